Source: an optimization exercise on an open RTL-to-GDS flow (aim: small area, a short achievable clock period and few clock cycles). Production flows keep margins and buffers that such runs may drop.
Function was checked by simulation only, so behaviour that the tests miss may differ from the original.
Order is by start time. A run may have started before the one above it ended, and the first run may already hold edits.
Some runs may be left out. An edit can pass the tests and still lose a function that they never use.

**run.sh**
```bash
#!/bin/bash
# synth_recipe.tcl (not shown) runs the flow's synth.tcl, then flattens the netlist and writes it again
# the make line also repeats each setting of config.mk as NAME=value (left out here)
make -C /OpenROAD-flow-scripts/flow DESIGN_CONFIG=/design/flow/config.mk WORK_HOME=/design/flow/orfs CLKGATE_MAP_FILE= SYNTH_SCRIPT=/design/flow/synth_recipe.tcl finish
```
**config.mk**
```make
export PLATFORM = sky130hd
export DESIGN_NAME = d_BCH_KES_top
export DESIGN_NICKNAME = d_BCH_KES_top
export VERILOG_FILES = /design/flow/design.v
export SDC_FILE = /design/flow/constraint.sdc
export NUM_CORES = 4
export LEC_CHECK = 0
export CAP_MARGIN = 20
export CORE_MARGIN = 2
export CORE_UTILIZATION = 30
export PLACE_DENSITY = 0.5
export SLEW_MARGIN = 20
```
**constraint.sdc**
```tcl
create_clock -name core_clock -period 8.5 [get_ports {i_clk}]
set_input_delay 1.7000 -clock core_clock [delete_from_list [all_inputs] [get_ports {i_clk}]]
set_output_delay 1.7000 -clock core_clock [all_outputs]
set_load 0.01 [all_outputs]
```
**design.v**
```verilog
`timescale 1ns / 1ps
module d_partial_FFM_gate_6b
(
	input  wire [5:0]  i_a,  
	input  wire [5:0]  i_b,  
	output wire [10:0] o_r   
);
	assign o_r[10] = (i_a[5]&i_b[5]);
	assign o_r[ 9] = (i_a[4]&i_b[5]) ^ (i_a[5]&i_b[4]);
	assign o_r[ 8] = (i_a[3]&i_b[5]) ^ (i_a[4]&i_b[4]) ^ (i_a[5]&i_b[3]);
	assign o_r[ 7] = (i_a[2]&i_b[5]) ^ (i_a[3]&i_b[4]) ^ (i_a[4]&i_b[3]) ^ (i_a[5]&i_b[2]);
	assign o_r[ 6] = (i_a[1]&i_b[5]) ^ (i_a[2]&i_b[4]) ^ (i_a[3]&i_b[3]) ^ (i_a[4]&i_b[2]) ^ (i_a[5]&i_b[1]);
	assign o_r[ 5] = (i_a[0]&i_b[5]) ^ (i_a[1]&i_b[4]) ^ (i_a[2]&i_b[3]) ^ (i_a[3]&i_b[2]) ^ (i_a[4]&i_b[1]) ^ (i_a[5]&i_b[0]);
	assign o_r[ 4] = (i_a[0]&i_b[4]) ^ (i_a[1]&i_b[3]) ^ (i_a[2]&i_b[2]) ^ (i_a[3]&i_b[1]) ^ (i_a[4]&i_b[0]);
	assign o_r[ 3] = (i_a[0]&i_b[3]) ^ (i_a[1]&i_b[2]) ^ (i_a[2]&i_b[1]) ^ (i_a[3]&i_b[0]);
	assign o_r[ 2] = (i_a[0]&i_b[2]) ^ (i_a[1]&i_b[1]) ^ (i_a[2]&i_b[0]);
	assign o_r[ 1] = (i_a[0]&i_b[1]) ^ (i_a[1]&i_b[0]);
	assign o_r[ 0] = (i_a[0]&i_b[0]);
endmodule
`timescale 1ns / 1ps
module d_parallel_FFM_gate_GF12
(
	input  wire [11: 0] i_poly_form_A,      
	input  wire [11: 0] i_poly_form_B,      
	output wire [11: 0] o_poly_form_result  
);
	wire [11: 6] w_p_A1;  
	wire [ 5: 0] w_p_A0;  
	wire [11: 6] w_p_B1;  
	wire [ 5: 0] w_p_B0;  
	wire [16: 6] w_p_r_A1_B0;  
	wire [10: 0] w_p_r_A0_B0;  
	wire [22:12] w_p_r_A1_B1;  
	wire [16: 6] w_p_r_A0_B1;  
	wire [22: 0] w_p_r_sum;  
	assign w_p_A1[11: 6] = i_poly_form_A[11: 6];
	assign w_p_A0[ 5: 0] = i_poly_form_A[ 5: 0];
	assign w_p_B1[11: 6] = i_poly_form_B[11: 6];
	assign w_p_B0[ 5: 0] = i_poly_form_B[ 5: 0];
	d_partial_FFM_gate_6b p_mul_A1_B0 (
    .i_a(w_p_A1[11: 6]), 
    .i_b(w_p_B0[ 5: 0]), 
    .o_r(w_p_r_A1_B0[16: 6]));
	d_partial_FFM_gate_6b p_mul_A0_B0 (
    .i_a(w_p_A0[ 5: 0]), 
    .i_b(w_p_B0[ 5: 0]), 
    .o_r(w_p_r_A0_B0[10: 0]));
	d_partial_FFM_gate_6b p_mul_A1_B1 (
    .i_a(w_p_A1[11: 6]), 
    .i_b(w_p_B1[11: 6]), 
    .o_r(w_p_r_A1_B1[22:12]));
	d_partial_FFM_gate_6b p_mul_A0_B1 (
    .i_a(w_p_A0[ 5: 0]), 
    .i_b(w_p_B1[11: 6]), 
    .o_r(w_p_r_A0_B1[16: 6]));
	assign w_p_r_sum[22:17] = w_p_r_A1_B1[22:17];
	assign w_p_r_sum[16:12] = w_p_r_A1_B1[16:12] ^ w_p_r_A0_B1[16:12] ^ w_p_r_A1_B0[16:12];
	assign w_p_r_sum[11]    = w_p_r_A0_B1[11]    ^ w_p_r_A1_B0[11];
	assign w_p_r_sum[10: 6] = w_p_r_A0_B1[10: 6] ^ w_p_r_A1_B0[10: 6] ^ w_p_r_A0_B0[10: 6];
	assign w_p_r_sum[ 5: 0] = w_p_r_A0_B0[ 5: 0];
	assign o_poly_form_result[11] = w_p_r_sum[11] ^ w_p_r_sum[16] ^ w_p_r_sum[19] ^ w_p_r_sum[20] ^ w_p_r_sum[21];
	assign o_poly_form_result[10] = w_p_r_sum[10] ^ w_p_r_sum[15] ^ w_p_r_sum[18] ^ w_p_r_sum[19] ^ w_p_r_sum[20] ^ w_p_r_sum[22];
	assign o_poly_form_result[ 9] = w_p_r_sum[ 9] ^ w_p_r_sum[14] ^ w_p_r_sum[17] ^ w_p_r_sum[18] ^ w_p_r_sum[19] ^ w_p_r_sum[21];
	assign o_poly_form_result[ 8] = w_p_r_sum[ 8] ^ w_p_r_sum[13] ^ w_p_r_sum[16] ^ w_p_r_sum[17] ^ w_p_r_sum[18] ^ w_p_r_sum[20];
	assign o_poly_form_result[ 7] = w_p_r_sum[ 7] ^ w_p_r_sum[12] ^ w_p_r_sum[15] ^ w_p_r_sum[16] ^ w_p_r_sum[17] ^ w_p_r_sum[19] ^ w_p_r_sum[22];
	assign o_poly_form_result[ 6] = w_p_r_sum[ 6] ^ w_p_r_sum[14] ^ w_p_r_sum[15] ^ w_p_r_sum[18] ^ w_p_r_sum[19] ^ w_p_r_sum[20] ^ w_p_r_sum[22];
	assign o_poly_form_result[ 5] = w_p_r_sum[ 5] ^ w_p_r_sum[13] ^ w_p_r_sum[14] ^ w_p_r_sum[17] ^ w_p_r_sum[18] ^ w_p_r_sum[19] ^ w_p_r_sum[21] ^ w_p_r_sum[22];
	assign o_poly_form_result[ 4] = w_p_r_sum[ 4] ^ w_p_r_sum[12] ^ w_p_r_sum[13] ^ w_p_r_sum[16] ^ w_p_r_sum[17] ^ w_p_r_sum[18] ^ w_p_r_sum[20] ^ w_p_r_sum[21];
	assign o_poly_form_result[ 3] = w_p_r_sum[ 3] ^ w_p_r_sum[12] ^ w_p_r_sum[15] ^ w_p_r_sum[17] ^ w_p_r_sum[21] ^ w_p_r_sum[22];
	assign o_poly_form_result[ 2] = w_p_r_sum[ 2] ^ w_p_r_sum[14] ^ w_p_r_sum[19] ^ w_p_r_sum[22];
	assign o_poly_form_result[ 1] = w_p_r_sum[ 1] ^ w_p_r_sum[13] ^ w_p_r_sum[18] ^ w_p_r_sum[21] ^ w_p_r_sum[22];
	assign o_poly_form_result[ 0] = w_p_r_sum[ 0] ^ w_p_r_sum[12] ^ w_p_r_sum[17] ^ w_p_r_sum[20] ^ w_p_r_sum[21] ^ w_p_r_sum[22];
endmodule
`timescale 1ns / 1ps
module d_KES_PE_DC_2MAXodr  
(
	input  wire                       i_clk,
	input  wire                       i_RESET_KES,
	input  wire						  i_stop_dec,
	input  wire                       i_EXECUTE_PE_DC,
	input  wire [12-1:0] i_S_in,
    input  wire [12-1:0] i_v_2i_X,
    output wire  [12-1:0] o_coef_2ip1
);
	parameter [11:0] D_KES_VALUE_ZERO = 12'b0000_0000_0000;
	parameter [11:0] D_KES_VALUE_ONE = 12'b0000_0000_0001;
	parameter PE_DC_RST = 2'b01;  
	parameter PE_DC_INP = 2'b10;  
	reg [1:0] r_cur_state;
	reg [1:0] r_nxt_state;
	reg  [12-1:0] r_S_in_b;
    reg  [12-1:0] r_v_2i_X_b;
	wire [12-1:0] w_coef_term;
	always @ (posedge i_clk)
	begin
		if ((i_RESET_KES) || (i_stop_dec)) begin
			r_cur_state <= PE_DC_RST;
		end else begin
			r_cur_state <= r_nxt_state;
		end
	end
	always @ ( * )
	begin
		case (r_cur_state)
		PE_DC_RST: begin
			r_nxt_state <= (i_EXECUTE_PE_DC)? (PE_DC_INP):(PE_DC_RST);
		end
		PE_DC_INP: begin
			r_nxt_state <= PE_DC_RST;
		end
		default: begin
			r_nxt_state <= PE_DC_RST;
		end
		endcase
	end
	always @ (posedge i_clk)
	begin
		if ((i_RESET_KES) || (i_stop_dec)) begin  
			r_S_in_b <= 0;
			r_v_2i_X_b <= 0;
		end
		else begin		
			case (r_nxt_state)
			PE_DC_RST: begin  
				r_S_in_b <= r_S_in_b;
				r_v_2i_X_b <= r_v_2i_X_b;
			end
			PE_DC_INP: begin  
				r_S_in_b <= i_S_in;
				r_v_2i_X_b <= i_v_2i_X;
			end
			default: begin
				r_S_in_b <= r_S_in_b;
				r_v_2i_X_b <= r_v_2i_X_b;
			end
			endcase
		end
	end	
	d_parallel_FFM_gate_GF12 d_S_in_FFM_v_2i_X (
    .i_poly_form_A     (r_S_in_b[12-1:0]), 
    .i_poly_form_B     (r_v_2i_X_b[12-1:0]), 
    .o_poly_form_result(w_coef_term[12-1:0]));
	assign o_coef_2ip1 = w_coef_term;
endmodule
`timescale 1ns / 1ps
module d_KES_PE_DC_NMLodr  
(
	input  wire                       i_clk,
	input  wire                       i_RESET_KES,
	input  wire						  i_stop_dec,
	input  wire                       i_EXECUTE_PE_DC,
	input  wire [12-1:0] i_S_in,
    input  wire [12-1:0] i_v_2i_X,
	output wire [12-1:0] o_S_out,
    output wire  [12-1:0] o_coef_2ip1
);
	parameter [11:0] D_KES_VALUE_ZERO = 12'b0000_0000_0000;
	parameter [11:0] D_KES_VALUE_ONE = 12'b0000_0000_0001;
	parameter PE_DC_RST = 2'b01;  
	parameter PE_DC_INP = 2'b10;  
	reg [1:0] r_cur_state;
	reg [1:0] r_nxt_state;
	reg  [12-1:0] r_S_in_b;
    reg  [12-1:0] r_v_2i_X_b;
	wire [12-1:0] w_coef_term;
	always @ (posedge i_clk)
	begin
		if ((i_RESET_KES) || (i_stop_dec)) begin
			r_cur_state <= PE_DC_RST;
		end else begin
			r_cur_state <= r_nxt_state;
		end
	end
	always @ ( * )
	begin
		case (r_cur_state)
		PE_DC_RST: begin
			r_nxt_state <= (i_EXECUTE_PE_DC)? (PE_DC_INP):(PE_DC_RST);
		end
		PE_DC_INP: begin
			r_nxt_state <= PE_DC_RST;
		end
		default: begin
			r_nxt_state <= PE_DC_RST;
		end
		endcase
	end
	always @ (posedge i_clk)
	begin
		if ((i_RESET_KES) || (i_stop_dec)) begin  
			r_S_in_b <= 0;
			r_v_2i_X_b <= 0;
		end
		else begin		
			case (r_nxt_state)
			PE_DC_RST: begin  
				r_S_in_b <= r_S_in_b;
				r_v_2i_X_b <= r_v_2i_X_b;
			end
			PE_DC_INP: begin  
				r_S_in_b <= i_S_in;
				r_v_2i_X_b <= i_v_2i_X;
			end
			default: begin
				r_S_in_b <= r_S_in_b;
				r_v_2i_X_b <= r_v_2i_X_b;
			end
			endcase
		end
	end	
	d_parallel_FFM_gate_GF12 d_S_in_FFM_v_2i_X (
    .i_poly_form_A     (r_S_in_b[12-1:0]), 
    .i_poly_form_B     (r_v_2i_X_b[12-1:0]), 
    .o_poly_form_result(w_coef_term[12-1:0]));
	assign o_S_out[12-1:0] = r_S_in_b[12-1:0];
    assign o_coef_2ip1 = w_coef_term;
endmodule
`timescale 1ns / 1ps
module d_KES_PE_ELU_MINodr  
(
	input  wire                       i_clk,
	input  wire                       i_RESET_KES,
	input  wire						  i_stop_dec,
	input  wire                       i_EXECUTE_PE_ELU,
	input  wire [12-1:0] i_delta_2im2,
	output reg  [12-1:0] o_v_2i_X,
	output reg                        o_v_2i_X_deg_chk_bit,
    output reg  [12-1:0] o_k_2i_X
);
	parameter [11:0] D_KES_VALUE_ZERO = 12'b0000_0000_0000;
	parameter [11:0] D_KES_VALUE_ONE = 12'b0000_0000_0001;
	parameter PE_ELU_RST = 2'b01;  
	parameter PE_ELU_OUT = 2'b10;  
	reg [1:0] r_cur_state;
	reg [1:0] r_nxt_state;
	wire [12-1:0] w_v_2ip2_X_term_A;
	wire [12-1:0] w_v_2ip2_X;
	wire [12-1:0] w_k_2ip2_X;
	always @ (posedge i_clk)
	begin
		if ((i_RESET_KES) || (i_stop_dec)) begin
			r_cur_state <= PE_ELU_RST;
		end else begin
			r_cur_state <= r_nxt_state;
		end
	end
	always @ ( * )
	begin
		case (r_cur_state)
		PE_ELU_RST: begin
			r_nxt_state <= (i_EXECUTE_PE_ELU)? (PE_ELU_OUT):(PE_ELU_RST);
		end
		PE_ELU_OUT: begin
			r_nxt_state <= PE_ELU_RST;
		end
		default: begin
			r_nxt_state <= PE_ELU_RST;
		end
		endcase
	end
	always @ (posedge i_clk)
	begin
		if ((i_RESET_KES) || (i_stop_dec)) begin  
			o_v_2i_X[12-1:0] <= D_KES_VALUE_ONE[12-1:0];
			o_v_2i_X_deg_chk_bit <= 1;
			o_k_2i_X[12-1:0] <= D_KES_VALUE_ONE[12-1:0];
		end
		else begin		
			case (r_nxt_state)
			PE_ELU_RST: begin  
				o_v_2i_X[12-1:0] <= o_v_2i_X[12-1:0];
				o_v_2i_X_deg_chk_bit <= o_v_2i_X_deg_chk_bit;
				o_k_2i_X[12-1:0] <= o_k_2i_X[12-1:0];
			end
			PE_ELU_OUT: begin  
				o_v_2i_X[12-1:0] <= w_v_2ip2_X[12-1:0];
				o_v_2i_X_deg_chk_bit <= |(w_v_2ip2_X[12-1:0]);
				o_k_2i_X[12-1:0] <= w_k_2ip2_X[12-1:0];
			end
			default: begin
				o_v_2i_X[12-1:0] <= o_v_2i_X[12-1:0];
				o_v_2i_X_deg_chk_bit <= o_v_2i_X_deg_chk_bit;
				o_k_2i_X[12-1:0] <= o_k_2i_X[12-1:0];
			end
			endcase
		end
	end
    d_parallel_FFM_gate_GF12 d_delta_2im2_FFM_v_2i_X (
    .i_poly_form_A     (i_delta_2im2[12-1:0]), 
    .i_poly_form_B     (o_v_2i_X[12-1:0]), 
    .o_poly_form_result(w_v_2ip2_X_term_A[12-1:0]));
	assign w_v_2ip2_X[12-1:0] = w_v_2ip2_X_term_A[12-1:0];
	assign w_k_2ip2_X[12-1:0] = D_KES_VALUE_ZERO[12-1:0];
endmodule
`timescale 1ns / 1ps
module d_KES_PE_ELU_sMINodr  
(
	input  wire                       i_clk,
	input  wire                       i_RESET_KES,
	input  wire						  i_stop_dec,
	input  wire                       i_EXECUTE_PE_ELU,
	input  wire [12-1:0] i_v_2i_Xm1,
    input  wire [12-1:0] i_k_2i_Xm1,
    input  wire [12-1:0] i_d_2i,
    input  wire [12-1:0] i_delta_2im2,
    input  wire                       i_condition_2i,
	output reg  [12-1:0] o_v_2i_X,
	output reg                        o_v_2i_X_deg_chk_bit,
    output reg  [12-1:0] o_k_2i_X
);
	parameter [11:0] D_KES_VALUE_ZERO = 12'b0000_0000_0000;
	parameter [11:0] D_KES_VALUE_ONE = 12'b0000_0000_0001;
	parameter PE_ELU_RST = 2'b01;  
	parameter PE_ELU_OUT = 2'b10;  
	reg  [1:0] r_cur_state;
	reg  [1:0] r_nxt_state;
	wire [12-1:0] w_v_2ip2_X_term_A;
	wire [12-1:0] w_v_2ip2_X_term_B;
	wire [12-1:0] w_v_2ip2_X;
	wire [12-1:0] w_k_2ip2_X;
	always @ (posedge i_clk)
	begin
		if ((i_RESET_KES) || (i_stop_dec)) begin
			r_cur_state <= PE_ELU_RST;
		end else begin
			r_cur_state <= r_nxt_state;
		end
	end
	always @ ( * )
	begin
		case (r_cur_state)
		PE_ELU_RST: begin
			r_nxt_state <= (i_EXECUTE_PE_ELU)? (PE_ELU_OUT):(PE_ELU_RST);
		end
		PE_ELU_OUT: begin
			r_nxt_state <= PE_ELU_RST;
		end
		default: begin
			r_nxt_state <= PE_ELU_RST;
		end
		endcase
	end
	always @ (posedge i_clk)
	begin
		if ((i_RESET_KES) || (i_stop_dec)) begin  
			o_v_2i_X[12-1:0] <= D_KES_VALUE_ZERO[12-1:0];
			o_v_2i_X_deg_chk_bit <= 0;
			o_k_2i_X[12-1:0] <= D_KES_VALUE_ZERO[12-1:0];
		end
		else begin		
			case (r_nxt_state)
			PE_ELU_RST: begin  
				o_v_2i_X[12-1:0] <= o_v_2i_X[12-1:0];
				o_v_2i_X_deg_chk_bit <= o_v_2i_X_deg_chk_bit;
				o_k_2i_X[12-1:0] <= o_k_2i_X[12-1:0];
			end
			PE_ELU_OUT: begin  
				o_v_2i_X[12-1:0] <= w_v_2ip2_X[12-1:0];
				o_v_2i_X_deg_chk_bit <= |(w_v_2ip2_X[12-1:0]);
				o_k_2i_X[12-1:0] <= w_k_2ip2_X[12-1:0];
			end
			default: begin
				o_v_2i_X[12-1:0] <= o_v_2i_X[12-1:0];
				o_v_2i_X_deg_chk_bit <= o_v_2i_X_deg_chk_bit;
				o_k_2i_X[12-1:0] <= o_k_2i_X[12-1:0];
			end
			endcase
		end
	end
	d_parallel_FFM_gate_GF12 d_delta_2im2_FFM_v_2i_X (
    .i_poly_form_A     (i_delta_2im2[12-1:0]), 
    .i_poly_form_B     (o_v_2i_X[12-1:0]), 
    .o_poly_form_result(w_v_2ip2_X_term_A[12-1:0]));
	d_parallel_FFM_gate_GF12 d_d_2i_FFM_k_2i_Xm1 (
    .i_poly_form_A     (i_d_2i[12-1:0]), 
    .i_poly_form_B     (i_k_2i_Xm1[12-1:0]), 
    .o_poly_form_result(w_v_2ip2_X_term_B[12-1:0]));
	assign w_v_2ip2_X[12-1:0] = w_v_2ip2_X_term_A[12-1:0] ^ w_v_2ip2_X_term_B[12-1:0];
	assign w_k_2ip2_X[12-1:0] = (i_condition_2i)? (i_v_2i_Xm1[12-1:0]):(D_KES_VALUE_ZERO[12-1:0]);
endmodule
`timescale 1ns / 1ps
module d_KES_PE_ELU_NMLodr  
(
	input  wire                       i_clk,
	input  wire                       i_RESET_KES,
	input  wire						  i_stop_dec,
	input  wire                       i_EXECUTE_PE_ELU,
	input  wire [12-1:0] i_v_2i_Xm1,
    input  wire [12-1:0] i_k_2i_Xm1,
    input  wire [12-1:0] i_k_2i_Xm2,
    input  wire [12-1:0] i_d_2i,
    input  wire [12-1:0] i_delta_2im2,
    input  wire                       i_condition_2i,
	output reg  [12-1:0] o_v_2i_X,
	output reg                        o_v_2i_X_deg_chk_bit,
    output reg  [12-1:0] o_k_2i_X
);
	parameter [11:0] D_KES_VALUE_ZERO = 12'b0000_0000_0000;
	parameter [11:0] D_KES_VALUE_ONE = 12'b0000_0000_0001;
	parameter PE_ELU_RST = 2'b01;  
	parameter PE_ELU_OUT = 2'b10;  
	reg  [1:0] r_cur_state;
	reg  [1:0] r_nxt_state;
	wire [12-1:0] w_v_2ip2_X_term_A;
	wire [12-1:0] w_v_2ip2_X_term_B;
	wire [12-1:0] w_v_2ip2_X;
	wire [12-1:0] w_k_2ip2_X;
	always @ (posedge i_clk)
	begin
		if ((i_RESET_KES) || (i_stop_dec)) begin
			r_cur_state <= PE_ELU_RST;
		end else begin
			r_cur_state <= r_nxt_state;
		end
	end
	always @ ( * )
	begin
		case (r_cur_state)
		PE_ELU_RST: begin
			r_nxt_state <= (i_EXECUTE_PE_ELU)? (PE_ELU_OUT):(PE_ELU_RST);
		end
		PE_ELU_OUT: begin
			r_nxt_state <= PE_ELU_RST;
		end
		default: begin
			r_nxt_state <= PE_ELU_RST;
		end
		endcase
	end
	always @ (posedge i_clk)
	begin
		if ((i_RESET_KES) || (i_stop_dec)) begin  
			o_v_2i_X[12-1:0] <= D_KES_VALUE_ZERO[12-1:0];
			o_v_2i_X_deg_chk_bit <= 0;
			o_k_2i_X[12-1:0] <= D_KES_VALUE_ZERO[12-1:0];
		end
		else begin		
			case (r_nxt_state)
			PE_ELU_RST: begin  
				o_v_2i_X[12-1:0] <= o_v_2i_X[12-1:0];
				o_v_2i_X_deg_chk_bit <= o_v_2i_X_deg_chk_bit;
				o_k_2i_X[12-1:0] <= o_k_2i_X[12-1:0];
			end
			PE_ELU_OUT: begin  
				o_v_2i_X[12-1:0] <= w_v_2ip2_X[12-1:0];
				o_v_2i_X_deg_chk_bit <= |(w_v_2ip2_X[12-1:0]);
				o_k_2i_X[12-1:0] <= w_k_2ip2_X[12-1:0];
			end
			default: begin
				o_v_2i_X[12-1:0] <= o_v_2i_X[12-1:0];
				o_v_2i_X_deg_chk_bit <= o_v_2i_X_deg_chk_bit;
				o_k_2i_X[12-1:0] <= o_k_2i_X[12-1:0];
			end
			endcase
		end
	end	
	d_parallel_FFM_gate_GF12 d_delta_2im2_FFM_v_2i_X (
    .i_poly_form_A     (i_delta_2im2[12-1:0]), 
    .i_poly_form_B     (o_v_2i_X[12-1:0]), 
    .o_poly_form_result(w_v_2ip2_X_term_A[12-1:0]));
	d_parallel_FFM_gate_GF12 d_d_2i_FFM_k_2i_Xm1 (
    .i_poly_form_A     (i_d_2i[12-1:0]), 
    .i_poly_form_B     (i_k_2i_Xm1[12-1:0]), 
    .o_poly_form_result(w_v_2ip2_X_term_B[12-1:0]));
	assign w_v_2ip2_X[12-1:0] = w_v_2ip2_X_term_A[12-1:0] ^ w_v_2ip2_X_term_B[12-1:0];
	assign w_k_2ip2_X[12-1:0] = (i_condition_2i)? (i_v_2i_Xm1[12-1:0]):(i_k_2i_Xm2[12-1:0]);
endmodule
`timescale 1ns / 1ps
module d_KES_PE_ELU_eMAXodr  
(
	input  wire                       i_clk,
	input  wire                       i_RESET_KES,
	input  wire						  i_stop_dec,
	input  wire                       i_EXECUTE_PE_ELU,
    input  wire [12-1:0] i_k_2i_Xm1,
    input  wire [12-1:0] i_d_2i,
    input  wire [12-1:0] i_delta_2im2,
	output reg                        o_v_2i_X_deg_chk_bit
);
	parameter [11:0] D_KES_VALUE_ZERO = 12'b0000_0000_0000;
	parameter [11:0] D_KES_VALUE_ONE = 12'b0000_0000_0001;
	parameter PE_ELU_RST = 2'b01;  
	parameter PE_ELU_OUT = 2'b10;  
	reg  [1:0] r_cur_state;
	reg  [1:0] r_nxt_state;
	wire [12-1:0] w_v_2ip2_X_term_A;
	wire [12-1:0] w_v_2ip2_X_term_B;
	wire [12-1:0] w_v_2ip2_X;
	reg  [12-1:0] r_v_2i_X;
	always @ (posedge i_clk)
	begin
		if ((i_RESET_KES) || (i_stop_dec)) begin
			r_cur_state <= PE_ELU_RST;
		end else begin
			r_cur_state <= r_nxt_state;
		end
	end
	always @ ( * )
	begin
		case (r_cur_state)
		PE_ELU_RST: begin
			r_nxt_state <= (i_EXECUTE_PE_ELU)? (PE_ELU_OUT):(PE_ELU_RST);
		end
		PE_ELU_OUT: begin
			r_nxt_state <= PE_ELU_RST;
		end
		default: begin
			r_nxt_state <= PE_ELU_RST;
		end
		endcase
	end
	always @ (posedge i_clk)
	begin
		if ((i_RESET_KES) || (i_stop_dec)) begin  
			r_v_2i_X[12-1:0] <= D_KES_VALUE_ZERO[12-1:0];
			o_v_2i_X_deg_chk_bit <= 0;
		end
		else begin		
			case (r_nxt_state)
			PE_ELU_RST: begin  
				r_v_2i_X[12-1:0] <= r_v_2i_X[12-1:0];
				o_v_2i_X_deg_chk_bit <= o_v_2i_X_deg_chk_bit;
			end
			PE_ELU_OUT: begin  
				r_v_2i_X[12-1:0] <= w_v_2ip2_X[12-1:0];  
				o_v_2i_X_deg_chk_bit <= |(w_v_2ip2_X[12-1:0]);
			end
			default: begin
				r_v_2i_X[12-1:0] <= D_KES_VALUE_ZERO[12-1:0];
				o_v_2i_X_deg_chk_bit <= 0;
			end
			endcase
		end
	end
	d_parallel_FFM_gate_GF12 d_delta_2im2_FFM_v_2i_X (
    .i_poly_form_A     (i_delta_2im2[12-1:0]), 
    .i_poly_form_B     (r_v_2i_X[12-1:0]), 
    .o_poly_form_result(w_v_2ip2_X_term_A[12-1:0]));
	d_parallel_FFM_gate_GF12 d_d_2i_FFM_k_2i_Xm1 (
    .i_poly_form_A     (i_d_2i[12-1:0]), 
    .i_poly_form_B     (i_k_2i_Xm1[12-1:0]), 
    .o_poly_form_result(w_v_2ip2_X_term_B[12-1:0]));
	assign w_v_2ip2_X[12-1:0] = w_v_2ip2_X_term_A[12-1:0] ^ w_v_2ip2_X_term_B[12-1:0];
endmodule
`timescale 1ns / 1ps
module d_BCH_KES_top
(
	input  wire 						i_clk,
	input  wire 						i_RESET,
	input  wire							i_stop_dec,
    input  wire [3:0]                   i_channel_sel,
	input  wire 						i_execute_kes,
    input  wire                         i_data_fowarding,
	input  wire							i_buf_available,
	input  wire	     					i_chunk_number,
	input  wire							i_buf_sequence_end,
	output reg							o_kes_sequence_end,
	output wire							o_kes_fail,
	output wire							o_kes_available,
	output reg  [3:0]                   o_channel_sel,				
	output reg 	     					o_chunk_number,
	output reg							o_buf_sequence_end,
	output reg	[4-1:0]	o_error_count,
    input wire [12*(14*2-1)-1:0] i_syndromes,
    output wire [12-1:0] 	o_v_2i_000,
    output wire [12-1:0] 	o_v_2i_001,
    output wire [12-1:0] 	o_v_2i_002,
    output wire [12-1:0] 	o_v_2i_003,
    output wire [12-1:0] 	o_v_2i_004,
    output wire [12-1:0] 	o_v_2i_005,
    output wire [12-1:0] 	o_v_2i_006,
    output wire [12-1:0] 	o_v_2i_007,
    output wire [12-1:0] 	o_v_2i_008,
    output wire [12-1:0] 	o_v_2i_009,
    output wire [12-1:0] 	o_v_2i_010,
    output wire [12-1:0] 	o_v_2i_011,
    output wire [12-1:0] 	o_v_2i_012,
    output wire [12-1:0] 	o_v_2i_013,
    output wire [12-1:0] 	o_v_2i_014
);
	parameter [11:0] D_KES_VALUE_ZERO = 12'b0000_0000_0000;
	parameter [11:0] D_KES_VALUE_ONE = 12'b0000_0000_0001;
	parameter KES_FSM_BIT = 7;
	parameter KES_RESET = 7'b0000001;  
	parameter KES_START = 7'b0000010;  
	parameter KES_STEP1 = 7'b0000100; 
	parameter KES_STEP2 = 7'b0001000; 
    parameter KES_FWD   = 7'b0010000;
    parameter KES_PAUSE = 7'b0100000;
	parameter KES_OUT	= 7'b1000000;
	wire [12-1:0] w_coef_2ip1_000;
    wire [12-1:0] w_coef_2ip1_001;
    wire [12-1:0] w_coef_2ip1_002;
    wire [12-1:0] w_coef_2ip1_003;
    wire [12-1:0] w_coef_2ip1_004;
    wire [12-1:0] w_coef_2ip1_005;
    wire [12-1:0] w_coef_2ip1_006;
    wire [12-1:0] w_coef_2ip1_007;
    wire [12-1:0] w_coef_2ip1_008;
    wire [12-1:0] w_coef_2ip1_009;
    wire [12-1:0] w_coef_2ip1_010;
    wire [12-1:0] w_coef_2ip1_011;
    wire [12-1:0] w_coef_2ip1_012;
    wire [12-1:0] w_coef_2ip1_013;
    wire [12-1:0] w_coef_2ip1_014;
    wire w_v_2i_X_deg_chk_bit_000;  
    wire w_v_2i_X_deg_chk_bit_001;  
    wire w_v_2i_X_deg_chk_bit_002;  
    wire w_v_2i_X_deg_chk_bit_003;  
    wire w_v_2i_X_deg_chk_bit_004;  
    wire w_v_2i_X_deg_chk_bit_005;  
    wire w_v_2i_X_deg_chk_bit_006;  
    wire w_v_2i_X_deg_chk_bit_007;  
    wire w_v_2i_X_deg_chk_bit_008;  
    wire w_v_2i_X_deg_chk_bit_009;  
    wire w_v_2i_X_deg_chk_bit_010;  
    wire w_v_2i_X_deg_chk_bit_011;  
    wire w_v_2i_X_deg_chk_bit_012;  
    wire w_v_2i_X_deg_chk_bit_013;  
    wire w_v_2i_X_deg_chk_bit_014;  
    wire w_v_2i_X_deg_chk_bit_015;  
	reg [(14*2*12)-1:0] r_sdr_buffer;
	reg [KES_FSM_BIT-1:0] r_cur_state;
	reg [KES_FSM_BIT-1:0] r_nxt_state;
	reg [4-1:0] r_count_kes;  
	reg  r_RESET_kes_sequence;
	wire w_RESET_KES;
	wire w_last_interation;
	wire [14:0]	w_v_error;
	wire                       w_d_2i_ZERO_chk_bit;
    wire [12-1:0] w_d_2i;
	wire [12-1:0] w_delta_2i;
	reg  [12-1:0] r_delta_2im2;
	reg  [12-1:0] r_delta_2im2_d0;  
	wire w_condition_2i;
	reg r_EXECUTE_PE_DC;
	reg r_EXECUTE_PE_ELU;
	wire [14+1:0] w_v_2ip2_deg_info;
	reg  [14+1:0] r_v_2i_X_deg_chk_bit_b;
	reg r_ELP_degree_condition_violation;
	reg [4-1:0] r_v_2i_maximum_deg;
	reg r_v_2i_deg_condition;
	wire [12-1:0] w_sdr_to_DC_001;
	wire [12-1:0] w_sdr_to_DC_000;
	reg						   r_buf_sequence_end;
    reg                        r_data_fowarding;
	assign w_RESET_KES = (i_RESET) | (r_RESET_kes_sequence);	
	assign w_last_interation = (r_count_kes == 14);
	assign o_kes_fail = (o_error_count == 4'b1110);
	assign o_kes_available = (r_cur_state == KES_RESET);  
	assign w_delta_2i[12-1:0] = (w_condition_2i)? (w_d_2i[12-1:0]):(r_delta_2im2[12-1:0]);
	assign w_v_error[14:0] = { (|o_v_2i_000[12-1:0]) , (|o_v_2i_001[12-1:0]) , (|o_v_2i_002[12-1:0]) , (|o_v_2i_003[12-1:0]) , (|o_v_2i_004[12-1:0]) , (|o_v_2i_005[12-1:0]) , (|o_v_2i_006[12-1:0]) , (|o_v_2i_007[12-1:0]) , (|o_v_2i_008[12-1:0]) , (|o_v_2i_009[12-1:0]) , (|o_v_2i_010[12-1:0]) , (|o_v_2i_011[12-1:0]) , (|o_v_2i_012[12-1:0]) , (|o_v_2i_013[12-1:0]) , (|o_v_2i_014[12-1:0]) };
    assign w_d_2i = w_coef_2ip1_000[12-1:0]^ w_coef_2ip1_001[12-1:0]^ w_coef_2ip1_002[12-1:0]^ w_coef_2ip1_003[12-1:0]^ w_coef_2ip1_004[12-1:0]^ w_coef_2ip1_005[12-1:0]^ w_coef_2ip1_006[12-1:0]^ w_coef_2ip1_007[12-1:0]^ w_coef_2ip1_008[12-1:0]^ w_coef_2ip1_009[12-1:0]^ w_coef_2ip1_010[12-1:0]^ w_coef_2ip1_011[12-1:0]^ w_coef_2ip1_012[12-1:0]^ w_coef_2ip1_013[12-1:0]^ w_coef_2ip1_014[12-1:0] ;
    assign w_v_2ip2_deg_info[14+1:0] = { w_v_2i_X_deg_chk_bit_015, w_v_2i_X_deg_chk_bit_014, w_v_2i_X_deg_chk_bit_013, w_v_2i_X_deg_chk_bit_012, w_v_2i_X_deg_chk_bit_011, w_v_2i_X_deg_chk_bit_010, w_v_2i_X_deg_chk_bit_009, w_v_2i_X_deg_chk_bit_008, w_v_2i_X_deg_chk_bit_007, w_v_2i_X_deg_chk_bit_006, w_v_2i_X_deg_chk_bit_005, w_v_2i_X_deg_chk_bit_004, w_v_2i_X_deg_chk_bit_003, w_v_2i_X_deg_chk_bit_002, w_v_2i_X_deg_chk_bit_001, w_v_2i_X_deg_chk_bit_000};
	assign w_d_2i_ZERO_chk_bit = |(w_d_2i[12-1:0]);
	always @ ( r_v_2i_maximum_deg, r_count_kes )
	begin	
		if ( r_v_2i_maximum_deg > r_count_kes )	begin
			r_v_2i_deg_condition <= 1'b0;
		end	else begin
			r_v_2i_deg_condition <= 1'b1;
		end
	end
	assign w_condition_2i = (w_d_2i_ZERO_chk_bit) & (r_v_2i_deg_condition);
	assign w_sdr_to_DC_001[12-1:0] = r_sdr_buffer[(14*2  )*12-1:(14*2-1)*12];
	assign w_sdr_to_DC_000[12-1:0] = r_sdr_buffer[(14*2-1)*12-1:(14*2-2)*12];
	always @ (posedge i_clk)
	begin
		if ((i_RESET) || (i_stop_dec)) begin
			r_cur_state <= KES_RESET;
		end else begin
			r_cur_state <= r_nxt_state;
		end
	end
	always @ ( * )
	begin
		if (o_kes_fail) begin
			r_nxt_state <= KES_RESET;
		end	else begin
			case (r_cur_state)
			KES_RESET: begin
				r_nxt_state <= (i_execute_kes)? KES_START:KES_RESET;
			end
			KES_START: begin
				r_nxt_state <= (r_data_fowarding)? KES_FWD:KES_STEP1;
			end
			KES_STEP1: begin
				r_nxt_state <= KES_STEP2;
			end
			KES_STEP2: begin
				r_nxt_state <= (w_last_interation)? ((i_buf_available)? (KES_OUT): (KES_PAUSE)):(KES_STEP1);
			end
            KES_FWD: begin
                r_nxt_state <= (i_buf_available)? (KES_OUT): (KES_FWD);
            end
            KES_PAUSE: begin
                r_nxt_state <= (i_buf_available)? (KES_OUT): (KES_PAUSE);
            end
			KES_OUT: begin
				r_nxt_state <= KES_RESET;
			end
			default: begin
				r_nxt_state <= KES_RESET;
			end
			endcase
		end
	end
	always @ (posedge i_clk)
	begin
		if ((i_RESET) || (i_stop_dec)) 
			o_kes_sequence_end <= 0;
		else begin
			case (r_nxt_state)
			KES_OUT: 
				o_kes_sequence_end <= 1'b1;
			default: 
				o_kes_sequence_end <= 0;
			endcase
			end
	end
	always @ (posedge i_clk)
	begin
		if ((i_RESET) || (i_stop_dec)) begin
			r_count_kes <= 0;
			r_sdr_buffer[(14*2*12)-1:0] <= 0;
			r_RESET_kes_sequence <= 1;
			r_v_2i_X_deg_chk_bit_b <= 0;
			r_EXECUTE_PE_DC <= 0;
			r_EXECUTE_PE_ELU <= 0;
			r_delta_2im2[12-1:0] <= D_KES_VALUE_ONE[12-1:0];
			r_delta_2im2_d0[12-1:0] <= 0;
		end
		else begin		
			case (r_nxt_state)
			KES_RESET: begin
				r_count_kes <= 0;
				r_sdr_buffer[(14*2*12)-1:0] <= 0;
				r_RESET_kes_sequence <= 1;
				r_v_2i_X_deg_chk_bit_b <= 0;
				r_EXECUTE_PE_DC <= 0;
				r_EXECUTE_PE_ELU <= 0;
				r_delta_2im2[12-1:0] <= D_KES_VALUE_ONE[12-1:0];
				r_delta_2im2_d0[12-1:0] <= 0;
			end
			KES_START: begin
				r_count_kes <= 0;
				r_sdr_buffer[(14*2*12)-1:0] <= { D_KES_VALUE_ONE[12-1:0], i_syndromes[12*(14*2-1)-1:0] };
				r_RESET_kes_sequence <= 0;
				r_v_2i_X_deg_chk_bit_b[14+1:0] <= w_v_2ip2_deg_info[14+1:0];
				r_EXECUTE_PE_DC <= 1;
				r_EXECUTE_PE_ELU <= 0;
				r_delta_2im2[12-1:0] <= w_delta_2i[12-1:0];
                r_delta_2im2_d0[12-1:0] <= 0;
			end
			KES_STEP1: begin
				r_count_kes <= r_count_kes + 1;
				r_sdr_buffer[(14*2*12)-1:0] <= r_sdr_buffer[(14*2*12)-1:0];
				r_RESET_kes_sequence <= 0;
				r_v_2i_X_deg_chk_bit_b[14+1:0] <= w_v_2ip2_deg_info[14+1:0];
				r_EXECUTE_PE_DC <= 0;
				r_EXECUTE_PE_ELU <= 1;
				r_delta_2im2[12-1:0] <= w_delta_2i[12-1:0];
				r_delta_2im2_d0[12-1:0] <= r_delta_2im2[12-1:0];
			end
			KES_STEP2: begin
				r_count_kes <= r_count_kes;
				r_sdr_buffer[(14*2*12)-1:0] <= (r_sdr_buffer[(14*2*12)-1:0]) << (12*2);
				r_RESET_kes_sequence <= 0;
				r_v_2i_X_deg_chk_bit_b[14+1:0] <= w_v_2ip2_deg_info[14+1:0];
				r_EXECUTE_PE_DC <= 1;
				r_EXECUTE_PE_ELU <= 0;
				r_delta_2im2[12-1:0] <= w_delta_2i[12-1:0];
				r_delta_2im2_d0 <= 0;
			end
            KES_FWD: begin
                r_count_kes <= 0;
				r_sdr_buffer[(14*2*12)-1:0] <= 0;
				r_RESET_kes_sequence <= 1;
				r_v_2i_X_deg_chk_bit_b <= 0;
				r_EXECUTE_PE_DC <= 0;
				r_EXECUTE_PE_ELU <= 0;
				r_delta_2im2[12-1:0] <= D_KES_VALUE_ONE[12-1:0];
				r_delta_2im2_d0[12-1:0] <= 0;
            end
            KES_PAUSE: begin
                r_count_kes <= r_count_kes;
				r_sdr_buffer[(14*2*12)-1:0] <= r_sdr_buffer[(14*2*12)-1:0];
				r_RESET_kes_sequence <= 0;
				r_v_2i_X_deg_chk_bit_b[14+1:0] <= r_v_2i_X_deg_chk_bit_b[14+1:0];
				r_EXECUTE_PE_DC <= 0;
				r_EXECUTE_PE_ELU <= 0;
				r_delta_2im2[12-1:0] <= r_delta_2im2[12-1:0];
				r_delta_2im2_d0 <= 0;
            end
			KES_OUT: begin
				r_count_kes <= r_count_kes;
				r_sdr_buffer[(14*2*12)-1:0] <= r_sdr_buffer[(14*2*12)-1:0];
				r_RESET_kes_sequence <= 1;  
				r_v_2i_X_deg_chk_bit_b[14+1:0] <= r_v_2i_X_deg_chk_bit_b[14+1:0];
				r_EXECUTE_PE_DC <= 0;
				r_EXECUTE_PE_ELU <= 0;
				r_delta_2im2[12-1:0] <= r_delta_2im2[12-1:0];
				r_delta_2im2_d0 <= 0;
			end
			default: begin
			end
			endcase
		end
	end
	always @ (posedge i_clk)
	begin
		if ((i_RESET) || (i_stop_dec)) begin
            r_data_fowarding <= 0;
			o_chunk_number <= 0;
            o_channel_sel <= 0;
			o_buf_sequence_end <= 0;
			r_buf_sequence_end <= 0;
			end
		else begin
			case (r_nxt_state)
				KES_RESET: begin
                    r_data_fowarding <= 0;
					o_chunk_number <= 0;
                    o_channel_sel <= o_channel_sel;
					o_buf_sequence_end <= 0;
					r_buf_sequence_end <= 0;
					end
				KES_START: begin
                    r_data_fowarding <= i_data_fowarding;
					o_chunk_number <= i_chunk_number;
                    o_channel_sel <= i_channel_sel;
					o_buf_sequence_end <= 0;
					r_buf_sequence_end <= i_buf_sequence_end;
					end
				KES_OUT: begin
                    r_data_fowarding <= r_data_fowarding;
					o_chunk_number <= o_chunk_number;
                    o_channel_sel <= o_channel_sel;
					o_buf_sequence_end <= r_buf_sequence_end;
					r_buf_sequence_end <= r_buf_sequence_end;
					end
				default: begin
                    r_data_fowarding <= r_data_fowarding;
					o_chunk_number <= o_chunk_number;
                    o_channel_sel <= o_channel_sel;
					o_buf_sequence_end <= 0;
					r_buf_sequence_end <= r_buf_sequence_end;
					end
			endcase
			end
	end
	always @ (posedge i_clk)
	begin
		if ((i_RESET) || (i_stop_dec)) begin
			o_error_count <= 0;
			end
		else
			case (r_nxt_state)
				KES_OUT: begin
					casez (w_v_error[14:0])
						15'b1?????????????1: begin
							o_error_count <= 4'b1110;
						end
						15'b1????????????10: begin
							o_error_count <= 4'b1101;
						end
						15'b1???????????100: begin
							o_error_count <= 4'b1100;
						end
						15'b1??????????1000: begin
							o_error_count <= 4'b1011;
						end
						15'b1?????????10000: begin
							o_error_count <= 4'b1010;
						end
						15'b1????????100000: begin
							o_error_count <= 4'b1001;
						end
						15'b1???????1000000: begin
							o_error_count <= 4'b1000;
						end
						15'b1??????10000000: begin
							o_error_count <= 4'b0111;
						end
						15'b1?????100000000: begin
							o_error_count <= 4'b0110;
						end
						15'b1????1000000000: begin
							o_error_count <= 4'b0101;
						end
						15'b1???10000000000: begin
							o_error_count <= 4'b0100;
						end
						15'b1??100000000000: begin
							o_error_count <= 4'b0011;
						end
						15'b1?1000000000000: begin
							o_error_count <= 4'b0010;
						end
						15'b110000000000000: begin
							o_error_count <= 4'b0001;
						end
						default: begin
							o_error_count <= 4'b0000;
						end
						endcase
					end
			default:
				o_error_count <= 0;
			endcase
	end
	always @ (posedge i_clk)
	begin
		if ((w_RESET_KES) || (i_stop_dec)) begin
			r_ELP_degree_condition_violation <= 0;
			r_v_2i_maximum_deg[4-1:0] <= 0;
		end	else begin			
			r_ELP_degree_condition_violation <= (w_last_interation)? r_v_2i_X_deg_chk_bit_b[14+1]:1'b0;
            casez (r_v_2i_X_deg_chk_bit_b[14+1:0])
            16'b000000000000000?: begin
                r_v_2i_maximum_deg[4 - 1:0] <= 4'b0000;
            end
            16'b000000000000001?: begin
                r_v_2i_maximum_deg[4 - 1:0] <= 4'b0001;
            end
            16'b00000000000001??: begin
                r_v_2i_maximum_deg[4 - 1:0] <= 4'b0010;
            end
            16'b0000000000001???: begin
                r_v_2i_maximum_deg[4 - 1:0] <= 4'b0011;
            end
            16'b000000000001????: begin
                r_v_2i_maximum_deg[4 - 1:0] <= 4'b0100;
            end
            16'b00000000001?????: begin
                r_v_2i_maximum_deg[4 - 1:0] <= 4'b0101;
            end
            16'b0000000001??????: begin
                r_v_2i_maximum_deg[4 - 1:0] <= 4'b0110;
            end
            16'b000000001???????: begin
                r_v_2i_maximum_deg[4 - 1:0] <= 4'b0111;
            end
            16'b00000001????????: begin
                r_v_2i_maximum_deg[4 - 1:0] <= 4'b1000;
            end
            16'b0000001?????????: begin
                r_v_2i_maximum_deg[4 - 1:0] <= 4'b1001;
            end
            16'b000001??????????: begin
                r_v_2i_maximum_deg[4 - 1:0] <= 4'b1010;
            end
            16'b00001???????????: begin
                r_v_2i_maximum_deg[4 - 1:0] <= 4'b1011;
            end
            16'b0001????????????: begin
                r_v_2i_maximum_deg[4 - 1:0] <= 4'b1100;
            end
            16'b001?????????????: begin
                r_v_2i_maximum_deg[4 - 1:0] <= 4'b1101;
            end
            16'b01??????????????: begin
                r_v_2i_maximum_deg[4 - 1:0] <= 4'b1110;
            end
            16'b1???????????????: begin
                r_v_2i_maximum_deg[4 - 1:0] <= 4'b1111;
            end
            default: begin
                r_v_2i_maximum_deg[4 - 1:0] <= 4'b0000;
            end
            endcase
		end
	end
    wire [12-1:0] w_sdr_from_DC_012_to_DC_014;
    wire [12-1:0] w_sdr_from_DC_011_to_DC_013;
    wire [12-1:0] w_sdr_from_DC_010_to_DC_012;
    wire [12-1:0] w_sdr_from_DC_009_to_DC_011;
    wire [12-1:0] w_sdr_from_DC_008_to_DC_010;
    wire [12-1:0] w_sdr_from_DC_007_to_DC_009;
    wire [12-1:0] w_sdr_from_DC_006_to_DC_008;
    wire [12-1:0] w_sdr_from_DC_005_to_DC_007;
    wire [12-1:0] w_sdr_from_DC_004_to_DC_006;
    wire [12-1:0] w_sdr_from_DC_003_to_DC_005;
    wire [12-1:0] w_sdr_from_DC_002_to_DC_004;
    wire [12-1:0] w_sdr_from_DC_001_to_DC_003;
    wire [12-1:0] w_sdr_from_DC_000_to_DC_002;
    d_KES_PE_DC_2MAXodr DC_014 (
    .i_clk(i_clk),
    .i_RESET_KES(w_RESET_KES),
	.i_stop_dec(i_stop_dec),
    .i_EXECUTE_PE_DC(r_EXECUTE_PE_DC),
    .i_S_in(w_sdr_from_DC_012_to_DC_014[12 - 1:0]),
    .i_v_2i_X(o_v_2i_014[12-1:0]),
    .o_coef_2ip1(w_coef_2ip1_014[12 - 1:0]));
    d_KES_PE_DC_2MAXodr DC_013 (
    .i_clk(i_clk),
    .i_RESET_KES(w_RESET_KES),
	.i_stop_dec(i_stop_dec),
    .i_EXECUTE_PE_DC(r_EXECUTE_PE_DC),
    .i_S_in(w_sdr_from_DC_011_to_DC_013[12 - 1:0]),
    .i_v_2i_X(o_v_2i_013[12-1:0]),
    .o_coef_2ip1(w_coef_2ip1_013[12 - 1:0]));
    d_KES_PE_DC_NMLodr DC_012 (
    .i_clk(i_clk),
    .i_RESET_KES(w_RESET_KES),
	.i_stop_dec(i_stop_dec),
    .i_EXECUTE_PE_DC(r_EXECUTE_PE_DC),
    .i_S_in(w_sdr_from_DC_010_to_DC_012[12 - 1:0]),
    .i_v_2i_X(o_v_2i_012[12-1:0]),
    .o_S_out(w_sdr_from_DC_012_to_DC_014[12 - 1:0]),
    .o_coef_2ip1(w_coef_2ip1_012[12 - 1:0]));
    d_KES_PE_DC_NMLodr DC_011 (
    .i_clk(i_clk),
    .i_RESET_KES(w_RESET_KES),
	.i_stop_dec(i_stop_dec),
    .i_EXECUTE_PE_DC(r_EXECUTE_PE_DC),
    .i_S_in(w_sdr_from_DC_009_to_DC_011[12 - 1:0]),
    .i_v_2i_X(o_v_2i_011[12-1:0]),
    .o_S_out(w_sdr_from_DC_011_to_DC_013[12 - 1:0]),
    .o_coef_2ip1(w_coef_2ip1_011[12 - 1:0]));
    d_KES_PE_DC_NMLodr DC_010 (
    .i_clk(i_clk),
    .i_RESET_KES(w_RESET_KES),
	.i_stop_dec(i_stop_dec),
    .i_EXECUTE_PE_DC(r_EXECUTE_PE_DC),
    .i_S_in(w_sdr_from_DC_008_to_DC_010[12 - 1:0]),
    .i_v_2i_X(o_v_2i_010[12-1:0]),
    .o_S_out(w_sdr_from_DC_010_to_DC_012[12 - 1:0]),
    .o_coef_2ip1(w_coef_2ip1_010[12 - 1:0]));
    d_KES_PE_DC_NMLodr DC_009 (
    .i_clk(i_clk),
    .i_RESET_KES(w_RESET_KES),
	.i_stop_dec(i_stop_dec),
    .i_EXECUTE_PE_DC(r_EXECUTE_PE_DC),
    .i_S_in(w_sdr_from_DC_007_to_DC_009[12 - 1:0]),
    .i_v_2i_X(o_v_2i_009[12-1:0]),
    .o_S_out(w_sdr_from_DC_009_to_DC_011[12 - 1:0]),
    .o_coef_2ip1(w_coef_2ip1_009[12 - 1:0]));
    d_KES_PE_DC_NMLodr DC_008 (
    .i_clk(i_clk),
    .i_RESET_KES(w_RESET_KES),
	.i_stop_dec(i_stop_dec),
    .i_EXECUTE_PE_DC(r_EXECUTE_PE_DC),
    .i_S_in(w_sdr_from_DC_006_to_DC_008[12 - 1:0]),
    .i_v_2i_X(o_v_2i_008[12-1:0]),
    .o_S_out(w_sdr_from_DC_008_to_DC_010[12 - 1:0]),
    .o_coef_2ip1(w_coef_2ip1_008[12 - 1:0]));
    d_KES_PE_DC_NMLodr DC_007 (
    .i_clk(i_clk),
    .i_RESET_KES(w_RESET_KES),
	.i_stop_dec(i_stop_dec),
    .i_EXECUTE_PE_DC(r_EXECUTE_PE_DC),
    .i_S_in(w_sdr_from_DC_005_to_DC_007[12 - 1:0]),
    .i_v_2i_X(o_v_2i_007[12-1:0]),
    .o_S_out(w_sdr_from_DC_007_to_DC_009[12 - 1:0]),
    .o_coef_2ip1(w_coef_2ip1_007[12 - 1:0]));
    d_KES_PE_DC_NMLodr DC_006 (
    .i_clk(i_clk),
    .i_RESET_KES(w_RESET_KES),
	.i_stop_dec(i_stop_dec),
    .i_EXECUTE_PE_DC(r_EXECUTE_PE_DC),
    .i_S_in(w_sdr_from_DC_004_to_DC_006[12 - 1:0]),
    .i_v_2i_X(o_v_2i_006[12-1:0]),
    .o_S_out(w_sdr_from_DC_006_to_DC_008[12 - 1:0]),
    .o_coef_2ip1(w_coef_2ip1_006[12 - 1:0]));
    d_KES_PE_DC_NMLodr DC_005 (
    .i_clk(i_clk),
    .i_RESET_KES(w_RESET_KES),
	.i_stop_dec(i_stop_dec),
    .i_EXECUTE_PE_DC(r_EXECUTE_PE_DC),
    .i_S_in(w_sdr_from_DC_003_to_DC_005[12 - 1:0]),
    .i_v_2i_X(o_v_2i_005[12-1:0]),
    .o_S_out(w_sdr_from_DC_005_to_DC_007[12 - 1:0]),
    .o_coef_2ip1(w_coef_2ip1_005[12 - 1:0]));
    d_KES_PE_DC_NMLodr DC_004 (
    .i_clk(i_clk),
    .i_RESET_KES(w_RESET_KES),
	.i_stop_dec(i_stop_dec),
    .i_EXECUTE_PE_DC(r_EXECUTE_PE_DC),
    .i_S_in(w_sdr_from_DC_002_to_DC_004[12 - 1:0]),
    .i_v_2i_X(o_v_2i_004[12-1:0]),
    .o_S_out(w_sdr_from_DC_004_to_DC_006[12 - 1:0]),
    .o_coef_2ip1(w_coef_2ip1_004[12 - 1:0]));
    d_KES_PE_DC_NMLodr DC_003 (
    .i_clk(i_clk),
    .i_RESET_KES(w_RESET_KES),
	.i_stop_dec(i_stop_dec),
    .i_EXECUTE_PE_DC(r_EXECUTE_PE_DC),
    .i_S_in(w_sdr_from_DC_001_to_DC_003[12 - 1:0]),
    .i_v_2i_X(o_v_2i_003[12-1:0]),
    .o_S_out(w_sdr_from_DC_003_to_DC_005[12 - 1:0]),
    .o_coef_2ip1(w_coef_2ip1_003[12 - 1:0]));
    d_KES_PE_DC_NMLodr DC_002 (
    .i_clk(i_clk),
    .i_RESET_KES(w_RESET_KES),
	.i_stop_dec(i_stop_dec),
    .i_EXECUTE_PE_DC(r_EXECUTE_PE_DC),
    .i_S_in(w_sdr_from_DC_000_to_DC_002[12 - 1:0]),
    .i_v_2i_X(o_v_2i_002[12-1:0]),
    .o_S_out(w_sdr_from_DC_002_to_DC_004[12 - 1:0]),
    .o_coef_2ip1(w_coef_2ip1_002[12 - 1:0]));
    d_KES_PE_DC_NMLodr DC_001 (
    .i_clk(i_clk),
    .i_RESET_KES(w_RESET_KES),
	.i_stop_dec(i_stop_dec),
    .i_EXECUTE_PE_DC(r_EXECUTE_PE_DC),
    .i_S_in(w_sdr_to_DC_001[12 - 1:0]),
    .i_v_2i_X(o_v_2i_001[12-1:0]),
    .o_S_out(w_sdr_from_DC_001_to_DC_003[12 - 1:0]),
    .o_coef_2ip1(w_coef_2ip1_001[12 - 1:0]));
    d_KES_PE_DC_NMLodr DC_000 (
    .i_clk(i_clk),
    .i_RESET_KES(w_RESET_KES),
	.i_stop_dec(i_stop_dec),
    .i_EXECUTE_PE_DC(r_EXECUTE_PE_DC),
    .i_S_in(w_sdr_to_DC_000[12 - 1:0]),
    .i_v_2i_X(o_v_2i_000[12-1:0]),
    .o_S_out(w_sdr_from_DC_000_to_DC_002[12 - 1:0]),
    .o_coef_2ip1(w_coef_2ip1_000[12 - 1:0]));
    wire [12-1:0] w_k_014;
    wire [12-1:0] w_k_013;
    wire [12-1:0] w_k_012;
    wire [12-1:0] w_k_011;
    wire [12-1:0] w_k_010;
    wire [12-1:0] w_k_009;
    wire [12-1:0] w_k_008;
    wire [12-1:0] w_k_007;
    wire [12-1:0] w_k_006;
    wire [12-1:0] w_k_005;
    wire [12-1:0] w_k_004;
    wire [12-1:0] w_k_003;
    wire [12-1:0] w_k_002;
    wire [12-1:0] w_k_001;
    wire [12-1:0] w_k_000;
    d_KES_PE_ELU_eMAXodr ELU_015 (
    .i_clk(i_clk),
    .i_RESET_KES(w_RESET_KES),
    .i_stop_dec(i_stop_dec),
    .i_EXECUTE_PE_ELU(r_EXECUTE_PE_ELU),
    .i_k_2i_Xm1(w_k_014[12-1:0]),
    .i_d_2i(w_d_2i[12-1:0]),
    .i_delta_2im2(r_delta_2im2_d0[12-1:0]),
    .o_v_2i_X_deg_chk_bit(w_v_2i_X_deg_chk_bit_015));
    d_KES_PE_ELU_NMLodr ELU_014 (
    .i_clk(i_clk),
    .i_RESET_KES(w_RESET_KES),
    .i_stop_dec(i_stop_dec),
    .i_EXECUTE_PE_ELU(r_EXECUTE_PE_ELU),
    .i_v_2i_Xm1(o_v_2i_013[12-1:0]),
    .i_k_2i_Xm1(w_k_013[12-1:0]),
    .i_k_2i_Xm2(w_k_012[12-1:0]),
    .i_d_2i(w_d_2i[12-1:0]),
    .i_delta_2im2(r_delta_2im2_d0[12-1:0]),
    .i_condition_2i(w_condition_2i),
    .o_v_2i_X(o_v_2i_014[12-1:0]),
    .o_v_2i_X_deg_chk_bit(w_v_2i_X_deg_chk_bit_014),
    .o_k_2i_X(w_k_014[12-1:0]));
    d_KES_PE_ELU_NMLodr ELU_013 (
    .i_clk(i_clk),
    .i_RESET_KES(w_RESET_KES),
    .i_stop_dec(i_stop_dec),
    .i_EXECUTE_PE_ELU(r_EXECUTE_PE_ELU),
    .i_v_2i_Xm1(o_v_2i_012[12-1:0]),
    .i_k_2i_Xm1(w_k_012[12-1:0]),
    .i_k_2i_Xm2(w_k_011[12-1:0]),
    .i_d_2i(w_d_2i[12-1:0]),
    .i_delta_2im2(r_delta_2im2_d0[12-1:0]),
    .i_condition_2i(w_condition_2i),
    .o_v_2i_X(o_v_2i_013[12-1:0]),
    .o_v_2i_X_deg_chk_bit(w_v_2i_X_deg_chk_bit_013),
    .o_k_2i_X(w_k_013[12-1:0]));
    d_KES_PE_ELU_NMLodr ELU_012 (
    .i_clk(i_clk),
    .i_RESET_KES(w_RESET_KES),
    .i_stop_dec(i_stop_dec),
    .i_EXECUTE_PE_ELU(r_EXECUTE_PE_ELU),
    .i_v_2i_Xm1(o_v_2i_011[12-1:0]),
    .i_k_2i_Xm1(w_k_011[12-1:0]),
    .i_k_2i_Xm2(w_k_010[12-1:0]),
    .i_d_2i(w_d_2i[12-1:0]),
    .i_delta_2im2(r_delta_2im2_d0[12-1:0]),
    .i_condition_2i(w_condition_2i),
    .o_v_2i_X(o_v_2i_012[12-1:0]),
    .o_v_2i_X_deg_chk_bit(w_v_2i_X_deg_chk_bit_012),
    .o_k_2i_X(w_k_012[12-1:0]));
    d_KES_PE_ELU_NMLodr ELU_011 (
    .i_clk(i_clk),
    .i_RESET_KES(w_RESET_KES),
    .i_stop_dec(i_stop_dec),
    .i_EXECUTE_PE_ELU(r_EXECUTE_PE_ELU),
    .i_v_2i_Xm1(o_v_2i_010[12-1:0]),
    .i_k_2i_Xm1(w_k_010[12-1:0]),
    .i_k_2i_Xm2(w_k_009[12-1:0]),
    .i_d_2i(w_d_2i[12-1:0]),
    .i_delta_2im2(r_delta_2im2_d0[12-1:0]),
    .i_condition_2i(w_condition_2i),
    .o_v_2i_X(o_v_2i_011[12-1:0]),
    .o_v_2i_X_deg_chk_bit(w_v_2i_X_deg_chk_bit_011),
    .o_k_2i_X(w_k_011[12-1:0]));
    d_KES_PE_ELU_NMLodr ELU_010 (
    .i_clk(i_clk),
    .i_RESET_KES(w_RESET_KES),
    .i_stop_dec(i_stop_dec),
    .i_EXECUTE_PE_ELU(r_EXECUTE_PE_ELU),
    .i_v_2i_Xm1(o_v_2i_009[12-1:0]),
    .i_k_2i_Xm1(w_k_009[12-1:0]),
    .i_k_2i_Xm2(w_k_008[12-1:0]),
    .i_d_2i(w_d_2i[12-1:0]),
    .i_delta_2im2(r_delta_2im2_d0[12-1:0]),
    .i_condition_2i(w_condition_2i),
    .o_v_2i_X(o_v_2i_010[12-1:0]),
    .o_v_2i_X_deg_chk_bit(w_v_2i_X_deg_chk_bit_010),
    .o_k_2i_X(w_k_010[12-1:0]));
    d_KES_PE_ELU_NMLodr ELU_009 (
    .i_clk(i_clk),
    .i_RESET_KES(w_RESET_KES),
    .i_stop_dec(i_stop_dec),
    .i_EXECUTE_PE_ELU(r_EXECUTE_PE_ELU),
    .i_v_2i_Xm1(o_v_2i_008[12-1:0]),
    .i_k_2i_Xm1(w_k_008[12-1:0]),
    .i_k_2i_Xm2(w_k_007[12-1:0]),
    .i_d_2i(w_d_2i[12-1:0]),
    .i_delta_2im2(r_delta_2im2_d0[12-1:0]),
    .i_condition_2i(w_condition_2i),
    .o_v_2i_X(o_v_2i_009[12-1:0]),
    .o_v_2i_X_deg_chk_bit(w_v_2i_X_deg_chk_bit_009),
    .o_k_2i_X(w_k_009[12-1:0]));
    d_KES_PE_ELU_NMLodr ELU_008 (
    .i_clk(i_clk),
    .i_RESET_KES(w_RESET_KES),
    .i_stop_dec(i_stop_dec),
    .i_EXECUTE_PE_ELU(r_EXECUTE_PE_ELU),
    .i_v_2i_Xm1(o_v_2i_007[12-1:0]),
    .i_k_2i_Xm1(w_k_007[12-1:0]),
    .i_k_2i_Xm2(w_k_006[12-1:0]),
    .i_d_2i(w_d_2i[12-1:0]),
    .i_delta_2im2(r_delta_2im2_d0[12-1:0]),
    .i_condition_2i(w_condition_2i),
    .o_v_2i_X(o_v_2i_008[12-1:0]),
    .o_v_2i_X_deg_chk_bit(w_v_2i_X_deg_chk_bit_008),
    .o_k_2i_X(w_k_008[12-1:0]));
    d_KES_PE_ELU_NMLodr ELU_007 (
    .i_clk(i_clk),
    .i_RESET_KES(w_RESET_KES),
    .i_stop_dec(i_stop_dec),
    .i_EXECUTE_PE_ELU(r_EXECUTE_PE_ELU),
    .i_v_2i_Xm1(o_v_2i_006[12-1:0]),
    .i_k_2i_Xm1(w_k_006[12-1:0]),
    .i_k_2i_Xm2(w_k_005[12-1:0]),
    .i_d_2i(w_d_2i[12-1:0]),
    .i_delta_2im2(r_delta_2im2_d0[12-1:0]),
    .i_condition_2i(w_condition_2i),
    .o_v_2i_X(o_v_2i_007[12-1:0]),
    .o_v_2i_X_deg_chk_bit(w_v_2i_X_deg_chk_bit_007),
    .o_k_2i_X(w_k_007[12-1:0]));
    d_KES_PE_ELU_NMLodr ELU_006 (
    .i_clk(i_clk),
    .i_RESET_KES(w_RESET_KES),
    .i_stop_dec(i_stop_dec),
    .i_EXECUTE_PE_ELU(r_EXECUTE_PE_ELU),
    .i_v_2i_Xm1(o_v_2i_005[12-1:0]),
    .i_k_2i_Xm1(w_k_005[12-1:0]),
    .i_k_2i_Xm2(w_k_004[12-1:0]),
    .i_d_2i(w_d_2i[12-1:0]),
    .i_delta_2im2(r_delta_2im2_d0[12-1:0]),
    .i_condition_2i(w_condition_2i),
    .o_v_2i_X(o_v_2i_006[12-1:0]),
    .o_v_2i_X_deg_chk_bit(w_v_2i_X_deg_chk_bit_006),
    .o_k_2i_X(w_k_006[12-1:0]));
    d_KES_PE_ELU_NMLodr ELU_005 (
    .i_clk(i_clk),
    .i_RESET_KES(w_RESET_KES),
    .i_stop_dec(i_stop_dec),
    .i_EXECUTE_PE_ELU(r_EXECUTE_PE_ELU),
    .i_v_2i_Xm1(o_v_2i_004[12-1:0]),
    .i_k_2i_Xm1(w_k_004[12-1:0]),
    .i_k_2i_Xm2(w_k_003[12-1:0]),
    .i_d_2i(w_d_2i[12-1:0]),
    .i_delta_2im2(r_delta_2im2_d0[12-1:0]),
    .i_condition_2i(w_condition_2i),
    .o_v_2i_X(o_v_2i_005[12-1:0]),
    .o_v_2i_X_deg_chk_bit(w_v_2i_X_deg_chk_bit_005),
    .o_k_2i_X(w_k_005[12-1:0]));
    d_KES_PE_ELU_NMLodr ELU_004 (
    .i_clk(i_clk),
    .i_RESET_KES(w_RESET_KES),
    .i_stop_dec(i_stop_dec),
    .i_EXECUTE_PE_ELU(r_EXECUTE_PE_ELU),
    .i_v_2i_Xm1(o_v_2i_003[12-1:0]),
    .i_k_2i_Xm1(w_k_003[12-1:0]),
    .i_k_2i_Xm2(w_k_002[12-1:0]),
    .i_d_2i(w_d_2i[12-1:0]),
    .i_delta_2im2(r_delta_2im2_d0[12-1:0]),
    .i_condition_2i(w_condition_2i),
    .o_v_2i_X(o_v_2i_004[12-1:0]),
    .o_v_2i_X_deg_chk_bit(w_v_2i_X_deg_chk_bit_004),
    .o_k_2i_X(w_k_004[12-1:0]));
    d_KES_PE_ELU_NMLodr ELU_003 (
    .i_clk(i_clk),
    .i_RESET_KES(w_RESET_KES),
    .i_stop_dec(i_stop_dec),
    .i_EXECUTE_PE_ELU(r_EXECUTE_PE_ELU),
    .i_v_2i_Xm1(o_v_2i_002[12-1:0]),
    .i_k_2i_Xm1(w_k_002[12-1:0]),
    .i_k_2i_Xm2(w_k_001[12-1:0]),
    .i_d_2i(w_d_2i[12-1:0]),
    .i_delta_2im2(r_delta_2im2_d0[12-1:0]),
    .i_condition_2i(w_condition_2i),
    .o_v_2i_X(o_v_2i_003[12-1:0]),
    .o_v_2i_X_deg_chk_bit(w_v_2i_X_deg_chk_bit_003),
    .o_k_2i_X(w_k_003[12-1:0]));
    d_KES_PE_ELU_NMLodr ELU_002 (
    .i_clk(i_clk),
    .i_RESET_KES(w_RESET_KES),
    .i_stop_dec(i_stop_dec),
    .i_EXECUTE_PE_ELU(r_EXECUTE_PE_ELU),
    .i_v_2i_Xm1(o_v_2i_001[12-1:0]),
    .i_k_2i_Xm1(w_k_001[12-1:0]),
    .i_k_2i_Xm2(w_k_000[12-1:0]),
    .i_d_2i(w_d_2i[12-1:0]),
    .i_delta_2im2(r_delta_2im2_d0[12-1:0]),
    .i_condition_2i(w_condition_2i),
    .o_v_2i_X(o_v_2i_002[12-1:0]),
    .o_v_2i_X_deg_chk_bit(w_v_2i_X_deg_chk_bit_002),
    .o_k_2i_X(w_k_002[12-1:0]));
    d_KES_PE_ELU_sMINodr ELU_001 (
    .i_clk(i_clk),
    .i_RESET_KES(w_RESET_KES),
    .i_stop_dec(i_stop_dec),
    .i_EXECUTE_PE_ELU(r_EXECUTE_PE_ELU),
    .i_v_2i_Xm1(o_v_2i_000[12-1:0]),
    .i_k_2i_Xm1(w_k_000[12-1:0]),
    .i_d_2i(w_d_2i[12-1:0]),
    .i_delta_2im2(r_delta_2im2_d0[12-1:0]),
    .i_condition_2i(w_condition_2i),
    .o_v_2i_X(o_v_2i_001[12-1:0]),
    .o_v_2i_X_deg_chk_bit(w_v_2i_X_deg_chk_bit_001),
    .o_k_2i_X(w_k_001[12-1:0]));
    d_KES_PE_ELU_MINodr ELU_000 (
    .i_clk(i_clk),
    .i_RESET_KES(w_RESET_KES),
    .i_stop_dec(i_stop_dec),
    .i_EXECUTE_PE_ELU(r_EXECUTE_PE_ELU),
    .i_delta_2im2(r_delta_2im2_d0[12-1:0]),
    .o_v_2i_X(o_v_2i_000[12-1:0]),
    .o_v_2i_X_deg_chk_bit(w_v_2i_X_deg_chk_bit_000),
    .o_k_2i_X(w_k_000[12-1:0]));
endmodule
```
==> impl_summary.log, run 1 <==
INFO  metric met3_length = 87500 um
INFO  metric worst-path-buf-inv = 2
INFO  metric globalRouteOverflowTotal = 0
INFO  metric critical_path.max_fanout = 18
INFO  metric setup.worst_path.class = flip-flop to flip-flop
INFO  metric netlist.area_leader.share = 0.294
INFO  metric kind_of_start_point_of_the_critical_path = flip-flop
INFO  metric number_of_antenna_violations_at_the_first_check_in_global_routing = 94
INFO  metric slew_violations = 0
INFO  metric post-synth-top-area-cell = sky130_fd_sc_hd__xnor2_1
INFO  metric filler_cell_count = 50331
INFO  metric postSynthRegisterBits = 1204
INFO  metric utilization = 0.347
INFO  metric syn-mean-instance-area = 6.89 um^2
INFO  metric reg_with_most_ffs = r_sdr_buffer
INFO  metric actual_transition_at_the_worst_max_transition_pin = 1.37 ns
INFO  metric worst_hold_path_type = flip-flop to flip-flop
INFO  metric synth_compound_area_frac = 0.0659
INFO  metric clk-insertion-delay-late = 0.99 ns
INFO  metric netlist_instances = 20622
INFO  metric period_minus_slack = 8.11 ns
INFO  metric yosys-top-cells-count = sky130_fd_sc_hd__nand2_1, sky130_fd_sc_hd__xnor2_1, sky130_fd_sc_hd__clkbuf_1, sky130_fd_sc_hd__xor2_1, sky130_fd_sc_hd__dfxtp_1
INFO  metric cp_slowest_stage_delay = 0.80 ns
INFO  metric synth_nets = 20964
INFO  metric max_cap_violations = 0
INFO  metric timing.fmax = 0.123 GHz
INFO  metric die_x = 692 um
INFO  metric detail_route.wirelength = 809000 um
INFO  metric routed-wl-met2 = 339000 um
INFO  metric post-route-period-util = 0.954
INFO  metric place_congestion = 1.11
INFO  metric vias = 142766
INFO  metric drt_drc_violations_left = 0
INFO  metric worst_setup_hold_path_clk_slew = 0.06 ns
INFO  metric clock_tree.root_cell = sky130_fd_sc_hd__clkbuf_16
INFO  metric first_pass_iters = 6
INFO  metric main_combinational_cell_family_by_area_after_synthesis = XOR/XNOR gates
INFO  metric cts_buffers = 168
INFO  metric setup_repair_bufs_after_cts = 0
INFO  metric post_synth_xor_area_fraction = 0.453
INFO  metric final_net_count = 20915
INFO  metric post_synth_mux_area_share = 0.00279
INFO  metric layout-drive-gt1-share = 0.0750
INFO  metric dpl.hpwl = 589000 um
INFO  metric route.detailed.vias_per_inst = 5.29
INFO  metric ys.warnings.count = 7
INFO  metric cpMostUsedCell = sky130_fd_sc_hd__xnor3_1
INFO  metric cts_max_level = 4
INFO  metric floorplan.initialDensity = 0.301
INFO  metric pin_count_of_the_biggest_net_entering_global_routing = 206
INFO  metric cts_resized = 0
INFO  metric report.final.hold_viol_count = 0
INFO  metric ctsHoldBuffers = 0
INFO  metric area_growth = 15.3%
INFO  metric count_of_different_cell_masters_after_synthesis = 70
INFO  metric detail_route.wirelength.met1 = 327000 um
INFO  metric cts.sinks = 1204
INFO  metric detail_route.iter0.violations = 18878
INFO  metric worst_path_dominant_cell_family = XOR/XNOR gates
INFO  metric timing.final.setup_violations = 0
INFO  metric worstPathCellList = buf_4 > nand2_1 > xor2_1 > xnor3_1 > xnor2_1 > xnor3_1 > xnor2_1 > xnor3_1 > xnor3_1 > xor3_4 > buf_4 > nand2_1 > xnor3_1 > xnor2_1 > xor2_1 > xnor2_1 > or3_1 > a211oi_1 > a31oi_1
INFO  metric yosys_most_used_dff = sky130_fd_sc_hd__dfxtp_1
INFO  metric placement.cell_area = 158000 um^2
INFO  metric rel_slew_slack = 0.0845
INFO  metric critical_path.endpoint_type = flip-flop
INFO  metric critical_path_cell_with_the_highest_stage_delay = sky130_fd_sc_hd__xnor3_1
INFO  metric grt_setup_unrepaired = false
INFO  metric final_area = 164000 um^2
INFO  metric timing.critical_path.arrival = 8.90 ns
INFO  metric floorplan.core_area = 471000 um^2
INFO  metric io_pins = 529
INFO  metric largest_register_ff_count = 336
INFO  metric final.setup.tns = 0 ns
INFO  metric number_of_enable_flip_flop_cells_after_synthesis = 0
INFO  metric synth_async_sr_flop_share = 0
INFO  metric cp_data_required_time = 9.29 ns
INFO  metric topRoutingLayerUsed = met5
INFO  metric port_buffers = 528
INFO  metric syn-cell-area = 142000 um^2
INFO  metric die_h = 692 um
INFO  metric yosys.area_share.simple = 0.254
INFO  metric first_pass_grt_wire_length = 1100000 um
INFO  metric synth.top_cells.by_area = sky130_fd_sc_hd__xnor2_1, sky130_fd_sc_hd__nand2_1, sky130_fd_sc_hd__dfxtp_1
INFO  metric synth_fa_ha_area_frac = 0.000528
INFO  metric largestRegisters = r_sdr_buffer: 336 flops, r_v_2i_X_deg_chk_bit_b: 15 flops
INFO  metric die_area = 479000 um^2
INFO  metric yosys.cell_count.top_type = sky130_fd_sc_hd__nand2_1
INFO  metric fin_skew = 0.120 ns
INFO  metric synth_sequential_area_ratio = 0.170
INFO  metric outcome = complete, no violations
INFO  metric rows = 252
INFO  metric first_global_vias = 131206
INFO  metric wl_per_cell = 30.0 um
INFO  metric final-seq-area = 24200 um^2
INFO  metric ant_nets = 0
INFO  metric tritoncts_clock_tree = built
INFO  metric multi_input_logic_area = 110000 um^2
INFO  metric global_route.usage.total = 0.323
INFO  metric number_of_buffers_between_clock_root_and_the_deepest_sink = 4
## final cells by class
class,count,share of cell area
well taps,6223,0.0475
inverters,57,0.00134
clock buffers,221,0.0291
diodes,42,0.000642
flip-flops and latches,1204,0.148
repair buffers,1687,0.0922
multi-input cells,17455,0.675
clock inverters,81,0.00710
## path summary, 6_finish.rpt
| path | start | endpoint | slack, ns | cells after the start |
|---|---|---|---|---|
| worst max-delay path | DC_013.r_v_2i_X_b[8] | ELU_014.o_v_2i_X_deg_chk_bit | 0.39 | 19 |
| worst min-delay path | r_delta_2im2[8] | r_delta_2im2[8] | 0.45 | 2 |
| worst max register to register | DC_013.r_v_2i_X_b[8] | ELU_014.o_v_2i_X_deg_chk_bit | 0.39 | 19 |
| worst min register to register | r_delta_2im2[8] | r_delta_2im2[8] | 0.45 | 2 |
## cell usage in the layout, fill, tap and decap left out, types with 145 or more instances in the layout
| master | n |
|---|---|
| sky130_fd_sc_hd__dfxtp_1 | 1171 |
| sky130_fd_sc_hd__xnor2_1 | 4771 |
| sky130_fd_sc_hd__xnor3_1 | 463 |
| sky130_fd_sc_hd__nand2_1 | 8255 |
| sky130_fd_sc_hd__a311oi_1 | 145 |
| sky130_fd_sc_hd__xor2_1 | 1267 |
| sky130_fd_sc_hd__a21oi_1 | 747 |
| sky130_fd_sc_hd__clkbuf_16 | 170 |
| sky130_fd_sc_hd__buf_4 | 1065 |
| sky130_fd_sc_hd__nor2_1 | 757 |
| sky130_fd_sc_hd__clkdlybuf4s50_1 | 528 |
| sky130_fd_sc_hd__a22oi_1 | 369 |
## stage by stage
stage	hold WS [ns]	setup WS (ns)	std cells
finish	0.448	0.389	26970
global route	0.460	0.368	26935
CTS	0.449	0.647	26923
detailed placement	0.441	0.725	26621
global placement	0.434	0.599	26617
floorplan	0.427	2.71	20622
## cells by family (layout without fill, tap and decap cells)
| family | count (synthesis) | in the layout |
|---|---|---|
| compound gates | 1493 | 1493 |
| xor+xnor | 6556 | 6556 |
| fa+ha+maj | 6 | 6 |
| buf+inv | 1963 | 2046 |
| flops | 1204 | 1204 |
| mux | 38 | 38 |
| other cells | 0 | 42 |
| simple gates | 9362 | 9362 |
## worst min-delay path, cell delays in order, from the launching register on
cell and delay [ns]:
sky130_fd_sc_hd__dfxtp_1 0.30, sky130_fd_sc_hd__nand2_1 0.05, sky130_fd_sc_hd__a21oi_1 0.05
## routing by layer
metal	vias up	global-route usage
met4	66	0.175
met2	8243	0.484
met5	-	0
met3	1942	0.0850
li1	63537	-
met1	68978	0.420
Power of run 1 is not shown: the default activity estimate is doubtful for this run.
==> run 2: too many edits to list; what changed since run 1 <==
design.v: 1348 -> 824 lines; modules unchanged: 0
  d_BCH_KES_top: edited, 803 -> 823 lines, shown in part
  removed: d_partial_FFM_gate_6b, d_parallel_FFM_gate_GF12, d_KES_PE_DC_2MAXodr, d_KES_PE_DC_NMLodr, d_KES_PE_ELU_MINodr, d_KES_PE_ELU_sMINodr, d_KES_PE_ELU_NMLodr, d_KES_PE_ELU_eMAXodr
  code outside the modules changed too, not shown
==> module d_BCH_KES_top, changes in run 2, first 47 of 1623 lines <==
@@ -1,803 +1,823 @@
 module d_BCH_KES_top
 (
-	input  wire 						i_clk,
-	input  wire 						i_RESET,
-	input  wire							i_stop_dec,
-    input  wire [3:0]                   i_channel_sel,
-	input  wire 						i_execute_kes,
-    input  wire                         i_data_fowarding,
-	input  wire							i_buf_available,
-	input  wire	     					i_chunk_number,
-	input  wire							i_buf_sequence_end,
-	output reg							o_kes_sequence_end,
-	output wire							o_kes_fail,
-	output wire							o_kes_available,
-	output reg  [3:0]                   o_channel_sel,				
-	output reg 	     					o_chunk_number,
-	output reg							o_buf_sequence_end,
-	output reg	[4-1:0]	o_error_count,
-    input wire [12*(14*2-1)-1:0] i_syndromes,
-    output wire [12-1:0] 	o_v_2i_000,
-    output wire [12-1:0] 	o_v_2i_001,
-    output wire [12-1:0] 	o_v_2i_002,
-    output wire [12-1:0] 	o_v_2i_003,
-    output wire [12-1:0] 	o_v_2i_004,
-    output wire [12-1:0] 	o_v_2i_005,
-    output wire [12-1:0] 	o_v_2i_006,
-    output wire [12-1:0] 	o_v_2i_007,
-    output wire [12-1:0] 	o_v_2i_008,
-    output wire [12-1:0] 	o_v_2i_009,
-    output wire [12-1:0] 	o_v_2i_010,
-    output wire [12-1:0] 	o_v_2i_011,
-    output wire [12-1:0] 	o_v_2i_012,
-    output wire [12-1:0] 	o_v_2i_013,
-    output wire [12-1:0] 	o_v_2i_014
+    input  wire         i_clk,
+    input  wire         i_RESET,
+    input  wire         i_stop_dec,
+    input  wire [3:0]   i_channel_sel,
+    input  wire         i_execute_kes,
+    input  wire         i_data_fowarding,
+    input  wire         i_buf_available,
+    input  wire         i_chunk_number,
+    input  wire         i_buf_sequence_end,
+    output reg          o_kes_sequence_end,
+    output wire         o_kes_fail,
+    output wire         o_kes_available,
--- a/config.mk
+++ b/config.mk
@@ -6,7 +6,9 @@
 export NUM_CORES = 4
 export LEC_CHECK = 0
+export ABC_CLOCK_PERIOD_IN_PS = 3000
 export CAP_MARGIN = 20
 export CORE_MARGIN = 2
-export CORE_UTILIZATION = 30
-export PLACE_DENSITY = 0.5
+export CORE_UTILIZATION = 40
+export PLACE_DENSITY = 0.6
+export SETUP_SLACK_MARGIN = 5
 export SLEW_MARGIN = 20
==> run 2 against run 1 <==
- setup slack better by 4.2 ns
- worst hold slack got worse by 0.14 ns
- synthesized area decreased by 6.0%
- cell count is 18% lower
- utilization grew 12 points
- first-iteration DRC count rose by 8.8%
- critical path depth shrank 6
- sequential share of layout area is 8.0 points higher
- cell area is 4.8% lower
- sequential cell count is 454 higher
- largest cell class unchanged
==> impl_summary.log, run 2 <==
INFO  metric outcome = complete, no violations
INFO  metric timing.hold.worst.start = b_t[20][5]
INFO  metric first_global_vias = 112442 (-14%)
INFO  metric actual_transition_at_the_worst_max_transition_pin = 1.20 ns (-0.168 ns)
INFO  metric cts.sinks = 1658 (+38%)
INFO  metric slew_violations = 0 (unchanged)
INFO  metric cp_data_required_time = 9.36 ns (+0.07 ns)
INFO  metric largestRegisters = a_t: 324 flops, b_t: 324 flops
INFO  metric yosys-top-cells-count = sky130_fd_sc_hd__nand2_1, sky130_fd_sc_hd__xnor2_1, sky130_fd_sc_hd__xor2_1, sky130_fd_sc_hd__dfxtp_1, sky130_fd_sc_hd__clkbuf_1
INFO  metric ys.warnings.count = 8 (+1)
INFO  metric final.setup.tns = 0 ns (unchanged)
INFO  metric worst_hold_path_type = flip-flop to flip-flop
INFO  metric wl_per_cell = 34.2 um (+14%)
INFO  metric fin_skew = 0.100 ns (-0.0198 ns)
INFO  metric rows = 212 (-16%)
INFO  metric multi_input_logic_area = 94800 um^2 (-14%)
INFO  metric setup.worst_path.class = flip-flop to flip-flop
INFO  metric ctsHoldBuffers = 0 (unchanged)
INFO  metric dpl.hpwl = 461000 um (-22%)
INFO  metric yosys_most_used_dff = sky130_fd_sc_hd__dfxtp_1
INFO  metric cp_slowest_stage_delay = 0.46 ns (-0.34 ns)
INFO  metric worstHoldEndpoint = a_t[18][5]
INFO  metric port_buffers = 528 (unchanged)
INFO  metric hold_path_depth = 0 (-2)
INFO  metric rr_startpoint = a_t[24][4]
INFO  metric report.final.hold_viol_count = 0 (unchanged)
INFO  metric io_pins = 529 (unchanged)
INFO  metric netlist_instances = 17319 (-16%)
INFO  metric critical_path_cell_with_the_highest_stage_delay = sky130_fd_sc_hd__dfxtp_1
INFO  metric final-seq-area = 35500 um^2 (+47%)
INFO  metric final.setup.worst_slack = 4.64 ns (+4.25 ns)
INFO  metric synth_async_sr_flop_share = 0 (unchanged)
INFO  metric placement.cell_area = 143000 um^2 (-9.1%)
INFO  metric worstPathCellList = buf_6 > nand2_1 > xnor2_1 > xnor2_1 > xnor2_1 > xnor2_2 > xnor2_2 > xnor2_2 > xnor2_4 > buf_6 > xor2_2 > xnor3_1 > a22o_1
INFO  metric critical_path.max_fanout = 12 (-6)
INFO  metric global_route.usage.total = 0.427 (+0.104)
INFO  metric first_pass_iters = 9 (+3)
INFO  metric worst_r2r_path_depth = 13 (-6)
INFO  metric grt_setup_unrepaired = true
INFO  metric ant_nets = 0 (unchanged)
INFO  metric worst_r2r_endpoint = b_d[4]
INFO  metric cts_buffers = 192 (+14%)
INFO  metric post-route-period-util = 0.455 (-0.500)
INFO  metric rel_slew_slack = 0.198 (+0.113)
INFO  metric die_area = 339000 um^2 (-29%)
INFO  metric worst_setup_hold_path_clk_slew = 0.07 ns (about the same)
INFO  metric timing.fmax = 0.259 GHz (+110%)
INFO  metric kind_of_start_point_of_the_critical_path = flip-flop
INFO  metric post-synth-top-area-cell = sky130_fd_sc_hd__xnor2_1
INFO  metric worst-path-buf-inv = 2 (unchanged)
INFO  metric synth_nets = 17669 (-16%)
INFO  metric clk-insertion-delay-late = 0.97 ns (-0.02 ns)
INFO  metric number_of_buffers_between_clock_root_and_the_deepest_sink = 4 (unchanged)
INFO  metric tritoncts_clock_tree = built
INFO  metric syn-cell-area = 134000 um^2 (-6.0%)
INFO  metric place_congestion = 1.07 (-3.7%)
INFO  metric floorplan.core_area = 333000 um^2 (-29%)
INFO  metric max_cap_violations = 0 (unchanged)
INFO  metric worst_slack_after_detailed_placement = 3.98 ns (+3.25 ns)
INFO  metric fin_hold_ws = 0.307 ns (-0.141 ns)
INFO  metric globalRouteOverflowTotal = 0 (unchanged)
INFO  metric die_h = 582 um (-16%)
INFO  metric drt_drc_violations_left = 0 (unchanged)
INFO  metric area_growth = 16.7%
INFO  metric route.detailed.vias_per_inst = 5.70 (+7.7%)
INFO  metric final_net_count = 17759 (-15%)
INFO  metric netlist.area_leader.share = 0.344 (+0.0497)
INFO  metric layout.cells.most_common = sky130_fd_sc_hd__nand2_1
INFO  metric floorplan.initialDensity = 0.401 (+0.0998)
INFO  metric synth.top_cells.by_area = sky130_fd_sc_hd__xnor2_1, sky130_fd_sc_hd__dfxtp_1, sky130_fd_sc_hd__nand2_1
INFO  metric timing.final.setup_violations = 0 (unchanged)
INFO  metric syn-mean-instance-area = 7.71 um^2 (+12%)
INFO  metric number_of_enable_flip_flop_cells_after_synthesis = 191 (+191)
INFO  metric regToRegSetupSlack = 4.64 ns (+4.25 ns)
INFO  metric die_x = 582 um (-16%)
INFO  metric worst_path_dominant_cell_family = XOR/XNOR gates
INFO  metric number_of_antenna_violations_at_the_first_check_in_global_routing = 129 (+37%)
INFO  metric postSynthRegisterBits = 1658 (+38%)
INFO  metric pin_count_of_the_biggest_net_entering_global_routing = 161 (-22%)
INFO  metric timing.critical_path.arrival = 4.72 ns (-4.18 ns)
INFO  metric filler_cell_count = 32349 (-36%)
INFO  metric detail_route.wirelength = 754000 um (-6.7%)
INFO  metric detail_route.iter0.violations = 20530 (+8.8%)
INFO  metric clock_tree.root_cell = sky130_fd_sc_hd__clkbuf_16
INFO  metric period_minus_slack = 3.86 ns (-4.25 ns)
INFO  metric layout.cells.most_common_list = sky130_fd_sc_hd__nand2_1, sky130_fd_sc_hd__xnor2_1, sky130_fd_sc_hd__xor2_1
INFO  metric synth_sequential_area_ratio = 0.263 (+0.0932)
INFO  metric critical_path.endpoint_type = flip-flop
INFO  metric final_area = 156000 um^2 (-4.8%)
INFO  metric yosys.cell_count.top_type = sky130_fd_sc_hd__nand2_1
INFO  metric vias = 125653 (-12%)
INFO  metric count_of_different_cell_masters_after_synthesis = 45 (-36%)
INFO  metric layout-drive-gt1-share = 0.106 (+0.0312)
INFO  metric first_pass_grt_wire_length = 1000000 um (-9.2%)
INFO  metric cts_max_level = 4 (unchanged)
-- run 2: changes by cell type after synthesis, sizes merged, moves of 191 or more --
cell	change
xnor2	+465
nor2	-743
edfxtp	+191
xor2	+216
nand2	-1757
a22oi	-369
a21oi	-744
nor2b	+372
dfxtp	+263
clkbuf	-724
xnor3	-452
mux2	+485
-- run 2: repair_timing --
item / in CTS / in global routing
endpoints found under the setup margin: 379 / 153
buffers inserted: 98 / 90
gates resized for setup: 673 / 323
cloned: 8 / 4
pin swaps: 20 / 38
-- run 2: final cells by class --
| class | instances | area share |
|---|---|---|
| tap | 4387 | 0.0352 |
| antenna | 92 | 0.00148 |
| clock buffer | 244 | 0.0339 |
| clock inverter | 112 | 0.00970 |
| sequential | 1658 | 0.228 |
| multi-input combinational | 14341 | 0.608 |
| timing repair buffer | 1204 | 0.0836 |
| inverter | 12 | 0.000313 |
-- run 2: cells by family (layout without fill, tap and decap cells) --
| kind of cell | after synthesis | after routing | synth area share |
|---|---|---|---|
| mux | 500 | 500 | 0.0421 |
| compound gates | 46 | 46 | 0.00257 |
| simple gates | 7017 | 7019 | 0.206 |
| flops | 1658 | 1658 | 0.263 |
| fa+ha+maj | 14 | 14 | 0.00131 |
| xor+xnor | 6762 | 6762 | 0.446 |
| other cells | 0 | 92 | 0 |
| buf+inv | 1322 | 1572 | 0.0387 |
-- run 2: worst max path at each step --
| stage | start | endpoint | slack [ns] | cells after the start |
|---|---|---|---|---|
| floorplan | r_pend | r_avail | 4.81 | 4 |
| global placement | a_t[13][7] | b_d[4] | 3.54 | 11 |
| detailed placement | b_dlt[11] | a_v[11][9] | 3.98 | 10 |
| CTS | a_t[26][11] | b_d[4] | 4.68 | 14 |
| global route | a_t[26][11] | b_d[4] | 4.69 | 14 |
| finish | a_t[24][4] | b_d[4] | 4.64 | 13 |
-- run 2: through the flow --
stage	cells	utilization
2_1_floorplan	17319	-
3_3_place_gp	21401	0.430
3_5_place_dp	21402	0.431
4_1_cts	21864	0.460
5_1_grt	21966	0.467
6_report	22050	0.468
-- run 2: routing by layer --
layer / wire length [um] / vias to the layer above / GRT usage
met3: 104000 / 2902 / 0.149
li1: - / 52257 / -
met2: 299000 / 10638 / 0.599
met1: 290000 / 59812 / 0.550
met4: 60800 / 44 / 0.277
met5: 405 / - / 0
Testbench counts for the RTL of run 2, summed over its fixed seeds: cycles 17,936.
Power of run 2 is not shown: the default activity estimate is doubtful for this run.
==> run 3: too many edits to list; what changed since run 2 <==
design.v: 824 -> 1090 lines; modules unchanged: 0
  d_BCH_KES_top: edited, 823 -> 1089 lines, shown in part
==> module d_BCH_KES_top as of run 3, first 54 of 1089 lines <==
module d_BCH_KES_top
(
    input  wire         i_clk,
    input  wire         i_RESET,
    input  wire         i_stop_dec,
    input  wire [3:0]   i_channel_sel,
    input  wire         i_execute_kes,
    input  wire         i_data_fowarding,
    input  wire         i_buf_available,
    input  wire         i_chunk_number,
    input  wire         i_buf_sequence_end,
    output reg          o_kes_sequence_end,
    output wire         o_kes_fail,
    output wire         o_kes_available,
    output wire [3:0]   o_channel_sel,
    output wire         o_chunk_number,
    output wire         o_buf_sequence_end,
    output wire [3:0]   o_error_count,
    input  wire [323:0] i_syndromes,
    output wire [11:0]  o_v_2i_000,
    output wire [11:0]  o_v_2i_001,
    output wire [11:0]  o_v_2i_002,
    output wire [11:0]  o_v_2i_003,
    output wire [11:0]  o_v_2i_004,
    output wire [11:0]  o_v_2i_005,
    output wire [11:0]  o_v_2i_006,
    output wire [11:0]  o_v_2i_007,
    output wire [11:0]  o_v_2i_008,
    output wire [11:0]  o_v_2i_009,
    output wire [11:0]  o_v_2i_010,
    output wire [11:0]  o_v_2i_011,
    output wire [11:0]  o_v_2i_012,
    output wire [11:0]  o_v_2i_013,
    output wire [11:0]  o_v_2i_014
);
    wire w_rst = i_RESET | i_stop_dec;
    reg         a_val, a_fwd, a_yng;
    reg  [3:0]  a_cnt, a_dp;
    reg  [5:0]  a_tag;
    reg  [11:0] a_dlt, a_rp;
    reg  [11:0] a_v [0:15];
    reg  [11:0] a_k [1:14];
    reg  [11:0] a_t [0:26];
    reg         b_val, b_fwd, b_yng, b_cd, b_cbd;
    reg  [3:0]  b_cnt, b_deg;
    reg  [5:0]  b_tag;
    reg  [11:0] b_dlt, b_rp, b_d;
    reg  [11:0] b_v [0:15];
    reg  [11:0] b_k [1:14];
    reg  [11:0] b_t [0:26];
    reg         r_pend, r_fail;
    reg  [3:0]  r_ec;
    reg  [5:0]  r_tag;
    reg  [11:0] r_v [0:14];
--- a/config.mk
+++ b/config.mk
@@ -9,6 +9,6 @@
 export CAP_MARGIN = 20
 export CORE_MARGIN = 2
-export CORE_UTILIZATION = 40
-export PLACE_DENSITY = 0.6
+export CORE_UTILIZATION = 30
+export PLACE_DENSITY = 0.5
 export SETUP_SLACK_MARGIN = 5
 export SLEW_MARGIN = 20
==> run 3 against run 2 <==
- synthesized area shrank 11%
- via count shrank 18%
- still clean
- synthesized cell count shrank 15%
==> impl_summary.log, run 3 <==
INFO  metric max_cap_violations = 0 (unchanged)
INFO  metric critical_path_cell_with_the_highest_stage_delay = sky130_fd_sc_hd__xnor3_2
INFO  metric ant_nets = 0 (unchanged)
INFO  metric route.detailed.vias_per_inst = 5.04 (-12%)
INFO  metric netlist.area_leader.share = 0.336 (-0.00821)
INFO  metric worst_setup_hold_path_clk_slew = 0.07 ns (about the same)
INFO  metric worst_hold_path_type = flip-flop to flip-flop
INFO  metric post-synth-top-area-cell = sky130_fd_sc_hd__xnor2_1
INFO  metric yosys-top-cells-count = sky130_fd_sc_hd__xnor2_1, sky130_fd_sc_hd__nand2_1, sky130_fd_sc_hd__nor2_1, sky130_fd_sc_hd__dfxtp_1, sky130_fd_sc_hd__xor2_1
INFO  metric clock_tree.root_cell = sky130_fd_sc_hd__clkbuf_16
INFO  metric floorplan.core_area = 396000 um^2 (+19%)
INFO  metric first_pass_grt_wire_length = 854000 um (-15%)
INFO  metric critical_path.endpoint_type = flip-flop
INFO  metric grt_setup_unrepaired = true
INFO  metric worst_path_dominant_cell_family = XOR/XNOR gates
INFO  metric number_of_buffers_between_clock_root_and_the_deepest_sink = 4 (unchanged)
INFO  metric worstPathCellList = buf_4 > nand2_1 > xor2_1 > xnor2_1 > xnor2_1 > xnor2_2 > xnor3_2 > xnor3_1 > xnor2_2 > xnor3_1 > xor2_1 > a22o_1
INFO  metric count_of_different_cell_masters_after_synthesis = 48 (+6.7%)
INFO  metric die_area = 403000 um^2 (+19%)
INFO  metric globalRouteOverflowTotal = 0 (unchanged)
INFO  metric topRoutingLayerUsed = met5
INFO  metric synth.top_cells.by_area = sky130_fd_sc_hd__xnor2_1, sky130_fd_sc_hd__dfxtp_1, sky130_fd_sc_hd__nand2_1
INFO  metric number_of_enable_flip_flop_cells_after_synthesis = 191 (unchanged)
INFO  metric critical_path.max_fanout = 6 (-6)
INFO  metric filler_cell_count = 40563 (+25%)
INFO  metric final.setup.tns = 0 ns (unchanged)
INFO  metric layout.cells.most_common = sky130_fd_sc_hd__xnor2_1
INFO  metric syn-mean-instance-area = 8.14 um^2 (+5.6%)
INFO  metric rel_slew_slack = 0.292 (+0.0946)
INFO  metric tritoncts_clock_tree = built
INFO  metric synth_nets = 14993 (-15%)
INFO  metric port_buffers = 528 (unchanged)
INFO  metric syn-cell-area = 119000 um^2 (-11%)
INFO  metric detail_route.wirelength.met1 = 255000 um (-12%)
INFO  metric cts.sinks = 1658 (unchanged)
INFO  metric synth_sequential_area_ratio = 0.294 (+0.0315)
INFO  metric actual_transition_at_the_worst_max_transition_pin = 1.06 ns (-0.142 ns)
INFO  metric met3_length = 64200 um (-38%)
INFO  metric global_route.usage.total = 0.307 (-0.120)
INFO  metric final_net_count = 15305 (-14%)
INFO  metric report.final.hold_viol_count = 0 (unchanged)
INFO  metric first_pass_iters = 7 (-2)
INFO  metric rows = 231 (+9.0%)
INFO  metric netlist_instances = 14643 (-15%)
INFO  metric placement.cell_area = 131000 um^2 (-8.9%)
INFO  metric period_minus_slack = 3.75 ns (-0.113 ns)
INFO  metric cp_data_required_time = 9.31 ns (-0.05 ns)
INFO  metric fin_skew = 0.117 ns (+0.0170 ns)
INFO  metric number_of_antenna_violations_at_the_first_check_in_global_routing = 66 (-49%)
INFO  metric dpl.hpwl = 444000 um (-3.6%)
INFO  metric layout-drive-gt1-share = 0.147 (+0.0410)
INFO  metric detail_route.iter0.violations = 13310 (-35%)
INFO  metric cts_max_level = 4 (unchanged)
INFO  metric drt_drc_violations_left = 0 (unchanged)
INFO  metric timing.critical_path.arrival = 4.56 ns (-0.16 ns)
INFO  metric floorplan.initialDensity = 0.301 (-0.0998)
INFO  metric synth_async_sr_flop_share = 0 (unchanged)
INFO  metric vias = 102760 (-18%)
INFO  metric worst_slack_after_detailed_placement = 3.88 ns (-0.0929 ns)
INFO  metric ys.warnings.count = 8 (unchanged)
INFO  metric kind_of_start_point_of_the_critical_path = flip-flop
INFO  metric cts_buffers = 195 (+1.6%)
INFO  metric die_h = 634 um (+9.0%)
INFO  metric timing.fmax = 0.267 GHz (+3.0%)
INFO  metric final_area = 146000 um^2 (-6.5%)
INFO  metric place.detailed.instances = 19682 (-8.0%)
INFO  metric detail_route.wirelength = 644000 um (-15%)
INFO  metric setup.worst_path.class = flip-flop to flip-flop
INFO  metric layout.cells.most_common_list = sky130_fd_sc_hd__xnor2_1, sky130_fd_sc_hd__nand2_1, sky130_fd_sc_hd__nor2_1
INFO  metric pin_count_of_the_biggest_net_entering_global_routing = 151 (-6.2%)
INFO  metric yosys_most_used_dff = sky130_fd_sc_hd__dfxtp_1
INFO  metric worst-path-buf-inv = 1 (-1)
INFO  metric first_global_vias = 96049 (-15%)
INFO  metric clk-insertion-delay-late = 1.01 ns (+0.04 ns)
INFO  metric routed-wl-met2 = 273000 um (-8.7%)
INFO  metric largestRegisters = a_t: 324 flops, b_t: 324 flops
INFO  metric wl_per_cell = 31.6 um (-7.7%)
INFO  metric postSynthRegisterBits = 1658 (unchanged)
INFO  metric cp_slowest_stage_delay = 0.50 ns (+0.04 ns)
INFO  metric area_growth = 22.2%
INFO  metric slew_violations = 0 (unchanged)
INFO  metric final.setup.worst_slack = 4.75 ns (+0.113 ns)
INFO  metric layout.cells.non_filler = 20406 (-7.5%)
INFO  metric die_x = 634 um (+9.0%)
INFO  metric io_pins = 529 (unchanged)
INFO  metric place_congestion = 1.04 (-2.6%)
INFO  metric outcome = complete, no violations
INFO  metric post-route-period-util = 0.441 (-0.0133)
INFO  metric timing.final.setup_violations = 0 (unchanged)
INFO  metric yosys.cell_count.top_type = sky130_fd_sc_hd__xnor2_1
==> run 3: changes by cell type in the layout (fill, tap and decap cells not counted), sizes merged, moves of 8 or more <==
cell	before	now
a22oi	0	8
buf	673	784
clkbuf	256	282
clkinv	51	41
diode	92	45
mux2	498	510
nand2	6500	3292
nor2	15	1601
xnor2	5255	4576
xnor3	20	46
xor2	1487	1173
==> run 3: cell families after synthesis <==
logic type	Yosys count	share of synthesized area
compound gates	59	0.00357
xor+xnor	5795	0.431
fa+ha+maj	14	0.00147
buf+inv	1202	0.0404
flops	1658	0.294
mux	511	0.0482
simple gates	5404	0.181
==> run 3: cell type report <==
class,instances,area [um^2],area share
Antenna cell,45,113,0.000773
Clock buffer,273,5590,0.0384
Clock inverter,88,1130,0.00777
Inverter,13,56.3,0.000386
Multi-Input combinational cell,11784,82800,0.569
Sequential cell,1658,35700,0.245
Tap cell,5242,6560,0.0450
Timing Repair Buffer,1303,13700,0.0940
==> run 3: metal layers <==
metal / vias to the layer above / global-route usage
li1: 44803 / -
met1: 49941 / 0.392
met2: 6259 / 0.465
met4: 24 / 0.201
met5: - / 0
met3: 1733 / 0.0680
==> run 3: path summary, 6_finish.rpt <==
path              startpoint   endpoint  slack, ns  cells past startpoint
setup / recovery  a_v[12][1]     b_d[7]       4.75                     12
hold / removal    b_t[10][5]  a_t[8][5]       0.26                      0
setup reg to reg  a_v[12][1]     b_d[7]       4.75                     12
hold reg to reg   b_t[10][5]  a_t[8][5]       0.26                      0
==> run 3: repair_timing <==
item,CTS,global route
cloned,3,5
buffers inserted,187,123
hold buffers,0,0
setup endpoints to repair,524,83
gates resized for setup,1096,326
pin swaps,89,92
==> run 3: per-stage QoR <==
stage                util  hold WS (ns)
global route        0.368         0.266
finish              0.368         0.257
detailed placement  0.330         0.312
floorplan               -         0.310
CTS                 0.361         0.255
global placement    0.330         0.310
Testbench counts for the RTL of run 3, summed over its fixed seeds: cycles 17,936.
Power of run 3 is not shown: the default activity estimate is doubtful for this run.
--- run 4: outline of the changes from run 3 ---
design.v: 1090 -> 1119 lines; modules unchanged: 0
  d_BCH_KES_top: edited, 1089 -> 1118 lines, shown in part
==> module d_BCH_KES_top, changes in run 4, first 39 of 196 lines <==
@@ -46,4 +46,6 @@
     reg  [5:0]  b_tag;
     reg  [11:0] b_dlt, b_rp, b_d;
+    reg  [5:0]  b_dlts, b_ds;
+    reg         r_g;
     reg  [11:0] b_v [0:15];
     reg  [11:0] b_k [1:14];
@@ -54,45 +56,60 @@
     reg  [11:0] r_v [0:14];
     wire [5:0] w_avs0 = a_v[0][5:0] ^ a_v[0][11:6];
-    wire [5:0] w_ats0 = a_t[0][5:0] ^ a_t[0][11:6];
+    wire [11:0] w_w0 = a_t[0] & {12{r_g}};
+    wire [5:0] w_ats0 = w_w0[5:0] ^ w_w0[11:6];
     wire [5:0] w_avs1 = a_v[1][5:0] ^ a_v[1][11:6];
-    wire [5:0] w_ats1 = a_t[26][5:0] ^ a_t[26][11:6];
+    wire [11:0] w_w1 = a_t[26] & {12{r_g}};
+    wire [5:0] w_ats1 = w_w1[5:0] ^ w_w1[11:6];
     wire [5:0] w_avs2 = a_v[2][5:0] ^ a_v[2][11:6];
-    wire [5:0] w_ats2 = a_t[25][5:0] ^ a_t[25][11:6];
+    wire [11:0] w_w2 = a_t[25] & {12{r_g}};
+    wire [5:0] w_ats2 = w_w2[5:0] ^ w_w2[11:6];
     wire [5:0] w_avs3 = a_v[3][5:0] ^ a_v[3][11:6];
-    wire [5:0] w_ats3 = a_t[24][5:0] ^ a_t[24][11:6];
+    wire [11:0] w_w3 = a_t[24] & {12{r_g}};
+    wire [5:0] w_ats3 = w_w3[5:0] ^ w_w3[11:6];
     wire [5:0] w_avs4 = a_v[4][5:0] ^ a_v[4][11:6];
-    wire [5:0] w_ats4 = a_t[23][5:0] ^ a_t[23][11:6];
+    wire [11:0] w_w4 = a_t[23] & {12{r_g}};
+    wire [5:0] w_ats4 = w_w4[5:0] ^ w_w4[11:6];
     wire [5:0] w_avs5 = a_v[5][5:0] ^ a_v[5][11:6];
-    wire [5:0] w_ats5 = a_t[22][5:0] ^ a_t[22][11:6];
+    wire [11:0] w_w5 = a_t[22] & {12{r_g}};
+    wire [5:0] w_ats5 = w_w5[5:0] ^ w_w5[11:6];
     wire [5:0] w_avs6 = a_v[6][5:0] ^ a_v[6][11:6];
-    wire [5:0] w_ats6 = a_t[21][5:0] ^ a_t[21][11:6];
+    wire [11:0] w_w6 = a_t[21] & {12{r_g}};
+    wire [5:0] w_ats6 = w_w6[5:0] ^ w_w6[11:6];
     wire [5:0] w_avs7 = a_v[7][5:0] ^ a_v[7][11:6];
-    wire [5:0] w_ats7 = a_t[20][5:0] ^ a_t[20][11:6];
removed: run.sh
==> flow/run.sh (new file) <==
#!/bin/bash
# Layout flow: the standard ORFS flow (standard.sh, unchanged synthesis), with plain
# buf_2 cells as the port buffers instead of the default delay buffers.
set -euo pipefail
cd "$(dirname "$0")/.."
bash standard.sh "BUFFER_PORTS_ARGS=-buffer_cell sky130_fd_sc_hd__buf_2" finish > run_standard.log 2>&1
==> standard.sh (new file) <==
#!/bin/bash
# synth_recipe.tcl (not shown) runs the flow's synth.tcl, then flattens the netlist and writes it again
# the make line also repeats each setting of config.mk as NAME=value (left out here)
make -C /OpenROAD-flow-scripts/flow DESIGN_CONFIG=/design/flow/config.mk WORK_HOME=/design/flow/orfs CLKGATE_MAP_FILE= SYNTH_SCRIPT=/design/flow/synth_recipe.tcl "${@:-finish}"
--- a/config.mk
+++ b/config.mk
@@ -10,4 +10,6 @@
 export CORE_MARGIN = 2
 export CORE_UTILIZATION = 30
+export CTS_CLUSTER_DIAMETER = 60
+export CTS_CLUSTER_SIZE = 30
 export PLACE_DENSITY = 0.5
 export SETUP_SLACK_MARGIN = 5
==> run 4 against run 3 <==
- synthesized area rose by 2.1%
- die area is 2.1% higher
- routed wire length is 5.1% higher
- still clean
- global-route usage rose by 0.98 points
==> impl_summary.log, run 4 <==
INFO  metric rows = 233 (+0.87%)
INFO  metric clock_tree.root_cell = sky130_fd_sc_hd__clkbuf_16
INFO  metric cts_buffers = 183 (-6.2%)
INFO  metric ys.warnings.count = 8 (unchanged)
INFO  metric critical_path.endpoint_type = flip-flop
INFO  metric post_synth_mux_area_share = 0.0473 (-0.000913)
INFO  metric first_pass_iters = 8 (+1)
INFO  metric synth_nets = 15217 (+1.5%)
INFO  metric cp_data_required_time = 9.38 ns (+0.07 ns)
INFO  metric main_combinational_cell_family_by_area_after_synthesis = XOR/XNOR gates
INFO  metric critical_path.max_fanout = 4 (-2)
INFO  metric drt_drc_violations_left = 0 (unchanged)
INFO  metric period_minus_slack = 3.73 ns (-0.0256 ns)
INFO  metric critical_path_cell_with_the_highest_stage_delay = sky130_fd_sc_hd__nor4_2
INFO  metric worst_setup_hold_path_clk_slew = 0.09 ns (+0.02 ns)
INFO  metric fin_hold_ws = 0.286 ns (+0.0295 ns)
INFO  metric vias = 105690 (+2.9%)
INFO  metric layout-drive-gt1-share = 0.210 (+0.0630)
INFO  metric final_net_count = 15639 (+2.2%)
INFO  metric yosys.area_share.simple = 0.185 (+0.00397)
INFO  metric route.detailed.vias_per_inst = 5.06 (+0.43%)
INFO  metric report.final.hold_viol_count = 0 (unchanged)
INFO  metric worst_r2r_path_depth = 15 (+3)
INFO  metric first_global_vias = 98256 (+2.3%)
INFO  metric rel_slew_slack = 0.118 (-0.175)
INFO  metric timing.hold.worst.start = b_t[15][10]
INFO  metric io_pins = 529 (unchanged)
INFO  metric synth.top_cells.by_area = sky130_fd_sc_hd__xnor2_1, sky130_fd_sc_hd__dfxtp_1, sky130_fd_sc_hd__nand2_1
INFO  metric global_route.usage.total = 0.317 (+0.00982)
INFO  metric post-route-period-util = 0.438 (-0.00301)
INFO  metric worstPathCellList = buf_12 > buf_12 > buf_4 > buf_4 > nor4_2 > nand3_1 > nor2_2 > nand2_1 > nand2_1 > a21boi_0 > nand2b_1 > ha_1 > nand3_1 > o22ai_1 > o221ai_1
INFO  metric globalRouteOverflowTotal = 0 (unchanged)
INFO  metric timing.critical_path.arrival = 4.61 ns (+0.05 ns)
INFO  metric dpl.hpwl = 467000 um (+5.2%)
INFO  metric cts_max_level = 4 (unchanged)
INFO  metric wl_per_cell = 32.4 um (+2.6%)
INFO  metric rr_startpoint = a_v[9][2]
INFO  metric die_x = 641 um (+1.0%)
INFO  metric setup.worst_path.class = flip-flop to flip-flop
INFO  metric count_of_different_cell_masters_after_synthesis = 56 (+17%)
INFO  metric area_growth = 24.6%
INFO  metric pin_count_of_the_biggest_net_entering_global_routing = 122 (-19%)
INFO  metric worst_hold_path_type = flip-flop to flip-flop
INFO  metric cts.sinks = 1671 (+0.78%)
INFO  metric largestRegisters = a_t: 324 flops, b_t: 324 flops
INFO  metric layout.cells.most_common_list = sky130_fd_sc_hd__nand2_1, sky130_fd_sc_hd__xnor2_1, sky130_fd_sc_hd__xor2_1
INFO  metric worstHoldEndpoint = a_t[13][10]
INFO  metric synth_async_sr_flop_share = 0 (unchanged)
INFO  metric port_buffers = 528 (unchanged)
INFO  metric synth_fa_ha_area_frac = 0.00144 (-0.0000300)
INFO  metric yosys-top-cells-count = sky130_fd_sc_hd__nand2_1, sky130_fd_sc_hd__xnor2_1, sky130_fd_sc_hd__xor2_1, sky130_fd_sc_hd__dfxtp_1, sky130_fd_sc_hd__clkbuf_1
INFO  metric final-seq-area = 36000 um^2 (+0.80%)
INFO  metric layout.cells.most_common = sky130_fd_sc_hd__nand2_1
INFO  metric yosys.cell_count.top_type = sky130_fd_sc_hd__nand2_1
INFO  metric floorplan.initialDensity = 0.302 (+0.000333)
INFO  metric final.setup.tns = 0 ns (unchanged)
INFO  metric regToRegSetupSlack = 4.77 ns (+0.03 ns)
INFO  metric detail_route.iter0.violations = 14058 (+5.6%)
INFO  metric timing.final.setup_violations = 0 (unchanged)
INFO  metric actual_transition_at_the_worst_max_transition_pin = 1.32 ns (+0.262 ns)
INFO  metric place_congestion = 1.03 (-0.58%)
INFO  metric clk-insertion-delay-late = 1.01 ns (about the same)
INFO  metric syn-cell-area = 122000 um^2 (+2.1%)
INFO  metric die_h = 641 um (+1.0%)
INFO  metric postSynthRegisterBits = 1671 (+0.78%)
INFO  metric first_pass_grt_wire_length = 891000 um (+4.3%)
INFO  metric timing.fmax = 0.268 GHz (+0.69%)
INFO  metric kind_of_start_point_of_the_critical_path = flip-flop
INFO  metric synth_sequential_area_ratio = 0.290 (-0.00387)
INFO  metric netlist_instances = 14867 (+1.5%)
INFO  metric hold_path_depth = 0 (unchanged)
INFO  metric netlist.area_leader.share = 0.304 (-0.0323)
INFO  metric number_of_antenna_violations_at_the_first_check_in_global_routing = 83 (+26%)
INFO  metric yosys_most_used_dff = sky130_fd_sc_hd__dfxtp_1
INFO  metric cp_slowest_stage_delay = 0.73 ns (+0.23 ns)
INFO  metric detail_route.wirelength = 677000 um (+5.1%)
INFO  metric multi_input_logic_area = 86800 um^2 (+4.8%)
INFO  metric tritoncts_clock_tree = built
INFO  metric ant_nets = 0 (unchanged)
INFO  metric filler_cell_count = 41207 (+1.6%)
INFO  metric slew_violations = 0 (unchanged)
INFO  metric worst_r2r_endpoint = b_cbd
INFO  metric synth_compound_area_frac = 0.00332 (-0.000248)
INFO  metric post-synth-top-area-cell = sky130_fd_sc_hd__xnor2_1
INFO  metric post_synth_xor_area_fraction = 0.429 (-0.00237)
INFO  metric max_cap_violations = 0 (unchanged)
INFO  metric number_of_enable_flip_flop_cells_after_synthesis = 191 (unchanged)
INFO  metric grt_setup_unrepaired = true
INFO  metric die_area = 411000 um^2 (+2.1%)
INFO  metric fin_skew = 0.0946 ns (-0.0229 ns)
INFO  metric syn-mean-instance-area = 8.19 um^2 (+0.55%)
INFO  metric outcome = complete, no violations
INFO  metric floorplan.core_area = 403000 um^2 (+2.0%)
INFO  metric number_of_buffers_between_clock_root_and_the_deepest_sink = 4 (unchanged)
[run 4: area by class of cell]
type / count / area share
flip-flops and latches: 1671 / 0.237
inverters: 15 / 0.000396
well taps: 5405 / 0.0446
clock buffers: 194 / 0.0313
clock inverters: 146 / 0.0168
repair buffers: 1476 / 0.0968
multi-input cells: 11942 / 0.572
diodes: 50 / 0.000825
[run 4: how the worst max path moves through the flow]
stage	start	end	slack (ns)	cells after the start
floorplan	r_pend	r_g	4.65	5
global placement	a_v[12][7]	b_ds[4]	3.32	10
detailed placement	a_v[11][6]	b_ds[3]	3.57	11
CTS	a_v[1][0]	b_d[5]	4.84	12
global route	a_v[4][2]	b_d[7]	4.77	12
finish	a_v[9][2]	b_cbd	4.77	15
[run 4: kinds of logic (layout without fill, tap and decap cells)]
logic type / after synthesis / count (layout)
xor+xnor: 5831 / 5831
simple gates: 5523 / 5523
flops: 1671 / 1671
buf+inv: 1254 / 1831
mux: 512 / 512
compound gates: 62 / 62
fa+ha+maj: 14 / 14
other cells: 0 / 50
[run 4: repair_timing]
action / 4_1_cts / 5_1_grt
endpoints found under the setup margin: 144 / 60
hold buffers: 0 / 0
pin swaps: 198 / 168
resized for setup: 1352 / 455
gates cloned: 10 / 2
buffers inserted: 355 / 163
[run 4: through the flow]
| step | cells | instance area (um^2) | utilization | setup WS [ns] |
|---|---|---|---|---|
| after floorplan | 14867 | 122000 | - | 4.65 |
| after global placement | 19978 | 130000 | 0.321 | 3.32 |
| after detailed placement | 19979 | 130000 | 0.321 | 3.57 |
| after CTS | 20684 | 148000 | 0.366 | 4.84 |
| after global routing | 20865 | 152000 | 0.376 | 4.77 |
| final | 20899 | 152000 | 0.376 | 4.77 |
[run 4: critical path: cells and delay by family (launching register included)]
family                   cells  cell delay (ns)
AO/OA/AOI/OAI                3             0.40
AND/OR/NAND/NOR              7             2.04
buffers and inverters        4             0.57
flip-flops                   1             0.34
adder cells (fa/ha/maj)      1             0.25
[run 4: layer usage]
metal	share of wire	up-vias	track usage
li1	-	45787	-
met1	0.39	51737	0.404
met2	0.42	6362	0.472
met3	0.10	1768	0.0747
met4	0.085	36	0.220
met5	0.00035	-	0
Testbench counts for the RTL of run 4, summed over its fixed seeds: cycles 17,936.
Power of run 4 is not shown: the default activity estimate is doubtful for this run.
==> inputs of run 5 (changes only) <==
--- a/design.v
+++ b/design.v
@@ -56,4 +56,46 @@
     reg  [5:0]  r_tag;
     reg  [11:0] r_v [0:14];
+    wire [11:0] w_s1 = i_syndromes[323:312];
+    wire [11:0] w_s2 = i_syndromes[311:300];
+    wire [11:0] w_s3 = i_syndromes[299:288];
+    wire [22:0] w_s12u;
+    assign w_s12u[0] = ^{(w_s1[0] & w_s2[0])};
+    assign w_s12u[1] = ^{(w_s1[0] & w_s2[1]), (w_s1[1] & w_s2[0])};
+    assign w_s12u[2] = ^{(w_s1[0] & w_s2[2]), (w_s1[1] & w_s2[1]), (w_s1[2] & w_s2[0])};
+    assign w_s12u[3] = ^{(w_s1[0] & w_s2[3]), (w_s1[1] & w_s2[2]), (w_s1[2] & w_s2[1]), (w_s1[3] & w_s2[0])};
+    assign w_s12u[4] = ^{(w_s1[0] & w_s2[4]), (w_s1[1] & w_s2[3]), (w_s1[2] & w_s2[2]), (w_s1[3] & w_s2[1]), (w_s1[4] & w_s2[0])};
+    assign w_s12u[5] = ^{(w_s1[0] & w_s2[5]), (w_s1[1] & w_s2[4]), (w_s1[2] & w_s2[3]), (w_s1[3] & w_s2[2]), (w_s1[4] & w_s2[1]), (w_s1[5] & w_s2[0])};
+    assign w_s12u[6] = ^{(w_s1[0] & w_s2[6]), (w_s1[1] & w_s2[5]), (w_s1[2] & w_s2[4]), (w_s1[3] & w_s2[3]), (w_s1[4] & w_s2[2]), (w_s1[5] & w_s2[1]), (w_s1[6] & w_s2[0])};
+    assign w_s12u[7] = ^{(w_s1[0] & w_s2[7]), (w_s1[1] & w_s2[6]), (w_s1[2] & w_s2[5]), (w_s1[3] & w_s2[4]), (w_s1[4] & w_s2[3]), (w_s1[5] & w_s2[2]), (w_s1[6] & w_s2[1]), (w_s1[7] & w_s2[0])};
+    assign w_s12u[8] = ^{(w_s1[0] & w_s2[8]), (w_s1[1] & w_s2[7]), (w_s1[2] & w_s2[6]), (w_s1[3] & w_s2[5]), (w_s1[4] & w_s2[4]), (w_s1[5] & w_s2[3]), (w_s1[6] & w_s2[2]), (w_s1[7] & w_s2[1]), (w_s1[8] & w_s2[0])};
+    assign w_s12u[9] = ^{(w_s1[0] & w_s2[9]), (w_s1[1] & w_s2[8]), (w_s1[2] & w_s2[7]), (w_s1[3] & w_s2[6]), (w_s1[4] & w_s2[5]), (w_s1[5] & w_s2[4]), (w_s1[6] & w_s2[3]), (w_s1[7] & w_s2[2]), (w_s1[8] & w_s2[1]), (w_s1[9] & w_s2[0])};
+    assign w_s12u[10] = ^{(w_s1[0] & w_s2[10]), (w_s1[1] & w_s2[9]), (w_s1[2] & w_s2[8]), (w_s1[3] & w_s2[7]), (w_s1[4] & w_s2[6]), (w_s1[5] & w_s2[5]), (w_s1[6] & w_s2[4]), (w_s1[7] & w_s2[3]), (w_s1[8] & w_s2[2]), (w_s1[9] & w_s2[1]), (w_s1[10] & w_s2[0])};
+    assign w_s12u[11] = ^{(w_s1[0] & w_s2[11]), (w_s1[1] & w_s2[10]), (w_s1[2] & w_s2[9]), (w_s1[3] & w_s2[8]), (w_s1[4] & w_s2[7]), (w_s1[5] & w_s2[6]), (w_s1[6] & w_s2[5]), (w_s1[7] & w_s2[4]), (w_s1[8] & w_s2[3]), (w_s1[9] & w_s2[2]), (w_s1[10] & w_s2[1]), (w_s1[11] & w_s2[0])};
+    assign w_s12u[12] = ^{(w_s1[1] & w_s2[11]), (w_s1[2] & w_s2[10]), (w_s1[3] & w_s2[9]), (w_s1[4] & w_s2[8]), (w_s1[5] & w_s2[7]), (w_s1[6] & w_s2[6]), (w_s1[7] & w_s2[5]), (w_s1[8] & w_s2[4]), (w_s1[9] & w_s2[3]), (w_s1[10] & w_s2[2]), (w_s1[11] & w_s2[1])};
+    assign w_s12u[13] = ^{(w_s1[2] & w_s2[11]), (w_s1[3] & w_s2[10]), (w_s1[4] & w_s2[9]), (w_s1[5] & w_s2[8]), (w_s1[6] & w_s2[7]), (w_s1[7] & w_s2[6]), (w_s1[8] & w_s2[5]), (w_s1[9] & w_s2[4]), (w_s1[10] & w_s2[3]), (w_s1[11] & w_s2[2])};
+    assign w_s12u[14] = ^{(w_s1[3] & w_s2[11]), (w_s1[4] & w_s2[10]), (w_s1[5] & w_s2[9]), (w_s1[6] & w_s2[8]), (w_s1[7] & w_s2[7]), (w_s1[8] & w_s2[6]), (w_s1[9] & w_s2[5]), (w_s1[10] & w_s2[4]), (w_s1[11] & w_s2[3])};
+    assign w_s12u[15] = ^{(w_s1[4] & w_s2[11]), (w_s1[5] & w_s2[10]), (w_s1[6] & w_s2[9]), (w_s1[7] & w_s2[8]), (w_s1[8] & w_s2[7]), (w_s1[9] & w_s2[6]), (w_s1[10] & w_s2[5]), (w_s1[11] & w_s2[4])};
+    assign w_s12u[16] = ^{(w_s1[5] & w_s2[11]), (w_s1[6] & w_s2[10]), (w_s1[7] & w_s2[9]), (w_s1[8] & w_s2[8]), (w_s1[9] & w_s2[7]), (w_s1[10] & w_s2[6]), (w_s1[11] & w_s2[5])};
+    assign w_s12u[17] = ^{(w_s1[6] & w_s2[11]), (w_s1[7] & w_s2[10]), (w_s1[8] & w_s2[9]), (w_s1[9] & w_s2[8]), (w_s1[10] & w_s2[7]), (w_s1[11] & w_s2[6])};
+    assign w_s12u[18] = ^{(w_s1[7] & w_s2[11]), (w_s1[8] & w_s2[10]), (w_s1[9] & w_s2[9]), (w_s1[10] & w_s2[8]), (w_s1[11] & w_s2[7])};
+    assign w_s12u[19] = ^{(w_s1[8] & w_s2[11]), (w_s1[9] & w_s2[10]), (w_s1[10] & w_s2[9]), (w_s1[11] & w_s2[8])};
+    assign w_s12u[20] = ^{(w_s1[9] & w_s2[11]), (w_s1[10] & w_s2[10]), (w_s1[11] & w_s2[9])};
+    assign w_s12u[21] = ^{(w_s1[10] & w_s2[11]), (w_s1[11] & w_s2[10])};
+    assign w_s12u[22] = ^{(w_s1[11] & w_s2[11])};
+    wire [11:0] w_d1;
+    assign w_d1[0] = ^{w_s12u[0], w_s12u[12], w_s12u[17], w_s12u[20], w_s12u[21], w_s12u[22], w_s3[0]};
+    assign w_d1[1] = ^{w_s12u[1], w_s12u[13], w_s12u[18], w_s12u[21], w_s12u[22], w_s3[1]};
+    assign w_d1[2] = ^{w_s12u[2], w_s12u[14], w_s12u[19], w_s12u[22], w_s3[2]};
+    assign w_d1[3] = ^{w_s12u[3], w_s12u[12], w_s12u[15], w_s12u[17], w_s12u[21], w_s12u[22], w_s3[3]};
+    assign w_d1[4] = ^{w_s12u[4], w_s12u[12], w_s12u[13], w_s12u[16], w_s12u[17], w_s12u[18], w_s12u[20], w_s12u[21], w_s3[4]};
+    assign w_d1[5] = ^{w_s12u[5], w_s12u[13], w_s12u[14], w_s12u[17], w_s12u[18], w_s12u[19], w_s12u[21], w_s12u[22], w_s3[5]};
+    assign w_d1[6] = ^{w_s12u[6], w_s12u[14], w_s12u[15], w_s12u[18], w_s12u[19], w_s12u[20], w_s12u[22], w_s3[6]};
+    assign w_d1[7] = ^{w_s12u[7], w_s12u[12], w_s12u[15], w_s12u[16], w_s12u[17], w_s12u[19], w_s12u[22], w_s3[7]};
+    assign w_d1[8] = ^{w_s12u[8], w_s12u[13], w_s12u[16], w_s12u[17], w_s12u[18], w_s12u[20], w_s3[8]};
+    assign w_d1[9] = ^{w_s12u[9], w_s12u[14], w_s12u[17], w_s12u[18], w_s12u[19], w_s12u[21], w_s3[9]};
+    assign w_d1[10] = ^{w_s12u[10], w_s12u[15], w_s12u[18], w_s12u[19], w_s12u[20], w_s12u[22], w_s3[10]};
+    assign w_d1[11] = ^{w_s12u[11], w_s12u[16], w_s12u[19], w_s12u[20], w_s12u[21], w_s3[11]};
+    wire [11:0] w_inj = {12{r_avail & ~i_data_fowarding}} & w_d1;
+    wire w_s1nz = ~i_data_fowarding & (|w_s1);
     wire [5:0] w_avs0 = a_v[0][5:0] ^ a_v[0][11:6];
     wire [11:0] w_w0 = a_t[0] & {12{r_g}};
@@ -137,5 +179,4 @@
     assign w_dH[9] = ^{(a_v[0][10] & w_w0[11]), (a_v[0][11] & w_w0[10]), (a_v[1][10] & w_w1[11]), (a_v[1][11] & w_w1[10]), (a_v[2][10] & w_w2[11]), (a_v[2][11] & w_w2[10]), (a_v[3][10] & w_w3[11]), (a_v[3][11] & w_w3[10]), (a_v[4][10] & w_w4[11]), (a_v[4][11] & w_w4[10]), (a_v[5][10] & w_w5[11]), (a_v[5][11] & w_w5[10]), (a_v[6][10] & w_w6[11]), (a_v[6][11] & w_w6[10]), (a_v[7][10] & w_w7[11]), (a_v[7][11] & w_w7[10]), (a_v[8][10] & w_w8[11]), (a_v[8][11] & w_w8[10]), (a_v[9][10] & w_w9[11]), (a_v[9][11] & w_w9[10]), (a_v[10][10] & w_w10[11]), (a_v[10][11] & w_w10[10]), (a_v[11][10] & w_w11[11]), (a_v[11][11] & w_w11[10]), (a_v[12][10] & w_w12[11]), (a_v[12][11] & w_w12[10]), (a_v[13][10] & w_w13[11]), (a_v[13][11] & w_w13[10]), (a_v[14][10] & w_w14[11]), (a_v[14][11] & w_w14[10])};
     assign w_dH[10] = ^{(a_v[0][11] & w_w0[11]), (a_v[1][11] & w_w1[11]), (a_v[2][11] & w_w2[11]), (a_v[3][11] & w_w3[11]), (a_v[4][11] & w_w4[11]), (a_v[5][11] & w_w5[11]), (a_v[6][11] & w_w6[11]), (a_v[7][11] & w_w7[11]), (a_v[8][11] & w_w8[11]), (a_v[9][11] & w_w9[11]), (a_v[10][11] & w_w10[11]), (a_v[11][11] & w_w11[11]), (a_v[12][11] & w_w12[11]), (a_v[13][11] & w_w13[11]), (a_v[14][11] & w_w14[11])};
-    wire [11:0] w_inj = {12{r_avail & ~i_data_fowarding}} & i_syndromes[323:312];
     wire [11:0] w_d;
     assign w_d[0] = ^{w_dH[0], w_dH[5], w_dH[6], w_dH[8], w_dH[9], w_dH[10], w_dL[0], w_dL[6], w_dM[6], w_inj[0]};
@@ -1056,16 +1097,19 @@
             b_fwd <= i_data_fowarding;
             b_yng <= b_val;
-            b_cnt <= 4'd0;
+            b_cnt <= 4'd1;
             b_tag <= {i_channel_sel, i_chunk_number, i_buf_sequence_end};
-            b_rp  <= 12'd1;
-            b_deg <= 4'd0;
+            b_rp  <= w_s1nz ? w_s1 : 12'd1;
+            b_deg <= {3'd0, w_s1nz};
             b_cd  <= 1'b1;
             b_cbd <= 1'b1;
-            b_dlt <= 12'd1;
-            b_dlts <= 6'd1;
+            b_dlt <= w_s1nz ? w_s1 : 12'd1;
+            b_dlts <= w_s1nz ? (w_s1[5:0] ^ w_s1[11:6]) : 6'd1;
             b_v[0] <= 12'd1;
-            for (i = 1; i < 16; i = i + 1) b_v[i] <= 12'd0;
-            for (i = 1; i < 15; i = i + 1) b_k[i] <= 12'd0;
-            for (i = 0; i < 27; i = i + 1) b_t[i] <= i_syndromes[323 - 12*i -: 12];
+            b_v[1] <= i_data_fowarding ? 12'd0 : w_s1;
+            for (i = 2; i < 16; i = i + 1) b_v[i] <= 12'd0;
+            b_k[1] <= {11'd0, w_s1nz};
+            b_k[2] <= {11'd0, ~w_s1nz};
+            for (i = 3; i < 15; i = i + 1) b_k[i] <= 12'd0;
+            for (i = 0; i < 27; i = i + 1) b_t[i] <= i_syndromes[323 - 12*((i + 2) % 27) -: 12];
         end else begin
             b_val <= a_val & ~w_rst;
==> run 5 against run 4 <==
- via count up 3.8%
- global-route usage shrank 0.86 points
- utilization decreased by 0.31 points
- critical path depth fell by 3
- register-to-register slack worse by 0.07 ns
- die area is 2.6% higher
- largest cell class unchanged
==> impl_summary.log, run 5 <==
INFO  metric syn-cell-area = 125000 um^2 (+2.6%)
INFO  metric fin_hold_ws = 0.279 ns (-0.00663 ns)
INFO  metric yosys_most_used_dff = sky130_fd_sc_hd__dfxtp_1
INFO  metric pin_count_of_the_biggest_net_entering_global_routing = 159 (+30%)
INFO  metric period_minus_slack = 3.80 ns (+0.0700 ns)
INFO  metric first_pass_iters = 10 (+2)
INFO  metric netlist.area_leader.share = 0.308 (+0.00410)
INFO  metric kind_of_start_point_of_the_critical_path = flip-flop
INFO  metric place.detailed.instances = 20410 (+2.2%)
INFO  metric wl_per_cell = 32.0 um (-1.2%)
INFO  metric area_growth = 23.6%
INFO  metric ant_nets = 0 (unchanged)
INFO  metric synth_sequential_area_ratio = 0.283 (-0.00735)
INFO  metric timing.final.setup_violations = 0 (unchanged)
INFO  metric hold_path_depth = 0 (unchanged)
INFO  metric detail_route.iter0.violations = 14758 (+5.0%)
INFO  metric detail_route.wirelength.met1 = 264000 um (-0.75%)
INFO  metric critical_path.max_fanout = 8 (+4)
INFO  metric routed-wl-met2 = 286000 um (+0.51%)
INFO  metric vias = 109655 (+3.8%)
INFO  metric setup.worst_path.class = flip-flop to flip-flop
INFO  metric floorplan.core_area = 414000 um^2 (+2.6%)
INFO  metric final_net_count = 16112 (+3.0%)
INFO  metric clock_tree.root_cell = sky130_fd_sc_hd__clkbuf_16
INFO  metric cts_buffers = 154 (-16%)
INFO  metric detail_route.wirelength = 685000 um (+1.2%)
INFO  metric globalRouteOverflowTotal = 0 (unchanged)
INFO  metric layout.cells.most_common_list = sky130_fd_sc_hd__nand2_1, sky130_fd_sc_hd__xnor2_1, sky130_fd_sc_hd__xor2_1
INFO  metric final.setup.tns = 0 ns (unchanged)
INFO  metric placement.cell_area = 133000 um^2 (+2.6%)
INFO  metric io_pins = 529 (unchanged)
INFO  metric number_of_enable_flip_flop_cells_after_synthesis = 191 (unchanged)
INFO  metric first_pass_grt_wire_length = 905000 um (+1.6%)
INFO  metric port_buffers = 528 (unchanged)
INFO  metric timing.fmax = 0.263 GHz (-1.8%)
INFO  metric postSynthRegisterBits = 1671 (unchanged)
INFO  metric die_h = 649 um (+1.3%)
INFO  metric cp_data_required_time = 9.28 ns (-0.10 ns)
INFO  metric rr_startpoint = a_t[22][8]
INFO  metric cts_max_level = 4 (unchanged)
INFO  metric synth_async_sr_flop_share = 0 (unchanged)
INFO  metric regToRegSetupSlack = 4.70 ns (-0.07 ns)
INFO  metric worstSetupEndpoint = b_ds[4]
INFO  metric report.final.hold_viol_count = 0 (unchanged)
INFO  metric ys.warnings.count = 8 (unchanged)
INFO  metric layout.cells.most_common = sky130_fd_sc_hd__nand2_1
INFO  metric synth.top_cells.by_area = sky130_fd_sc_hd__xnor2_1, sky130_fd_sc_hd__dfxtp_1, sky130_fd_sc_hd__nand2_1
INFO  metric critPathLaunch = a_t[22][8]
INFO  metric floorplan.initialDensity = 0.302 (about the same)
INFO  metric drt_drc_violations_left = 0 (unchanged)
INFO  metric grt_setup_unrepaired = true
INFO  metric syn-mean-instance-area = 8.20 um^2 (+0.15%)
INFO  metric netlist_instances = 15230 (+2.4%)
INFO  metric tritoncts_clock_tree = built
INFO  metric place_congestion = 1.06 (+2.6%)
INFO  metric worst_r2r_path_depth = 12 (-3)
INFO  metric final_area = 154000 um^2 (+1.8%)
INFO  metric timing.critical_path.arrival = 4.57 ns (-0.04 ns)
INFO  metric die_area = 422000 um^2 (+2.6%)
INFO  metric post-synth-top-area-cell = sky130_fd_sc_hd__xnor2_1
INFO  metric topRoutingLayerUsed = met5
INFO  metric rows = 236 (+1.3%)
INFO  metric layout.cells.non_filler = 21407 (+2.4%)
INFO  metric max_cap_violations = 0 (unchanged)
INFO  metric worst_r2r_endpoint = b_ds[4]
INFO  metric clk-insertion-delay-late = 0.95 ns (-0.06 ns)
INFO  metric actual_transition_at_the_worst_max_transition_pin = 1.17 ns (-0.149 ns)
INFO  metric route.detailed.vias_per_inst = 5.12 (+1.3%)
INFO  metric worst_setup_hold_path_clk_slew = 0.09 ns (about the same)
INFO  metric post-route-period-util = 0.447 (+0.00823)
INFO  metric largestRegisters = a_t: 324 flops, b_t: 324 flops
INFO  metric synth_nets = 15580 (+2.4%)
INFO  metric filler_cell_count = 42137 (+2.3%)
INFO  metric slew_violations = 0 (unchanged)
INFO  metric met3_length = 71400 um (+3.6%)
INFO  metric fin_skew = 0.0819 ns (-0.0127 ns)
INFO  metric ctsHoldBuffers = 0 (unchanged)
INFO  metric worst_hold_path_type = flip-flop to flip-flop
INFO  metric global_route.usage.total = 0.309 (-0.00859)
INFO  metric cts.sinks = 1671 (unchanged)
INFO  metric yosys-top-cells-count = sky130_fd_sc_hd__nand2_1, sky130_fd_sc_hd__xnor2_1, sky130_fd_sc_hd__dfxtp_1, sky130_fd_sc_hd__xor2_1, sky130_fd_sc_hd__clkbuf_1
INFO  metric critical_path.endpoint_type = flip-flop
INFO  metric dpl.hpwl = 467000 um (about the same)
INFO  metric outcome = complete, no violations
INFO  metric number_of_antenna_violations_at_the_first_check_in_global_routing = 74 (-11%)
INFO  metric rel_slew_slack = 0.211 (+0.0937)
INFO  metric die_x = 649 um (+1.3%)
INFO  metric first_global_vias = 102182 (+4.0%)
INFO  metric number_of_buffers_between_clock_root_and_the_deepest_sink = 4 (unchanged)
INFO  metric yosys.cell_count.top_type = sky130_fd_sc_hd__nand2_1
INFO  metric layout-drive-gt1-share = 0.209 (-0.00127)
INFO  metric count_of_different_cell_masters_after_synthesis = 51 (-8.9%)
[run 5: cell count changes after synthesis, moves of 18 or more]
cell,previous run,this run
sky130_fd_sc_hd__nand3_1,260,519
sky130_fd_sc_hd__xnor2_1,4219,4387
sky130_fd_sc_hd__nand2_1,4666,4576
sky130_fd_sc_hd__and2_1,84,13
sky130_fd_sc_hd__xor2_1,1507,1450
sky130_fd_sc_hd__buf_2,290,240
sky130_fd_sc_hd__buf_4,59,106
sky130_fd_sc_hd__clkbuf_1,743,786
sky130_fd_sc_hd__xor2_2,44,81
sky130_fd_sc_hd__inv_1,15,42
sky130_fd_sc_hd__nor2b_1,380,355
sky130_fd_sc_hd__o21ai_0,21,43
sky130_fd_sc_hd__xor2_4,0,18
[run 5: logic make-up after synthesis]
family	Yosys count	share of synthesized area
adders and majority gates	14	0.00140
AOI/OAI and AO/OA	97	0.00473
xor gates and xnor gates	5995	0.434
and+or+nand+nor	5607	0.183
buffers and inverters	1338	0.0473
DFF	1671	0.283
muxes	508	0.0458
[run 5: per-layer routing]
metal | GRT usage | up-vias
met5 | 0.00192 | -
met4 | 0.231 | 32
met3 | 0.0838 | 2072
met2 | 0.457 | 6973
met1 | 0.381 | 53294
li1 | - | 47284
[run 5: worst min path at each step]
stage                from          to  slack [ns]
6_report       b_t[26][6]  a_t[24][6]        0.28
5_1_grt        b_t[26][6]  a_t[24][6]        0.28
4_1_cts        b_t[26][6]  a_t[24][6]        0.28
3_5_place_dp   b_t[13][9]  a_t[11][9]        0.31
3_3_place_gp    b_t[0][7]  a_t[25][7]        0.31
2_1_floorplan    b_deg[0]     a_dp[0]        0.31
[run 5: cell type report]
cell class / instances / area (um^2) / area share
Antenna cell: 51 / 128 / 0.000827
Multi-Input combinational cell: 12222 / 88800 / 0.575
Clock buffer: 164 / 3940 / 0.0255
Timing Repair Buffer: 1671 / 16800 / 0.109
Sequential cell: 1671 / 35900 / 0.233
Clock inverter: 112 / 1740 / 0.0113
Inverter: 42 / 161 / 0.00105
Tap cell: 5474 / 6850 / 0.0444
[run 5: worst max-delay path, cell delays in order, from the launching register on]
cell and delay [ns]:
sky130_fd_sc_hd__dfxtp_4 0.52, sky130_fd_sc_hd__xor2_4 0.29, sky130_fd_sc_hd__buf_4 0.18, sky130_fd_sc_hd__nand3_1 0.16, sky130_fd_sc_hd__xor2_4 0.22, sky130_fd_sc_hd__xnor2_2 0.28
sky130_fd_sc_hd__xnor2_2 0.15, sky130_fd_sc_hd__xnor2_4 0.31, sky130_fd_sc_hd__xnor2_2 0.14, sky130_fd_sc_hd__xnor2_2 0.28, sky130_fd_sc_hd__xnor3_2 0.58, sky130_fd_sc_hd__xnor2_2 0.18
sky130_fd_sc_hd__xnor3_1 0.32
[run 5: timing repair]
| item | CTS | global route |
|---|---|---|
| resized for setup | 1145 | 595 |
| setup endpoints to repair | 242 | 103 |
| cloned | 12 | 11 |
| pin swaps | 195 | 218 |
| buffers inserted | 408 | 239 |
[run 5: metrics by stage]
step | setup slack, ns | util
after floorplan | 4.43 | -
after global placement | 3.19 | 0.321
after detailed placement | 3.18 | 0.321
after CTS | 4.74 | 0.359
after global routing | 4.73 | 0.373
final | 4.70 | 0.373
Testbench counts for the RTL of run 5, summed over its fixed seeds: cycles 16,656.
Power of run 5 is not shown: the default activity estimate is doubtful for this run.
==> inputs of run 6 (changes only) <==
--- a/config.mk
+++ b/config.mk
@@ -10,6 +10,4 @@
 export CORE_MARGIN = 2
 export CORE_UTILIZATION = 30
-export CTS_CLUSTER_DIAMETER = 60
-export CTS_CLUSTER_SIZE = 30
 export PLACE_DENSITY = 0.5
 export SETUP_SLACK_MARGIN = 5
==> run 6 against run 5 <==
- worst hold slack lost 0.010 ns
- sequential cell count is the same
- cell count about the same
- largest cell class unchanged
- routed wire length grew 0.36%
- critical endpoint is now b_d[7]
- critical path depth up 4
==> impl_summary.log, run 6 <==
INFO  metric rows = 236 (unchanged)
INFO  metric place_congestion = 1.06 (unchanged)
INFO  metric cts.sinks = 1671 (unchanged)
INFO  metric synth_sequential_area_ratio = 0.283 (unchanged)
INFO  metric final.setup.worst_slack = 4.65 ns (-0.0512 ns)
INFO  metric placement.cell_area = 133000 um^2 (unchanged)
INFO  metric floorplan.initialDensity = 0.302 (unchanged)
INFO  metric final_net_count = 16083 (-0.18%)
INFO  metric cp_data_required_time = 9.30 ns (+0.02 ns)
INFO  metric timing.final.setup_violations = 0 (unchanged)
INFO  metric wl_per_cell = 32.1 um (+0.33%)
INFO  metric ant_nets = 0 (unchanged)
INFO  metric detail_route.iter0.violations = 15240 (+3.3%)
INFO  metric critical_path.endpoint_type = flip-flop
INFO  metric netlist.area_leader.share = 0.308 (unchanged)
INFO  metric synth.top_cells.by_area = sky130_fd_sc_hd__xnor2_1, sky130_fd_sc_hd__dfxtp_1, sky130_fd_sc_hd__nand2_1
INFO  metric kind_of_start_point_of_the_critical_path = flip-flop
INFO  metric netlist_instances = 15230 (unchanged)
INFO  metric slew_violations = 0 (unchanged)
INFO  metric fin_skew = 0.103 ns (+0.0213 ns)
INFO  metric worst_slack_after_detailed_placement = 3.18 ns (unchanged)
INFO  metric dpl.hpwl = 467000 um (unchanged)
INFO  metric layout-drive-gt1-share = 0.200 (-0.00888)
INFO  metric clk-insertion-delay-late = 0.97 ns (+0.02 ns)
INFO  metric yosys-top-cells-count = sky130_fd_sc_hd__nand2_1, sky130_fd_sc_hd__xnor2_1, sky130_fd_sc_hd__dfxtp_1, sky130_fd_sc_hd__xor2_1, sky130_fd_sc_hd__clkbuf_1
INFO  metric number_of_antenna_violations_at_the_first_check_in_global_routing = 72 (-2.7%)
INFO  metric worst_hold_path_type = flip-flop to flip-flop
INFO  metric outcome = complete, no violations
INFO  metric report.final.hold_viol_count = 0 (unchanged)
INFO  metric layout.cells.non_filler = 21414 (+0.033%)
INFO  metric floorplan.core_area = 414000 um^2 (unchanged)
INFO  metric tritoncts_clock_tree = built
INFO  metric period_minus_slack = 3.85 ns (+0.0512 ns)
INFO  metric area_growth = 23.0%
INFO  metric global_route.usage.total = 0.310 (+0.00163)
INFO  metric postSynthRegisterBits = 1671 (unchanged)
INFO  metric drt_drc_violations_left = 0 (unchanged)
INFO  metric ys.warnings.count = 8 (unchanged)
INFO  metric final.setup.tns = 0 ns (unchanged)
INFO  metric final_area = 154000 um^2 (-0.54%)
INFO  metric actual_transition_at_the_worst_max_transition_pin = 1.08 ns (-0.0916 ns)
INFO  metric worst_setup_hold_path_clk_slew = 0.07 ns (-0.02 ns)
INFO  metric syn-mean-instance-area = 8.20 um^2 (unchanged)
INFO  metric layout.cells.most_common_list = sky130_fd_sc_hd__nand2_1, sky130_fd_sc_hd__xnor2_1, sky130_fd_sc_hd__xor2_1
INFO  metric route.detailed.vias_per_inst = 5.14 (+0.43%)
INFO  metric count_of_different_cell_masters_after_synthesis = 51 (unchanged)
INFO  metric pin_count_of_the_biggest_net_entering_global_routing = 159 (unchanged)
INFO  metric clock_tree.root_cell = sky130_fd_sc_hd__clkbuf_16
INFO  metric io_pins = 529 (unchanged)
INFO  metric synth_nets = 15580 (unchanged)
INFO  metric globalRouteOverflowTotal = 0 (unchanged)
INFO  metric syn-cell-area = 125000 um^2 (unchanged)
INFO  metric post-synth-top-area-cell = sky130_fd_sc_hd__xnor2_1
INFO  metric timing.fmax = 0.260 GHz (-1.3%)
INFO  metric place.detailed.instances = 20410 (unchanged)
INFO  metric first_pass_grt_wire_length = 908000 um (+0.42%)
INFO  metric number_of_enable_flip_flop_cells_after_synthesis = 191 (unchanged)
INFO  metric detail_route.wirelength = 688000 um (+0.36%)
INFO  metric grt_setup_unrepaired = true
INFO  metric yosys.cell_count.top_type = sky130_fd_sc_hd__nand2_1
INFO  metric port_buffers = 528 (unchanged)
INFO  metric vias = 110168 (+0.47%)
INFO  metric die_area = 422000 um^2 (unchanged)
INFO  metric first_pass_iters = 9 (-1)
INFO  metric timing.critical_path.arrival = 4.65 ns (+0.08 ns)
INFO  metric first_global_vias = 102278 (+0.094%)
INFO  metric post-route-period-util = 0.453 (+0.00603)
INFO  metric setup.worst_path.class = flip-flop to flip-flop
INFO  metric ctsHoldBuffers = 0 (unchanged)
INFO  metric cts_buffers = 186 (+21%)
INFO  metric layout.cells.most_common = sky130_fd_sc_hd__nand2_1
INFO  metric cts_max_level = 4 (unchanged)
INFO  metric rel_slew_slack = 0.273 (+0.0615)
INFO  metric largestRegisters = a_t: 324 flops, b_t: 324 flops
INFO  metric synth_async_sr_flop_share = 0 (unchanged)
INFO  metric yosys_most_used_dff = sky130_fd_sc_hd__dfxtp_1
INFO  metric number_of_buffers_between_clock_root_and_the_deepest_sink = 4 (unchanged)
INFO  metric max_cap_violations = 0 (unchanged)
INFO  metric critical_path.max_fanout = 4 (-4)
INFO  metric die_x = 649 um (unchanged)
INFO  metric die_h = 649 um (unchanged)
-- run 6: changes by cell type in the layout (fill, tap and decap cells not counted), moves of 22 or more --
| cell | delta |
|---|---|
| sky130_fd_sc_hd__xnor2_1 | +40 |
| sky130_fd_sc_hd__dfxtp_4 | -22 |
| sky130_fd_sc_hd__clkbuf_16 | +38 |
| sky130_fd_sc_hd__clkbuf_8 | +23 |
| sky130_fd_sc_hd__xnor2_2 | -41 |
| sky130_fd_sc_hd__buf_12 | -38 |
| sky130_fd_sc_hd__buf_6 | -28 |
| sky130_fd_sc_hd__clkbuf_1 | +30 |
-- run 6: worst max-delay path, cell delays in order, from the launching register on --
cell	delay, ns
sky130_fd_sc_hd__dfxtp_1	0.36
sky130_fd_sc_hd__buf_12	0.15
sky130_fd_sc_hd__xor2_4	0.27
sky130_fd_sc_hd__buf_4	0.20
sky130_fd_sc_hd__nand3_4	0.12
sky130_fd_sc_hd__xor2_2	0.20
sky130_fd_sc_hd__xnor2_2	0.23
sky130_fd_sc_hd__xnor2_2	0.12
sky130_fd_sc_hd__xnor2_2	0.27
sky130_fd_sc_hd__xnor3_2	0.53
sky130_fd_sc_hd__xnor2_4	0.33
sky130_fd_sc_hd__buf_6	0.15
sky130_fd_sc_hd__buf_6	0.08
sky130_fd_sc_hd__buf_6	0.09
sky130_fd_sc_hd__xor2_4	0.19
sky130_fd_sc_hd__xnor3_1	0.30
sky130_fd_sc_hd__xnor2_1	0.14
-- run 6: cell type report --
type	instances	area, um^2
diodes	63	158
clock buffers	254	5310
clock inverters	78	950
fillers	42220	260000
inverters	42	161
multi-input cells	12222	88400
flip-flops and latches	1671	35800
well taps	5474	6850
repair buffers	1610	15900
-- run 6: repair_timing --
action	in CTS	in global routing
cloned	17	10
gates resized for setup	1010	516
buffers inserted	376	206
endpoints found under the setup margin	238	132
pin swaps	168	148
-- run 6: cells by family (layout without fill, tap and decap cells) --
logic type,after synthesis,count (layout),synth area share
adders and majority gates,14,14,0.00140
muxes,508,508,0.0458
DFF,1671,1671,0.283
buffers and inverters,1338,1984,0.0473
AOI/OAI and AO/OA,97,97,0.00473
xor gates and xnor gates,5995,5995,0.434
other,0,63,0
and+or+nand+nor,5607,5608,0.183
-- run 6: per-stage QoR --
step / utilization / hold WS (ns)
floorplan: - / 0.310
global placement: 0.321 / 0.310
detailed placement: 0.321 / 0.312
CTS: 0.359 / 0.253
global route: 0.371 / 0.281
finish: 0.371 / 0.269
-- run 6: worst paths after layout --
path / start / to / slack (ns) / cells after the start
max: a_v[5][3] / b_d[7] / 4.65 / 16
min: b_t[20][6] / a_t[18][6] / 0.27 / 0
max reg2reg: a_v[5][3] / b_d[7] / 4.65 / 16
min reg2reg: b_t[20][6] / a_t[18][6] / 0.27 / 0
-- run 6: per-layer routing --
| layer | global-route usage | up-vias | wire (um) | share of wire |
|---|---|---|---|---|
| met1 | 0.384 | 53336 | 262000 | 0.38 |
| met4 | 0.235 | 32 | 63600 | 0.092 |
| met3 | 0.0858 | 2123 | 74000 | 0.11 |
| met2 | 0.457 | 7412 | 287000 | 0.42 |
| met5 | 0 | - | 621 | 0.00090 |
| li1 | - | 47265 | - | - |
Power of run 6 is not shown: the default activity estimate is doubtful for this run.
==> inputs of run 7 (changes only) <==
--- a/design.v
+++ b/design.v
@@ -42,5 +42,5 @@
     reg  [11:0] a_v [0:15];
     reg  [11:0] a_k [1:14];
-    reg  [11:0] a_t [0:26];
+    reg  [11:0] a_t [0:25];
     reg         b_val, b_fwd, b_yng, b_cd, b_cbd;
     reg  [3:0]  b_cnt, b_deg;
@@ -51,5 +51,5 @@
     reg  [11:0] b_v [0:15];
     reg  [11:0] b_k [1:14];
-    reg  [11:0] b_t [0:26];
+    reg  [11:0] b_t [0:25];
     reg         r_pend, r_fail;
     reg  [3:0]  r_ec;
@@ -99,47 +99,47 @@
     wire w_s1nz = ~i_data_fowarding & (|w_s1);
     wire [5:0] w_avs0 = a_v[0][5:0] ^ a_v[0][11:6];
-    wire [11:0] w_w0 = a_t[0] & {12{r_g}};
+    wire [11:0] w_w0 = a_t[25] & {12{r_g}};
     wire [5:0] w_ats0 = w_w0[5:0] ^ w_w0[11:6];
     wire [5:0] w_avs1 = a_v[1][5:0] ^ a_v[1][11:6];
-    wire [11:0] w_w1 = a_t[26] & {12{r_g}};
+    wire [11:0] w_w1 = a_t[24] & {12{r_g}};
     wire [5:0] w_ats1 = w_w1[5:0] ^ w_w1[11:6];
     wire [5:0] w_avs2 = a_v[2][5:0] ^ a_v[2][11:6];
-    wire [11:0] w_w2 = a_t[25] & {12{r_g}};
+    wire [11:0] w_w2 = a_t[23] & {12{r_g}};
     wire [5:0] w_ats2 = w_w2[5:0] ^ w_w2[11:6];
     wire [5:0] w_avs3 = a_v[3][5:0] ^ a_v[3][11:6];
-    wire [11:0] w_w3 = a_t[24] & {12{r_g}};
+    wire [11:0] w_w3 = a_t[22] & {12{r_g}};
     wire [5:0] w_ats3 = w_w3[5:0] ^ w_w3[11:6];
     wire [5:0] w_avs4 = a_v[4][5:0] ^ a_v[4][11:6];
-    wire [11:0] w_w4 = a_t[23] & {12{r_g}};
+    wire [11:0] w_w4 = a_t[21] & {12{r_g}};
     wire [5:0] w_ats4 = w_w4[5:0] ^ w_w4[11:6];
     wire [5:0] w_avs5 = a_v[5][5:0] ^ a_v[5][11:6];
-    wire [11:0] w_w5 = a_t[22] & {12{r_g}};
+    wire [11:0] w_w5 = a_t[20] & {12{r_g}};
     wire [5:0] w_ats5 = w_w5[5:0] ^ w_w5[11:6];
     wire [5:0] w_avs6 = a_v[6][5:0] ^ a_v[6][11:6];
-    wire [11:0] w_w6 = a_t[21] & {12{r_g}};
+    wire [11:0] w_w6 = a_t[19] & {12{r_g}};
     wire [5:0] w_ats6 = w_w6[5:0] ^ w_w6[11:6];
     wire [5:0] w_avs7 = a_v[7][5:0] ^ a_v[7][11:6];
-    wire [11:0] w_w7 = a_t[20] & {12{r_g}};
+    wire [11:0] w_w7 = a_t[18] & {12{r_g}};
     wire [5:0] w_ats7 = w_w7[5:0] ^ w_w7[11:6];
     wire [5:0] w_avs8 = a_v[8][5:0] ^ a_v[8][11:6];
-    wire [11:0] w_w8 = a_t[19] & {12{r_g}};
+    wire [11:0] w_w8 = a_t[17] & {12{r_g}};
     wire [5:0] w_ats8 = w_w8[5:0] ^ w_w8[11:6];
     wire [5:0] w_avs9 = a_v[9][5:0] ^ a_v[9][11:6];
-    wire [11:0] w_w9 = a_t[18] & {12{r_g}};
+    wire [11:0] w_w9 = a_t[16] & {12{r_g}};
     wire [5:0] w_ats9 = w_w9[5:0] ^ w_w9[11:6];
     wire [5:0] w_avs10 = a_v[10][5:0] ^ a_v[10][11:6];
-    wire [11:0] w_w10 = a_t[17] & {12{r_g}};
+    wire [11:0] w_w10 = a_t[15] & {12{r_g}};
     wire [5:0] w_ats10 = w_w10[5:0] ^ w_w10[11:6];
     wire [5:0] w_avs11 = a_v[11][5:0] ^ a_v[11][11:6];
-    wire [11:0] w_w11 = a_t[16] & {12{r_g}};
+    wire [11:0] w_w11 = a_t[14] & {12{r_g}};
     wire [5:0] w_ats11 = w_w11[5:0] ^ w_w11[11:6];
     wire [5:0] w_avs12 = a_v[12][5:0] ^ a_v[12][11:6];
-    wire [11:0] w_w12 = a_t[15] & {12{r_g}};
+    wire [11:0] w_w12 = a_t[13] & {12{r_g}};
     wire [5:0] w_ats12 = w_w12[5:0] ^ w_w12[11:6];
     wire [5:0] w_avs13 = a_v[13][5:0] ^ a_v[13][11:6];
-    wire [11:0] w_w13 = a_t[14] & {12{r_g}};
+    wire [11:0] w_w13 = a_t[12] & {12{r_g}};
     wire [5:0] w_ats13 = w_w13[5:0] ^ w_w13[11:6];
     wire [5:0] w_avs14 = a_v[14][5:0] ^ a_v[14][11:6];
-    wire [11:0] w_w14 = a_t[13] & {12{r_g}};
+    wire [11:0] w_w14 = a_t[11] & {12{r_g}};
     wire [5:0] w_ats14 = w_w14[5:0] ^ w_w14[11:6];
     wire [10:0] w_dL;
@@ -1092,5 +1092,5 @@
         for (i = 0; i < 16; i = i + 1) a_v[i] <= w_nv[i];
         for (i = 1; i < 15; i = i + 1) a_k[i] <= w_nk[i];
-        for (i = 0; i < 27; i = i + 1) a_t[i] <= b_t[(i + 2) % 27];
+        for (i = 0; i < 26; i = i + 1) a_t[i] <= b_t[(i + 2) % 26];
         if (w_free) begin
             b_val <= i_execute_kes & ~w_rst;
@@ -1111,5 +1111,5 @@
             b_k[2] <= {11'd0, ~w_s1nz};
             for (i = 3; i < 15; i = i + 1) b_k[i] <= 12'd0;
-            for (i = 0; i < 27; i = i + 1) b_t[i] <= i_syndromes[323 - 12*((i + 2) % 27) -: 12];
+            for (i = 0; i < 26; i = i + 1) b_t[i] <= i_syndromes[323 - 12*((i + 2) % 26 + 1) -: 12];
         end else begin
             b_val <= a_val & ~w_rst;
@@ -1126,5 +1126,5 @@
             for (i = 0; i < 16; i = i + 1) b_v[i] <= a_v[i];
             for (i = 1; i < 15; i = i + 1) b_k[i] <= a_k[i];
-            for (i = 0; i < 27; i = i + 1) b_t[i] <= a_t[i];
+            for (i = 0; i < 26; i = i + 1) b_t[i] <= a_t[i];
         end
         b_d   <= w_d;
==> run 7 against run 6 <==
- still clean
- critical path depth shrank 3
- cell count fell by 1.1%
- cell area shrank 1.7%
- highest routed layer unchanged
- routed wire length decreased by 3.3%
- clock skew is 0.025 ns lower
- sequential share of layout area increased by 0.065 points
- fmax increased by 1.5%
- die area down 1.2%
- synthesized area down 1.2%
==> impl_summary.log, run 7 <==
INFO  metric syn-mean-instance-area = 8.14 um^2 (-0.79%)
INFO  metric slew_violations = 0 (unchanged)
INFO  metric die_h = 645 um (-0.59%)
INFO  metric place_congestion = 1.06 (+0.22%)
INFO  metric final_area = 151000 um^2 (-1.7%)
INFO  metric ys.warnings.count = 8 (unchanged)
INFO  metric cpMostUsedCell = sky130_fd_sc_hd__xnor2_1
INFO  metric kind_of_start_point_of_the_critical_path = flip-flop
INFO  metric grt_setup_unrepaired = true
INFO  metric place.detailed.instances = 20315 (-0.47%)
INFO  metric ant_nets = 0 (unchanged)
INFO  metric tritoncts_clock_tree = built
INFO  metric clk-insertion-delay-late = 0.97 ns (about the same)
INFO  metric synth_nets = 15521 (-0.38%)
INFO  metric ctsHoldBuffers = 0 (unchanged)
INFO  metric number_of_enable_flip_flop_cells_after_synthesis = 191 (unchanged)
INFO  metric drt_drc_violations_left = 0 (unchanged)
INFO  metric setup.worst_path.class = flip-flop to flip-flop
INFO  metric post-route-period-util = 0.446 (-0.00678)
INFO  metric cts.sinks = 1647 (-1.4%)
INFO  metric dpl.hpwl = 452000 um (-3.2%)
INFO  metric floorplan.core_area = 410000 um^2 (-1.1%)
INFO  metric route.detailed.vias_per_inst = 5.08 (-1.2%)
INFO  metric port_buffers = 528 (unchanged)
INFO  metric layout.cells.non_filler = 21186 (-1.1%)
INFO  metric final.setup.tns = 0 ns (unchanged)
INFO  metric vias = 107714 (-2.2%)
INFO  metric post-synth-top-area-cell = sky130_fd_sc_hd__xnor2_1
INFO  metric rel_slew_slack = 0.270 (-0.00306)
INFO  metric layout.cells.most_common_list = sky130_fd_sc_hd__nand2_1, sky130_fd_sc_hd__xnor2_1, sky130_fd_sc_hd__xor2_1
INFO  metric layout-drive-gt1-share = 0.192 (-0.00838)
INFO  metric number_of_antenna_violations_at_the_first_check_in_global_routing = 99 (+38%)
INFO  metric final_net_count = 15880 (-1.3%)
INFO  metric first_pass_iters = 7 (-2)
INFO  metric clock_tree.root_cell = sky130_fd_sc_hd__clkbuf_16
INFO  metric hold_path_depth = 0 (unchanged)
INFO  metric yosys.cell_count.top_type = sky130_fd_sc_hd__nand2_1
INFO  metric cp_data_required_time = 9.28 ns (-0.02 ns)
INFO  metric floorplan.initialDensity = 0.301 (-0.000342)
INFO  metric count_of_different_cell_masters_after_synthesis = 53 (+3.9%)
INFO  metric detail_route.wirelength = 665000 um (-3.3%)
INFO  metric cts_max_level = 4 (unchanged)
INFO  metric wl_per_cell = 31.4 um (-2.3%)
INFO  metric filler_cell_count = 41749 (-1.1%)
INFO  metric cp_slowest_stage_delay = 0.49 ns (-0.04 ns)
INFO  metric worst_setup_hold_path_clk_slew = 0.07 ns (about the same)
INFO  metric actual_transition_at_the_worst_max_transition_pin = 1.10 ns (+0.0119 ns)
INFO  metric netlist.area_leader.share = 0.310 (+0.00217)
INFO  metric synth_sequential_area_ratio = 0.283 (-0.000526)
INFO  metric path_depth = 13 (-3)
INFO  metric synth_async_sr_flop_share = 0 (unchanged)
INFO  metric placement.cell_area = 132000 um^2 (-1.0%)
INFO  metric postSynthRegisterBits = 1647 (-1.4%)
INFO  metric pin_count_of_the_biggest_net_entering_global_routing = 155 (-2.5%)
INFO  metric critical_path.max_fanout = 7 (+3)
INFO  metric cts_buffers = 185 (-0.54%)
INFO  metric detail_route.iter0.violations = 14852 (-2.5%)
INFO  metric worst_r2r_path_depth = 13 (-3)
INFO  metric timing.fmax = 0.264 GHz (+1.5%)
INFO  metric timing.final.setup_violations = 0 (unchanged)
INFO  metric layout.cells.most_common = sky130_fd_sc_hd__nand2_1
INFO  metric timing.critical_path.arrival = 4.57 ns (-0.08 ns)
INFO  metric rows = 235 (-0.42%)
INFO  metric die_x = 645 um (-0.59%)
INFO  metric worst-path-buf-inv = 2 (-3)
INFO  metric report.final.hold_viol_count = 0 (unchanged)
INFO  metric netlist_instances = 15171 (-0.39%)
INFO  metric worst_path_dominant_cell_family = XOR/XNOR gates
INFO  metric fin_hold_ws = 0.300 ns (+0.0308 ns)
INFO  metric io_pins = 529 (unchanged)
INFO  metric worstPathCellList = buf_4 > nand2_1 > xor2_1 > xnor2_1 > xnor2_1 > xnor2_2 > xnor2_1 > xnor3_2 > nand2_4 > xor2_4 > buf_4 > xnor3_2 > xor2_1
INFO  metric syn-cell-area = 123000 um^2 (-1.2%)
INFO  metric max_cap_violations = 0 (unchanged)
INFO  metric yosys-top-cells-count = sky130_fd_sc_hd__nand2_1, sky130_fd_sc_hd__xnor2_1, sky130_fd_sc_hd__xor2_1, sky130_fd_sc_hd__dfxtp_1, sky130_fd_sc_hd__clkbuf_1
INFO  metric first_pass_grt_wire_length = 881000 um (-3.0%)
INFO  metric yosys_most_used_dff = sky130_fd_sc_hd__dfxtp_1
INFO  metric globalRouteOverflowTotal = 0 (unchanged)
INFO  metric fin_skew = 0.0779 ns (-0.0252 ns)
INFO  metric synth.top_cells.by_area = sky130_fd_sc_hd__xnor2_1, sky130_fd_sc_hd__dfxtp_1, sky130_fd_sc_hd__nand2_1
INFO  metric critical_path_cell_with_the_highest_stage_delay = sky130_fd_sc_hd__xnor3_2
INFO  metric period_minus_slack = 3.79 ns (-0.0576 ns)
INFO  metric largestRegisters = a_t: 312 flops, b_t: 312 flops
INFO  metric outcome = complete, no violations
INFO  metric number_of_buffers_between_clock_root_and_the_deepest_sink = 4 (unchanged)
INFO  metric area_growth = 22.3%
INFO  metric global_route.usage.total = 0.305 (-0.00563)
INFO  metric die_area = 417000 um^2 (-1.2%)
INFO  metric critical_path.endpoint_type = flip-flop
INFO  metric first_global_vias = 100424 (-1.8%)
INFO  metric worst_hold_path_type = flip-flop to flip-flop
==> run 7: cell count changes in the layout (fill, tap and decap cells not counted), sizes merged, moves of 6 or more <==
cell / previous run / this run
clkinv: 38 / 56
nor2: 33 / 26
mux2: 506 / 495
xnor2: 4393 / 4373
diode: 63 / 51
clkbuf: 266 / 245
dfxtp: 1480 / 1456
nand2b: 12 / 6
xor2: 1549 / 1572
nand3: 523 / 416
buf: 1590 / 1431
and2: 14 / 43
nand2: 4576 / 4679
==> run 7: worst register-to-register path: cells and delay by family (launching register included) <==
kind | cells | cell delay, ns
xor gates and xnor gates | 9 | 2.39
buffers and inverters | 2 | 0.52
DFF | 1 | 0.44
and+or+nand+nor | 2 | 0.29
==> run 7: timing repair <==
action | in CTS | in global routing
endpoints found under the setup margin | 265 | 81
pin swaps | 223 | 83
cloned | 23 | 8
gates resized for setup | 1181 | 272
setup buffers | 337 | 111
==> run 7: cell type report <==
cell class | instances | area [um^2] | area share
Tap cell | 5451 | 6820 | 0.0452
Sequential cell | 1647 | 35300 | 0.234
Clock inverter | 104 | 1280 | 0.00850
Antenna cell | 51 | 128 | 0.000845
Inverter | 40 | 154 | 0.00102
Timing Repair Buffer | 1445 | 14300 | 0.0944
Clock buffer | 237 | 5180 | 0.0343
Multi-Input combinational cell | 12211 | 87800 | 0.582
==> run 7: metal layers <==
layer | vias up | global-route usage | wire length, um
met5 | - | 0.00833 | 793
met3 | 1964 | 0.0751 | 66300
met4 | 50 | 0.202 | 54300
met1 | 52136 | 0.386 | 263000
li1 | 46684 | - | -
met2 | 6880 | 0.456 | 280000
==> run 7: final timing paths <==
| path | startpoint | to | slack (ns) |
|---|---|---|---|
| setup / recovery | a_v[0][3] | b_ds[2] | 4.71 |
| hold / removal | b_t[13][2] | a_t[11][2] | 0.30 |
| setup reg to reg | a_v[0][3] | b_ds[2] | 4.71 |
| hold reg to reg | b_t[13][2] | a_t[11][2] | 0.30 |
==> run 7: kinds of logic after synthesis <==
family,Yosys count,synth area share
buffers and inverters,1314,0.0447
adders and majority gates,14,0.00142
and+or+nand+nor,5620,0.185
AOI/OAI and AO/OA,86,0.00433
xor gates and xnor gates,5994,0.436
muxes,496,0.0452
DFF,1647,0.283
==> run 7: through the flow <==
stage / utilization / worst slack, ns
2_1_floorplan: - / 4.39
3_3_place_gp: 0.321 / 3.41
3_5_place_dp: 0.321 / 3.50
4_1_cts: 0.361 / 4.81
5_1_grt: 0.368 / 4.65
6_report: 0.369 / 4.71
Testbench counts for the RTL of run 7, summed over its fixed seeds: cycles 16,656.
Power of run 7 is not shown: the default activity estimate is doubtful for this run.
==> inputs of run 8 (changes only) <==
--- a/design.v
+++ b/design.v
@@ -57,44 +57,54 @@
     reg  [11:0] r_v [0:14];
     wire [11:0] w_s1 = i_syndromes[323:312];
+    wire w_ing = r_avail & ~i_data_fowarding;
+    wire [11:0] w_s1g = {12{w_ing}} & w_s1;
+    wire [11:0] w_s3g = {12{w_ing}} & i_syndromes[299:288];
     wire [11:0] w_s2 = i_syndromes[311:300];
     wire [11:0] w_s3 = i_syndromes[299:288];
     wire [22:0] w_s12u;
-    assign w_s12u[0] = ^{(w_s1[0] & w_s2[0])};
-    assign w_s12u[1] = ^{(w_s1[0] & w_s2[1]), (w_s1[1] & w_s2[0])};
-    assign w_s12u[2] = ^{(w_s1[0] & w_s2[2]), (w_s1[1] & w_s2[1]), (w_s1[2] & w_s2[0])};
-    assign w_s12u[3] = ^{(w_s1[0] & w_s2[3]), (w_s1[1] & w_s2[2]), (w_s1[2] & w_s2[1]), (w_s1[3] & w_s2[0])};
-    assign w_s12u[4] = ^{(w_s1[0] & w_s2[4]), (w_s1[1] & w_s2[3]), (w_s1[2] & w_s2[2]), (w_s1[3] & w_s2[1]), (w_s1[4] & w_s2[0])};
-    assign w_s12u[5] = ^{(w_s1[0] & w_s2[5]), (w_s1[1] & w_s2[4]), (w_s1[2] & w_s2[3]), (w_s1[3] & w_s2[2]), (w_s1[4] & w_s2[1]), (w_s1[5] & w_s2[0])};
-    assign w_s12u[6] = ^{(w_s1[0] & w_s2[6]), (w_s1[1] & w_s2[5]), (w_s1[2] & w_s2[4]), (w_s1[3] & w_s2[3]), (w_s1[4] & w_s2[2]), (w_s1[5] & w_s2[1]), (w_s1[6] & w_s2[0])};
-    assign w_s12u[7] = ^{(w_s1[0] & w_s2[7]), (w_s1[1] & w_s2[6]), (w_s1[2] & w_s2[5]), (w_s1[3] & w_s2[4]), (w_s1[4] & w_s2[3]), (w_s1[5] & w_s2[2]), (w_s1[6] & w_s2[1]), (w_s1[7] & w_s2[0])};
-    assign w_s12u[8] = ^{(w_s1[0] & w_s2[8]), (w_s1[1] & w_s2[7]), (w_s1[2] & w_s2[6]), (w_s1[3] & w_s2[5]), (w_s1[4] & w_s2[4]), (w_s1[5] & w_s2[3]), (w_s1[6] & w_s2[2]), (w_s1[7] & w_s2[1]), (w_s1[8] & w_s2[0])};
-    assign w_s12u[9] = ^{(w_s1[0] & w_s2[9]), (w_s1[1] & w_s2[8]), (w_s1[2] & w_s2[7]), (w_s1[3] & w_s2[6]), (w_s1[4] & w_s2[5]), (w_s1[5] & w_s2[4]), (w_s1[6] & w_s2[3]), (w_s1[7] & w_s2[2]), (w_s1[8] & w_s2[1]), (w_s1[9] & w_s2[0])};
-    assign w_s12u[10] = ^{(w_s1[0] & w_s2[10]), (w_s1[1] & w_s2[9]), (w_s1[2] & w_s2[8]), (w_s1[3] & w_s2[7]), (w_s1[4] & w_s2[6]), (w_s1[5] & w_s2[5]), (w_s1[6] & w_s2[4]), (w_s1[7] & w_s2[3]), (w_s1[8] & w_s2[2]), (w_s1[9] & w_s2[1]), (w_s1[10] & w_s2[0])};
-    assign w_s12u[11] = ^{(w_s1[0] & w_s2[11]), (w_s1[1] & w_s2[10]), (w_s1[2] & w_s2[9]), (w_s1[3] & w_s2[8]), (w_s1[4] & w_s2[7]), (w_s1[5] & w_s2[6]), (w_s1[6] & w_s2[5]), (w_s1[7] & w_s2[4]), (w_s1[8] & w_s2[3]), (w_s1[9] & w_s2[2]), (w_s1[10] & w_s2[1]), (w_s1[11] & w_s2[0])};
-    assign w_s12u[12] = ^{(w_s1[1] & w_s2[11]), (w_s1[2] & w_s2[10]), (w_s1[3] & w_s2[9]), (w_s1[4] & w_s2[8]), (w_s1[5] & w_s2[7]), (w_s1[6] & w_s2[6]), (w_s1[7] & w_s2[5]), (w_s1[8] & w_s2[4]), (w_s1[9] & w_s2[3]), (w_s1[10] & w_s2[2]), (w_s1[11] & w_s2[1])};
-    assign w_s12u[13] = ^{(w_s1[2] & w_s2[11]), (w_s1[3] & w_s2[10]), (w_s1[4] & w_s2[9]), (w_s1[5] & w_s2[8]), (w_s1[6] & w_s2[7]), (w_s1[7] & w_s2[6]), (w_s1[8] & w_s2[5]), (w_s1[9] & w_s2[4]), (w_s1[10] & w_s2[3]), (w_s1[11] & w_s2[2])};
-    assign w_s12u[14] = ^{(w_s1[3] & w_s2[11]), (w_s1[4] & w_s2[10]), (w_s1[5] & w_s2[9]), (w_s1[6] & w_s2[8]), (w_s1[7] & w_s2[7]), (w_s1[8] & w_s2[6]), (w_s1[9] & w_s2[5]), (w_s1[10] & w_s2[4]), (w_s1[11] & w_s2[3])};
-    assign w_s12u[15] = ^{(w_s1[4] & w_s2[11]), (w_s1[5] & w_s2[10]), (w_s1[6] & w_s2[9]), (w_s1[7] & w_s2[8]), (w_s1[8] & w_s2[7]), (w_s1[9] & w_s2[6]), (w_s1[10] & w_s2[5]), (w_s1[11] & w_s2[4])};
-    assign w_s12u[16] = ^{(w_s1[5] & w_s2[11]), (w_s1[6] & w_s2[10]), (w_s1[7] & w_s2[9]), (w_s1[8] & w_s2[8]), (w_s1[9] & w_s2[7]), (w_s1[10] & w_s2[6]), (w_s1[11] & w_s2[5])};
-    assign w_s12u[17] = ^{(w_s1[6] & w_s2[11]), (w_s1[7] & w_s2[10]), (w_s1[8] & w_s2[9]), (w_s1[9] & w_s2[8]), (w_s1[10] & w_s2[7]), (w_s1[11] & w_s2[6])};
-    assign w_s12u[18] = ^{(w_s1[7] & w_s2[11]), (w_s1[8] & w_s2[10]), (w_s1[9] & w_s2[9]), (w_s1[10] & w_s2[8]), (w_s1[11] & w_s2[7])};
-    assign w_s12u[19] = ^{(w_s1[8] & w_s2[11]), (w_s1[9] & w_s2[10]), (w_s1[10] & w_s2[9]), (w_s1[11] & w_s2[8])};
-    assign w_s12u[20] = ^{(w_s1[9] & w_s2[11]), (w_s1[10] & w_s2[10]), (w_s1[11] & w_s2[9])};
-    assign w_s12u[21] = ^{(w_s1[10] & w_s2[11]), (w_s1[11] & w_s2[10])};
-    assign w_s12u[22] = ^{(w_s1[11] & w_s2[11])};
+    assign w_s12u[0] = ^{(w_s1g[0] & w_s2[0])};
+    assign w_s12u[1] = ^{(w_s1g[0] & w_s2[1]), (w_s1g[1] & w_s2[0])};
+    assign w_s12u[2] = ^{(w_s1g[0] & w_s2[2]), (w_s1g[1] & w_s2[1]), (w_s1g[2] & w_s2[0])};
+    assign w_s12u[3] = ^{(w_s1g[0] & w_s2[3]), (w_s1g[1] & w_s2[2]), (w_s1g[2] & w_s2[1]), (w_s1g[3] & w_s2[0])};
+    assign w_s12u[4] = ^{(w_s1g[0] & w_s2[4]), (w_s1g[1] & w_s2[3]), (w_s1g[2] & w_s2[2]), (w_s1g[3] & w_s2[1]), (w_s1g[4] & w_s2[0])};
+    assign w_s12u[5] = ^{(w_s1g[0] & w_s2[5]), (w_s1g[1] & w_s2[4]), (w_s1g[2] & w_s2[3]), (w_s1g[3] & w_s2[2]), (w_s1g[4] & w_s2[1]), (w_s1g[5] & w_s2[0])};
+    assign w_s12u[6] = ^{(w_s1g[0] & w_s2[6]), (w_s1g[1] & w_s2[5]), (w_s1g[2] & w_s2[4]), (w_s1g[3] & w_s2[3]), (w_s1g[4] & w_s2[2]), (w_s1g[5] & w_s2[1]), (w_s1g[6] & w_s2[0])};
+    assign w_s12u[7] = ^{(w_s1g[0] & w_s2[7]), (w_s1g[1] & w_s2[6]), (w_s1g[2] & w_s2[5]), (w_s1g[3] & w_s2[4]), (w_s1g[4] & w_s2[3]), (w_s1g[5] & w_s2[2]), (w_s1g[6] & w_s2[1]), (w_s1g[7] & w_s2[0])};
+    assign w_s12u[8] = ^{(w_s1g[0] & w_s2[8]), (w_s1g[1] & w_s2[7]), (w_s1g[2] & w_s2[6]), (w_s1g[3] & w_s2[5]), (w_s1g[4] & w_s2[4]), (w_s1g[5] & w_s2[3]), (w_s1g[6] & w_s2[2]), (w_s1g[7] & w_s2[1]), (w_s1g[8] & w_s2[0])};
+    assign w_s12u[9] = ^{(w_s1g[0] & w_s2[9]), (w_s1g[1] & w_s2[8]), (w_s1g[2] & w_s2[7]), (w_s1g[3] & w_s2[6]), (w_s1g[4] & w_s2[5]), (w_s1g[5] & w_s2[4]), (w_s1g[6] & w_s2[3]), (w_s1g[7] & w_s2[2]), (w_s1g[8] & w_s2[1]), (w_s1g[9] & w_s2[0])};
+    assign w_s12u[10] = ^{(w_s1g[0] & w_s2[10]), (w_s1g[1] & w_s2[9]), (w_s1g[2] & w_s2[8]), (w_s1g[3] & w_s2[7]), (w_s1g[4] & w_s2[6]), (w_s1g[5] & w_s2[5]), (w_s1g[6] & w_s2[4]), (w_s1g[7] & w_s2[3]), (w_s1g[8] & w_s2[2]), (w_s1g[9] & w_s2[1]), (w_s1g[10] & w_s2[0])};
+    assign w_s12u[11] = ^{(w_s1g[0] & w_s2[11]), (w_s1g[1] & w_s2[10]), (w_s1g[2] & w_s2[9]), (w_s1g[3] & w_s2[8]), (w_s1g[4] & w_s2[7]), (w_s1g[5] & w_s2[6]), (w_s1g[6] & w_s2[5]), (w_s1g[7] & w_s2[4]), (w_s1g[8] & w_s2[3]), (w_s1g[9] & w_s2[2]), (w_s1g[10] & w_s2[1]), (w_s1g[11] & w_s2[0])};
+    assign w_s12u[12] = ^{(w_s1g[1] & w_s2[11]), (w_s1g[2] & w_s2[10]), (w_s1g[3] & w_s2[9]), (w_s1g[4] & w_s2[8]), (w_s1g[5] & w_s2[7]), (w_s1g[6] & w_s2[6]), (w_s1g[7] & w_s2[5]), (w_s1g[8] & w_s2[4]), (w_s1g[9] & w_s2[3]), (w_s1g[10] & w_s2[2]), (w_s1g[11] & w_s2[1])};
+    assign w_s12u[13] = ^{(w_s1g[2] & w_s2[11]), (w_s1g[3] & w_s2[10]), (w_s1g[4] & w_s2[9]), (w_s1g[5] & w_s2[8]), (w_s1g[6] & w_s2[7]), (w_s1g[7] & w_s2[6]), (w_s1g[8] & w_s2[5]), (w_s1g[9] & w_s2[4]), (w_s1g[10] & w_s2[3]), (w_s1g[11] & w_s2[2])};
+    assign w_s12u[14] = ^{(w_s1g[3] & w_s2[11]), (w_s1g[4] & w_s2[10]), (w_s1g[5] & w_s2[9]), (w_s1g[6] & w_s2[8]), (w_s1g[7] & w_s2[7]), (w_s1g[8] & w_s2[6]), (w_s1g[9] & w_s2[5]), (w_s1g[10] & w_s2[4]), (w_s1g[11] & w_s2[3])};
+    assign w_s12u[15] = ^{(w_s1g[4] & w_s2[11]), (w_s1g[5] & w_s2[10]), (w_s1g[6] & w_s2[9]), (w_s1g[7] & w_s2[8]), (w_s1g[8] & w_s2[7]), (w_s1g[9] & w_s2[6]), (w_s1g[10] & w_s2[5]), (w_s1g[11] & w_s2[4])};
+    assign w_s12u[16] = ^{(w_s1g[5] & w_s2[11]), (w_s1g[6] & w_s2[10]), (w_s1g[7] & w_s2[9]), (w_s1g[8] & w_s2[8]), (w_s1g[9] & w_s2[7]), (w_s1g[10] & w_s2[6]), (w_s1g[11] & w_s2[5])};
+    assign w_s12u[17] = ^{(w_s1g[6] & w_s2[11]), (w_s1g[7] & w_s2[10]), (w_s1g[8] & w_s2[9]), (w_s1g[9] & w_s2[8]), (w_s1g[10] & w_s2[7]), (w_s1g[11] & w_s2[6])};
+    assign w_s12u[18] = ^{(w_s1g[7] & w_s2[11]), (w_s1g[8] & w_s2[10]), (w_s1g[9] & w_s2[9]), (w_s1g[10] & w_s2[8]), (w_s1g[11] & w_s2[7])};
+    assign w_s12u[19] = ^{(w_s1g[8] & w_s2[11]), (w_s1g[9] & w_s2[10]), (w_s1g[10] & w_s2[9]), (w_s1g[11] & w_s2[8])};
+    assign w_s12u[20] = ^{(w_s1g[9] & w_s2[11]), (w_s1g[10] & w_s2[10]), (w_s1g[11] & w_s2[9])};
+    assign w_s12u[21] = ^{(w_s1g[10] & w_s2[11]), (w_s1g[11] & w_s2[10])};
+    assign w_s12u[22] = ^{(w_s1g[11] & w_s2[11])};
     wire [11:0] w_d1;
-    assign w_d1[0] = ^{w_s12u[0], w_s12u[12], w_s12u[17], w_s12u[20], w_s12u[21], w_s12u[22], w_s3[0]};
-    assign w_d1[1] = ^{w_s12u[1], w_s12u[13], w_s12u[18], w_s12u[21], w_s12u[22], w_s3[1]};
-    assign w_d1[2] = ^{w_s12u[2], w_s12u[14], w_s12u[19], w_s12u[22], w_s3[2]};
-    assign w_d1[3] = ^{w_s12u[3], w_s12u[12], w_s12u[15], w_s12u[17], w_s12u[21], w_s12u[22], w_s3[3]};
-    assign w_d1[4] = ^{w_s12u[4], w_s12u[12], w_s12u[13], w_s12u[16], w_s12u[17], w_s12u[18], w_s12u[20], w_s12u[21], w_s3[4]};
-    assign w_d1[5] = ^{w_s12u[5], w_s12u[13], w_s12u[14], w_s12u[17], w_s12u[18], w_s12u[19], w_s12u[21], w_s12u[22], w_s3[5]};
-    assign w_d1[6] = ^{w_s12u[6], w_s12u[14], w_s12u[15], w_s12u[18], w_s12u[19], w_s12u[20], w_s12u[22], w_s3[6]};
-    assign w_d1[7] = ^{w_s12u[7], w_s12u[12], w_s12u[15], w_s12u[16], w_s12u[17], w_s12u[19], w_s12u[22], w_s3[7]};
-    assign w_d1[8] = ^{w_s12u[8], w_s12u[13], w_s12u[16], w_s12u[17], w_s12u[18], w_s12u[20], w_s3[8]};
-    assign w_d1[9] = ^{w_s12u[9], w_s12u[14], w_s12u[17], w_s12u[18], w_s12u[19], w_s12u[21], w_s3[9]};
-    assign w_d1[10] = ^{w_s12u[10], w_s12u[15], w_s12u[18], w_s12u[19], w_s12u[20], w_s12u[22], w_s3[10]};
-    assign w_d1[11] = ^{w_s12u[11], w_s12u[16], w_s12u[19], w_s12u[20], w_s12u[21], w_s3[11]};
-    wire [11:0] w_inj = {12{r_avail & ~i_data_fowarding}} & w_d1;
+    assign w_d1[0] = ^{w_s12u[0], w_s12u[12], w_s12u[17], w_s12u[20], w_s12u[21], w_s12u[22], w_s3g[0]};
+    assign w_d1[1] = ^{w_s12u[1], w_s12u[13], w_s12u[18], w_s12u[21], w_s12u[22], w_s3g[1]};
+    assign w_d1[2] = ^{w_s12u[2], w_s12u[14], w_s12u[19], w_s12u[22], w_s3g[2]};
+    assign w_d1[3] = ^{w_s12u[3], w_s12u[12], w_s12u[15], w_s12u[17], w_s12u[21], w_s12u[22], w_s3g[3]};
+    assign w_d1[4] = ^{w_s12u[4], w_s12u[12], w_s12u[13], w_s12u[16], w_s12u[17], w_s12u[18], w_s12u[20], w_s12u[21], w_s3g[4]};
+    assign w_d1[5] = ^{w_s12u[5], w_s12u[13], w_s12u[14], w_s12u[17], w_s12u[18], w_s12u[19], w_s12u[21], w_s12u[22], w_s3g[5]};
+    assign w_d1[6] = ^{w_s12u[6], w_s12u[14], w_s12u[15], w_s12u[18], w_s12u[19], w_s12u[20], w_s12u[22], w_s3g[6]};
+    assign w_d1[7] = ^{w_s12u[7], w_s12u[12], w_s12u[15], w_s12u[16], w_s12u[17], w_s12u[19], w_s12u[22], w_s3g[7]};
+    assign w_d1[8] = ^{w_s12u[8], w_s12u[13], w_s12u[16], w_s12u[17], w_s12u[18], w_s12u[20], w_s3g[8]};
+    assign w_d1[9] = ^{w_s12u[9], w_s12u[14], w_s12u[17], w_s12u[18], w_s12u[19], w_s12u[21], w_s3g[9]};
+    assign w_d1[10] = ^{w_s12u[10], w_s12u[15], w_s12u[18], w_s12u[19], w_s12u[20], w_s12u[22], w_s3g[10]};
+    assign w_d1[11] = ^{w_s12u[11], w_s12u[16], w_s12u[19], w_s12u[20], w_s12u[21], w_s3g[11]};
+    wire [11:0] w_inj = w_d1;
+    wire [5:0] w_injs;
+    assign w_injs[0] = ^{w_s12u[0], w_s12u[12], w_s12u[14], w_s12u[15], w_s12u[17], w_s12u[18], w_s12u[19], w_s12u[21], w_s12u[6], w_s3g[0], w_s3g[6]};
+    assign w_injs[1] = ^{w_s12u[12], w_s12u[13], w_s12u[15], w_s12u[16], w_s12u[17], w_s12u[18], w_s12u[19], w_s12u[1], w_s12u[21], w_s12u[7], w_s3g[1], w_s3g[7]};
+    assign w_injs[2] = ^{w_s12u[13], w_s12u[14], w_s12u[16], w_s12u[17], w_s12u[18], w_s12u[19], w_s12u[20], w_s12u[22], w_s12u[2], w_s12u[8], w_s3g[2], w_s3g[8]};
+    assign w_injs[3] = ^{w_s12u[12], w_s12u[14], w_s12u[15], w_s12u[18], w_s12u[19], w_s12u[22], w_s12u[3], w_s12u[9], w_s3g[3], w_s3g[9]};
+    assign w_injs[4] = ^{w_s12u[10], w_s12u[12], w_s12u[13], w_s12u[15], w_s12u[16], w_s12u[17], w_s12u[19], w_s12u[21], w_s12u[22], w_s12u[4], w_s3g[4], w_s3g[10]};
+    assign w_injs[5] = ^{w_s12u[11], w_s12u[13], w_s12u[14], w_s12u[16], w_s12u[17], w_s12u[18], w_s12u[20], w_s12u[22], w_s12u[5], w_s3g[5], w_s3g[11]};
     wire w_s1nz = ~i_data_fowarding & (|w_s1);
     wire [5:0] w_avs0 = a_v[0][5:0] ^ a_v[0][11:6];
@@ -193,10 +203,10 @@
     assign w_d[11] = ^{w_dH[4], w_dH[5], w_dH[7], w_dH[8], w_dH[9], w_dH[10], w_dL[5], w_dL[10], w_dM[5], w_dM[10], w_inj[11]};
     wire [5:0] w_dsx;
-    assign w_dsx[0] = ^{w_dH[2], w_dH[3], w_dH[5], w_dH[7], w_dH[8], w_dL[8], w_dL[9], w_dM[0], w_dM[6], w_dM[8], w_dM[9], w_inj[0], w_inj[6]};
-    assign w_dsx[1] = ^{w_dH[0], w_dH[3], w_dH[4], w_dH[5], w_dH[10], w_dL[6], w_dL[9], w_dL[10], w_dM[1], w_dM[6], w_dM[7], w_dM[9], w_dM[10], w_inj[1], w_inj[7]};
-    assign w_dsx[2] = ^{w_dH[1], w_dH[4], w_dH[5], w_dH[6], w_dL[7], w_dL[10], w_dM[2], w_dM[7], w_dM[8], w_dM[10], w_inj[2], w_inj[8]};
-    assign w_dsx[3] = ^{w_dH[0], w_dH[2], w_dH[7], w_dH[8], w_dH[9], w_dH[10], w_dL[6], w_dL[8], w_dM[3], w_dM[6], w_dM[8], w_dM[9], w_inj[3], w_inj[9]};
-    assign w_dsx[4] = ^{w_dH[0], w_dH[1], w_dH[3], w_dH[5], w_dH[6], w_dL[6], w_dL[7], w_dL[9], w_dM[4], w_dM[6], w_dM[7], w_dM[9], w_dM[10], w_inj[4], w_inj[10]};
-    assign w_dsx[5] = ^{w_dH[1], w_dH[2], w_dH[4], w_dH[6], w_dH[7], w_dL[7], w_dL[8], w_dL[10], w_dM[5], w_dM[7], w_dM[8], w_dM[10], w_inj[5], w_inj[11]};
+    assign w_dsx[0] = ^{w_dH[2], w_dH[3], w_dH[5], w_dH[7], w_dH[8], w_dL[8], w_dL[9], w_dM[0], w_dM[6], w_dM[8], w_dM[9], w_injs[0]};
+    assign w_dsx[1] = ^{w_dH[0], w_dH[3], w_dH[4], w_dH[5], w_dH[10], w_dL[6], w_dL[9], w_dL[10], w_dM[1], w_dM[6], w_dM[7], w_dM[9], w_dM[10], w_injs[1]};
+    assign w_dsx[2] = ^{w_dH[1], w_dH[4], w_dH[5], w_dH[6], w_dL[7], w_dL[10], w_dM[2], w_dM[7], w_dM[8], w_dM[10], w_injs[2]};
+    assign w_dsx[3] = ^{w_dH[0], w_dH[2], w_dH[7], w_dH[8], w_dH[9], w_dH[10], w_dL[6], w_dL[8], w_dM[3], w_dM[6], w_dM[8], w_dM[9], w_injs[3]};
+    assign w_dsx[4] = ^{w_dH[0], w_dH[1], w_dH[3], w_dH[5], w_dH[6], w_dL[6], w_dL[7], w_dL[9], w_dM[4], w_dM[6], w_dM[7], w_dM[9], w_dM[10], w_injs[4]};
+    assign w_dsx[5] = ^{w_dH[1], w_dH[2], w_dH[4], w_dH[6], w_dH[7], w_dL[7], w_dL[8], w_dL[10], w_dM[5], w_dM[7], w_dM[8], w_dM[10], w_injs[5]};
     wire w_frz = a_fwd | (a_cnt == 4'd14);
     wire [15:1] w_anz;
==> run 8 against run 7 <==
- largest cell class unchanged
- clock skew shrank 0.013 ns
- still clean
- cell area grew 2.7%
- global-route usage grew 0.80 points
- synthesized area grew 0.31%
- sequential share of layout area shrank 0.49 points
- via count grew 2.2%
- sequential cell count is the same
- highest routed layer unchanged
==> impl_summary.log, run 8 <==
INFO  metric worst_path_dominant_cell_family = XOR/XNOR gates
INFO  metric setup.worst_path.class = flip-flop to flip-flop
INFO  metric syn-cell-area = 124000 um^2 (+0.31%)
INFO  metric floorplan.core_area = 410000 um^2 (+0.14%)
INFO  metric dpl.hpwl = 467000 um (+3.3%)
INFO  metric fin_hold_ws = 0.271 ns (-0.0287 ns)
INFO  metric layout.cells.non_filler = 21525 (+1.6%)
INFO  metric yosys.cell_count.top_type = sky130_fd_sc_hd__nand2_1
INFO  metric die_area = 418000 um^2 (+0.31%)
INFO  metric fin_skew = 0.0652 ns (-0.0127 ns)
INFO  metric first_pass_grt_wire_length = 903000 um (+2.4%)
INFO  metric critical_path_cell_with_the_highest_stage_delay = sky130_fd_sc_hd__xnor3_2
INFO  metric layout.cells.most_common_list = sky130_fd_sc_hd__nand2_1, sky130_fd_sc_hd__xnor2_1, sky130_fd_sc_hd__xor2_1
INFO  metric timing.critical_path.arrival = 4.54 ns (-0.03 ns)
INFO  metric first_pass_iters = 7 (unchanged)
INFO  metric first_global_vias = 101510 (+1.1%)
INFO  metric port_buffers = 528 (unchanged)
INFO  metric final_net_count = 16225 (+2.2%)
INFO  metric number_of_buffers_between_clock_root_and_the_deepest_sink = 4 (unchanged)
INFO  metric timing.fmax = 0.266 GHz (+0.87%)
INFO  metric globalRouteOverflowTotal = 0 (unchanged)
INFO  metric layout-drive-gt1-share = 0.207 (+0.0156)
INFO  metric area_growth = 25.2%
INFO  metric max_cap_violations = 0 (unchanged)
INFO  metric number_of_enable_flip_flop_cells_after_synthesis = 191 (unchanged)
INFO  metric final.setup.tns = 0 ns (unchanged)
INFO  metric synth_nets = 15612 (+0.59%)
INFO  metric clk-insertion-delay-late = 0.96 ns (about the same)
INFO  metric count_of_different_cell_masters_after_synthesis = 52 (-1.9%)
INFO  metric detail_route.iter0.violations = 14871 (+0.13%)
INFO  metric yosys-top-cells-count = sky130_fd_sc_hd__nand2_1, sky130_fd_sc_hd__xnor2_1, sky130_fd_sc_hd__xor2_1, sky130_fd_sc_hd__dfxtp_1, sky130_fd_sc_hd__clkbuf_1
INFO  metric syn-mean-instance-area = 8.11 um^2 (-0.29%)
INFO  metric report.final.hold_viol_count = 0 (unchanged)
INFO  metric worst_slack_after_detailed_placement = 3.31 ns (-0.188 ns)
INFO  metric timing.final.setup_violations = 0 (unchanged)
INFO  metric postSynthRegisterBits = 1647 (unchanged)
INFO  metric place.detailed.instances = 20426 (+0.55%)
INFO  metric netlist_instances = 15262 (+0.60%)
INFO  metric path_depth = 12 (-1)
INFO  metric rows = 235 (unchanged)
INFO  metric global_route.usage.total = 0.313 (+0.00801)
INFO  metric critPathLaunch = a_t[20][5]
INFO  metric timing.hold.worst.start = b_t[14][11]
INFO  metric final.setup.worst_slack = 4.74 ns (+0.0327 ns)
INFO  metric rel_slew_slack = 0.175 (-0.0944)
INFO  metric outcome = complete, no violations
INFO  metric vias = 110128 (+2.2%)
INFO  metric cts_max_level = 4 (unchanged)
INFO  metric largestRegisters = a_t: 312 flops, b_t: 312 flops
INFO  metric wl_per_cell = 31.8 um (+1.4%)
INFO  metric critical_path.endpoint_type = flip-flop
INFO  metric route.detailed.vias_per_inst = 5.12 (+0.63%)
INFO  metric yosys_most_used_dff = sky130_fd_sc_hd__dfxtp_1
INFO  metric worst_r2r_path_depth = 12 (-1)
INFO  metric detail_route.wirelength = 685000 um (+3.0%)
INFO  metric worstSetupEndpoint = b_d[5]
INFO  metric period_minus_slack = 3.76 ns (-0.0327 ns)
INFO  metric clock_tree.root_cell = sky130_fd_sc_hd__clkbuf_16
INFO  metric ys.warnings.count = 8 (unchanged)
INFO  metric post-synth-top-area-cell = sky130_fd_sc_hd__xnor2_1
INFO  metric synth_async_sr_flop_share = 0 (unchanged)
INFO  metric worst_hold_path_type = flip-flop to flip-flop
INFO  metric post-route-period-util = 0.442 (-0.00384)
INFO  metric worstPathCellList = buf_4 > nand2_1 > xor2_1 > xnor2_2 > xnor2_2 > xnor2_2 > xnor2_2 > xnor3_2 > nand2_4 > xnor3_2 > xnor3_1 > xnor3_1
INFO  metric cp_slowest_stage_delay = 0.59 ns (+0.10 ns)
INFO  metric die_h = 646 um (+0.15%)
INFO  metric cts.sinks = 1647 (unchanged)
INFO  metric layout.cells.most_common = sky130_fd_sc_hd__nand2_1
INFO  metric place_congestion = 1.04 (-2.5%)
INFO  metric cp_data_required_time = 9.28 ns (about the same)
INFO  metric actual_transition_at_the_worst_max_transition_pin = 1.23 ns (+0.133 ns)
INFO  metric critical_path.max_fanout = 7 (unchanged)
INFO  metric grt_setup_unrepaired = true
INFO  metric cts_buffers = 190 (+2.7%)
INFO  metric filler_cell_count = 41749 (unchanged)
INFO  metric worst_setup_hold_path_clk_slew = 0.08 ns (about the same)
INFO  metric regToRegSetupSlack = 4.74 ns (+0.03 ns)
INFO  metric worst-path-buf-inv = 1 (-1)
INFO  metric slew_violations = 0 (unchanged)
INFO  metric worst_r2r_endpoint = b_d[5]
INFO  metric drt_drc_violations_left = 0 (unchanged)
INFO  metric floorplan.initialDensity = 0.302 (+0.000495)
INFO  metric synth.top_cells.by_area = sky130_fd_sc_hd__xnor2_1, sky130_fd_sc_hd__dfxtp_1, sky130_fd_sc_hd__nand2_1
INFO  metric number_of_antenna_violations_at_the_first_check_in_global_routing = 71 (-28%)
INFO  metric cpMostUsedCell = sky130_fd_sc_hd__xnor2_2
INFO  metric ant_nets = 0 (unchanged)
INFO  metric synth_sequential_area_ratio = 0.282 (-0.000868)
INFO  metric tritoncts_clock_tree = built
INFO  metric pin_count_of_the_biggest_net_entering_global_routing = 153 (-1.3%)
INFO  metric kind_of_start_point_of_the_critical_path = flip-flop
INFO  metric netlist.area_leader.share = 0.308 (-0.00194)
INFO  metric rr_startpoint = a_t[20][5]
INFO  metric io_pins = 529 (unchanged)
INFO  metric die_x = 646 um (+0.15%)
## run 8: cell types whose count changed after synthesis, sizes merged, moves of 11 or more
cell    delta
nor2      +23
xnor3     +16
nand2     +65
nand3     -41
xnor2     -21
xor2      +14
clkbuf   +100
buf       -98
o21ai     +11
## run 8: area by class of cell
| type | instances | area, um^2 | area share |
|---|---|---|---|
| multi-input combinational | 12300 | 88500 | 0.571 |
| sequential | 1647 | 35500 | 0.229 |
| timing repair buffer | 1696 | 17500 | 0.113 |
| tap | 5451 | 6820 | 0.0440 |
| clock buffer | 250 | 5490 | 0.0354 |
| clock inverter | 92 | 947 | 0.00611 |
| inverter | 40 | 154 | 0.000993 |
| antenna | 49 | 123 | 0.000791 |
## run 8: metal layers
layer	share of wire	up-vias	track usage	routed length [um]
li1	-	47451	-	-
met1	0.38	53125	0.391	263000
met2	0.41	7410	0.454	280000
met3	0.11	2084	0.0898	78200
met4	0.092	58	0.234	63200
met5	0.00070	-	0	476
## run 8: worst min-delay path by stage
stage               slack [ns]  cells past startpoint           to
finish                    0.27                      0  a_t[12][11]
global route              0.30                      0   a_t[12][9]
CTS                       0.29                      0  a_t[12][11]
detailed placement        0.31                      0   a_t[11][4]
global placement          0.31                      0    a_t[1][9]
floorplan                 0.31                      0      a_dp[0]
## run 8: what timing repair did
item | in CTS | in global routing
hold buffers | 0 | 0
cloned | 12 | 20
endpoints found under the setup margin | 399 | 67
setup buffers | 438 | 238
resized for setup | 1332 | 487
pin swaps | 205 | 158
## run 8: cells by family after synthesis
family,after synthesis,share of synthesized area
compound gates,107,0.00530
xor+xnor,6003,0.435
fa+ha+maj,14,0.00141
buf+inv,1316,0.0445
flops,1647,0.282
mux,498,0.0453
simple gates,5677,0.186
## run 8: stage by stage
stage,instance area (um^2),utilization
finish,155000,0.378
global placement,132000,0.322
detailed placement,132000,0.322
CTS,150000,0.365
floorplan,124000,-
global route,155000,0.378
Testbench counts for the RTL of run 8, summed over its fixed seeds: cycles 16,656.
Power of run 8 is not shown: the default activity estimate is doubtful for this run.
==> inputs of run 9 (changes only) <==
--- a/design.v
+++ b/design.v
@@ -100,11 +100,4 @@
     assign w_d1[11] = ^{w_s12u[11], w_s12u[16], w_s12u[19], w_s12u[20], w_s12u[21], w_s3g[11]};
     wire [11:0] w_inj = w_d1;
-    wire [5:0] w_injs;
-    assign w_injs[0] = ^{w_s12u[0], w_s12u[12], w_s12u[14], w_s12u[15], w_s12u[17], w_s12u[18], w_s12u[19], w_s12u[21], w_s12u[6], w_s3g[0], w_s3g[6]};
-    assign w_injs[1] = ^{w_s12u[12], w_s12u[13], w_s12u[15], w_s12u[16], w_s12u[17], w_s12u[18], w_s12u[19], w_s12u[1], w_s12u[21], w_s12u[7], w_s3g[1], w_s3g[7]};
-    assign w_injs[2] = ^{w_s12u[13], w_s12u[14], w_s12u[16], w_s12u[17], w_s12u[18], w_s12u[19], w_s12u[20], w_s12u[22], w_s12u[2], w_s12u[8], w_s3g[2], w_s3g[8]};
-    assign w_injs[3] = ^{w_s12u[12], w_s12u[14], w_s12u[15], w_s12u[18], w_s12u[19], w_s12u[22], w_s12u[3], w_s12u[9], w_s3g[3], w_s3g[9]};
-    assign w_injs[4] = ^{w_s12u[10], w_s12u[12], w_s12u[13], w_s12u[15], w_s12u[16], w_s12u[17], w_s12u[19], w_s12u[21], w_s12u[22], w_s12u[4], w_s3g[4], w_s3g[10]};
-    assign w_injs[5] = ^{w_s12u[11], w_s12u[13], w_s12u[14], w_s12u[16], w_s12u[17], w_s12u[18], w_s12u[20], w_s12u[22], w_s12u[5], w_s3g[5], w_s3g[11]};
     wire w_s1nz = ~i_data_fowarding & (|w_s1);
     wire [5:0] w_avs0 = a_v[0][5:0] ^ a_v[0][11:6];
@@ -203,10 +196,10 @@
     assign w_d[11] = ^{w_dH[4], w_dH[5], w_dH[7], w_dH[8], w_dH[9], w_dH[10], w_dL[5], w_dL[10], w_dM[5], w_dM[10], w_inj[11]};
     wire [5:0] w_dsx;
-    assign w_dsx[0] = ^{w_dH[2], w_dH[3], w_dH[5], w_dH[7], w_dH[8], w_dL[8], w_dL[9], w_dM[0], w_dM[6], w_dM[8], w_dM[9], w_injs[0]};
-    assign w_dsx[1] = ^{w_dH[0], w_dH[3], w_dH[4], w_dH[5], w_dH[10], w_dL[6], w_dL[9], w_dL[10], w_dM[1], w_dM[6], w_dM[7], w_dM[9], w_dM[10], w_injs[1]};
-    assign w_dsx[2] = ^{w_dH[1], w_dH[4], w_dH[5], w_dH[6], w_dL[7], w_dL[10], w_dM[2], w_dM[7], w_dM[8], w_dM[10], w_injs[2]};
-    assign w_dsx[3] = ^{w_dH[0], w_dH[2], w_dH[7], w_dH[8], w_dH[9], w_dH[10], w_dL[6], w_dL[8], w_dM[3], w_dM[6], w_dM[8], w_dM[9], w_injs[3]};
-    assign w_dsx[4] = ^{w_dH[0], w_dH[1], w_dH[3], w_dH[5], w_dH[6], w_dL[6], w_dL[7], w_dL[9], w_dM[4], w_dM[6], w_dM[7], w_dM[9], w_dM[10], w_injs[4]};
-    assign w_dsx[5] = ^{w_dH[1], w_dH[2], w_dH[4], w_dH[6], w_dH[7], w_dL[7], w_dL[8], w_dL[10], w_dM[5], w_dM[7], w_dM[8], w_dM[10], w_injs[5]};
+    assign w_dsx[0] = ^{w_dH[2], w_dH[3], w_dH[5], w_dH[7], w_dH[8], w_dL[8], w_dL[9], w_dM[0], w_dM[6], w_dM[8], w_dM[9], w_inj[0], w_inj[6]};
+    assign w_dsx[1] = ^{w_dH[0], w_dH[3], w_dH[4], w_dH[5], w_dH[10], w_dL[6], w_dL[9], w_dL[10], w_dM[1], w_dM[6], w_dM[7], w_dM[9], w_dM[10], w_inj[1], w_inj[7]};
+    assign w_dsx[2] = ^{w_dH[1], w_dH[4], w_dH[5], w_dH[6], w_dL[7], w_dL[10], w_dM[2], w_dM[7], w_dM[8], w_dM[10], w_inj[2], w_inj[8]};
+    assign w_dsx[3] = ^{w_dH[0], w_dH[2], w_dH[7], w_dH[8], w_dH[9], w_dH[10], w_dL[6], w_dL[8], w_dM[3], w_dM[6], w_dM[8], w_dM[9], w_inj[3], w_inj[9]};
+    assign w_dsx[4] = ^{w_dH[0], w_dH[1], w_dH[3], w_dH[5], w_dH[6], w_dL[6], w_dL[7], w_dL[9], w_dM[4], w_dM[6], w_dM[7], w_dM[9], w_dM[10], w_inj[4], w_inj[10]};
+    assign w_dsx[5] = ^{w_dH[1], w_dH[2], w_dH[4], w_dH[6], w_dH[7], w_dL[7], w_dL[8], w_dL[10], w_dM[5], w_dM[7], w_dM[8], w_dM[10], w_inj[5], w_inj[11]};
     wire w_frz = a_fwd | (a_cnt == 4'd14);
     wire [15:1] w_anz;
==> run 9 against run 8 <==
- sequential share of layout area grew 0.42 points
- worst hold slack improved by 0.0048 ns
- cell area fell by 2.4%
- die area is essentially flat
- via count is 1.6% lower
- critical path depth stayed put
- sequential cell count is the same
- critical path type unchanged
==> impl_summary.log, run 9 <==
INFO  metric regToRegSetupSlack = 4.44 ns (-0.30 ns)
INFO  metric synth_nets = 15523 (-0.57%)
INFO  metric first_pass_iters = 9 (+2)
INFO  metric timing.critical_path.arrival = 4.82 ns (+0.28 ns)
INFO  metric ctsHoldBuffers = 0 (unchanged)
INFO  metric globalRouteOverflowTotal = 0 (unchanged)
INFO  metric port_buffers = 528 (unchanged)
INFO  metric utilization = 0.369 (-0.00932)
INFO  metric worstHoldEndpoint = a_t[22][6]
INFO  metric final.setup.worst_slack = 4.44 ns (-0.300 ns)
INFO  metric cts_max_level = 4 (unchanged)
INFO  metric ys.warnings.count = 8 (unchanged)
INFO  metric clock_tree.root_cell = sky130_fd_sc_hd__clkbuf_16
INFO  metric grt_setup_unrepaired = true
INFO  metric route.detailed.vias_per_inst = 5.11 (-0.20%)
INFO  metric layout.cells.most_common = sky130_fd_sc_hd__nand2_1
INFO  metric rr_startpoint = a_v[12][3]
INFO  metric final_net_count = 15907 (-2.0%)
INFO  metric cp_data_required_time = 9.27 ns (about the same)
INFO  metric worst_r2r_path_depth = 12 (unchanged)
INFO  metric ant_nets = 0 (unchanged)
INFO  metric critical_path.endpoint_type = flip-flop
INFO  metric dpl.hpwl = 446000 um (-4.4%)
INFO  metric vias = 108419 (-1.6%)
INFO  metric rows = 235 (unchanged)
INFO  metric layout.cells.most_common_list = sky130_fd_sc_hd__nand2_1, sky130_fd_sc_hd__xnor2_1, sky130_fd_sc_hd__xor2_1
INFO  metric place.detailed.instances = 20333 (-0.46%)
INFO  metric yosys.area_share.simple = 0.185 (-0.000869)
INFO  metric report.final.hold_viol_count = 0 (unchanged)
INFO  metric setup.worst_path.class = flip-flop to flip-flop
INFO  metric synth_sequential_area_ratio = 0.282 (about the same)
INFO  metric rel_slew_slack = 0.205 (+0.0299)
INFO  metric tritoncts_clock_tree = built
INFO  metric worst_setup_hold_path_clk_slew = 0.07 ns (about the same)
INFO  metric slew_violations = 0 (unchanged)
INFO  metric period_minus_slack = 4.06 ns (+0.300 ns)
INFO  metric outcome = complete, no violations
INFO  metric netlist.area_leader.share = 0.309 (+0.00146)
INFO  metric wl_per_cell = 31.1 um (-2.4%)
INFO  metric worst_r2r_endpoint = b_ds[4]
INFO  metric final.setup.tns = 0 ns (unchanged)
INFO  metric timing.final.setup_violations = 0 (unchanged)
INFO  metric synth.top_cells.by_area = sky130_fd_sc_hd__xnor2_1, sky130_fd_sc_hd__dfxtp_1, sky130_fd_sc_hd__nand2_1
INFO  metric die_h = 647 um (about the same)
INFO  metric yosys-top-cells-count = sky130_fd_sc_hd__nand2_1, sky130_fd_sc_hd__xnor2_1, sky130_fd_sc_hd__dfxtp_1, sky130_fd_sc_hd__xor2_1, sky130_fd_sc_hd__clkbuf_1
INFO  metric detail_route.wirelength = 659000 um (-3.7%)
INFO  metric main_combinational_cell_family_by_area_after_synthesis = XOR/XNOR gates
INFO  metric clk-insertion-delay-late = 0.97 ns (about the same)
INFO  metric layout.cells.non_filler = 21234 (-1.4%)
INFO  metric global_route.usage.total = 0.304 (-0.00853)
INFO  metric area_growth = 22.2%
INFO  metric postSynthRegisterBits = 1647 (unchanged)
INFO  metric actual_transition_at_the_worst_max_transition_pin = 1.19 ns (-0.0365 ns)
INFO  metric fin_skew = 0.101 ns (+0.0358 ns)
INFO  metric number_of_buffers_between_clock_root_and_the_deepest_sink = 4 (unchanged)
INFO  metric post_synth_xor_area_fraction = 0.435 (about the same)
INFO  metric place_congestion = 1.06 (+2.2%)
INFO  metric cts_buffers = 187 (-1.6%)
INFO  metric synth_fa_ha_area_frac = 0.00141 (about the same)
INFO  metric die_area = 418000 um^2 (about the same)
INFO  metric hold_path_depth = 0 (unchanged)
INFO  metric largestRegisters = a_t: 312 flops, b_t: 312 flops
INFO  metric floorplan.core_area = 410000 um^2 (about the same)
INFO  metric cts.sinks = 1647 (unchanged)
INFO  metric timing.hold.worst.start = b_t[24][6]
INFO  metric post-route-period-util = 0.477 (+0.0352)
INFO  metric syn-cell-area = 124000 um^2 (about the same)
INFO  metric max_cap_violations = 0 (unchanged)
INFO  metric die_x = 647 um (about the same)
INFO  metric first_global_vias = 101182 (-0.32%)
INFO  metric detail_route.iter0.violations = 14448 (-2.8%)
INFO  metric synth_compound_area_frac = 0.00447 (-0.000821)
INFO  metric syn-mean-instance-area = 8.16 um^2 (+0.64%)
INFO  metric timing.fmax = 0.247 GHz (-7.4%)
INFO  metric number_of_antenna_violations_at_the_first_check_in_global_routing = 79 (+11%)
INFO  metric pin_count_of_the_biggest_net_entering_global_routing = 141 (-7.8%)
INFO  metric post_synth_mux_area_share = 0.0451 (-0.000196)
INFO  metric critical_path.max_fanout = 9 (+2)
INFO  metric synth_async_sr_flop_share = 0 (unchanged)
INFO  metric io_pins = 529 (unchanged)
INFO  metric drt_drc_violations_left = 0 (unchanged)
INFO  metric netlist_instances = 15173 (-0.58%)
INFO  metric number_of_enable_flip_flop_cells_after_synthesis = 191 (unchanged)
INFO  metric yosys.cell_count.top_type = sky130_fd_sc_hd__nand2_1
INFO  metric first_pass_grt_wire_length = 883000 um (-2.2%)
INFO  metric post-synth-top-area-cell = sky130_fd_sc_hd__xnor2_1
INFO  metric worst_slack_after_detailed_placement = 3.19 ns (-0.116 ns)
INFO  metric yosys_most_used_dff = sky130_fd_sc_hd__dfxtp_1
INFO  metric floorplan.initialDensity = 0.302 (about the same)
INFO  metric count_of_different_cell_masters_after_synthesis = 54 (+3.8%)
INFO  metric worst_hold_path_type = flip-flop to flip-flop
INFO  metric kind_of_start_point_of_the_critical_path = flip-flop
INFO  metric layout-drive-gt1-share = 0.192 (-0.0149)
run 9: logic make-up after synthesis:
kind of cell,after synthesis
XOR/XNOR,5972
AND/OR/NAND/NOR,5632
flip-flops,1647
buffers and inverters,1321
multiplexers,496
AO/OA/AOI/OAI,91
adder cells (fa/ha/maj),14
run 9: critical path, cell delays in order, from the launching register on:
cell and delay (ns):
sky130_fd_sc_hd__dfxtp_1 0.48, sky130_fd_sc_hd__buf_8 0.25, sky130_fd_sc_hd__nand2_1 0.11, sky130_fd_sc_hd__xor2_1 0.25, sky130_fd_sc_hd__xnor2_1 0.12, sky130_fd_sc_hd__xnor2_1 0.22, sky130_fd_sc_hd__xnor2_1 0.16, sky130_fd_sc_hd__xnor2_2 0.58
sky130_fd_sc_hd__xnor3_2 0.51, sky130_fd_sc_hd__nand2_4 0.16, sky130_fd_sc_hd__xor2_4 0.18, sky130_fd_sc_hd__xnor3_2 0.47, sky130_fd_sc_hd__xor3_1 0.39
run 9: stage by stage:
stage / area (um^2) / hold WS, ns
4_1_cts: 148000 / 0.259
6_report: 151000 / 0.276
3_3_place_gp: 132000 / 0.309
3_5_place_dp: 132000 / 0.312
2_1_floorplan: 125000 / 0.310
5_1_grt: 151000 / 0.284
run 9: cell type report:
type / count / area, um^2
Sequential cell: 1647 / 35300
Clock inverter: 99 / 1260
Fill cell: 42078 / 259000
Inverter: 40 / 154
Timing Repair Buffer: 1475 / 14300
Multi-Input combinational cell: 12206 / 88000
Antenna cell: 68 / 170
Tap cell: 5451 / 6820
Clock buffer: 248 / 5340
run 9: worst max-delay path by stage:
stage,start,to,slack (ns),depth (start not counted)
after global routing,a_v[5][3],b_ds[3],4.51,15
after CTS,i_syndromes[302],b_ds[4],4.64,12
after detailed placement,i_data_fowarding,b_d[8],3.19,11
final,a_v[12][3],b_ds[4],4.44,12
after global placement,i_data_fowarding,b_d[8],3.15,11
after floorplan,i_syndromes[311],b_ds[4],4.35,12
run 9: timing repair:
| action | CTS | global route |
|---|---|---|
| gates cloned | 6 | 4 |
| hold endpoints to repair | 0 | 0 |
| setup endpoints to repair | 239 | 114 |
| buffers inserted | 374 | 102 |
| gates resized for setup | 1125 | 348 |
| pin swaps | 162 | 127 |
run 9: routing by layer:
layer / share of wire / routed length (um) / track usage
met1: 0.39 / 256000 / 0.376
met2: 0.42 / 274000 / 0.447
met3: 0.11 / 71400 / 0.0935
met4: 0.087 / 57100 / 0.216
met5: 0.0012 / 791 / 0.00509
Testbench counts for the RTL of run 9, summed over its fixed seeds: cycles 16,656.
Power of run 9 is not shown: the default activity estimate is doubtful for this run.

-- afterwards: timing with drivers on the ports --
The results above use ideal ports. As a check the final layouts listed here were re-extracted and re-timed, cells and wires unchanged.
Step 1: set_driving_cell puts a clkbuf_16 on i_clk and a buf_2 on each other input, an assumption about the parent block.
Step 2 moves the port delays by t, midway between the first and last clock arrival at a register: inputs arrive t later, outputs are due t later. That takes back most of the time a late clock gives input paths.
Slacks: ideal / step 1 / step 2; pairs: ideal / step 1.
run	shift t [ns]	slack for setup (ns)	hold WS [ns]	slew at the worst register clock pin (ns)
run 1	1.077	0.389 / 0.389 / 0.389	0.448 / 0.448 / 0.448	0.07 / 0.07
run 2	1.034	4.635 / 4.635 / 4.635	0.307 / 0.307 / 0.307	0.08 / 0.08
run 3	1.056	4.748 / 4.724 / 4.748	0.257 / 0.257 / 0.257	0.08 / 0.08
run 4	1.090	4.774 / 4.774 / 4.774	0.286 / 0.286 / 0.286	0.10 / 0.10
run 5	1.031	4.704 / 4.704 / 3.802	0.279 / 0.279 / 0.279	0.11 / 0.11
run 6	1.038	4.653 / 4.653 / 3.855	0.269 / 0.269 / 0.269	0.08 / 0.08
run 7	1.048	4.710 / 4.710 / 3.743	0.300 / 0.300 / 0.300	0.09 / 0.09
run 8	1.048	4.743 / 4.743 / 3.725	0.271 / 0.271 / 0.271	0.08 / 0.08
run 9	1.040	4.443 / 4.443 / 3.593	0.276 / 0.276 / 0.276	0.08 / 0.08
After both steps every run listed still meets setup and hold. For run 8, which loses most, drivers alone change the setup slack by 0.000 ns; drivers and shift together by -1.018 ns.
